From an optimization exercise on the open Yosys and OpenROAD flow, aimed at small area, a short achievable clock period and few clock cycles; shortcuts taken in it are not production practice. Where RTL was checked, it was by simulation tests only, not by an equivalence proof against the original. The runs stand in the order in which they began. Some may have run side by side, so a run need not build on the results above it, and the first need not be the original design. The series may have gaps, and a smaller design here may also do less where the tests do not look. The RTL of runs 3, 4, 9, 11 and 12 was laid out without a check of its function. Power figures rest on the tool's default switching activity, not on a simulated workload.

[design/flow/run.sh]
#!/bin/bash
# synth_recipe.tcl (not shown) runs the flow's synth.tcl, then flattens the netlist and writes it again
# the make line also repeats each setting of config.mk as NAME=value (left out here)
make -C /OpenROAD-flow-scripts/flow DESIGN_CONFIG=/design/flow/config.mk WORK_HOME=/design/flow/orfs CLKGATE_MAP_FILE= SYNTH_SCRIPT=/design/flow/synth_recipe.tcl finish
[design/flow/config.mk]
export PLATFORM = sky130hd
export DESIGN_NAME = convUnit
export DESIGN_NICKNAME = convUnit
export VERILOG_FILES = /design/flow/design.v
export SDC_FILE = /design/flow/constraint.sdc
export NUM_CORES = 4
export LEC_CHECK = 0
export CAP_MARGIN = 20
export CORE_AREA = 5 5 285 285
export DIE_AREA = 0 0 290 290
export SLEW_MARGIN = 20
[design/flow/constraint.sdc]
create_clock -name core_clock -period 16.0 [get_ports {clk}]
set_input_delay 3.2000 -clock core_clock [delete_from_list [all_inputs] [get_ports {clk}]]
set_output_delay 3.2000 -clock core_clock [all_outputs]
set_load 0.01 [all_outputs]
[design/flow/design.v]
`timescale 100 ns / 10 ps
module floatMult16 (floatA,floatB,product);
input [15:0] floatA, floatB;
output reg [15:0] product;
reg sign;
reg signed [5:0] exponent;  
reg [9:0] mantissa;
reg [10:0] fractionA, fractionB;	 
reg [21:0] fraction;
always @ (floatA or floatB) begin
	if (floatA == 0 || floatB == 0) begin
		product = 0;
	end else begin
		sign = floatA[15] ^ floatB[15];
		exponent = floatA[14:10] + floatB[14:10] - 5'd15 + 5'd2;
		fractionA = {1'b1,floatA[9:0]};
		fractionB = {1'b1,floatB[9:0]};
		fraction = fractionA * fractionB;
		if (fraction[21] == 1'b1) begin
			fraction = fraction << 1;
			exponent = exponent - 1; 
		end else if (fraction[20] == 1'b1) begin
			fraction = fraction << 2;
			exponent = exponent - 2;
		end else if (fraction[19] == 1'b1) begin
			fraction = fraction << 3;
			exponent = exponent - 3;
		end else if (fraction[18] == 1'b1) begin
			fraction = fraction << 4;
			exponent = exponent - 4;
		end else if (fraction[17] == 1'b1) begin
			fraction = fraction << 5;
			exponent = exponent - 5;
		end else if (fraction[16] == 1'b1) begin
			fraction = fraction << 6;
			exponent = exponent - 6;
		end else if (fraction[15] == 1'b1) begin
			fraction = fraction << 7;
			exponent = exponent - 7;
		end else if (fraction[14] == 1'b1) begin
			fraction = fraction << 8;
			exponent = exponent - 8;
		end else if (fraction[13] == 1'b1) begin
			fraction = fraction << 9;
			exponent = exponent - 9;
		end else if (fraction[12] == 1'b0) begin
			fraction = fraction << 10;
			exponent = exponent - 10;
		end 
		mantissa = fraction[21:12];
		if(exponent[5]==1'b1) begin  
			product=16'b0000000000000000;
		end
		else begin
			product = {sign,exponent[4:0],mantissa};
		end
	end
end
endmodule
`timescale 100 ns / 10 ps
module floatAdd16 (floatA,floatB,sum);
input [15:0] floatA, floatB;
output reg [15:0] sum;
reg sign;
reg signed [5:0] exponent;  
reg [9:0] mantissa;
reg [4:0] exponentA, exponentB;
reg [10:0] fractionA, fractionB, fraction;	 
reg [7:0] shiftAmount;
reg cout;
always @ (floatA or floatB) begin
	exponentA = floatA[14:10];
	exponentB = floatB[14:10];
	fractionA = {1'b1,floatA[9:0]};
	fractionB = {1'b1,floatB[9:0]}; 
	exponent = exponentA;
	if (floatA == 0) begin						 
		sum = floatB;
	end else if (floatB == 0) begin					 
		sum = floatA;
	end else if (floatA[14:0] == floatB[14:0] && floatA[15]^floatB[15]==1'b1) begin
		sum=0;
	end else begin
		if (exponentB > exponentA) begin
			shiftAmount = exponentB - exponentA;
			fractionA = fractionA >> (shiftAmount);
			exponent = exponentB;
		end else if (exponentA > exponentB) begin 
			shiftAmount = exponentA - exponentB;
			fractionB = fractionB >> (shiftAmount);
			exponent = exponentA;
		end
		if (floatA[15] == floatB[15]) begin			 
			{cout,fraction} = fractionA + fractionB;
			if (cout == 1'b1) begin
				{cout,fraction} = {cout,fraction} >> 1;
				exponent = exponent + 1;
			end
			sign = floatA[15];
		end else begin						 
			if (floatA[15] == 1'b1) begin
				{cout,fraction} = fractionB - fractionA;
			end else begin
				{cout,fraction} = fractionA - fractionB;
			end
			sign = cout;
			if (cout == 1'b1) begin
				fraction = -fraction;
			end else begin
			end
			if (fraction [10] == 0) begin
				if (fraction[9] == 1'b1) begin
					fraction = fraction << 1;
					exponent = exponent - 1;
				end else if (fraction[8] == 1'b1) begin
					fraction = fraction << 2;
					exponent = exponent - 2;
				end else if (fraction[7] == 1'b1) begin
					fraction = fraction << 3;
					exponent = exponent - 3;
				end else if (fraction[6] == 1'b1) begin
					fraction = fraction << 4;
					exponent = exponent - 4;
				end else if (fraction[5] == 1'b1) begin
					fraction = fraction << 5;
					exponent = exponent - 5;
				end else if (fraction[4] == 1'b1) begin
					fraction = fraction << 6;
					exponent = exponent - 6;
				end else if (fraction[3] == 1'b1) begin
					fraction = fraction << 7;
					exponent = exponent - 7;
				end else if (fraction[2] == 1'b1) begin
					fraction = fraction << 8;
					exponent = exponent - 8;
				end else if (fraction[1] == 1'b1) begin
					fraction = fraction << 9;
					exponent = exponent - 9;
				end else if (fraction[0] == 1'b1) begin
					fraction = fraction << 10;
					exponent = exponent - 10;
				end 
			end
		end
		mantissa = fraction[9:0];
		if(exponent[5]==1'b1) begin  
			sum = 16'b0000000000000000;
		end
		else begin
			sum = {sign,exponent[4:0],mantissa};
		end		
	end		
end
endmodule
`timescale 100 ns / 10 ps
module processingElement16(clk,reset,floatA,floatB,result);
parameter DATA_WIDTH = 16;
input clk, reset;
input [DATA_WIDTH-1:0] floatA, floatB;
output reg [DATA_WIDTH-1:0] result;
wire [DATA_WIDTH-1:0] multResult;
wire [DATA_WIDTH-1:0] addResult;
floatMult16 FM (floatA,floatB,multResult);
floatAdd16 FADD (multResult,result,addResult);
always @ (posedge clk or posedge reset) begin
	if (reset == 1'b1) begin
		result <= 0;
	end else begin
		result <= addResult;
	end
end
endmodule
`timescale 100 ns / 10 ps
module convUnit (
    clk,
    reset,
    image,
    filter,
    result,
    done
);
    parameter DATA_WIDTH = 16;
    parameter D = 1;
    parameter F = 5;
    input clk, reset;
    input [D*F*F*DATA_WIDTH-1:0] image, filter;
    output [DATA_WIDTH-1:0] result;
    output reg done;   
    reg [DATA_WIDTH-1:0] selectedInput1, selectedInput2;
    integer i;
    processingElement16 PE (
        .clk   (clk),
        .reset (reset),
        .floatA(selectedInput1),
        .floatB(selectedInput2),
        .result(result)
    );
    always @(posedge clk, posedge reset) begin
        if (reset == 1'b1) begin   
            i <= 0;
            selectedInput1 <= 0;
            selectedInput2 <= 0;
            done <= 1'b0;
        end else if (i > D*F*F-1) begin  
            selectedInput1 <= 0;
            selectedInput2 <= 0;
            done <= 1'b1;
        end else begin  
            selectedInput1 <= image[DATA_WIDTH*i+:DATA_WIDTH];
            selectedInput2 <= filter[DATA_WIDTH*i+:DATA_WIDTH];
            i <= i + 1;
        end
    end
endmodule
==> results of run 1 <==
## power groups by stage
| stage | sequential [mW] | clock [mW] | combinational [mW] |
|---|---|---|---|
| after global placement | 0.278 | 0 | 2.87 |
| after CTS | 0.273 | 0.228 | 2.86 |
| final | 0.276 | 0.222 | 2.96 |
| after global routing | 0.278 | 0.234 | 3.14 |
| after floorplan | 0.264 | 0 | 1.97 |
| after detailed placement | 0.277 | 0 | 2.85 |
## synth_stat cells (27+ instances only)
cell      instances
nor4_1           27
ha_1            144
nand3_1          45
a211oi_1         27
xor2_1           32
nor3_1           41
and2_1           65
dfrtp_1          81
a21oi_1         112
nor2_1          173
nand2_1         201
buf_1            28
inv_1           205
fa_1             86
mux2i_1          84
o21ai_0         136
clkbuf_1        125
xnor2_1          91
mux4_2          224
## registers in the layout (all words and copies together), names as in the netlist
| register | cells |
|---|---|
| selectedInput1 | 16 |
| PE.result | 16 |
| done | 1 |
| i | 32 |
| selectedInput2 | 16 |
## logic make-up (layout without fill, tap and decap cells)
| family | count (synthesis) | count (layout) | synth area share, % |
|---|---|---|---|
| fa+ha+maj | 230 | 230 | 16.5 |
| compound gates | 587 | 587 | 18.9 |
| mux | 313 | 313 | 27.9 |
| xor+xnor | 126 | 126 | 5.28 |
| flops | 81 | 81 | 9.51 |
| simple gates | 664 | 664 | 14.9 |
| buf+inv | 386 | 1084 | 7.02 |
| other cells | 0 | 7 | 0 |
## critical path, delay by kind of cell, from the launching register on
family	cells	cell delay [ns]
adder cells (fa/ha/maj)	8	3.48
flip-flops	1	0.55
AND/OR/NAND/NOR	8	1.70
multiplexers	1	0.18
AO/OA/AOI/OAI	26	8.02
buffers and inverters	7	0.70
## final timing paths
path	to	depth (start not counted)	from
max reg2reg	PE.result[10]$_DFFE_PP0P_	50	selectedInput1[5]$_DFF_PP0_
min in group asynchronous	PE.result[5]$_DFFE_PP0P_	2	reset
min	done$_DFFE_PP0N_	1	done$_DFFE_PP0N_
min reg2reg	done$_DFFE_PP0N_	1	done$_DFFE_PP0N_
max	PE.result[10]$_DFFE_PP0P_	50	selectedInput1[5]$_DFF_PP0_
max in group asynchronous	i[3]$_DFFE_PP0P_	3	reset
## layer usage
layer,track usage (%),up-vias,wire [microns]
li1,-,10300,-
met1,36.9,11600,50400
met2,46.1,1365,57800
met3,5.96,193,10500
met4,7.90,26,4140
met5,0,-,169
## area by class of cell
cell class | instances | area, sq um
Timing Repair Buffer | 859 | 8510
Multi-Input combinational cell | 1920 | 17800
Clock buffer | 10 | 239
Sequential cell | 81 | 2040
Tap cell | 1040 | 1300
Inverter | 209 | 786
Fill cell | 7871 | 46900
Clock inverter | 6 | 50.0
Antenna cell | 7 | 17.5
==> summary.txt, run 1 <==
The portion of the post-synthesis area used by sequential elements is 9.51%. The slowest library cell on the worst path is o221ai_1. In this run, the number of DRC markers left after iteration 0 of detailed routing was 2650. In this run switching power makes up 57.4% of total power. The post-synthesis average cell area is 8.93 sq um. Setup repair after global routing left no endpoint under its margin. The number of search-and-repair iterations in the first detailed-routing pass came out at 5. The insertion delay of the later-clocked pin in the worst-skew pair came out at 0.39 ns.

The worst register-to-register path has a setup slack of 1.24 ns. In this run, distinct cell masters in the synthesized netlist total 98. The worst-margin pin slew is 1.16 ns. The final cell count without fillers is 4132. The proportion of register bits with asynchronous set or reset after synthesis is 100%. The worst setup path is of the reg -> reg kind. The count of cells resized by post-cts repair is 0. The clock slew seen by the registers of the worst setup and hold paths came out at 0.07 ns. Sorting the synthesized cells by area gives the leading types as mux4_2 (24%), dfrtp_1 (9.5%), ha_1 (8.5%). Combinational logic is responsible for 85.6% of the overall power. For the final database, setup skew stands at 0.0125 ns. The initial antenna violation count came out at 43. For this configuration, the core starts out at a cell density of 27.5%. OpenSTA, run right after detailed placement, puts the worst setup slack at 1.57 ns. The maximum clock rate is 0.0677 GHz. The setup-violating endpoint count in the final report is 0. The part of the power in registers is 8.0%. The combined global-route utilization of all metal layers is 27.9%. The buffer count from post-CTS setup fixing is 0.

The via count of the first global-routing pass is 23100. The post-synthesis instance area came out at 21300 sq um. After detailed routing, the number of vias per cell comes to 5.68.

The capturing element type of the critical path is a register. The clock tree from TritonCTS is built. The setup total negative slack came out at 0 ns. The required time of the critical path is 16.26 ns.

The first global-routing pass estimated 172000 microns of wire. The worst-case IR drop observed on VDD is 0.212 mV. The overall power consumption came out at 3.46 mW. The share of total power in the clock network is 6.4%. Summed over all cells, the static leakage comes to 12.4 nW.

The worst path arrival time came out at 15.02 ns. The area of the die is 84100 sq um. The cell total after placement came out at 4109.

The net count of the mapped netlist is 3419. The number of nets in the layout is 4112. In this run the worst path has a maximum fanout of 24. Clock tree synthesis selected as its root buffer the cell clkbuf_16. In this design, the critical path's most frequently occurring cell is inv_1. The total number of vias is 23500. The delay of the slowest critical-path stage came out at 0.76 ns. The post-DP HPWL is 106000 microns. Summed over all instances, the cell type with the most area after synthesis is mux4_2. The min-delay analysis places its worst path in the category reg -> reg. The final core utilization came out at 39.6%. The total net switching power came out at 1.99 mW. The number of warnings issued by yosys is 4. 819 I/O pins were placed. The number of buffers inserted for hold repair after clock tree synthesis came out at 0. The total count of max-transition violations in the final report was 0.

Routability-driven placement finished with a final weighted congestion of 1.04. The number of buffers between clock root and the deepest sink is 2. Entering global routing, the biggest net connects 92 pins. The fraction of post-synthesis cell area in the top cell type by area came out at 23.7%. The synthesis-to-finish area growth is 44.3%. The final critical-path setup slack is 1.24 ns. The die extent in y came out at 290 microns.

The tightest slew margin relative to the limit is 22.1%. The total global routing overflow came out at 0. The flow ran to the end and the layout has no timing, DRC or antenna violations. The cell area reported after detailed placement came out at 30400 sq um. The number of port buffers is 818. Across the run, the number of max-cap violations was 0.

The internal power of the cells totals 1.47 mW. The die width came out at 290 microns. The worst setup path is launched from a register.

The instance count of the mapped netlist is 2387. The post-route antenna net violation count came out at 0. The number of sinks on the clock net is 81. In the routed design, unresolved DRC markers number 0.

With fillers left out, the area of the finished cells amounts to 30700 sq um. The area of the core is 77600 sq um. The final clock period utilization by the worst path came out at 92.3%. The final layout contains routed wiring with a total length of 123000 microns.

The clock period minus worst slack came out at 14.76 ns. The synthesized flop and latch total came out at 81. The clock buffer count from CTS is 9. The power per cell area is 112 nW/um^2. Leaving out fill and tap cells, the most frequent cell in the layout is clkdlybuf4s50_1. Dividing the detail-routed wire length by the instance count gives 29.8 microns. The share of cells above drive strength 1 is 11.2%. The maximum level of the CTS H-tree came out at 3. The number of core rows came out at 102. The number of enable flip-flop cells after synthesis came out at 0. The final hold violation count came out at 0.

The most used flip-flop cell after synthesis is dfrtp_1. The tightest hold margin is 0.485 ns. Leaving out fill and tap cells, the most frequent cells in the layout are clkdlybuf4s50_1 (818), mux4_2 (224), inv_1 (204).
Testbench counts, summed over its fixed seeds: cycles 13,824.
==> inputs of run 2 (changes only) <==
==> design/flow/design.v (replaced) <==
`timescale 100 ns / 10 ps
module floatMult16 (floatA, floatB, product);
input  [15:0] floatA, floatB;
output [15:0] product;
wire [21:0] p = {1'b1, floatA[9:0]} * {1'b1, floatB[9:0]};
wire [5:0]  esum = {1'b0, floatA[14:10]} + {1'b0, floatB[14:10]};
wire [6:0]  e = {1'b0, esum} - 7'd15 + {6'd0, p[21]};
wire [9:0]  m = p[21] ? p[20:11] : p[19:10];
wire        zero = (floatA == 16'd0) | (floatB == 16'd0) | e[6] | e[5];
assign product = zero ? 16'd0 : {floatA[15] ^ floatB[15], e[4:0], m};
endmodule
`timescale 100 ns / 10 ps
module floatAdd16 (floatA, floatB, sum);
input  [15:0] floatA, floatB;
output [15:0] sum;
wire a_zero = (floatA == 16'd0);
wire b_zero = (floatB == 16'd0);
wire cancel = (floatA[14:0] == floatB[14:0]) & (floatA[15] ^ floatB[15]);
wire a_big  = (floatA[14:0] >= floatB[14:0]);
wire [15:0] x = a_big ? floatA : floatB;    
wire [15:0] y = a_big ? floatB : floatA;
wire [4:0]  ex = x[14:10];
wire [4:0]  d  = x[14:10] - y[14:10];
wire [10:0] fx = {1'b1, x[9:0]};
wire [10:0] fy = {1'b1, y[9:0]} >> d;
wire        sub = floatA[15] ^ floatB[15];
wire [11:0] s   = {1'b0, fx} + {1'b0, fy};
wire [5:0]  es  = {1'b0, ex} + {5'd0, s[11]};
wire [9:0]  ms  = s[11] ? s[10:1] : s[9:0];
wire        zs  = es[5];
wire [10:0] r = fx - fy;
reg  [3:0]  lz;
integer k;
always @(*) begin
    lz = 4'd10;
    for (k = 0; k <= 10; k = k + 1)
        if (r[k]) lz = 4'd10 - k[3:0];
end
wire [10:0] rn = r << lz;
wire [5:0]  ed = {1'b0, ex} - {2'b0, lz};
wire        zd = ed[5];
wire [4:0] eo = sub ? ed[4:0] : es[4:0];
wire [9:0] mo = sub ? rn[9:0] : ms;
wire       zo = sub ? zd : zs;
assign sum = a_zero ? floatB :
             b_zero ? floatA :
             (cancel | zo) ? 16'd0 : {x[15], eo, mo};
endmodule
`timescale 100 ns / 10 ps
module processingElement16(clk,reset,floatA,floatB,valid,result);
parameter DATA_WIDTH = 16;
input clk, reset;
input [DATA_WIDTH-1:0] floatA, floatB;
input valid;
output reg [DATA_WIDTH-1:0] result;
wire [DATA_WIDTH-1:0] multResult;
wire [DATA_WIDTH-1:0] addResult;
reg  [DATA_WIDTH-1:0] product;
reg                   pvalid;
floatMult16 FM (floatA,floatB,multResult);
floatAdd16 FADD (product,result,addResult);
always @ (posedge clk) begin
	product <= multResult;
end
always @ (posedge clk or posedge reset) begin
	if (reset == 1'b1) begin
		pvalid <= 1'b0;
		result <= 0;
	end else begin
		pvalid <= valid;
		if (pvalid) result <= addResult;
	end
end
endmodule
`timescale 100 ns / 10 ps
module convUnit (
    clk,
    reset,
    image,
    filter,
    result,
    done
);
    parameter DATA_WIDTH = 16;
    parameter D = 1;
    parameter F = 5;
    localparam N = D*F*F;
    input clk, reset;
    input [N*DATA_WIDTH-1:0] image, filter;
    output [DATA_WIDTH-1:0] result;
    output reg done;   
    reg  [N-1:1] nz;       
    reg  [N-1:1] used;     
    reg          last;     
    reg          valid;    
    reg  [DATA_WIDTH-1:0] opA, opB;
    wire [N-1:1] pend = nz & ~used;
    wire [N-1:1] sel;
    wire [N-1:0] pick;
    genvar t;
    generate
        for (t = 1; t < N; t = t + 1) begin : g_sel
            if (t == 1) begin : g_first
                assign sel[t] = pend[t];
            end else begin : g_rest
                assign sel[t] = pend[t] & ~|pend[t-1:1];
            end
            assign pick[t] = sel[t] & ~reset;
        end
    endgenerate
    assign pick[0] = reset;
    wire any = |pend;
    reg [DATA_WIDTH-1:0] muxA, muxB;
    integer j;
    always @(*) begin
        muxA = 0;
        muxB = 0;
        for (j = 0; j < N; j = j + 1) begin
            muxA = muxA | ({DATA_WIDTH{pick[j]}} & image[DATA_WIDTH*j+:DATA_WIDTH]);
            muxB = muxB | ({DATA_WIDTH{pick[j]}} & filter[DATA_WIDTH*j+:DATA_WIDTH]);
        end
    end
    integer e;
    always @(posedge clk) begin
        for (e = 1; e < N; e = e + 1)
            nz[e] <= |image[DATA_WIDTH*e+:DATA_WIDTH];
        opA <= muxA;
        opB <= muxB;
        valid <= reset | (any & ~last);
    end
    always @(posedge clk, posedge reset) begin
        if (reset == 1'b1) begin
            used <= 0;
            last <= 1'b0;
            done <= 1'b0;
        end else begin
            used <= used | sel;
            last <= last | ~any;
            done <= last;
        end
    end
    processingElement16 PE (
        .clk   (clk),
        .reset (reset),
        .floatA(opA),
        .floatB(opB),
        .valid (valid),
        .result(result)
    );
endmodule
==> run 2 against run 1 <==
Net effect: largest power group unchanged; synthesized cell count shrank 16%; first-iteration DRC count shrank 7.9%; register-to-register slack gained 3.9 ns; power grew 11%; critical path depth shrank 16; final cell count shrank 7.0%; sequential share of layout area grew 3.0 points; setup slack gained 3.9 ns; maximum frequency grew 36%; largest cell class unchanged; clock power grew 69%.
==> summary.txt, run 2 <==
Status: complete, no violations (unchanged). The number of maximum-capacitance violations is 0 (unchanged). The number of sinks on the clock net is 116 (was 81). The tightest slew margin relative to the limit came out at 27.1% (was 22.1%). The area of the die came out at 84100 sq um (unchanged). The via count of the first global-routing pass is 21200 (was 23100). The class of the tightest hold or removal check is reg -> reg (unchanged). The die width is 290 microns (unchanged).

The worst-margin pin slew is 1.08 ns (was 1.16 ns). The synthesis-to-finish area growth is 61.5% (was 44.3%). The reg-to-reg critical path endpoint is PE.result[7]$_DFFE_PP0P_ (was PE.result[10]$_DFFE_PP0P_). The number of core rows is 102 (unchanged).

The pin count of the biggest net entering global routing is 48 (was 92). In the final layout, the registers with the most flip-flops are nz: 24 flops, used: 24 flops. The number of enable flip-flop cells after synthesis is 0 (unchanged). The portion of the post-synthesis area used by sequential elements came out at 15.6% (was 9.51%). The clock tree from TritonCTS is built (unchanged). The startpoint-to-endpoint class of the critical path is reg -> reg (unchanged). The routing usage on met1 came to 35.8% (was 36.9%). The clock buffer count from CTS is 17 (was 9).

The worst IR drop on VDD was 0.193 mV (was 0.212 mV). The count of cells resized by post-cts repair is 0 (unchanged). The leakage power total came out at 10.2 nW (was 12.4 nW). The post-synthesis average cell area came to 8.09 sq um (was 8.93 sq um). The average vias per placed instance came out at 5.68 (about the same). The category of the worst setup path launch point is a register (unchanged). The maximum level of the CTS H-tree came out at 4 (was 3). The post-synthesis instance area came out at 16300 sq um (was 21300 sq um). The fraction of met2 tracks used by global routing came out at 53.3% (was 46.1%). The post-route antenna net violation count is 0 (unchanged). The count of unique library cells instantiated by Yosys is 98 (unchanged). The final core utilization was 33.8% (was 39.6%). The clock slew seen by the registers of the worst setup and hold paths is 0.06 ns (was 0.07 ns). The fraction of post-synthesis cell area in the top cell type by area came out at 10.2% (was 23.7%). The required time of the critical path came out at 16.40 ns (was 16.26 ns). The register-to-register setup slack is 5.18 ns (was 1.24 ns). The power per cell area came out at 147 nW/um^2 (was 112 nW/um^2). The simple-gate share of the synthesized area was 21.4% (was 14.9%). The final estimated routing congestion in global placement came out at 1.02 (was 1.04). The routed wirelength normalized by instance count came out at 36.5 microns (was 29.8 microns). The endpoint of the worst hold-timing path was PE.pvalid$_DFF_PP0_ (was done$_DFFE_PP0N_).

The final worst clock skew came to 0.0144 ns (was 0.0125 ns). The cell taking the most area after synthesis was fa_1 (was mux4_2). The number of cells on the worst reg-to-reg path is 34 (was 50).

The worst path arrival time is 11.22 ns (was 15.02 ns). The wire length of the first global-routing pass came out at 184000 microns (was 172000 microns). The synthesized flop and latch total is 116 (was 81). The initial antenna violation count came out at 92 (was 43). The share of cells above drive strength 1 is 5.33% (was 11.2%). The met3 demand-to-capacity share in global routing came out at 8.92% (was 5.96%). The proportion of register bits with asynchronous set or reset after synthesis came out at 37.1% (was 100%). The startpoint of the tightest hold check path was valid$_DFF_P_ (was done$_DFFE_PP0N_). The largest fanout of any net on the critical path is 26 (was 24). The net count of the mapped netlist was 3002 (was 3419).

The number of buffers inserted for hold repair after clock tree synthesis came out at 0 (unchanged). The routed wire length is 140000 microns (was 123000 microns). The multiplexer share of the synthesized area came out at 2.09% (was 27.9%). The combined global-route utilization of all metal layers is 31.4% (was 27.9%). The number of instances on the worst hold path is 0 (was 1).

The number of warnings issued by yosys was 3 (was 4). The setup total negative slack came out at 0 ns (unchanged). The main combinational cell family by area after synthesis is compound AO/OA/AOI/OAI gates (was multiplexers). The number of top-level pins is 819 (unchanged). The clock period minus worst slack is 10.82 ns (was 14.76 ns).

The instance count of the mapped netlist was 2009 (was 2387). The top flip-flop cell by instance count after synthesis is dfxtp_1 (was dfrtp_1). The number of buffers between clock root and the deepest sink came out at 2 (unchanged). The xor/xnor share of the synthesized area was 1.83% (was 5.28%). The total count of max-transition violations in the final report came out at 0 (unchanged). The maximum clock rate came out at 0.0924 GHz (was 0.0677 GHz). The number of port buffers came out at 818 (unchanged). The initial DRC count is 2440 (was 2650). The buffer cell driving the clock tree root is clkbuf_16 (unchanged). The post-DP HPWL came out at 124000 microns (was 106000 microns). The insertion delay of the later-clocked pin in the worst-skew pair was 0.46 ns (was 0.39 ns).

The adder and majority cell fraction of the synthesized area came out at 18.5% (was 16.5%). The final critical-path setup slack came out at 5.18 ns (was 1.24 ns). RSZ-0062 raised after global routing: no (unchanged). The number of nets in the layout is 3738 (was 4112).

The post-route DRC violation count is 0 (unchanged). The area of the core is 77600 sq um (unchanged). The slowest library cell on the worst path is and2_1 (was o221ai_1). The delay of the slowest critical-path stage is 0.84 ns (was 0.76 ns).

The startpoint of the most critical register-to-register path is PE.result[10]$_DFFE_PP0P_ (was selectedInput1[5]$_DFF_PP0_). The capturing element type of the critical path is a register (unchanged). The area fraction in compound gates after synthesis is 32.6% (was 18.9%). The most congested layer reported by global routing was met2 (unchanged). The minimum setup slack after placement came out at 5.45 ns (was 1.57 ns). The cell with the most instances after synthesis is inv_1 (was mux4_2).

The die extent in y came out at 290 microns (unchanged). The number of search-and-repair iterations in the first detailed-routing pass is 8 (was 5). The total global routing overflow is 0 (unchanged). The total number of vias is 21800 (was 23500). The final hold violation count came out at 0 (unchanged). Most frequent cells in the layout: clkdlybuf4s50_1 (817), inv_1 (182), a22oi_1 (130), a221oi_1 (130), nand2_1 (114) (was clkdlybuf4s50_1 (818), mux4_2 (224), inv_1 (204)). The setup-violating endpoint count in the final report is 0 (unchanged). Most numerous cell types in the synthesized netlist: inv_1 (183), a221oi_1 (130), a22oi_1 (130) (was mux4_2 (224), inv_1 (205), nand2_1 (201)). The buffer count from post-CTS setup fixing is 0 (unchanged). The final clock period utilization by the worst path is 67.6% (was 92.3%). Top area cells in the synthesized netlist: fa_1 (10%), dfxtp_1 (9.0%), ha_1 (8.3%) (was mux4_2 (24%), dfrtp_1 (9.5%), ha_1 (8.5%)). The effective utilization at floorplan came out at 21.0% (was 27.5%).

The most common cell after layout, fill and taps aside is clkdlybuf4s50_1 (unchanged).
[run 2: cell count changes in the layout (fill, tap and decap cells not counted), moves of 84 or more]
| cell | delta |
|---|---|
| a221o_1 | +89 |
| a221oi_1 | +121 |
| a22oi_1 | +114 |
| mux4_2 | -223 |
| nand2_1 | -86 |
| nor2_1 | -93 |
| nor4_1 | +84 |
[run 2: area by class of cell]
type | instances | area, sq um
inverter | 186 | 699
timing repair buffer | 856 | 8470
sequential | 116 | 2540
antenna | 43 | 108
clock buffer | 20 | 478
fill | 8336 | 51300
multi-input combinational | 1568 | 12600
clock inverter | 12 | 91.3
tap | 1040 | 1300
[run 2: worst max path at each step]
| stage | start | end | slack [ns] | cells after the start |
|---|---|---|---|---|
| after CTS | PE.result[10]$_DFFE_PP0P_ | PE.result[7]$_DFFE_PP0P_ | 5.40 | 34 |
| after global routing | PE.result[10]$_DFFE_PP0P_ | PE.result[7]$_DFFE_PP0P_ | 4.56 | 34 |
| after floorplan | PE.result[4]$_DFFE_PP0P_ | PE.result[7]$_DFFE_PP0P_ | 8.17 | 39 |
| after global placement | PE.result[10]$_DFFE_PP0P_ | PE.result[7]$_DFFE_PP0P_ | 5.64 | 34 |
| after detailed placement | PE.result[10]$_DFFE_PP0P_ | PE.result[7]$_DFFE_PP0P_ | 5.45 | 34 |
| final | PE.result[10]$_DFFE_PP0P_ | PE.result[7]$_DFFE_PP0P_ | 5.18 | 34 |
[run 2: routing by layer]
layer	part of all wire [%]	vias up
met4	6.7	30
met5	0.13	-
met3	9.4	333
li1	-	9323
met1	37	10700
met2	47	1455
[run 2: worst max-delay path, delay by kind of cell, from the launching register on]
kind | cells | cell delay [ns]
buffers and inverters | 2 | 0.24
adders and majority gates | 4 | 1.71
xor gates and xnor gates | 2 | 1.13
DFF | 1 | 0.45
AOI/OAI and AO/OA | 11 | 2.86
and+or+nand+nor | 15 | 4.33
[run 2: kinds of logic after synthesis]
group	Yosys count
fa+ha+maj	191
mux	31
compound gates	681
simple gates	631
xor+xnor	34
buf+inv	325
flops	116
[run 2: per-stage QoR]
stage               instances  hold WS, ns  total power, mW  cell area [sq um]
floorplan                2009        0.316             2.39              16300
global placement         3766        0.321             3.43              25600
detailed placement       3766        0.323             3.39              25600
CTS                      3798        0.324             3.79              26200
global route             3821        0.332             4.08              26200
finish                   3841        0.323             3.85              26300
[run 2: power by group]
part	switching (mW)	leakage (nW)	total, mW	internal, mW
Sequential	0.0597	1.04	0.389	0.329
Clock	0.158	0.287	0.375	0.217
Combinational	1.88	8.93	3.09	1.21
Testbench counts for the RTL of run 2, summed over its fixed seeds: cycles 10,736.
==> inputs of run 3 (changes only) <==
==> design/flow/design.v (replaced) <==
`timescale 100 ns / 10 ps
module floatMult16 (floatA, floatB, product);
input  [15:0] floatA, floatB;
output [15:0] product;
wire [9:0] a = floatA[9:0];
wire [9:0] b = floatB[9:0];
wire [99:0] pp;
genvar gi, gj;
generate
    for (gi = 0; gi < 10; gi = gi + 1) begin : g_i
        for (gj = 0; gj < 10; gj = gj + 1) begin : g_j
            assign pp[gi*10+gj] = a[gi] & b[gj];
        end
    end
endgenerate
    wire s0 = pp[9] ^ pp[18];
    wire c0 = pp[9] & pp[18];
    wire s1 = pp[19] ^ pp[28] ^ pp[37];
    wire c1 = (pp[19] & pp[28]) | (pp[37] & (pp[19] ^ pp[28]));
    wire s2 = pp[46] ^ pp[55];
    wire c2 = pp[46] & pp[55];
    wire s3 = pp[29] ^ pp[38] ^ pp[47];
    wire c3 = (pp[29] & pp[38]) | (pp[47] & (pp[29] ^ pp[38]));
    wire s4 = pp[56] ^ pp[65];
    wire c4 = pp[56] & pp[65];
    wire s5 = pp[39] ^ pp[48] ^ pp[57];
    wire c5 = (pp[39] & pp[48]) | (pp[57] & (pp[39] ^ pp[48]));
    wire s6 = pp[6] ^ pp[15];
    wire c6 = pp[6] & pp[15];
    wire s7 = pp[7] ^ pp[16] ^ pp[25];
    wire c7 = (pp[7] & pp[16]) | (pp[25] & (pp[7] ^ pp[16]));
    wire s8 = pp[34] ^ pp[43];
    wire c8 = pp[34] & pp[43];
    wire s9 = pp[8] ^ pp[17] ^ pp[26];
    wire c9 = (pp[8] & pp[17]) | (pp[26] & (pp[8] ^ pp[17]));
    wire s10 = pp[35] ^ pp[44] ^ pp[53];
    wire c10 = (pp[35] & pp[44]) | (pp[53] & (pp[35] ^ pp[44]));
    wire s11 = pp[62] ^ pp[71];
    wire c11 = pp[62] & pp[71];
    wire s12 = pp[27] ^ pp[36] ^ pp[45];
    wire c12 = (pp[27] & pp[36]) | (pp[45] & (pp[27] ^ pp[36]));
    wire s13 = pp[54] ^ pp[63] ^ pp[72];
    wire c13 = (pp[54] & pp[63]) | (pp[72] & (pp[54] ^ pp[63]));
    wire s14 = pp[81] ^ pp[90] ^ s0;
    wire c14 = (pp[81] & pp[90]) | (s0 & (pp[81] ^ pp[90]));
    wire s15 = pp[64] ^ pp[73] ^ pp[82];
    wire c15 = (pp[64] & pp[73]) | (pp[82] & (pp[64] ^ pp[73]));
    wire s16 = pp[91] ^ a[0] ^ b[0];
    wire c16 = (pp[91] & a[0]) | (b[0] & (pp[91] ^ a[0]));
    wire s17 = s1 ^ s2 ^ c0;
    wire c17 = (s1 & s2) | (c0 & (s1 ^ s2));
    wire s18 = pp[74] ^ pp[83] ^ pp[92];
    wire c18 = (pp[74] & pp[83]) | (pp[92] & (pp[74] ^ pp[83]));
    wire s19 = a[1] ^ b[1] ^ s3;
    wire c19 = (a[1] & b[1]) | (s3 & (a[1] ^ b[1]));
    wire s20 = s4 ^ c1 ^ c2;
    wire c20 = (s4 & c1) | (c2 & (s4 ^ c1));
    wire s21 = pp[66] ^ pp[75] ^ pp[84];
    wire c21 = (pp[66] & pp[75]) | (pp[84] & (pp[66] ^ pp[75]));
    wire s22 = pp[93] ^ a[2] ^ b[2];
    wire c22 = (pp[93] & a[2]) | (b[2] & (pp[93] ^ a[2]));
    wire s23 = s5 ^ c3 ^ c4;
    wire c23 = (s5 & c3) | (c4 & (s5 ^ c3));
    wire s24 = pp[49] ^ pp[58] ^ pp[67];
    wire c24 = (pp[49] & pp[58]) | (pp[67] & (pp[49] ^ pp[58]));
    wire s25 = pp[76] ^ pp[85] ^ pp[94];
    wire c25 = (pp[76] & pp[85]) | (pp[94] & (pp[76] ^ pp[85]));
    wire s26 = a[3] ^ b[3] ^ c5;
    wire c26 = (a[3] & b[3]) | (c5 & (a[3] ^ b[3]));
    wire s27 = pp[59] ^ pp[68] ^ pp[77];
    wire c27 = (pp[59] & pp[68]) | (pp[77] & (pp[59] ^ pp[68]));
    wire s28 = pp[86] ^ pp[95] ^ a[4];
    wire c28 = (pp[86] & pp[95]) | (a[4] & (pp[86] ^ pp[95]));
    wire s29 = pp[69] ^ pp[78] ^ pp[87];
    wire c29 = (pp[69] & pp[78]) | (pp[87] & (pp[69] ^ pp[78]));
    wire s30 = pp[4] ^ pp[13];
    wire c30 = pp[4] & pp[13];
    wire s31 = pp[5] ^ pp[14] ^ pp[23];
    wire c31 = (pp[5] & pp[14]) | (pp[23] & (pp[5] ^ pp[14]));
    wire s32 = pp[32] ^ pp[41];
    wire c32 = pp[32] & pp[41];
    wire s33 = pp[24] ^ pp[33] ^ pp[42];
    wire c33 = (pp[24] & pp[33]) | (pp[42] & (pp[24] ^ pp[33]));
    wire s34 = pp[51] ^ pp[60] ^ s6;
    wire c34 = (pp[51] & pp[60]) | (s6 & (pp[51] ^ pp[60]));
    wire s35 = pp[52] ^ pp[61] ^ pp[70];
    wire c35 = (pp[52] & pp[61]) | (pp[70] & (pp[52] ^ pp[61]));
    wire s36 = s7 ^ s8 ^ c6;
    wire c36 = (s7 & s8) | (c6 & (s7 ^ s8));
    wire s37 = pp[80] ^ s9 ^ s10;
    wire c37 = (pp[80] & s9) | (s10 & (pp[80] ^ s9));
    wire s38 = s11 ^ c7 ^ c8;
    wire c38 = (s11 & c7) | (c8 & (s11 ^ c7));
    wire s39 = s12 ^ s13 ^ s14;
    wire c39 = (s12 & s13) | (s14 & (s12 ^ s13));
    wire s40 = c9 ^ c10 ^ c11;
    wire c40 = (c9 & c10) | (c11 & (c9 ^ c10));
    wire s41 = s15 ^ s16 ^ s17;
    wire c41 = (s15 & s16) | (s17 & (s15 ^ s16));
    wire s42 = c12 ^ c13 ^ c14;
    wire c42 = (c12 & c13) | (c14 & (c12 ^ c13));
    wire s43 = s18 ^ s19 ^ s20;
    wire c43 = (s18 & s19) | (s20 & (s18 ^ s19));
    wire s44 = c15 ^ c16 ^ c17;
    wire c44 = (c15 & c16) | (c17 & (c15 ^ c16));
    wire s45 = s21 ^ s22 ^ s23;
    wire c45 = (s21 & s22) | (s23 & (s21 ^ s22));
    wire s46 = c18 ^ c19 ^ c20;
    wire c46 = (c18 & c19) | (c20 & (c18 ^ c19));
    wire s47 = s24 ^ s25 ^ s26;
    wire c47 = (s24 & s25) | (s26 & (s24 ^ s25));
    wire s48 = c21 ^ c22 ^ c23;
    wire c48 = (c21 & c22) | (c23 & (c21 ^ c22));
    wire s49 = b[4] ^ s27 ^ s28;
    wire c49 = (b[4] & s27) | (s28 & (b[4] ^ s27));
    wire s50 = c24 ^ c25 ^ c26;
    wire c50 = (c24 & c25) | (c26 & (c24 ^ c25));
    wire s51 = pp[96] ^ a[5] ^ b[5];
    wire c51 = (pp[96] & a[5]) | (b[5] & (pp[96] ^ a[5]));
    wire s52 = s29 ^ c27 ^ c28;
    wire c52 = (s29 & c27) | (c28 & (s29 ^ c27));
    wire s53 = pp[79] ^ pp[88] ^ pp[97];
    wire c53 = (pp[79] & pp[88]) | (pp[97] & (pp[79] ^ pp[88]));
    wire s54 = a[6] ^ b[6] ^ c29;
    wire c54 = (a[6] & b[6]) | (c29 & (a[6] ^ b[6]));
    wire s55 = pp[89] ^ pp[98] ^ a[7];
    wire c55 = (pp[89] & pp[98]) | (a[7] & (pp[89] ^ pp[98]));
    wire s56 = pp[3] ^ pp[12];
    wire c56 = pp[3] & pp[12];
    wire s57 = pp[22] ^ pp[31] ^ pp[40];
    wire c57 = (pp[22] & pp[31]) | (pp[40] & (pp[22] ^ pp[31]));
    wire s58 = pp[50] ^ s31 ^ s32;
    wire c58 = (pp[50] & s31) | (s32 & (pp[50] ^ s31));
    wire s59 = s33 ^ s34 ^ c31;
    wire c59 = (s33 & s34) | (c31 & (s33 ^ s34));
    wire s60 = s35 ^ s36 ^ c33;
    wire c60 = (s35 & s36) | (c33 & (s35 ^ s36));
    wire s61 = s37 ^ s38 ^ c35;
    wire c61 = (s37 & s38) | (c35 & (s37 ^ s38));
    wire s62 = s39 ^ s40 ^ c37;
    wire c62 = (s39 & s40) | (c37 & (s39 ^ s40));
    wire s63 = s41 ^ s42 ^ c39;
    wire c63 = (s41 & s42) | (c39 & (s41 ^ s42));
    wire s64 = s43 ^ s44 ^ c41;
    wire c64 = (s43 & s44) | (c41 & (s43 ^ s44));
    wire s65 = s45 ^ s46 ^ c43;
    wire c65 = (s45 & s46) | (c43 & (s45 ^ s46));
    wire s66 = s47 ^ s48 ^ c45;
    wire c66 = (s47 & s48) | (c45 & (s47 ^ s48));
    wire s67 = s49 ^ s50 ^ c47;
    wire c67 = (s49 & s50) | (c47 & (s49 ^ s50));
    wire s68 = s51 ^ s52 ^ c49;
    wire c68 = (s51 & s52) | (c49 & (s51 ^ s52));
    wire s69 = s53 ^ s54 ^ c51;
    wire c69 = (s53 & s54) | (c51 & (s53 ^ s54));
    wire s70 = b[7] ^ s55 ^ c53;
    wire c70 = (b[7] & s55) | (c53 & (b[7] ^ s55));
    wire s71 = pp[99] ^ a[8] ^ b[8];
    wire c71 = (pp[99] & a[8]) | (b[8] & (pp[99] ^ a[8]));
    wire s72 = pp[2] ^ pp[11];
    wire c72 = pp[2] & pp[11];
    wire s73 = pp[21] ^ pp[30] ^ s56;
    wire c73 = (pp[21] & pp[30]) | (s56 & (pp[21] ^ pp[30]));
    wire s74 = s30 ^ s57 ^ c56;
    wire c74 = (s30 & s57) | (c56 & (s30 ^ s57));
    wire s75 = c30 ^ s58 ^ c57;
    wire c75 = (c30 & s58) | (c57 & (c30 ^ s58));
    wire s76 = c32 ^ s59 ^ c58;
    wire c76 = (c32 & s59) | (c58 & (c32 ^ s59));
    wire s77 = c34 ^ s60 ^ c59;
    wire c77 = (c34 & s60) | (c59 & (c34 ^ s60));
    wire s78 = c36 ^ s61 ^ c60;
    wire c78 = (c36 & s61) | (c60 & (c36 ^ s61));
    wire s79 = c38 ^ s62 ^ c61;
    wire c79 = (c38 & s62) | (c61 & (c38 ^ s62));
    wire s80 = c40 ^ s63 ^ c62;
    wire c80 = (c40 & s63) | (c62 & (c40 ^ s63));
    wire s81 = c42 ^ s64 ^ c63;
    wire c81 = (c42 & s64) | (c63 & (c42 ^ s64));
    wire s82 = c44 ^ s65 ^ c64;
    wire c82 = (c44 & s65) | (c64 & (c44 ^ s65));
    wire s83 = c46 ^ s66 ^ c65;
    wire c83 = (c46 & s66) | (c65 & (c46 ^ s66));
    wire s84 = c48 ^ s67 ^ c66;
    wire c84 = (c48 & s67) | (c66 & (c48 ^ s67));
    wire s85 = c50 ^ s68 ^ c67;
    wire c85 = (c50 & s68) | (c67 & (c50 ^ s68));
    wire s86 = c52 ^ s69 ^ c68;
    wire c86 = (c52 & s69) | (c68 & (c52 ^ s69));
    wire s87 = c54 ^ s70 ^ c69;
    wire c87 = (c54 & s70) | (c69 & (c54 ^ s70));
    wire s88 = c55 ^ s71 ^ c70;
    wire c88 = (c55 & s71) | (c70 & (c55 ^ s71));
    wire s89 = a[9] ^ b[9] ^ c71;
    wire c89 = (a[9] & b[9]) | (c71 & (a[9] ^ b[9]));
wire [21:0] r0 = {1'b0, 1'b1, s89, s88, s87, s86, s85, s84, s83, s82, s81, s80, s79, s78, s77, s76, s75, s74, s73, pp[20], pp[1], pp[0]};
wire [21:0] r1 = {1'b0, c89, c88, c87, c86, c85, c84, c83, c82, c81, c80, c79, c78, c77, c76, c75, c74, c73, c72, s72, pp[10], 1'b0};
wire [21:0] p = r0 + r1;
wire [5:0] esum = {1'b0, floatA[14:10]} + {1'b0, floatB[14:10]};
wire [6:0] e0 = {1'b0, esum} - 7'd15;
wire [6:0] e1 = {1'b0, esum} - 7'd14;
wire       ok0 = ~e0[6] & ~e0[5];
wire       ok1 = ~e1[6] & ~e1[5];
wire       nz  = (floatA != 16'd0) & (floatB != 16'd0);
wire [9:0] m   = p[21] ? p[20:11] : p[19:10];
wire [4:0] e   = p[21] ? e1[4:0] : e0[4:0];
wire       ok  = nz & (p[21] ? ok1 : ok0);
assign product = ok ? {floatA[15] ^ floatB[15], e, m} : 16'd0;
endmodule
`timescale 100 ns / 10 ps
module floatAdd16 (floatA, floatB, sum);
input  [15:0] floatA, floatB;
output [15:0] sum;
wire        sa = floatA[15], sb = floatB[15];
wire [4:0]  ea = floatA[14:10], eb = floatB[14:10];
wire [10:0] fa = {1'b1, floatA[9:0]};
wire [10:0] fb = {1'b1, floatB[9:0]};
wire        sub = sa ^ sb;
wire a_zero = (floatA == 16'd0);
wire b_zero = (floatB == 16'd0);
wire cancel = (floatA[14:0] == floatB[14:0]) & sub;
wire [5:0] dab = {1'b0, ea} - {1'b0, eb};
wire [5:0] dba = {1'b0, eb} - {1'b0, ea};
wire       age = ~dab[5];                  
wire [10:0] sha = (dba[4] | (dba[3:0] > 4'd10)) ? 11'd0 : (fa >> dba[3:0]);
wire [10:0] shb = (dab[4] | (dab[3:0] > 4'd10)) ? 11'd0 : (fb >> dab[3:0]);
wire [4:0]  xe  = age ? ea : eb;
wire        xs  = age ? sa : sb;
wire [10:0] fx  = age ? fa : fb;
wire [10:0] fys = age ? shb : sha;
wire [4:0]  xe_p1 = xe + 5'd1;
wire [4:0]  xe_m1 = xe - 5'd1;
wire        xe_max = (xe == 5'd31);
wire        xe_min = (xe == 5'd0);
wire [11:0] s   = {1'b0, fx} + {1'b0, fys};
wire [10:0] r   = fx - fys;                
wire [14:0] res_add  = s[11] ? {xe_p1, s[10:1]} : {xe, s[9:0]};
wire        v_add    = ~(s[11] & xe_max);
wire [14:0] res_fsub = r[10] ? {xe, r[9:0]} : {xe_m1, r[8:0], 1'b0};
wire        v_fsub   = ~(~r[10] & xe_min);
wire        d0  = (ea == eb);
wire        da1 = (dab == 6'd1);             
wire        db1 = (dba == 6'd1);             
wire [11:0] r0  = {1'b0, fa} - {1'b0, fb};   
wire [10:0] r1  = fb - fa;                   
wire [10:0] r2  = fa - {1'b0, fb[10:1]};     
wire [10:0] r3  = fb - {1'b0, fa[10:1]};     
wire [10:0] rc  = d0 ? (r0[11] ? r1 : r0[10:0]) : (da1 ? r2 : r3);
wire        sc  = d0 ? (r0[11] ? sb : sa) : (da1 ? sa : sb);
wire        close = sub & (d0 | da1 | db1);
reg  [3:0]  lz;
integer k;
always @(*) begin
    lz = 4'd10;
    for (k = 0; k <= 10; k = k + 1)
        if (rc[k]) lz = 4'd10 - k[3:0];
end
wire [10:0] rn = rc << lz;
wire [5:0]  ec = {1'b0, xe} - {2'b0, lz};
wire use_b = a_zero;
wire use_a = ~a_zero & b_zero;
wire use_c = ~a_zero & ~b_zero & ~cancel & close;
wire use_s = ~a_zero & ~b_zero & ~cancel & ~close & sub;
wire use_d = ~a_zero & ~b_zero & ~cancel & ~sub;
assign sum = ({16{use_b}} & floatB)
           | ({16{use_a}} & floatA)
           | ({16{use_c & ~ec[5]}} & {sc, ec[4:0], rn[9:0]})
           | ({16{use_s & v_fsub}} & {xs, res_fsub})
           | ({16{use_d & v_add}}  & {xs, res_add});
endmodule
`timescale 100 ns / 10 ps
module processingElement16(clk,reset,floatA,floatB,valid,result);
parameter DATA_WIDTH = 16;
input clk, reset;
input [DATA_WIDTH-1:0] floatA, floatB;
input valid;
output reg [DATA_WIDTH-1:0] result;
wire [DATA_WIDTH-1:0] multResult;
wire [DATA_WIDTH-1:0] addResult;
reg  [DATA_WIDTH-1:0] product;
reg                   pvalid;
floatMult16 FM (floatA,floatB,multResult);
floatAdd16 FADD (product,result,addResult);
always @ (posedge clk) begin
	product <= multResult;
end
always @ (posedge clk or posedge reset) begin
	if (reset == 1'b1) begin
		pvalid <= 1'b0;
		result <= 0;
	end else begin
		pvalid <= valid;
		if (pvalid) result <= addResult;
	end
end
endmodule
`timescale 100 ns / 10 ps
module convUnit (
    clk,
    reset,
    image,
    filter,
    result,
    done
);
    parameter DATA_WIDTH = 16;
    parameter D = 1;
    parameter F = 5;
    localparam N = D*F*F;
    input clk, reset;
    input [N*DATA_WIDTH-1:0] image, filter;
    output [DATA_WIDTH-1:0] result;
    output reg done;   
    reg  [N-1:1] pend;     
    reg          last;     
    reg          valid;    
    reg  [DATA_WIDTH-1:0] opA, opB;
    wire [N-1:1] sel;      
    wire [N-1:0] pick;
    genvar t;
    generate
        for (t = 1; t < N; t = t + 1) begin : g_sel
            if (t == 1) begin : g_first
                assign sel[t] = pend[t];
            end else begin : g_rest
                assign sel[t] = pend[t] & ~|pend[t-1:1];
            end
            assign pick[t] = sel[t] & ~reset;
        end
    endgenerate
    assign pick[0] = reset;
    wire any = |pend;
    reg [DATA_WIDTH-1:0] muxA, muxB;
    reg [N-1:1] nz;
    integer j;
    always @(*) begin
        muxA = 0;
        muxB = 0;
        for (j = 0; j < N; j = j + 1) begin
            muxA = muxA | ({DATA_WIDTH{pick[j]}} & image[DATA_WIDTH*j+:DATA_WIDTH]);
            muxB = muxB | ({DATA_WIDTH{pick[j]}} & filter[DATA_WIDTH*j+:DATA_WIDTH]);
        end
        for (j = 1; j < N; j = j + 1)
            nz[j] = |image[DATA_WIDTH*j+:DATA_WIDTH];
    end
    always @(posedge clk) begin
        pend  <= reset ? nz : (pend & ~sel);
        opA   <= muxA;
        opB   <= muxB;
        valid <= reset | any;
    end
    always @(posedge clk, posedge reset) begin
        if (reset == 1'b1) begin
            last <= 1'b0;
            done <= 1'b0;
        end else begin
            last <= ~any;
            done <= last;
        end
    end
    processingElement16 PE (
        .clk   (clk),
        .reset (reset),
        .floatA(opA),
        .floatB(opB),
        .valid (valid),
        .result(result)
    );
endmodule
==> design/flow/flow/run.sh (new file) <==
#!/bin/bash
set -euo pipefail
export BUFFER_PORTS_ARGS="-buffer_cell sky130_fd_sc_hd__buf_1"
export SETUP_SLACK_MARGIN="${MARGIN:-$(cat flow/margin.txt)}"
bash standard.sh > standard.log 2>&1
==> design/flow/flow/margin.txt (new file) <==
10
==> design/flow/standard.sh (new file) <==
#!/bin/bash
# synth_recipe.tcl (not shown) runs the flow's synth.tcl, then flattens the netlist and writes it again
# the make line also repeats each setting of config.mk as NAME=value (left out here)
make -C /OpenROAD-flow-scripts/flow DESIGN_CONFIG=/design/flow/config.mk WORK_HOME=/design/flow/orfs CLKGATE_MAP_FILE= SYNTH_SCRIPT=/design/flow/synth_recipe.tcl "${@:-finish}"
--- a/design/flow/config.mk
+++ b/design/flow/config.mk
@@ -8,4 +8,4 @@
 export CAP_MARGIN = 20
-export CORE_AREA = 5 5 285 285
-export DIE_AREA = 0 0 290 290
+export CORE_AREA = 5 5 225 225
+export DIE_AREA = 0 0 230 230
 export SLEW_MARGIN = 20
removed: design/flow/run.sh
==> run 3 against run 2 <==
Net effect: via count grew 19%; power grew 47%; count of clock-buffer cells in the layout shrank 9.
==> summary.txt, run 3 <==
The delay of the slowest critical-path stage was 0.44 ns (was 0.84 ns). The final estimated routing congestion in global placement came out at 1.39 (was 1.02). Status: complete, no violations (unchanged).

The slowest library cell on the worst path is a221o_1 (was and2_1). RSZ-0062 raised after global routing: yes (was no). The number of search-and-repair iterations in the first detailed-routing pass was 10 (was 8). The category of the worst setup path launch point is an input pin (was register). The final clock period utilization by the worst path came out at 38.1% (was 67.6%). The average vias per placed instance came out at 6.98 (was 5.68). The number of buffers inserted for hold repair after clock tree synthesis is 0 (unchanged). The fraction of post-synthesis cell area in the top cell type by area is 10.2% (about the same). The class of the tightest hold or removal check is reg -> reg (unchanged). The main combinational cell family by area after synthesis is compound AO/OA/AOI/OAI gates (unchanged). The clock period minus worst slack came out at 6.10 ns (was 10.82 ns).

The post-synthesis average cell area is 7.58 sq um (was 8.09 sq um). The number of core rows is 80 (was 102). The via count of the first global-routing pass is 24200 (was 21200).

The maximum clock rate came out at 0.164 GHz (was 0.0924 GHz). The adder and majority cell fraction of the synthesized area is 18.3% (was 18.5%). The synthesis-to-finish area growth is 29.2% (was 61.5%). The final hold violation count was 0 (unchanged). The number of maximum-capacitance violations came out at 0 (unchanged).

The post-DP HPWL came out at 114000 microns (was 124000 microns). The maximum level of the CTS H-tree is 3 (was 4). The number of top-level pins is 819 (unchanged). The tightest hold margin was 0.339 ns (was 0.323 ns). The effective utilization at floorplan is 36.8% (was 21.0%). The number of enable flip-flop cells after synthesis is 0 (unchanged). The count of unique library cells instantiated by Yosys came out at 86 (was 98). The number of cells on the worst reg-to-reg path is 18 (was 34). The cell taking the most area after synthesis is fa_1 (unchanged). The post-route antenna net violation count is 0 (unchanged). The combined buffer and inverter count along the critical path came out at 3 (was 2). The number of port buffers was 818 (unchanged).

The required time of the critical path is 16.24 ns (was 16.40 ns). The post-route DRC violation count came out at 0 (unchanged). The clock tree from TritonCTS is built (unchanged). The share of cells above drive strength 1 is 9.83% (was 5.33%). The area fraction in compound gates after synthesis is 36.0% (was 32.6%). The initial DRC count came out at 4439 (was 2440). The routed wirelength normalized by instance count came to 36.7 microns (was 36.5 microns). The area taken by flip-flops and latches is 1970 sq um (was 2540 sq um). The synthesized flop and latch total came out at 92 (was 116). The proportion of register bits with asynchronous set or reset after synthesis is 20.7% (was 37.1%).

The combined global-route utilization of all metal layers is 47.9% (was 31.4%). The capturing element type of the critical path is a register (unchanged). The wire length of the first global-routing pass is 183000 microns (was 184000 microns).

The xor/xnor share of the synthesized area is 3.08% (was 1.83%). The cell with the most instances after synthesis is a22oi_1 (was inv_1). The area occupied by multi-input gates was 15400 sq um (was 12600 sq um). The clock buffer count from CTS is 9 (was 17). The startpoint-to-endpoint class of the critical path was in -> reg (was reg -> reg). The power per cell area came to 249 nW/um^2 (was 147 nW/um^2).

The area of the die is 52900 sq um (was 84100 sq um). The net count of the mapped netlist is 3328 (was 3002). The routed wire length is 136000 microns (was 140000 microns). The number of fill cells in the layout was 4910 (was 8336). The worst IR drop on VDD came out at 0.212 mV (was 0.193 mV). The number of buffers between clock root and the deepest sink was 2 (unchanged). The number of nets in the layout came out at 4053 (was 3738). The insertion delay of the later-clocked pin in the worst-skew pair was 0.40 ns (was 0.46 ns). The portion of the post-synthesis area used by sequential elements is 11.0% (was 15.6%).

The die width is 230 microns (was 290 microns). The initial antenna violation count is 52 (was 92). The pin count of the biggest net entering global routing was 46 (was 48). The flip-flop count of the largest register after layout is 24.

The number of sinks on the clock net is 92 (was 116). Traced cell by cell, the critical path runs through buf_4 -> buf_12 -> nor3_1 -> and3_4 -> buf_12 -> a22o_1 -> a21oi_2 -> o21ai_0 -> a21oi_1 -> nand3_2 -> a221oi_2 -> nand2_1 -> a221oi_2 -> nand3_2 -> a221o_1. The simple-gate share of the synthesized area is 21.1% (was 21.4%).

The area of the core came out at 47800 sq um (was 77600 sq um). The total global routing overflow is 0 (unchanged). The number of instances on the worst hold path is 0 (unchanged). The die extent in y is 230 microns (was 290 microns). The final worst clock skew came out at 0.0119 ns (was 0.0144 ns). The register with the most flip-flops is pend.

The top flip-flop cell by instance count after synthesis is dfxtp_1 (unchanged). The total count of max-transition violations in the final report is 0 (unchanged). The instance count of the mapped netlist is 2322 (was 2009). The kind of cell adding the most delay to the critical path is compound AO/OA/AOI/OAI gates (was simple AND/OR/NAND/NOR gates).

The buffer cell driving the clock tree root is clkbuf_16 (unchanged). The clock slew seen by the registers of the worst setup and hold paths is 0.07 ns (was 0.06 ns). The number of cells on the critical path was 15 (was 34). Top area cells in the synthesized netlist: fa_1 (10%), dfxtp_1 (8.3%), ha_1 (8.1%) (was fa_1 (10%), dfxtp_1 (9.0%), ha_1 (8.3%)). The number of warnings issued by yosys came out at 3 (unchanged). The leakage power total is 8.69 nW (was 10.2 nW). The worst path arrival time is 6.35 ns (was 11.22 ns). The setup-violating endpoint count in the final report is 0 (unchanged).

The setup total negative slack is 0 ns (unchanged). Most frequent cells in the layout: buf_1 (817), a22oi_1 (172), inv_1 (170) (was clkdlybuf4s50_1 (817), inv_1 (182), a22oi_1 (130), a221oi_1 (130), nand2_1 (114)). The worst-margin pin slew came to 1.12 ns (was 1.08 ns). The tightest slew margin relative to the limit came to 25.3% (was 27.1%). The total number of vias is 25900 (was 21800). Most numerous cell types in the synthesized netlist: a22oi_1 (176), inv_1 (170), a21oi_1 (159) (was inv_1 (183), a221oi_1 (130), a22oi_1 (130)). The post-synthesis instance area is 17600 sq um (was 16300 sq um).

The multiplexer share of the synthesized area is 3.21% (was 2.09%). The largest fanout of any net on the critical path is 16 (was 26). The most common cell after layout, fill and taps aside is buf_1 (was clkdlybuf4s50_1).
## run 3: cell types whose count changed after synthesis, sizes merged, moves of 26 or more
cell,previous run,this run
a22oi,130,176
and3,39,13
a221oi,130,103
a21oi,84,159
o21ai,74,113
nand2,114,153
a222oi,0,32
nor2,82,148
a221o,96,38
## run 3: worst paths after layout
| check | startpoint | slack [ns] | to |
|---|---|---|---|
| hold / removal | valid$_DFF_P_ | 0.34 | PE.pvalid$_DFF_PP0_ |
| max in group asynchronous | reset | 12.16 | last$_DFF_PP0_ |
| setup reg to reg | opB[8]$_DFF_P_ | 10.22 | PE.product[14]$_SDFF_PN0_ |
| hold reg to reg | valid$_DFF_P_ | 0.34 | PE.pvalid$_DFF_PP0_ |
| min in group asynchronous | reset | 2.93 | PE.result[5]$_DFFE_PP0P_ |
| setup / recovery | reset | 9.90 | opB[10]$_DFF_P_ |
## run 3: per-stage QoR
step           cell area, sq um  total power, mW  instances  util [%]  setup slack, ns
3_3_place_gp              21100             4.84       3631      44.2             8.47
2_1_floorplan             17600             3.66       2322         -            10.35
3_5_place_dp              21100             4.89       3631      44.2             8.46
4_1_cts                   22000             5.23       3650      46.0             9.95
5_1_grt                   22700             6.03       3692      47.5             9.96
6_report                  22700             5.67       3703      47.5             9.90
## run 3: power by group
part	switching (mW)	internal [mW]	total (mW)	leakage, nW
clock	0.113	0.114	0.227	0.138
combinational	3.08	1.93	5.00	7.71
sequential	0.148	0.292	0.439	0.847
total	3.34	2.33	5.67	8.69
## run 3: kinds of logic after synthesis
group                      count (synthesis)
AOI/OAI and AO/OA                        872
and+or+nand+nor                          714
buffers and inverters                    333
adders and majority gates                204
DFF                                       92
xor gates and xnor gates                  61
muxes                                     46
## run 3: per-layer routing
metal	up-vias	routed length, microns	GRT usage (%)
li1	10500	-	-
met3	517	18600	20.4
met1	12500	50800	59.5
met4	36	11400	33.0
met5	-	243	0
met2	2336	54800	66.7
## run 3: cell type report
type                            instances  area share, %
Clock buffer                           11           1.11
Sequential cell                        92           8.68
Timing Repair Buffer                  872           15.7
Tap cell                              615           3.38
Clock inverter                          5          0.149
Multi-Input combinational cell       1899           67.7
Antenna cell                           36          0.396
Inverter                              173           2.88
## run 3: timing repair
action                                  4_1_cts  5_1_grt
pin swaps                                     3       16
cloned                                        2        2
buffers inserted                              1       15
endpoints found under the setup margin       64       64
resized for setup                           109      110
## run 3: worst register-to-register path, cell delays in order, from the launching register on
cell and delay [ns]:
dfxtp_4 0.43, inv_1 0.16, nor2_2 0.16, fa_1 0.46
fa_1 0.52, fa_1 0.46, fa_1 0.49, inv_1 0.05
fa_1 0.50, inv_1 0.05, ha_1 0.36, a21o_1 0.18
a21oi_1 0.17, o22ai_1 0.17, o2111ai_2 0.29, a21oi_4 0.14
o311a_1 0.33, or4b_2 0.63, mux2i_1 0.17
==> inputs of run 4 (changes only) <==
==> design/flow/run.sh (new file) <==
#!/bin/bash
# synth_recipe.tcl (not shown) runs the flow's synth.tcl, then flattens the netlist and writes it again
# the make line also repeats each setting of config.mk as NAME=value (left out here)
make -C /OpenROAD-flow-scripts/flow DESIGN_CONFIG=/design/flow/config.mk WORK_HOME=/design/flow/orfs CLKGATE_MAP_FILE= SYNTH_SCRIPT=/design/flow/synth_recipe.tcl finish
removed: design/flow/flow/run.sh
removed: design/flow/flow/margin.txt
removed: design/flow/standard.sh
==> run 4 against run 3 <==
Net effect: sequential share of layout area shrank 1.4 points; wire length shrank 3.9%; hold slack gained 0.017 ns; sequential power shrank 2%; flip-flop and latch count is the same; power shrank 2.2%; setup slack lost 1.2 ns; count of clock-buffer cells in the layout shrank 1; maximum frequency shrank 17%; largest power group unchanged; highest routed layer unchanged.
==> summary.txt, run 4 <==
The clock slew seen by the registers of the worst setup and hold paths is 0.09 ns (was 0.07 ns). The number of port buffers came out at 818 (unchanged). The initial DRC count came out at 4349 (was 4439). Most numerous cell types in the synthesized netlist: a22oi_1 (176), inv_1 (170), a21oi_1 (159) (unchanged). The clock buffer count from CTS is 9 (unchanged). The die extent in y is 230 microns (unchanged).

The register with the most flip-flops is pend (unchanged). The final estimated routing congestion in global placement is 1.24 (was 1.39). The number of maximum-capacitance violations is 0 (unchanged). The synthesized flop and latch total came out at 92 (unchanged). The final worst clock skew is 0.0267 ns (was 0.0119 ns). The buffer count from post-CTS setup fixing is 0 (was 1). Top area cells in the synthesized netlist: fa_1 (10%), dfxtp_1 (8.3%), ha_1 (8.1%) (unchanged).

The wire length of the first global-routing pass came out at 180000 microns (was 183000 microns). The most common cell after layout, fill and taps aside is clkdlybuf4s50_1 (was buf_1). The delay of the slowest critical-path stage is 0.96 ns (was 0.44 ns). The total number of vias came out at 25300 (was 25900). The clock tree from TritonCTS is built (unchanged). The category of the worst setup path launch point is an input pin (unchanged). The number of sinks on the clock net came to 92 (unchanged).

The synthesis-to-finish area growth came out at 51.5% (was 29.2%). The pin count of the biggest net entering global routing is 47 (was 46). The count of cells resized by post-cts repair was 0 (was 109). The worst IR drop on VDD is 0.207 mV (was 0.212 mV). The routed wirelength normalized by instance count came out at 35.5 microns (was 36.7 microns). The maximum level of the CTS H-tree came out at 3 (unchanged). The post-synthesis instance area is 17600 sq um (unchanged). The kind of cell adding the most delay to the critical path is compound AO/OA/AOI/OAI gates (unchanged). The number of buffers inserted for hold repair after clock tree synthesis is 0 (unchanged). The area of the die is 52900 sq um (unchanged). RSZ-0062 raised after global routing: no (was yes). The required time of the critical path came out at 16.26 ns (was 16.24 ns). The leakage power total came out at 10.5 nW (was 8.69 nW). The average vias per placed instance is 6.88 (was 6.98). The post-synthesis average cell area is 7.58 sq um (unchanged).

The final clock period utilization by the worst path came out at 45.9% (was 38.1%). The net count of the mapped netlist is 3328 (unchanged). The via count of the first global-routing pass came out at 24500 (was 24200).

The number of top-level pins came out at 819 (unchanged). The startpoint-to-endpoint class of the critical path is in -> reg (unchanged). The effective utilization at floorplan is 36.8% (unchanged). The cell taking the most area after synthesis is fa_1 (unchanged).

The die width came to 230 microns (unchanged). The post-route DRC violation count is 0 (unchanged). The instance count of the mapped netlist was 2322 (unchanged). The routed wire length came out at 131000 microns (was 136000 microns). The setup total negative slack is 0 ns (unchanged). The number of enable flip-flop cells after synthesis came out at 0 (unchanged). The slowest library cell on the worst path was a221oi_1 (was a221o_1).

The initial antenna violation count was 37 (was 52). Crit path cell chain: buf_4 -> nor3_1 -> and3_1 -> buf_4 -> a22o_1 -> a21oi_1 -> o21ai_0 -> a21oi_1 -> nand3_1 -> a221oi_1 -> nand2_1 -> a221oi_1 -> nand3_1 -> a221o_1 (was buf_4 -> buf_12 -> nor3_1 -> and3_4 -> buf_12 -> a22o_1 -> a21oi_2 -> o21ai_0 -> a21oi_1 -> nand3_2 -> a221oi_2 -> nand2_1 -> a221oi_2 -> nand3_2 -> a221o_1). The area of the core came to 47800 sq um (unchanged). The largest fanout of any net on the critical path was 38 (was 16).

The worst-margin pin slew is 1.23 ns (was 1.12 ns). The class of the tightest hold or removal check is reg -> reg (unchanged). The worst path arrival time came out at 7.61 ns (was 6.35 ns).

The total global routing overflow is 0 (unchanged). The portion of the post-synthesis area used by sequential elements is 11.0% (unchanged). Most frequent cells in the layout: clkdlybuf4s50_1 (817), a22oi_1 (176), inv_1 (170) (was buf_1 (817), a22oi_1 (172), inv_1 (170)).

The cell area reported after detailed placement was 26300 sq um (was 21100 sq um). The final hold violation count came to 0 (unchanged). Status: complete, no violations (unchanged). The count of unique library cells instantiated by Yosys came out at 86 (unchanged). The setup-violating endpoint count in the final report came out at 0 (unchanged). The clock period minus worst slack is 7.35 ns (was 6.10 ns). The post-DP HPWL came to 111000 microns (was 114000 microns). The fraction of post-synthesis cell area in the top cell type by area was 10.2% (unchanged). The proportion of register bits with asynchronous set or reset after synthesis came out at 20.7% (unchanged). The buffer cell driving the clock tree root was clkbuf_16 (unchanged). The maximum clock rate came out at 0.136 GHz (was 0.164 GHz).

The number of warnings issued by yosys is 3 (unchanged). The power per cell area is 208 nW/um^2 (was 249 nW/um^2). The flip-flop count of the largest register after layout came to 24 (unchanged).

The number of search-and-repair iterations in the first detailed-routing pass came to 12 (was 10). The total count of max-transition violations in the final report came out at 0 (unchanged). The capturing element type of the critical path was a register (unchanged). The tightest slew margin relative to the limit came to 18.1% (was 25.3%). The insertion delay of the later-clocked pin in the worst-skew pair is 0.39 ns (was 0.40 ns). The cell with the most instances after synthesis is a22oi_1 (unchanged).

The share of cells above drive strength 1 came out at 3.86% (was 9.83%). The number of core rows came out at 80 (unchanged). The number of buffers between clock root and the deepest sink is 2 (unchanged). The number of nets in the layout is 4034 (was 4053). The combined global-route utilization of all metal layers came out at 46.4% (was 47.9%). The post-route antenna net violation count came to 0 (unchanged).

The combined buffer and inverter count along the critical path is 2 (was 3). The final core utilization came to 55.8% (was 47.5%). The post-route cell area is 26700 sq um (was 22700 sq um).

The top flip-flop cell by instance count after synthesis is dfxtp_1 (unchanged).
[run 4: worst paths after layout]
| kind | from | to | slack (ns) | cells past startpoint |
|---|---|---|---|---|
| min in group asynchronous | reset | last$_DFF_PP0_ | 3.77 | 4 |
| max in group asynchronous | reset | PE.result[6]$_DFFE_PP0P_ | 11.91 | 4 |
| hold / removal | valid$_DFF_P_ | PE.pvalid$_DFF_PP0_ | 0.36 | 0 |
| setup reg to reg | PE.product[10]$_SDFF_PN0_ | PE.result[15]$_DFFE_PP0P_ | 9.11 | 23 |
| hold reg to reg | valid$_DFF_P_ | PE.pvalid$_DFF_PP0_ | 0.36 | 0 |
| setup / recovery | reset | opB[14]$_DFF_P_ | 8.65 | 14 |
[run 4: cell type report]
| cell class | count | area, sq um |
|---|---|---|
| Fill cell | 4402 | 21200 |
| Multi-Input combinational cell | 1897 | 14500 |
| Timing Repair Buffer | 855 | 8460 |
| Sequential cell | 92 | 1940 |
| Tap cell | 615 | 769 |
| Inverter | 173 | 649 |
| Clock buffer | 10 | 239 |
| Clock inverter | 6 | 93.8 |
| Antenna cell | 31 | 77.6 |
[run 4: metal layers]
| layer | track usage (%) | vias up | part of all wire [%] |
|---|---|---|---|
| met1 | 58.4 | 12100 | 37 |
| met2 | 67.0 | 2314 | 41 |
| li1 | - | 10400 | - |
| met5 | 2.11 | - | 0.17 |
| met4 | 29.0 | 16 | 8.2 |
| met3 | 16.8 | 440 | 14 |
[run 4: power breakdown]
group	switching, mW	internal [mW]	total [mW]
Clock	0.112	0.143	0.255
Sequential	0.142	0.289	0.430
Combinational	2.94	1.92	4.86
Total	3.19	2.35	5.55
[run 4: stage by stage]
step                      std cells  power [mW]  hold WS (ns)  worst slack, ns
after floorplan                2322        3.66         0.316            10.35
after global placement         3631        5.00         0.319             8.53
after detailed placement       3632        5.05         0.322             8.51
after CTS                      3648        5.35         0.364             8.89
after global routing           3672        5.90         0.357             8.63
final                          3679        5.55         0.356             8.65
[run 4: logic make-up (layout without fill, tap and decap cells)]
| kind of cell | after synthesis | count (layout) | share of synthesized area (%) |
|---|---|---|---|
| other | 0 | 31 | 0 |
| buffers and inverters | 333 | 1044 | 7.35 |
| DFF | 92 | 92 | 11.0 |
| AOI/OAI and AO/OA | 872 | 872 | 36.0 |
| adders and majority gates | 204 | 204 | 18.3 |
| and+or+nand+nor | 714 | 714 | 21.1 |
| xor gates and xnor gates | 61 | 61 | 3.08 |
| muxes | 46 | 46 | 3.21 |
[run 4: worst reg2reg max path: stages, from the launching register on]
cell and delay [ns]:
dfxtp_1 0.43, inv_1 0.08, ha_1 0.22, fa_1 0.80, inv_1 0.21, or4_1 0.68
nor3_1 0.63, nor3_1 0.15, o22ai_1 0.31, nand2_1 0.12, o21ba_2 0.26, o31a_1 0.47
clkinv_1 0.37, ha_1 0.37, nor2b_1 0.12, o21ai_0 0.16, nand2b_1 0.12, a211oi_1 0.24
nor2_1 0.09, nand2_1 0.34, nor2_1 0.10, o21ai_0 0.18, o221ai_1 0.14, a22o_1 0.20
==> inputs of run 5 (changes only) <==
--- a/design/flow/design.v
+++ b/design/flow/design.v
@@ -204,6 +204,5 @@
 wire       nz  = (floatA != 16'd0) & (floatB != 16'd0);
-wire [9:0] m   = p[21] ? p[20:11] : p[19:10];
-wire [4:0] e   = p[21] ? e1[4:0] : e0[4:0];
-wire       ok  = nz & (p[21] ? ok1 : ok0);
-assign product = ok ? {floatA[15] ^ floatB[15], e, m} : 16'd0;
+wire [15:0] q0 = (nz & ok0) ? {floatA[15] ^ floatB[15], e0[4:0], p[19:10]} : 16'd0;
+wire [15:0] q1 = (nz & ok1) ? {floatA[15] ^ floatB[15], e1[4:0], p[20:11]} : 16'd0;
+assign product = p[21] ? q1 : q0;
 endmodule
@@ -271,26 +270,34 @@
 `timescale 100 ns / 10 ps
-module processingElement16(clk,reset,floatA,floatB,valid,result);
+module processingElement16(reset, pend, image, filter, opA, opB, nz);
 parameter DATA_WIDTH = 16;
-input clk, reset;
-input [DATA_WIDTH-1:0] floatA, floatB;
-input valid;
-output reg [DATA_WIDTH-1:0] result;
-wire [DATA_WIDTH-1:0] multResult;
-wire [DATA_WIDTH-1:0] addResult;
-reg  [DATA_WIDTH-1:0] product;
-reg                   pvalid;
-floatMult16 FM (floatA,floatB,multResult);
-floatAdd16 FADD (product,result,addResult);
-always @ (posedge clk) begin
-	product <= multResult;
-end
-always @ (posedge clk or posedge reset) begin
-	if (reset == 1'b1) begin
-		pvalid <= 1'b0;
-		result <= 0;
-	end else begin
-		pvalid <= valid;
-		if (pvalid) result <= addResult;
+parameter N = 25;
+input  reset;
+input  [N-1:1] pend;
+input  [N*DATA_WIDTH-1:0] image, filter;
+output [DATA_WIDTH-1:0] opA, opB;
+output reg [N-1:1] nz;
+wire [N-1:1] sel;
+genvar t;
+generate
+	for (t = 1; t < N; t = t + 1) begin : g_sel
+		if (t == 1) begin : g_first
+			assign sel[t] = pend[t];
+		end else begin : g_rest
+			assign sel[t] = pend[t] & ~|pend[t-1:1];
+		end
+	end
+endgenerate
+reg [DATA_WIDTH-1:0] muxA, muxB;
+integer j;
+always @(*) begin
+	muxA = 0;
+	muxB = 0;
+	for (j = 1; j < N; j = j + 1) begin
+		muxA = muxA | ({DATA_WIDTH{sel[j]}} & image[DATA_WIDTH*j+:DATA_WIDTH]);
+		muxB = muxB | ({DATA_WIDTH{sel[j]}} & filter[DATA_WIDTH*j+:DATA_WIDTH]);
+		nz[j] = |image[DATA_WIDTH*j+:DATA_WIDTH];
 	end
 end
+assign opA = reset ? image[DATA_WIDTH-1:0]  : muxA;
+assign opB = reset ? filter[DATA_WIDTH-1:0] : muxB;
 endmodule
@@ -311,41 +318,29 @@
     input [N*DATA_WIDTH-1:0] image, filter;
-    output [DATA_WIDTH-1:0] result;
+    output reg [DATA_WIDTH-1:0] result;
     output reg done;   
-    reg  [N-1:1] pend;     
-    reg          last;     
-    reg          valid;    
-    reg  [DATA_WIDTH-1:0] opA, opB;
-    wire [N-1:1] sel;      
-    wire [N-1:0] pick;
-    genvar t;
-    generate
-        for (t = 1; t < N; t = t + 1) begin : g_sel
-            if (t == 1) begin : g_first
-                assign sel[t] = pend[t];
-            end else begin : g_rest
-                assign sel[t] = pend[t] & ~|pend[t-1:1];
-            end
-            assign pick[t] = sel[t] & ~reset;
-        end
-    endgenerate
-    assign pick[0] = reset;
+    reg  [N-1:1] pend;      
+    reg          last;      
+    reg          valid;     
+    reg          pvalid;    
+    reg  [DATA_WIDTH-1:0] opA, opB, product;
+    wire [N-1:1] nz;
+    wire [DATA_WIDTH-1:0] selA, selB, multResult, addResult;
     wire any = |pend;
-    reg [DATA_WIDTH-1:0] muxA, muxB;
-    reg [N-1:1] nz;
-    integer j;
-    always @(*) begin
-        muxA = 0;
-        muxB = 0;
-        for (j = 0; j < N; j = j + 1) begin
-            muxA = muxA | ({DATA_WIDTH{pick[j]}} & image[DATA_WIDTH*j+:DATA_WIDTH]);
-            muxB = muxB | ({DATA_WIDTH{pick[j]}} & filter[DATA_WIDTH*j+:DATA_WIDTH]);
-        end
-        for (j = 1; j < N; j = j + 1)
-            nz[j] = |image[DATA_WIDTH*j+:DATA_WIDTH];
-    end
+    processingElement16 #(.DATA_WIDTH(DATA_WIDTH), .N(N)) SEL (
+        .reset (reset),
+        .pend  (pend),
+        .image (image),
+        .filter(filter),
+        .opA   (selA),
+        .opB   (selB),
+        .nz    (nz)
+    );
+    floatMult16 FM (opA, opB, multResult);
+    floatAdd16 FADD (product, result, addResult);
     always @(posedge clk) begin
-        pend  <= reset ? nz : (pend & ~sel);
-        opA   <= muxA;
-        opB   <= muxB;
-        valid <= reset | any;
+        pend    <= reset ? nz : (pend & (pend - 1'b1));
+        opA     <= selA;
+        opB     <= selB;
+        valid   <= reset | any;
+        product <= multResult;
     end
@@ -353,17 +348,13 @@
         if (reset == 1'b1) begin
-            last <= 1'b0;
-            done <= 1'b0;
+            last   <= 1'b0;
+            done   <= 1'b0;
+            pvalid <= 1'b0;
+            result <= 0;
         end else begin
-            last <= ~any;
-            done <= last;
+            last   <= ~any;
+            done   <= last;
+            pvalid <= valid;
+            if (pvalid) result <= addResult;
         end
     end
-    processingElement16 PE (
-        .clk   (clk),
-        .reset (reset),
-        .floatA(opA),
-        .floatB(opB),
-        .valid (valid),
-        .result(result)
-    );
 endmodule
==> design/flow/flow/run.sh (new file) <==
#!/bin/bash
set -euo pipefail
export BUFFER_PORTS_ARGS="-buffer_cell sky130_fd_sc_hd__buf_1"
export SETUP_SLACK_MARGIN="${MARGIN:-$(cat flow/margin.txt)}"
bash standard.sh > standard.log 2>&1
==> design/flow/flow/margin.txt (new file) <==
10.5
==> design/flow/standard.sh (new file) <==
#!/bin/bash
# synth_recipe.tcl (not shown) runs the flow's synth.tcl, then flattens the netlist and writes it again
# the make line also repeats each setting of config.mk as NAME=value (left out here)
make -C /OpenROAD-flow-scripts/flow DESIGN_CONFIG=/design/flow/config.mk WORK_HOME=/design/flow/orfs CLKGATE_MAP_FILE= SYNTH_SCRIPT=/design/flow/synth_recipe.tcl "${@:-finish}"
--- a/design/flow/config.mk
+++ b/design/flow/config.mk
@@ -8,4 +8,4 @@
 export CAP_MARGIN = 20
-export CORE_AREA = 5 5 225 225
-export DIE_AREA = 0 0 230 230
+export CORE_AREA = 5 5 245 245
+export DIE_AREA = 0 0 250 250
 export SLEW_MARGIN = 20
removed: design/flow/run.sh
==> run 5 against run 4 <==
Net effect: hold slack worse by 0.017 ns; global-route usage is 12 points lower; flip-flop and latch count did not move; final cell count grew 7.6%; critical path depth down 2; sequential power fell by 6.3%; sequential share of layout area rose by 0.84 points; still clean.
==> summary.txt, run 5 <==
The die width came out at 250 microns (was 230 microns). The effective utilization at floorplan came out at 30.6% (was 36.8%). The area of the core came out at 57400 sq um (was 47800 sq um). The flip-flop count of the largest register after layout came to 24 (unchanged).

The number of enable flip-flop cells after synthesis was 0 (unchanged). The number of maximum-capacitance violations is 0 (unchanged). Most numerous cell types in the synthesized netlist: nand2_1 (325), inv_1 (178), nor2_1 (148) (was a22oi_1 (176), inv_1 (170), a21oi_1 (159)).

The instance count of the mapped netlist came to 2372 (was 2322). The required time of the critical path was 16.25 ns (was 16.26 ns). The number of search-and-repair iterations in the first detailed-routing pass is 10 (was 12). The post-route antenna net violation count came out at 0 (unchanged). The combined global-route utilization of all metal layers is 34.7% (was 46.4%). The insertion delay of the later-clocked pin in the worst-skew pair came to 0.39 ns (about the same). The synthesis-to-finish area growth came out at 40.3% (was 51.5%). The number of port buffers was 818 (unchanged). The post-synthesis instance area is 17500 sq um (was 17600 sq um). The largest fanout of any net on the critical path came out at 11 (was 38). The count of unique library cells instantiated by Yosys is 88 (was 86). The portion of the post-synthesis area used by sequential elements is 11.1% (was 11.0%). The most common cell after layout, fill and taps aside was buf_1 (was clkdlybuf4s50_1). The average vias per placed instance was 6.27 (was 6.88). The most congested layer reported by global routing is met2 (unchanged). The category of the worst setup path launch point is an input pin (unchanged). The number of buffers between clock root and the deepest sink is 2 (unchanged). The via count of the first global-routing pass came out at 23500 (was 24500).

RSZ-0062 raised after global routing: yes (was no). The clock tree from TritonCTS was built (unchanged). The number of top-level pins came out at 819 (unchanged). The setup total negative slack was 0 ns (unchanged).

The fraction of post-synthesis cell area in the top cell type by area is 10.3% (was 10.2%). The total global routing overflow came to 0 (unchanged). The number of warnings issued by yosys came to 3 (unchanged). The wire length of the first global-routing pass came out at 162000 microns (was 180000 microns). Status: complete, no violations (unchanged). Most frequent cells in the layout: buf_1 (815), nand2_1 (310), inv_1 (172) (was clkdlybuf4s50_1 (817), a22oi_1 (176), inv_1 (170)).

The clock period minus worst slack came out at 5.66 ns (was 7.35 ns). The number of nets in the layout came to 4186 (was 4034). The die extent in y is 250 microns (was 230 microns). The met3 demand-to-capacity share in global routing is 11.0% (was 16.8%). The startpoint-to-endpoint class of the critical path was in -> reg (unchanged). The synthesized flop and latch total came out at 92 (unchanged). The routed wire length came out at 119000 microns (was 131000 microns). The clock buffer count from CTS came out at 9 (unchanged). The clock slew seen by the registers of the worst setup and hold paths came out at 0.07 ns (was 0.09 ns). The tightest hold margin came out at 0.339 ns (was 0.356 ns).

The tightest slew margin relative to the limit came out at 30.3% (was 18.1%). Top area cells in the synthesized netlist: fa_1 (10%), dfxtp_1 (8.3%), ha_1 (8.1%) (unchanged). The final estimated routing congestion in global placement came out at 1.16 (was 1.24).

The fraction of met2 tracks used by global routing was 56.8% (was 67.0%). The routing usage on met1 is 43.4% (was 58.4%). The share of cells above drive strength 1 came out at 15.8% (was 3.86%). The proportion of register bits with asynchronous set or reset after synthesis came out at 20.7% (unchanged). The final core utilization came out at 42.9% (was 55.8%). The final hold violation count came out at 0 (unchanged). The post-DP HPWL is 96000 microns (was 111000 microns).

The power per cell area is 250 nW/um^2 (was 208 nW/um^2). The setup-violating endpoint count in the final report came out at 0 (unchanged). The maximum clock rate is 0.177 GHz (was 0.136 GHz). The cell taking the most area after synthesis is fa_1 (unchanged). The pin count of the biggest net entering global routing came out at 39 (was 47).

The number of core rows came out at 88 (was 80). The worst-margin pin slew is 1.04 ns (was 1.23 ns). The initial antenna violation count came out at 19 (was 37).

The total count of max-transition violations in the final report came out at 0 (unchanged). The capturing element type of the critical path was a register (unchanged). The worst path arrival time is 5.91 ns (was 7.61 ns). The leakage power total is 9.02 nW (was 10.5 nW). The area of the die is 62500 sq um (was 52900 sq um). The final clock period utilization by the worst path came out at 35.4% (was 45.9%).

The post-route DRC violation count came out at 0 (unchanged). The routed wirelength normalized by instance count was 30.0 microns (was 35.5 microns). The buffer cell driving the clock tree root was clkbuf_16 (unchanged). The total number of vias is 24800 (was 25300). The worst IR drop on VDD came to 0.223 mV (was 0.207 mV). The cell with the most instances after synthesis was nand2_1 (was a22oi_1). The maximum level of the CTS H-tree came out at 3 (unchanged).

The number of buffers inserted for hold repair after clock tree synthesis is 0 (unchanged). The initial DRC count is 3339 (was 4349). The top flip-flop cell by instance count after synthesis was dfxtp_1 (unchanged). The net count of the mapped netlist came out at 3378 (was 3328). The number of sinks on the clock net came out at 92 (unchanged). The class of the tightest hold or removal check is reg -> reg (unchanged). The final worst clock skew came out at 0.0161 ns (was 0.0267 ns). The post-synthesis average cell area was 7.39 sq um (was 7.58 sq um). The register with the most flip-flops is pend (unchanged).
run 5: worst paths after layout:
kind / start / to / slack (ns) / cells past startpoint
hold / removal: valid$_DFF_P_ / pvalid$_DFF_PP0_ / 0.34 / 0
setup reg to reg: opB[8]$_DFF_P_ / product[1]$_DFF_P_ / 10.57 / 21
max in group asynchronous: reset / result[11]$_DFFE_PP0P_ / 11.90 / 5
min in group asynchronous: reset / result[9]$_DFFE_PP0P_ / 3.19 / 4
setup / recovery: reset / opA[13]$_DFF_P_ / 10.34 / 12
hold reg to reg: valid$_DFF_P_ / pvalid$_DFF_PP0_ / 0.34 / 0
run 5: where the power goes:
group,switching [mW],internal [mW]
clock network,0.108,0.116
logic,3.17,2.34
registers,0.112,0.291
total,3.39,2.75
run 5: layer usage:
metal / part of all wire [%] / wire length [microns]
met5: 0.049 / 58
met4: 4.7 / 5590
met3: 12 / 14500
met2: 46 / 54000
met1: 37 / 44400
run 5: cells by family (layout without fill, tap and decap cells):
group                    after synthesis  count (layout)  share of synthesized area [%]
AND/OR/NAND/NOR                      882             884                           24.5
AO/OA/AOI/OAI                        773             773                           33.4
buffers and inverters                330            1141                           7.31
adder cells (fa/ha/maj)              204             204                           18.4
flip-flops                            92              92                           11.1
XOR/XNOR                              49              49                           2.49
multiplexers                          42              42                           2.74
other                                  0               8                              0
run 5: area by class of cell:
cell class / instances / area [sq um]
Inverter: 179 / 684
Multi-Input combinational cell: 1952 / 16400
Clock buffer: 13 / 260
Timing Repair Buffer: 946 / 4290
Fill cell: 6055 / 32800
Tap cell: 765 / 957
Sequential cell: 92 / 1990
Antenna cell: 8 / 20.0
Clock inverter: 3 / 26.3
run 5: per-stage QoR:
stage / power [mW] / cells / worst slack [ns] / cell area (sq um)
detailed placement: 4.83 / 3837 / 9.01 / 21300
CTS: 5.38 / 3883 / 10.41 / 23000
global route: 6.58 / 3956 / 10.28 / 24600
global placement: 4.85 / 3836 / 8.95 / 21300
floorplan: 3.67 / 2372 / 10.51 / 17500
finish: 6.14 / 3958 / 10.34 / 24600
run 5: critical path, stage by stage:
cell and delay [ns]:
clkbuf_16 0.16, buf_16 0.18, a221oi_4 0.19, nand3_2 0.13, a221oi_2 0.20, nand3_2 0.16
a221o_1 0.37, a221oi_2 0.29, nand2_2 0.15, a221o_1 0.33, a221oi_4 0.32, a41oi_2 0.18
run 5: what timing repair did:
action                                 CTS  global route
setup endpoints to repair               63            64
pin swaps                               91           123
setup buffers                           25            60
gates resized for setup                215           188
endpoints found under the hold margin    0             0
gates cloned                             5             5
Testbench counts for the RTL of run 5, summed over its fixed seeds: cycles 10,736.
==> inputs of run 6 (changes only) <==
==> design/flow/flow/margin.txt (replaced) <==
0
--- a/design/flow/config.mk
+++ b/design/flow/config.mk
@@ -7,2 +7,3 @@
 export LEC_CHECK = 0
+export ABC_AREA = 1
 export CAP_MARGIN = 20
==> run 6 against run 5 <==
Net effect: wire length rose by 1.1%; critical path type is now reg -> reg; final cell count up 14%; count of clock-buffer cells in the layout fell by 1; global-route usage up 1.4 points; synthesized cell count increased by 26%; largest cell class unchanged; clock skew is 0.0013 ns lower; combinational power decreased by 2%; highest routed layer unchanged; power fell by 0.78%; hold slack worse by 0.0055 ns; design area shrank 7.5%.
==> summary.txt, run 6 <==
Status: complete, no violations (unchanged). Most numerous cell types in the synthesized netlist: nand2_1 (763), inv_1 (486), o21ai_0 (157) (was nand2_1 (325), inv_1 (178), nor2_1 (148)). The startpoint of the most critical register-to-register path is opA[5]$_DFF_P_ (was opB[8]$_DFF_P_). The cell-internal power is 2.30 mW (was 2.75 mW). The total net switching power came to 3.79 mW (was 3.39 mW). The average vias per placed instance is 5.64 (was 6.27).

The final estimated routing congestion in global placement came to 1.10 (was 1.16). The post-synthesis average cell area is 6.23 sq um (was 7.39 sq um). The cell taking the most area after synthesis is nand2_1 (was fa_1). The die extent in y came out at 250 microns (unchanged). The initial antenna violation count is 17 (was 19). The effective utilization at floorplan is 32.5% (was 30.6%). The top flip-flop cell by instance count after synthesis is dfxtp_1 (unchanged). The cell with the most instances after synthesis is nand2_1 (unchanged). The required time of the critical path came out at 16.28 ns (was 16.25 ns). The tightest slew margin relative to the limit came out at 21.1% (was 30.3%). The worst path arrival time came to 6.21 ns (was 5.91 ns).

The final hold violation count came out at 0 (unchanged). The wire length of the first global-routing pass came out at 167000 microns (was 162000 microns). The number of maximum-capacitance violations is 0 (unchanged). The buffer count from post-CTS setup fixing came out at 0 (was 25). The net count of the mapped netlist came out at 3995 (was 3378). The clock buffer count from CTS came out at 9 (unchanged). The register-to-register setup slack came out at 10.06 ns (was 10.57 ns).

The number of cells on the worst reg-to-reg path came out at 21 (unchanged). The post-route cell area came out at 22800 sq um (was 24600 sq um). The total number of vias is 25400 (was 24800).

The buffer cell driving the clock tree root was clkbuf_16 (unchanged). The most common cell after layout, fill and taps aside was buf_1 (unchanged). The final worst clock skew came to 0.0148 ns (was 0.0161 ns). The area of the die is 62500 sq um (unchanged).

The clock period minus worst slack is 5.94 ns (was 5.66 ns). The category of the worst setup path launch point was a register (was input pin). The number of core rows came out at 88 (unchanged).

The flip-flop count of the largest register after layout was 24 (unchanged). The post-route DRC violation count came out at 0 (unchanged). Top area cells in the synthesized netlist: nand2_1 (15%), inv_1 (9.8%), fa_1 (9.7%) (was fa_1 (10%), dfxtp_1 (8.3%), ha_1 (8.1%)). The final core utilization is 39.7% (was 42.9%). The final cell count without fillers came to 4506 (was 3958). The endpoint of the worst hold-timing path was pvalid$_DFF_PP0_ (unchanged).

The startpoint-to-endpoint class of the critical path was reg -> reg (was in -> reg). The reg-to-reg critical path endpoint is product[13]$_DFF_P_ (was product[1]$_DFF_P_). The power per cell area came to 268 nW/um^2 (was 250 nW/um^2).

The startpoint of the tightest hold check path is valid$_DFF_P_ (unchanged). The number of search-and-repair iterations in the first detailed-routing pass is 6 (was 10). The cell area reported after detailed placement was 22400 sq um (was 21300 sq um).

The pin count of the biggest net entering global routing is 43 (was 39). The number of top-level pins came to 819 (unchanged). The worst IR drop on VDD came to 0.176 mV (was 0.223 mV). The clock slew seen by the registers of the worst setup and hold paths came out at 0.08 ns (was 0.07 ns). The part of the power in registers came to 7.0% (was 6.6%). The proportion of total power due to net switching was 62.2% (was 55.2%). The capturing element type of the critical path is a register (unchanged). The class of the tightest hold or removal check is reg -> reg (unchanged). The share of cells above drive strength 1 came to 3.91% (was 15.8%). The post-route antenna net violation count came out at 0 (unchanged).

The final clock period utilization by the worst path came to 37.1% (was 35.4%). The fraction of post-synthesis cell area in the top cell type by area came out at 15.4% (was 10.3%). The routed wirelength normalized by instance count is 26.6 microns (was 30.0 microns). The largest fanout of any net on the critical path came to 12 (was 11). The combined global-route utilization of all metal layers was 36.1% (was 34.7%). The via count of the first global-routing pass came out at 24400 (was 23500).

The maximum clock rate came out at 0.168 GHz (was 0.177 GHz). The routed wire length came out at 120000 microns (was 119000 microns). The synthesis-to-finish area growth came out at 22.1% (was 40.3%).

RSZ-0062 raised after global routing: no (was yes). The synthesized flop and latch total came out at 92 (unchanged). The proportion of register bits with asynchronous set or reset after synthesis was 20.7% (unchanged). Most frequent cells in the layout: buf_1 (817), nand2_1 (763), inv_1 (486) (was buf_1 (815), nand2_1 (310), inv_1 (172)). The post-DP HPWL was 103000 microns (was 96000 microns). The worst-margin pin slew is 1.18 ns (was 1.04 ns). The leakage power total is 10.5 nW (was 9.02 nW). The total global routing overflow came out at 0 (unchanged). The number of enable flip-flop cells after synthesis came to 0 (unchanged).

The setup total negative slack is 0 ns (unchanged). The number of warnings issued by yosys is 3 (unchanged). The maximum level of the CTS H-tree came to 3 (unchanged). The total count of max-transition violations in the final report is 0 (unchanged).

The insertion delay of the later-clocked pin in the worst-skew pair came out at 0.40 ns (was 0.39 ns). The logic gate share of total power is 89.2% (was 89.8%). The number of instances on the worst hold path came to 0 (unchanged). The die width came out at 250 microns (unchanged). The setup-violating endpoint count in the final report is 0 (unchanged). The count of unique library cells instantiated by Yosys came out at 73 (was 88). The area of the core is 57400 sq um (unchanged). The post-synthesis instance area is 18600 sq um (was 17500 sq um). The clock tree from TritonCTS is built (unchanged).

The final critical-path setup slack came to 10.06 ns (was 10.34 ns). The register with the most flip-flops is pend (unchanged). The number of buffers between clock root and the deepest sink is 2 (unchanged). The number of nets in the layout is 4733 (was 4186). The cell total after placement was 4481 (was 3837). The initial DRC count was 3221 (was 3339). The count of cells resized by post-cts repair is 0 (was 215). The number of sinks on the clock net is 92 (unchanged). The instance count of the mapped netlist is 2989 (was 2372).

The minimum setup slack after placement came out at 10.13 ns (was 9.01 ns). The share of total power in the clock network is 3.8% (was 3.6%). The number of fill cells in the layout came out at 6568 (was 6055).

The number of buffers inserted for hold repair after clock tree synthesis is 0 (unchanged). The portion of the post-synthesis area used by sequential elements is 10.4% (was 11.1%). The number of port buffers is 818 (unchanged).
[run 6: worst max-delay path: stages (launching register included)]
cell,delay (ns)
dfxtp_1,0.73
nand2_1,0.10
inv_1,0.11
fa_1,0.17
inv_1,0.05
fa_1,0.47
inv_1,0.05
fa_1,0.45
fa_1,0.55
inv_1,0.05
fa_1,0.49
inv_1,0.04
ha_1,0.35
a21oi_1,0.17
o21ai_0,0.08
a2111oi_0,0.49
o21ai_0,0.18
a31oi_1,0.29
inv_1,0.07
nand3_1,0.26
clkinv_1,0.31
a32o_1,0.34
[run 6: routing by layer]
metal / up-vias / global-route usage, % / wire length [microns]
li1: 11700 / - / -
met4: 8 / 15.2 / 6170
met1: 11900 / 46.4 / 47700
met3: 255 / 7.99 / 11900
met2: 1560 / 58.4 / 54100
met5: - / 0 / 67
[run 6: worst max path at each step]
stage	startpoint	to	slack, ns	cells past startpoint
after floorplan	opB[9]$_DFF_P_	product[9]$_DFF_P_	10.80	21
after global placement	opA[5]$_DFF_P_	product[11]$_DFF_P_	10.15	21
after detailed placement	opA[5]$_DFF_P_	product[13]$_DFF_P_	10.13	21
after CTS	opA[5]$_DFF_P_	product[13]$_DFF_P_	10.10	21
after global routing	result[10]$_DFFE_PP0P_	result[0]$_DFFE_PP0P_	9.55	29
final	opA[5]$_DFF_P_	product[13]$_DFF_P_	10.06	21
[run 6: logic make-up after synthesis]
logic type / count (synthesis) / synth area share, %
DFF: 92 / 10.4
adders and majority gates: 204 / 17.3
and+or+nand+nor: 1300 / 31.0
buffers and inverters: 641 / 13.5
AOI/OAI and AO/OA: 690 / 24.9
xor gates and xnor gates: 61 / 2.87
muxes: 1 / 0.0537
[run 6: power by group through the flow]
stage	clock network (mW)	registers (mW)	logic (mW)
global route	0.244	0.431	5.98
detailed placement	0	0.427	5.26
finish	0.231	0.428	5.43
CTS	0.237	0.421	5.29
global placement	0	0.425	5.31
floorplan	0	0.368	4.05
[run 6: metrics by stage]
step | hold slack [ns] | power, mW
floorplan | 0.316 | 4.42
global placement | 0.318 | 5.73
detailed placement | 0.325 | 5.69
CTS | 0.334 | 5.95
global route | 0.336 | 6.66
finish | 0.334 | 6.09
[run 6: area by class of cell]
| cell class | instances | area [sq um] | share of cell area [%] |
|---|---|---|---|
| antenna | 9 | 22.5 | 0.0990 |
| clock buffer | 12 | 258 | 1.13 |
| clock inverter | 4 | 32.5 | 0.143 |
| inverter | 509 | 1920 | 8.42 |
| multi-input combinational | 2256 | 14300 | 62.6 |
| sequential | 92 | 1940 | 8.51 |
| tap | 765 | 957 | 4.21 |
| timing repair buffer | 859 | 3380 | 14.9 |
==> inputs of run 7 (changes only) <==
==> design/flow/flow/margin.txt (replaced) <==
10
==> run 7 against run 6 <==
Net effect: maximum frequency is 5.6% higher; count of clock-buffer cells in the layout stayed put; non-clock buffer count is 3 higher; design area is 0.31% higher; still clean on timing, DRC and antenna; wire length is 0.15% higher; critical path type unchanged.
==> summary.txt, run 7 <==
The startpoint of the most critical register-to-register path is result[10]$_DFFE_PP0P_ (was opA[5]$_DFF_P_). The buffer cell driving the clock tree root is clkbuf_16 (unchanged). The most common cell after layout, fill and taps aside is buf_1 (unchanged).

Most numerous cell types in the synthesized netlist: nand2_1 (763), inv_1 (486), o21ai_0 (157) (unchanged). The final estimated routing congestion in global placement was 1.10 (unchanged). The post-route DRC violation count is 0 (unchanged). The total global routing overflow is 0 (unchanged). The worst path arrival time is 5.88 ns (was 6.21 ns).

The share of cells above drive strength 1 is 4.58% (was 3.91%). The die extent in y was 250 microns (unchanged). The fraction of post-synthesis cell area in the top cell type by area came out at 15.4% (unchanged).

The number of search-and-repair iterations in the first detailed-routing pass came out at 8 (was 6). The initial antenna violation count was 17 (unchanged). The setup total negative slack is 0 ns (unchanged). The number of buffers between clock root and the deepest sink is 2 (unchanged). The number of nets in the layout came out at 4736 (was 4733). The clock buffer count from CTS came out at 9 (unchanged).

The leakage power total came out at 10.5 nW (about the same). The total number of vias is 25400 (about the same). The synthesized flop and latch total came out at 92 (unchanged). The number of top-level pins is 819 (unchanged). The area taken by flip-flops and latches came out at 1960 sq um (was 1940 sq um). The average vias per placed instance is 5.64 (about the same). The die width is 250 microns (unchanged).

The combined global-route utilization of all metal layers is 36.1% (unchanged). The total count of max-transition violations in the final report came out at 0 (unchanged). The initial DRC count was 3150 (was 3221).

The clock slew seen by the registers of the worst setup and hold paths is 0.08 ns (about the same). The synthesis-to-finish area growth came out at 22.5% (was 22.1%). The number of buffers inserted for hold repair after clock tree synthesis came out at 0 (unchanged). The number of maximum-capacitance violations came out at 0 (unchanged). Top area cells in the synthesized netlist: nand2_1 (15%), inv_1 (9.8%), fa_1 (9.7%) (unchanged). The effective utilization at floorplan came out at 32.5% (unchanged).

The insertion delay of the later-clocked pin in the worst-skew pair is 0.40 ns (about the same). The count of unique library cells instantiated by Yosys came out at 73 (unchanged). The post-route antenna net violation count came out at 0 (unchanged). The cell taking the most area after synthesis is nand2_1 (unchanged). The maximum level of the CTS H-tree was 3 (unchanged).

The number of cells on the worst reg-to-reg path is 29 (was 21). The final worst clock skew came to 0.0149 ns (was 0.0148 ns). The tightest hold margin came out at 0.338 ns (was 0.334 ns). The maximum clock rate came to 0.178 GHz (was 0.168 GHz). The cell with the most instances after synthesis is nand2_1 (unchanged). The routed wirelength normalized by instance count is 26.6 microns (about the same). The category of the worst setup path launch point is a register (unchanged).

The number of instances on the worst hold path came out at 0 (unchanged). The setup-violating endpoint count in the final report is 0 (unchanged). The net count of the mapped netlist is 3995 (unchanged).

The pin count of the biggest net entering global routing came out at 43 (unchanged). The number of core rows is 88 (unchanged). RSZ-0062 raised after global routing: yes (was no). The area of the die came out at 62500 sq um (unchanged). Status: complete, no violations (unchanged).

The instance count of the mapped netlist is 2989 (unchanged). The routed wire length came out at 120000 microns (about the same). The power per cell area is 268 nW/um^2 (about the same). The final clock period utilization by the worst path is 35.1% (was 37.1%). The reg-to-reg critical path endpoint is result[6]$_DFFE_PP0P_ (was product[13]$_DFF_P_). The largest fanout of any net on the critical path came out at 12 (unchanged). The register with the most flip-flops is pend (unchanged).

The final hold violation count is 0 (unchanged). The endpoint of the worst hold-timing path is pvalid$_DFF_PP0_ (unchanged). The post-synthesis instance area came to 18600 sq um (unchanged). The via count of the first global-routing pass came out at 24400 (unchanged). The register-to-register setup slack is 10.38 ns (was 10.06 ns). The startpoint of the tightest hold check path is valid$_DFF_P_ (unchanged).

The overall power consumption came out at 6.12 mW (was 6.09 mW). The flip-flop count of the largest register after layout is 24 (unchanged). The number of warnings issued by yosys came out at 3 (unchanged). The post-DP HPWL came out at 103000 microns (unchanged). The worst IR drop on VDD is 0.177 mV (was 0.176 mV).

The worst-margin pin slew came out at 1.17 ns (was 1.18 ns). The wire length of the first global-routing pass is 167000 microns (unchanged). The proportion of register bits with asynchronous set or reset after synthesis came out at 20.7% (unchanged). The startpoint-to-endpoint class of the critical path was reg -> reg (unchanged). The delay of the slowest critical-path stage came out at 0.71 ns (was 0.73 ns).

The critical path's most frequent cell is inv_1 (unchanged). The area occupied by multi-input gates is 14300 sq um (about the same). The slowest library cell on the worst path is fa_2 (was dfxtp_1). The number of enable flip-flop cells after synthesis came out at 0 (unchanged).

The number of fill cells in the layout came out at 6564 (was 6568). The post-synthesis average cell area is 6.23 sq um (unchanged). The required time of the critical path came out at 16.26 ns (was 16.28 ns).

The portion of the post-synthesis area used by sequential elements is 10.4% (unchanged). The class of the tightest hold or removal check is reg -> reg (unchanged). The clock tree from TritonCTS is built (unchanged). The area of the core was 57400 sq um (unchanged). The number of sinks on the clock net is 92 (unchanged). The top flip-flop cell by instance count after synthesis was dfxtp_1 (unchanged). The tightest slew margin relative to the limit came out at 21.9% (was 21.1%).

The capturing element type of the critical path is a register (unchanged). The clock period minus worst slack is 5.62 ns (was 5.94 ns). The number of port buffers is 818 (unchanged). Most frequent cells in the layout: buf_1 (817), nand2_1 (762), inv_1 (486) (was buf_1 (817), nand2_1 (763), inv_1 (486)).
run 7: cell counts after synthesis:
Identical to the previous run, type by type.
run 7: logic make-up after synthesis:
group / synth area share [%]
muxes: 0.0537
and+or+nand+nor: 31.0
adders and majority gates: 17.3
xor gates and xnor gates: 2.87
buffers and inverters: 13.5
DFF: 10.4
AOI/OAI and AO/OA: 24.9
run 7: per-stage QoR:
stage          cells  area, sq um  worst slack [ns]  utilization (%)
2_1_floorplan   2989        18600             10.80                -
3_3_place_gp    4481        22400             10.15             39.1
3_5_place_dp    4481        22400             10.13             39.1
4_1_cts         4497        22700             10.10             39.6
5_1_grt         4504        22800              9.96             39.8
6_report        4508        22800             10.38             39.8
run 7: critical path: cells and delay by family, from the launching register on:
kind / cells / cell delay, ns
adder cells (fa/ha/maj): 3 / 1.38
AO/OA/AOI/OAI: 5 / 0.72
flip-flops: 1 / 0.46
buffers and inverters: 7 / 0.88
AND/OR/NAND/NOR: 14 / 2.01
run 7: repair_timing:
action | CTS | global route
buffers inserted | 0 | 3
setup endpoints to repair | 0 | 31
gates resized for setup | 0 | 24
endpoints found under the hold margin | 0 | 0
run 7: worst max path at each step:
stage | start | end | depth (start not counted)
3_3_place_gp | opA[5]$_DFF_P_ | product[11]$_DFF_P_ | 21
2_1_floorplan | opB[9]$_DFF_P_ | product[9]$_DFF_P_ | 21
4_1_cts | opA[5]$_DFF_P_ | product[13]$_DFF_P_ | 21
5_1_grt | opB[7]$_DFF_P_ | product[13]$_DFF_P_ | 21
3_5_place_dp | opA[5]$_DFF_P_ | product[13]$_DFF_P_ | 21
6_report | result[10]$_DFFE_PP0P_ | result[6]$_DFFE_PP0P_ | 29
run 7: metal layers:
metal / track usage [%] / vias to the layer above / wire length [microns]
met4: 15.2 / 10 / 6320
met1: 46.4 / 12000 / 47200
met3: 7.99 / 236 / 12400
met5: 0 / - / 80
li1: - / 11700 / -
met2: 58.4 / 1546 / 54000
run 7: final cells by class:
| cell class | instances | share of cell area (%) |
|---|---|---|
| Sequential cell | 92 | 8.57 |
| Inverter | 509 | 8.43 |
| Timing Repair Buffer | 862 | 14.9 |
| Antenna cell | 8 | 0.0877 |
| Clock inverter | 4 | 0.143 |
| Multi-Input combinational cell | 2256 | 62.5 |
| Tap cell | 765 | 4.19 |
| Clock buffer | 12 | 1.13 |
run 7: power breakdown:
part           internal, mW  total [mW]  leakage, nW  switching (mW)
sequential            0.305       0.430        0.844           0.125
combinational          1.89        5.46         9.48            3.56
clock                 0.116       0.231        0.140           0.114
==> inputs of run 8 (changes only) <==
==> design/flow/flow/margin.txt (replaced) <==
12
==> run 8 against run 7 <==
Net effect: largest cell class unchanged; maximum frequency grew 12%; critical path depth shrank 7; setup slack gained 0.62 ns; wire length grew 9.8%; still clean; critical path type unchanged; count of clock-buffer cells in the layout shrank 1.
==> summary.txt, run 8 <==
Status: complete, no violations (unchanged). The combined global-route utilization of all metal layers is 39.4% (was 36.1%). The cell taking the most area after synthesis is nand2_1 (unchanged). The capturing element type of the critical path is a register (unchanged).

The class of the tightest hold or removal check is reg -> reg (unchanged). The post-synthesis average cell area is 6.23 sq um (unchanged). The number of top-level pins came out at 819 (unchanged). The setup total negative slack is 0 ns (unchanged). The routed wirelength normalized by instance count is 28.3 microns (was 26.6 microns).

The number of warnings issued by yosys is 3 (unchanged). The clock buffer count from CTS came to 9 (unchanged). The leakage power total came to 11.9 nW (was 10.5 nW).

The worst setup path endpoint is product[8]$_DFF_P_ (was result[6]$_DFFE_PP0P_). The insertion delay of the later-clocked pin in the worst-skew pair came out at 0.40 ns (about the same). The required time of the critical path is 16.29 ns (was 16.26 ns). The number of port buffers came out at 818 (unchanged). The worst-margin pin slew came out at 1.15 ns (was 1.17 ns). The pin count of the biggest net entering global routing was 41 (was 43). The most common cell after layout, fill and taps aside was buf_1 (unchanged). The slowest library cell on the worst path is fa_1 (was fa_2). The effective utilization at floorplan is 32.5% (unchanged). Most frequent cells in the layout: buf_1 (771), nand2_1 (717), inv_1 (447) (was buf_1 (817), nand2_1 (762), inv_1 (486)).

The clock period minus worst slack is 5.00 ns (was 5.62 ns). The total number of vias came out at 27000 (was 25400). The average vias per placed instance was 5.80 (was 5.64). The proportion of register bits with asynchronous set or reset after synthesis is 20.7% (unchanged). The startpoint of the most critical register-to-register path is opA[2]$_DFF_P_ (was result[10]$_DFFE_PP0P_).

The largest fanout of any net on the critical path is 4 (was 12). The launching instance or port of the critical path was opA[2]$_DFF_P_ (was result[10]$_DFFE_PP0P_). The tightest slew margin relative to the limit is 23.3% (was 21.9%). The die extent in y came out at 250 microns (unchanged).

The synthesis-to-finish area growth came out at 43.9% (was 22.5%). The clock slew seen by the registers of the worst setup and hold paths came out at 0.08 ns (about the same). The post-synthesis instance area came out at 18600 sq um (unchanged). The register-to-register setup slack came out at 11.00 ns (was 10.38 ns). The number of cells on the worst reg-to-reg path is 22 (was 29). The worst path arrival time came to 5.29 ns (was 5.88 ns).

The count of unique library cells instantiated by Yosys came to 73 (unchanged). The share of cells above drive strength 1 came out at 17.9% (was 4.58%). The maximum clock rate is 0.200 GHz (was 0.178 GHz). The number of buffers inserted for hold repair after clock tree synthesis was 0 (unchanged). The routed wire length is 132000 microns (was 120000 microns).

The maximum level of the CTS H-tree was 3 (unchanged). The portion of the post-synthesis area used by sequential elements came out at 10.4% (unchanged). The delay of the slowest critical-path stage came out at 0.57 ns (was 0.71 ns).

The post-route DRC violation count came to 0 (unchanged). The area of the die is 62500 sq um (unchanged). The number of nets in the layout came out at 4853 (was 4736). The critical path's most frequent cell is nand2_1 (was inv_1). The setup-violating endpoint count in the final report is 0 (unchanged). The number of search-and-repair iterations in the first detailed-routing pass came out at 5 (was 8). The final estimated routing congestion in global placement is 1.06 (was 1.10). The total global routing overflow came out at 0 (unchanged). The register with the most flip-flops is pend (unchanged).

RSZ-0062 raised after global routing: yes (unchanged). The clock tree from TritonCTS is built (unchanged). The category of the worst setup path launch point is a register (unchanged). The post-route antenna net violation count is 0 (unchanged).

Most numerous cell types in the synthesized netlist: nand2_1 (763), inv_1 (486), o21ai_0 (157) (unchanged). Walking the worst path, the cells encountered are nand2_1 -> inv_1 -> fa_1 -> fa_2 -> fa_2 -> fa_1 -> fa_1 -> ha_4 -> a21oi_2 -> o21ai_1 -> a21oi_2 -> inv_1 -> a21oi_2 -> o21bai_2 -> nand2_1 -> nand2_1 -> nand2_1 -> nand2_2 -> nand3_2 -> nand2_2 -> xor2_2 -> a22o_1. The worst IR drop on VDD is 0.259 mV (was 0.177 mV). The power per cell area is 295 nW/um^2 (was 268 nW/um^2). The buffer cell driving the clock tree root is clkbuf_16 (unchanged). The net count of the mapped netlist is 3995 (unchanged). The number of enable flip-flop cells after synthesis came out at 0 (unchanged). The total count of max-transition violations in the final report came out at 0 (unchanged). The tightest hold margin was 0.330 ns (was 0.338 ns). The initial DRC count is 3037 (was 3150).

The number of maximum-capacitance violations is 0 (unchanged). The flip-flop count of the largest register after layout is 24 (unchanged). The initial antenna violation count is 45 (was 17). The top flip-flop cell by instance count after synthesis was dfxtp_1 (unchanged).

Top area cells in the synthesized netlist: nand2_1 (15%), inv_1 (9.8%), fa_1 (9.7%) (unchanged). The die width is 250 microns (unchanged). The instance count of the mapped netlist came out at 2989 (unchanged). The number of sinks on the clock net came out at 92 (unchanged). The final hold violation count is 0 (unchanged).

The reg-to-reg critical path endpoint is product[8]$_DFF_P_ (was result[6]$_DFFE_PP0P_). The final clock period utilization by the worst path came to 31.2% (was 35.1%). The fraction of post-synthesis cell area in the top cell type by area came out at 15.4% (unchanged).

The number of buffers between clock root and the deepest sink is 2 (unchanged). The wire length of the first global-routing pass is 181000 microns (was 167000 microns). The post-DP HPWL came to 109000 microns (was 103000 microns). The area of the core is 57400 sq um (unchanged). The final worst clock skew came out at 0.0142 ns (was 0.0149 ns). The startpoint-to-endpoint class of the critical path is reg -> reg (unchanged). The number of core rows was 88 (unchanged). The synthesized flop and latch total is 92 (unchanged). The via count of the first global-routing pass is 25900 (was 24400). The cell with the most instances after synthesis is nand2_1 (unchanged).
==> run 8: timing repair <==
| action | 4_1_cts | 5_1_grt |
|---|---|---|
| endpoints found under the setup margin | 113 | 93 |
| pin swaps | 145 | 93 |
| endpoints found under the hold margin | 0 | 0 |
| buffers inserted | 95 | 27 |
| gates cloned | 5 | 1 |
| gates resized for setup | 415 | 174 |
==> run 8: report_power, final <==
part           total (mW)  switching, mW  internal, mW  leakage, nW
logic                7.22           4.38          2.84         10.9
registers           0.440          0.129         0.311        0.834
clock network       0.255          0.118         0.137        0.159
==> run 8: how the worst min path moves through the flow <==
stage,end,startpoint,cells after the start,slack [ns]
2_1_floorplan,pvalid$_DFF_PP0_,valid$_DFF_P_,0,0.32
3_3_place_gp,pvalid$_DFF_PP0_,valid$_DFF_P_,0,0.32
3_5_place_dp,pvalid$_DFF_PP0_,valid$_DFF_P_,0,0.33
4_1_cts,pvalid$_DFF_PP0_,valid$_DFF_P_,0,0.33
5_1_grt,pvalid$_DFF_PP0_,valid$_DFF_P_,0,0.34
6_report,pvalid$_DFF_PP0_,valid$_DFF_P_,0,0.33
==> run 8: layout make-up <==
| cell class | count | area, sq um |
|---|---|---|
| clock inverter | 5 | 66.3 |
| antenna | 34 | 85.1 |
| fill | 6228 | 30500 |
| clock buffer | 11 | 264 |
| multi-input combinational | 2259 | 16600 |
| sequential | 92 | 2010 |
| inverter | 509 | 2000 |
| timing repair buffer | 976 | 4810 |
| tap | 765 | 957 |
==> run 8: routing by layer <==
layer  global-route usage, %  share of wire (%)  wire [microns]
met4                    32.2                 10           13300
met2                    61.6                 44           58000
met3                    9.27                 10           13300
met1                    46.0                 36           47200
met5                       0              0.020              26
==> run 8: kinds of logic after synthesis <==
family / synth area share (%)
and+or+nand+nor: 31.0
AOI/OAI and AO/OA: 24.9
buffers and inverters: 13.5
adders and majority gates: 17.3
DFF: 10.4
xor gates and xnor gates: 2.87
muxes: 0.0537
==> run 8: metrics by stage <==
stage	cell area (sq um)	util [%]	setup WS [ns]	instances	power, mW
after floorplan	19200	-	11.22	2989	4.73
after global placement	22800	39.7	10.49	4471	6.15
after detailed placement	22800	39.7	10.52	4472	6.07
after CTS	25800	45.0	11.03	4588	7.37
after global routing	26800	46.7	10.83	4649	8.47
final	26800	46.7	11.00	4651	7.91
==> run 8: worst max-delay path, delay by kind of cell, from the launching register on <==
family / cells / cell delay (ns)
xor+xnor: 1 / 0.15
compound gates: 6 / 0.91
buf+inv: 2 / 0.13
flops: 1 / 0.40
fa+ha+maj: 6 / 2.78
simple gates: 7 / 0.50
==> inputs of run 9 (changes only) <==
--- a/design/flow/design.v
+++ b/design/flow/design.v
@@ -322,4 +322,2 @@
     reg          last;      
-    reg          valid;     
-    reg          pvalid;    
     reg  [DATA_WIDTH-1:0] opA, opB, product;
@@ -343,4 +341,2 @@
         opB     <= selB;
-        valid   <= reset | any;
-        product <= multResult;
     end
@@ -348,11 +344,11 @@
         if (reset == 1'b1) begin
-            last   <= 1'b0;
-            done   <= 1'b0;
-            pvalid <= 1'b0;
-            result <= 0;
+            last    <= 1'b0;
+            done    <= 1'b0;
+            product <= 0;
+            result  <= 0;
         end else begin
-            last   <= ~any;
-            done   <= last;
-            pvalid <= valid;
-            if (pvalid) result <= addResult;
+            last    <= ~any;
+            done    <= last;
+            product <= multResult;
+            result  <= addResult;
         end
==> design/flow/flow/margin.txt (replaced) <==
11
==> run 9 against run 8 <==
Net effect: still clean; die area unchanged; sequential power shrank 4%; final cell count fell by 2.0%; wire length up 7.7%; count of clock-buffer cells in the layout down 2; non-clock buffer count decreased by 31; via count is 0.68% lower; synthesized cell count decreased by 2.4%; setup slack got worse by 0.067 ns; clock skew is 0.0017 ns higher; largest cell class unchanged; largest power group unchanged.
==> summary.txt, run 9 <==
The startpoint of the tightest hold check path is last$_DFF_PP0_ (was valid$_DFF_P_). The cell with the most instances after synthesis is nand2_1 (unchanged). The maximum clock rate is 0.197 GHz (was 0.200 GHz). The category of the worst setup path launch point was an input pin (was register).

The area of the core came out at 57400 sq um (unchanged). The maximum level of the CTS H-tree came out at 3 (unchanged). The die width came out at 250 microns (unchanged). The area taken by flip-flops and latches came out at 2040 sq um (was 2010 sq um).

The post-route antenna net violation count came out at 0 (unchanged). The initial DRC count is 3441 (was 3037). The startpoint-to-endpoint class of the critical path was in -> reg (was reg -> reg). Top area cells in the synthesized netlist: nand2_1 (15%), fa_1 (9.8%), inv_1 (9.1%) (was nand2_1 (15%), inv_1 (9.8%), fa_1 (9.7%)). The post-DP HPWL came to 121000 microns (was 109000 microns). The routed wirelength normalized by instance count is 31.1 microns (was 28.3 microns). The number of nets in the layout came to 4751 (was 4853). The share of cells above drive strength 1 is 10.4% (was 17.9%). The largest fanout of any net on the critical path came out at 2 (was 4). The area of the die is 62500 sq um (unchanged).

The critical path's most frequent cell was nor2_1 (was nand2_1). Most frequent cells in the layout: buf_1 (813), nand2_1 (743), inv_1 (425) (was buf_1 (771), nand2_1 (717), inv_1 (447)). The adder and majority cell fraction of the synthesized area is 17.6% (was 17.3%). The insertion delay of the later-clocked pin in the worst-skew pair is 0.41 ns (was 0.40 ns). The average vias per placed instance is 5.88 (was 5.80). The area occupied by multi-input gates came to 14800 sq um (was 16600 sq um).

Crit path cell chain: buf_1 -> inv_1 -> nor2_1 -> a221oi_1 -> nand3_1 -> nor2_1 -> a41oi_1 (was nand2_1 -> inv_1 -> fa_1 -> fa_2 -> fa_2 -> fa_1 -> fa_1 -> ha_4 -> a21oi_2 -> o21ai_1 -> a21oi_2 -> inv_1 -> a21oi_2 -> o21bai_2 -> nand2_1 -> nand2_1 -> nand2_1 -> nand2_2 -> nand3_2 -> nand2_2 -> xor2_2 -> a22o_1). The multiplexer share of the synthesized area is 0.218% (was 0.0537%). Most numerous cell types in the synthesized netlist: nand2_1 (752), inv_1 (444), nor2_1 (165) (was nand2_1 (763), inv_1 (486), o21ai_0 (157)). The overall power consumption came out at 6.91 mW (was 7.91 mW). The number of instances on the worst hold path came out at 0 (unchanged). The setup total negative slack came out at 0 ns (unchanged). The simple-gate share of the synthesized area came to 33.1% (was 31.0%).

The clock period minus worst slack is 5.07 ns (was 5.00 ns). The number of fill cells in the layout was 6395 (was 6228). The final estimated routing congestion in global placement came out at 1.18 (was 1.06). RSZ-0062 raised after global routing: yes (unchanged). The final worst clock skew is 0.0159 ns (was 0.0142 ns). The register with the most flip-flops is pend (unchanged).

The routed wire length came out at 142000 microns (was 132000 microns). The worst-margin pin slew is 1.31 ns (was 1.15 ns). The flip-flop count of the largest register after layout came out at 24 (unchanged). The number of port buffers came out at 818 (unchanged).

The clock slew seen by the registers of the worst setup and hold paths came out at 0.08 ns (about the same). The total global routing overflow is 0 (unchanged). The wire length of the first global-routing pass came out at 190000 microns (was 181000 microns). The reg-to-reg critical path endpoint is opA[15]$_DFF_P_ (was product[8]$_DFF_P_). The total number of vias is 26800 (was 27000). The kind of cell adding the most delay to the critical path is compound AO/OA/AOI/OAI gates (was adder cells). The clock buffer count from CTS came out at 9 (unchanged). The most common cell after layout, fill and taps aside is buf_1 (unchanged).

The area fraction in compound gates after synthesis came out at 22.8% (was 24.9%). The tightest slew margin relative to the limit was 12.8% (was 23.3%). The leakage power total is 10.6 nW (was 11.9 nW).

The slowest library cell on the worst path is a221oi_1 (was fa_1). The top flip-flop cell by instance count after synthesis was dfxtp_1 (unchanged). The number of core rows was 88 (unchanged). The class of the tightest hold or removal check was reg -> reg (unchanged).

The number of cells on the worst reg-to-reg path came out at 13 (was 22). The setup-violating endpoint count in the final report is 0 (unchanged). The endpoint of the worst hold-timing path was done$_DFF_PP0_ (was pvalid$_DFF_PP0_). The post-synthesis average cell area is 6.31 sq um (was 6.23 sq um). The count of unique library cells instantiated by Yosys is 68 (was 73). The combined global-route utilization of all metal layers came out at 42.5% (was 39.4%).

The combined buffer and inverter count along the critical path is 2 (unchanged). The cell taking the most area after synthesis is nand2_1 (unchanged). The clock tree from TritonCTS is built (unchanged). The effective utilization at floorplan is 32.1% (was 32.5%). The register-to-register setup slack is 11.00 ns (about the same).

The final core utilization was 42.1% (was 46.7%). The startpoint of the most critical register-to-register path is pend[7]$_DFF_P_ (was opA[2]$_DFF_P_). The instance count of the mapped netlist was 2916 (was 2989). The delay of the slowest critical-path stage is 1.03 ns (was 0.57 ns).

The number of maximum-capacitance violations came out at 0 (unchanged). The pin count of the biggest net entering global routing is 74 (was 41). The buffer cell driving the clock tree root was clkbuf_16 (unchanged). The via count of the first global-routing pass is 25400 (was 25900). The initial antenna violation count is 77 (was 45).

The total count of max-transition violations in the final report is 0 (unchanged). The post-synthesis instance area was 18400 sq um (was 18600 sq um). The synthesized flop and latch total is 90 (was 92).

Status: complete, no violations (unchanged). The number of sinks on the clock net is 90 (was 92). The proportion of register bits with asynchronous set or reset after synthesis came out at 37.8% (was 20.7%). The net count of the mapped netlist is 3922 (was 3995).

The number of search-and-repair iterations in the first detailed-routing pass came out at 8 (was 5). The number of top-level pins is 819 (unchanged). The fraction of post-synthesis cell area in the top cell type by area came to 15.4% (about the same). The main combinational cell family by area after synthesis is simple AND/OR/NAND/NOR gates (unchanged). The required time of the critical path is 16.16 ns (was 16.29 ns). The final clock period utilization by the worst path came out at 31.7% (was 31.2%).

The worst path arrival time came out at 5.23 ns (was 5.29 ns). The number of enable flip-flop cells after synthesis is 0 (unchanged). The worst IR drop on VDD is 0.206 mV (was 0.259 mV). The power per cell area came out at 286 nW/um^2 (was 295 nW/um^2). The die extent in y is 250 microns (unchanged). The post-route DRC violation count came out at 0 (unchanged). The number of buffers between clock root and the deepest sink is 2 (unchanged). The capturing element type of the critical path is a register (unchanged).

The portion of the post-synthesis area used by sequential elements came to 10.7% (was 10.4%). The xor/xnor share of the synthesized area is 2.95% (was 2.87%). The number of buffers inserted for hold repair after clock tree synthesis came out at 0 (unchanged). The final hold violation count is 0 (unchanged). The number of warnings issued by yosys is 3 (unchanged).

The synthesis-to-finish area growth is 31.3% (was 43.9%).
==> run 9: cell types whose count changed in the layout (fill, tap and decap cells not counted), moves of 22 or more <==
cell / delta
a221oi_4: -24
buf_6: -32
a22oi_1: +33
inv_1: -22
buf_4: -24
nor4_1: +30
nand2_1: +26
nand3_1: +27
buf_1: +42
a221oi_1: +56
==> run 9: final cells by class <==
cell class	count	share of cell area (%)
Antenna cell	45	0.466
Clock buffer	9	0.933
Clock inverter	7	0.326
Inverter	463	7.36
Multi-Input combinational cell	2236	61.1
Sequential cell	90	8.46
Tap cell	765	3.96
Timing Repair Buffer	945	17.4
==> run 9: logic make-up after synthesis <==
group,count (synthesis)
multiplexers,4
AND/OR/NAND/NOR,1351
flip-flops,90
AO/OA/AOI/OAI,614
buffers and inverters,591
XOR/XNOR,62
adder cells (fa/ha/maj),204
==> run 9: per-layer routing <==
layer / part of all wire, % / vias up / wire length [microns] / GRT usage [%]
met5: 0.14 / - / 192 / 0
met4: 10 / 34 / 14400 / 35.1
met3: 11 / 505 / 16000 / 13.9
met2: 43 / 2019 / 61600 / 65.1
met1: 35 / 12500 / 49700 / 48.1
li1: - / 11700 / - / -
==> run 9: power by group <==
part	internal [mW]	leakage (nW)	switching, mW
Clock	0.112	0.151	0.127
Combinational	2.34	9.54	3.91
Sequential	0.302	0.886	0.118
==> run 9: worst max-delay path by stage <==
stage                                startpoint               endpoint  slack (ns)  cells past startpoint
final                                image[287]        opA[15]$_DFF_P_       10.93                      7
after global routing      product[10]$_DFF_PP0_    result[7]$_DFF_PP0_       10.80                     28
after CTS                  result[10]$_DFF_PP0_    result[5]$_DFF_PP0_       10.98                     30
after detailed placement   result[14]$_DFF_PP0_    result[5]$_DFF_PP0_        9.97                     29
after global placement           opA[4]$_DFF_P_  product[12]$_DFF_PP0_       10.11                     21
after floorplan                  opB[9]$_DFF_P_  product[13]$_DFF_PP0_       11.09                     21
==> run 9: through the flow <==
step                instances  hold WS [ns]  worst slack, ns  instance area (sq um)
floorplan                2916         0.331            11.09                  18400
global placement         4408         0.336            10.11                  22200
detailed placement       4409         0.337             9.97                  22200
CTS                      4451         0.356            10.98                  23000
global route             4551         0.367            10.80                  24100
finish                   4560         0.355            10.93                  24100
==> run 9: repair_timing <==
item / 4_1_cts / 5_1_grt
gates cloned: 1 / 2
gates resized for setup: 94 / 140
endpoints found under the setup margin: 44 / 41
buffers inserted: 25 / 60
pin swaps: 12 / 51
==> inputs of run 10 (changes only) <==
--- a/design/flow/design.v
+++ b/design/flow/design.v
@@ -322,2 +322,4 @@
     reg          last;      
+    reg          valid;     
+    reg          pvalid;    
     reg  [DATA_WIDTH-1:0] opA, opB, product;
@@ -341,2 +343,4 @@
         opB     <= selB;
+        valid   <= reset | any;
+        product <= multResult;
     end
@@ -344,11 +348,11 @@
         if (reset == 1'b1) begin
-            last    <= 1'b0;
-            done    <= 1'b0;
-            product <= 0;
-            result  <= 0;
+            last   <= 1'b0;
+            done   <= 1'b0;
+            pvalid <= 1'b0;
+            result <= 0;
         end else begin
-            last    <= ~any;
-            done    <= last;
-            product <= multResult;
-            result  <= addResult;
+            last   <= ~any;
+            done   <= last;
+            pvalid <= valid;
+            if (pvalid) result <= addResult;
         end
==> run 10 against run 9 <==
Net effect: sequential power is 2% higher; power is 7.1% higher; largest cell class unchanged; synthesized cell count is 2.5% higher; largest power group unchanged; still clean; clock skew is 0.0030 ns higher; first-iteration DRC count is 13% lower; sequential share of layout area is 0.21 points lower; flip-flop and latch count is 2 higher; maximum frequency is 1.3% higher.
==> summary.txt, run 10 <==
The number of cells on the critical path came out at 22 (was 7). The delay of the slowest critical-path stage was 0.59 ns (was 1.03 ns). The post-route antenna net violation count came out at 0 (unchanged). The launching instance or port of the critical path was opA[3]$_DFF_P_ (was image[287]). The worst path arrival time came to 5.27 ns (was 5.23 ns).

The net count of the mapped netlist is 3995 (was 3922). The number of search-and-repair iterations in the first detailed-routing pass is 6 (was 8). The number of sinks on the clock net came out at 92 (was 90). The worst IR drop on VDD came out at 0.226 mV (was 0.206 mV). Crit path cell chain: nand2_1 -> inv_1 -> fa_1 -> fa_1 -> fa_2 -> fa_1 -> fa_1 -> ha_4 -> a21oi_2 -> o21ai_2 -> a21oi_2 -> inv_1 -> a21oi_2 -> o21bai_4 -> nand2_1 -> nand2_2 -> nand2_1 -> nand2_2 -> nand3_2 -> nand2_2 -> xor2_2 -> a22o_1 (was buf_1 -> inv_1 -> nor2_1 -> a221oi_1 -> nand3_1 -> nor2_1 -> a41oi_1).

The number of port buffers came to 818 (unchanged). The count of unique library cells instantiated by Yosys is 73 (was 68). The worst-margin pin slew came out at 1.19 ns (was 1.31 ns). The total number of vias is 26100 (was 26800). The overall power consumption is 7.40 mW (was 6.91 mW). The register-to-register setup slack was 11.00 ns (about the same).

The buffer cell driving the clock tree root is clkbuf_16 (unchanged). The number of warnings issued by yosys is 3 (unchanged). The initial antenna violation count was 10 (was 77). The area of the die is 62500 sq um (unchanged).

The number of top-level pins is 819 (unchanged). The clock buffer count from CTS came out at 9 (unchanged). The post-route DRC violation count came out at 0 (unchanged). The synthesis-to-finish area growth is 30.7% (was 31.3%).

The final clock period utilization by the worst path came out at 31.3% (was 31.7%). Most frequent cells in the layout: buf_1 (817), nand2_1 (749), inv_1 (467) (was buf_1 (813), nand2_1 (743), inv_1 (425)). The total global routing overflow came out at 0 (unchanged). The routed wirelength normalized by instance count was 26.8 microns (was 31.1 microns). The area of the core is 57400 sq um (unchanged).

The clock period minus worst slack is 5.00 ns (was 5.07 ns). The cell with the most instances after synthesis was nand2_1 (unchanged). The category of the worst setup path launch point is a register (was input pin). The post-DP HPWL came to 104000 microns (was 121000 microns).

Top area cells in the synthesized netlist: nand2_1 (15%), inv_1 (9.8%), fa_1 (9.7%) (was nand2_1 (15%), fa_1 (9.8%), inv_1 (9.1%)). The insertion delay of the later-clocked pin in the worst-skew pair is 0.39 ns (was 0.41 ns). The routed wire length came out at 123000 microns (was 142000 microns).

The number of core rows came to 88 (unchanged). The proportion of register bits with asynchronous set or reset after synthesis came out at 20.7% (was 37.8%). The most common cell after layout, fill and taps aside is buf_1 (unchanged).

The synthesized flop and latch total came out at 92 (was 90). The power per cell area is 304 nW/um^2 (was 286 nW/um^2). The class of the tightest hold or removal check is reg -> reg (unchanged). The via count of the first global-routing pass is 24900 (was 25400).

The flip-flop count of the largest register after layout came out at 24 (unchanged). The clock slew seen by the registers of the worst setup and hold paths came out at 0.09 ns (was 0.08 ns). The combined global-route utilization of all metal layers is 36.8% (was 42.5%). The setup total negative slack came out at 0 ns (unchanged). The cell taking the most area after synthesis is nand2_1 (unchanged).

The number of cells on the worst reg-to-reg path was 22 (was 13). The cell total after placement was 4479 (was 4409). The number of buffers between clock root and the deepest sink was 2 (unchanged). The final cell count without fillers was 4604 (was 4560). The share of cells above drive strength 1 came to 10.8% (was 10.4%). The maximum clock rate came out at 0.200 GHz (was 0.197 GHz).

The post-synthesis instance area came out at 18600 sq um (was 18400 sq um). The kind of cell adding the most delay to the critical path is adder cells (was compound AO/OA/AOI/OAI gates). The effective utilization at floorplan is 32.5% (was 32.1%). The final estimated routing congestion in global placement came to 1.06 (was 1.18). The tightest hold margin is 0.361 ns (was 0.355 ns). The initial DRC count was 2980 (was 3441). The worst setup path endpoint was product[8]$_DFF_P_ (was opA[15]$_DFF_P_). The fraction of post-synthesis cell area in the top cell type by area came to 15.4% (about the same). The capturing element type of the critical path is a register (unchanged). The post-synthesis average cell area came out at 6.23 sq um (was 6.31 sq um). The portion of the post-synthesis area used by sequential elements was 10.4% (was 10.7%). The critical path's most frequent cell is fa_1 (was nor2_1). The setup-violating endpoint count in the final report is 0 (unchanged). The die extent in y came out at 250 microns (unchanged). The final worst clock skew came out at 0.0189 ns (was 0.0159 ns). The slowest library cell on the worst path is fa_2 (was a221oi_1).

The maximum level of the CTS H-tree came to 3 (unchanged). The top flip-flop cell by instance count after synthesis is dfxtp_1 (unchanged). The number of nets in the layout is 4833 (was 4751).

The total count of max-transition violations in the final report is 0 (unchanged). Most numerous cell types in the synthesized netlist: nand2_1 (763), inv_1 (486), o21ai_0 (157) (was nand2_1 (752), inv_1 (444), nor2_1 (165)). The tightest slew margin relative to the limit came to 20.4% (was 12.8%).

RSZ-0062 raised after global routing: yes (unchanged). The startpoint of the most critical register-to-register path is opA[3]$_DFF_P_ (was pend[7]$_DFF_P_). The average vias per placed instance was 5.66 (was 5.88).

The largest fanout of any net on the critical path is 6 (was 2). The clock tree from TritonCTS is built (unchanged). The combined buffer and inverter count along the critical path is 2 (unchanged). The number of enable flip-flop cells after synthesis was 0 (unchanged).

The final hold violation count was 0 (unchanged). The instance count of the mapped netlist is 2989 (was 2916). The reg-to-reg critical path endpoint is product[8]$_DFF_P_ (was opA[15]$_DFF_P_).

The number of maximum-capacitance violations is 0 (unchanged). The required time of the critical path is 16.27 ns (was 16.16 ns). Status: complete, no violations (unchanged). The leakage power total is 11.0 nW (was 10.6 nW). The die width came out at 250 microns (unchanged). The register with the most flip-flops is pend (unchanged).

The pin count of the biggest net entering global routing is 59 (was 74). The startpoint-to-endpoint class of the critical path is reg -> reg (was in -> reg). The wire length of the first global-routing pass came out at 171000 microns (was 190000 microns).
[run 10: cell count changes after synthesis, moves of 16 or more]
cell	change
a211oi_1	+25
a221oi_1	-22
a22o_1	+19
a22oi_1	-32
dfxtp_1	+17
inv_1	+42
nand4_1	-19
nor2_1	-16
nor4_1	-21
o21ai_0	+37
o22ai_1	+18
[run 10: layout make-up]
class | count | area (sq um)
Fill cell | 6385 | 33000
Multi-Input combinational cell | 2257 | 15000
Timing Repair Buffer | 957 | 4140
Sequential cell | 92 | 2010
Inverter | 509 | 1960
Tap cell | 765 | 957
Clock buffer | 10 | 239
Clock inverter | 6 | 53.8
Antenna cell | 7 | 17.5
Timing Repair inverter | 1 | 5.00
[run 10: timing repair]
item / 4_1_cts / 5_1_grt
endpoints found under the setup margin: 36 / 35
cloned: 1 / 1
hold endpoints to repair: 0 / 0
hold buffers: 0 / 0
pin swaps: 15 / 69
setup buffers: 23 / 77
resized for setup: 104 / 143
[run 10: worst min-delay path by stage]
stage | from | end | slack, ns | cells past startpoint
floorplan | valid$_DFF_P_ | pvalid$_DFF_PP0_ | 0.32 | 0
finish | last$_DFF_PP0_ | done$_DFF_PP0_ | 0.36 | 0
detailed placement | last$_DFF_PP0_ | done$_DFF_PP0_ | 0.34 | 0
global placement | last$_DFF_PP0_ | done$_DFF_PP0_ | 0.34 | 0
CTS | last$_DFF_PP0_ | done$_DFF_PP0_ | 0.36 | 0
global route | last$_DFF_PP0_ | done$_DFF_PP0_ | 0.38 | 0
[run 10: logic make-up after synthesis]
family,after synthesis,synth area share [%]
simple gates,1300,31.0
xor+xnor,61,2.87
flops,92,10.4
mux,1,0.0537
buf+inv,641,13.5
compound gates,690,24.9
fa+ha+maj,204,17.3
[run 10: metrics by stage]
stage          area, sq um  worst slack (ns)  util [%]
2_1_floorplan        18600             11.04         -
3_3_place_gp         22400             10.07      39.1
3_5_place_dp         22400             10.06      39.1
4_1_cts              23300             10.96      40.5
5_1_grt              24300             10.85      42.4
6_report             24300             11.00      42.4
[run 10: metal layers]
| metal | wire [microns] | global-route usage [%] | vias up |
|---|---|---|---|
| met5 | 124 | 1.31 | - |
| met4 | 6960 | 16.5 | 4 |
| met3 | 13500 | 9.56 | 265 |
| met2 | 54300 | 57.5 | 1705 |
| met1 | 48400 | 47.6 | 12200 |
| li1 | - | - | 11900 |
[run 10: power breakdown]
part	leakage, nW	internal (mW)	switching [mW]
Sequential	0.835	0.310	0.120
Combinational	10.0	2.57	4.17
Clock	0.142	0.113	0.122
Total	11.0	3.00	4.41
Testbench counts for the RTL of run 10, summed over its fixed seeds: cycles 10,736.
==> inputs of run 11 (changes only) <==
--- a/design/flow/design.v
+++ b/design/flow/design.v
@@ -322,4 +322,2 @@
     reg          last;      
-    reg          valid;     
-    reg          pvalid;    
     reg  [DATA_WIDTH-1:0] opA, opB, product;
@@ -343,4 +341,2 @@
         opB     <= selB;
-        valid   <= reset | any;
-        product <= multResult;
     end
@@ -348,11 +344,11 @@
         if (reset == 1'b1) begin
-            last   <= 1'b0;
-            done   <= 1'b0;
-            pvalid <= 1'b0;
-            result <= 0;
+            last    <= 1'b0;
+            done    <= 1'b0;
+            product <= 0;
+            result  <= 0;
         end else begin
-            last   <= ~any;
-            done   <= last;
-            pvalid <= valid;
-            if (pvalid) result <= addResult;
+            last    <= ~any;
+            done    <= last;
+            product <= multResult;
+            result  <= addResult;
         end
--- a/design/flow/config.mk
+++ b/design/flow/config.mk
@@ -9,4 +9,4 @@
 export CAP_MARGIN = 20
-export CORE_AREA = 5 5 245 245
-export DIE_AREA = 0 0 250 250
+export CORE_AREA = 5 5 220 220
+export DIE_AREA = 0 0 225 225
 export SLEW_MARGIN = 20
==> run 11 against run 10 <==
Net effect: the run now fails in 3_2_place_iop; synthesized cell count shrank 2.4%; area after synthesis shrank 1.3%.
==> summary.txt, run 11 <==
The adder and majority cell fraction of the synthesized area is 17.6% (was 17.3%). The number of enable flip-flop cells after synthesis came out at 0 (unchanged). The proportion of register bits with asynchronous set or reset after synthesis is 37.8% (was 20.7%).

The post-synthesis instance area came out at 18400 sq um (was 18600 sq um). The post-synthesis average cell area came to 6.31 sq um (was 6.23 sq um). The cell taking the most area after synthesis is nand2_1 (unchanged). Top area cells in the synthesized netlist: nand2_1 (15%), fa_1 (9.8%), inv_1 (9.1%) (was nand2_1 (15%), inv_1 (9.8%), fa_1 (9.7%)).

The net count of the mapped netlist was 3922 (was 3995). The number of warnings issued by yosys is 3 (unchanged). The simple-gate share of the synthesized area is 33.1% (was 31.0%). The multiplexer share of the synthesized area came out at 0.218% (was 0.0537%). The effective utilization at floorplan came to 40.3% (was 32.5%). The synthesized flop and latch total came out at 90 (was 92). The die extent in y came to 225 microns (was 250 microns). The instance count of the mapped netlist was 2916 (was 2989). The count of unique library cells instantiated by Yosys came out at 68 (was 73). The top flip-flop cell by instance count after synthesis is dfxtp_1 (unchanged).

The fraction of post-synthesis cell area in the top cell type by area is 15.4% (about the same). The portion of the post-synthesis area used by sequential elements came out at 10.7% (was 10.4%). The main combinational cell family by area after synthesis is simple AND/OR/NAND/NOR gates (unchanged).

Most numerous cell types in the synthesized netlist: nand2_1 (752), inv_1 (444), nor2_1 (165) (was nand2_1 (763), inv_1 (486), o21ai_0 (157)). The xor/xnor share of the synthesized area came to 2.95% (was 2.87%). The tool reported: "[ERROR PPL-0024] Number of IO pins (819) exceeds maximum number of available positions (810). Increase the die perimeter from 900.00um to 1113.84um". The cell with the most instances after synthesis is nand2_1 (unchanged).

It got as far as 3_2_place_iop and failed there. The die width is 225 microns (was 250 microns). Status: aborted with a tool error (was complete, no violations).

The number of core rows came to 78 (was 88). The area fraction in compound gates after synthesis was 22.8% (was 24.9%).
==> run 11: kinds of logic after synthesis <==
| family | count (synthesis) |
|---|---|
| AO/OA/AOI/OAI | 614 |
| XOR/XNOR | 62 |
| adder cells (fa/ha/maj) | 204 |
| buffers and inverters | 591 |
| flip-flops | 90 |
| multiplexers | 4 |
| AND/OR/NAND/NOR | 1351 |
==> inputs of run 12 (changes only) <==
--- a/design/flow/config.mk
+++ b/design/flow/config.mk
@@ -9,4 +9,5 @@
 export CAP_MARGIN = 20
-export CORE_AREA = 5 5 220 220
-export DIE_AREA = 0 0 225 225
+export CORE_AREA = 5 5 235 235
+export DIE_AREA = 0 0 240 240
+export PLACE_DENSITY = 0.7
 export SLEW_MARGIN = 20
==> run 12 against run 11 <==
Net effect: the run now finishes clean; area after synthesis did not move; synthesized cell count unchanged.
==> summary.txt, run 12 <==
The tightest slew margin relative to the limit is 16.5%. Setup total negative slack on the finished layout was measured at 0 ns. Setup repair after global routing could not meet its margin everywhere.

In the layout the commonest cells are buf_1 (817), nand2_1 (741), inv_1 (423). The post-synthesis instance area is 18400 sq um (unchanged). The number of enable flip-flop cells after synthesis came out at 0 (unchanged).

The slowest library cell on the worst path is a211oi_2. The post-DP HPWL came out at 124000 microns. The portion of the post-synthesis area used by sequential elements is 10.7% (unchanged). Walking the worst path, the cells encountered are buf_1 -> a22o_1 -> a21oi_1 -> nand4_1 -> a211oi_1 -> o21ai_0 -> a211oi_2 -> a31oi_1. For this design the top-level I/O count stands at 819.

The worst path arrival time is 5.29 ns. The synthesis-to-finish area growth came out at 29.2%. The top flip-flop cell by instance count after synthesis was dfxtp_1 (unchanged). The final critical-path setup slack came out at 10.94 ns. The number of nets in the layout came out at 4736. The proportion of register bits with asynchronous set or reset after synthesis is 37.8% (unchanged). Together, buffers and inverters on the worst path number 1. The final estimated routing congestion in global placement is 1.16. The instance count of the mapped netlist came out at 2916 (unchanged).

For this design, the CTS-stage hold fixing added 0 buffers. The die width is 240 microns (was 225 microns). The initial DRC count is 3208. The cell-internal power is 2.71 mW.

The initial antenna violation count came out at 43. Top area cells in the synthesized netlist: nand2_1 (15%), fa_1 (9.8%), inv_1 (9.1%) (unchanged). The via count of the first global-routing pass is 25400. Dividing the detail-routed wire length by the instance count gives 32.7 microns.

The fraction of met2 tracks used by global routing is 70.4%. The number of maximum-capacitance violations came out at 0. For this design the static power due to leakage is 10.4 nW.

TritonCTS built the clock tree. The cell taking the most area after synthesis is nand2_1 (unchanged). The final clock period utilization by the worst path is 31.7%. The maximum clock rate is 0.197 GHz. The net count of the mapped netlist came to 3922 (unchanged). After global routing the overflow that remains totals 0. The number of cells on the critical path came out at 8. In this design, the largest share of critical-path delay is due to compound AO/OA/AOI/OAI gates. The combined global-route utilization of all metal layers came out at 47.6%.

The region available for standard cell placement spans 52400 sq um. Measured in cells, the most critical reg-to-reg path has a length of 20. The share of cells above drive strength 1 is 9.78%.

CTS placed an instance of clkbuf_16 at the clock tree root. The routed layout has 27000 vias. The maximum level of the CTS H-tree came out at 3.

The cell with the most instances after synthesis is nand2_1 (unchanged). The routed wire length came out at 146000 microns. The minimum setup slack after placement came out at 9.66 ns.

The register with the most flip-flops in the layout has 24 of them. The post-synthesis average cell area is 6.31 sq um (unchanged). The part of the power in registers came out at 6.0%. In this run the worst path has a maximum fanout of 2. The worst hold path belongs to the class reg -> reg. The effective utilization at floorplan came out at 35.1% (was 40.3%). The met3 demand-to-capacity share in global routing is 19.0%. The worst IR drop on VDD is 0.172 mV. The count of unique library cells instantiated by Yosys is 68 (unchanged). Most numerous cell types in the synthesized netlist: nand2_1 (752), inv_1 (444), nor2_1 (165) (unchanged).

The post-route DRC violation count is 0. The number of buffers between clock root and the deepest sink came out at 2. The launching instance or port of the critical path is image[25]. The pin count of the biggest net entering global routing came out at 72.

The worst-margin pin slew is 1.25 ns. The logic gate share of total power came out at 90.4%. Buffers placed on the I/O ports in this run total 818. In this run, the clock network consumes 3.6% of the power. The delay of the slowest critical-path stage is 0.47 ns. The clock slew seen by the registers of the worst setup and hold paths is 0.07 ns. The proportion of total power due to net switching is 61.3%.

Once detail routing completed, the nets flagged for antenna violations numbered 0. In this run the critical register-to-register path is captured at product[9]$_DFF_PP0_. The register-to-register setup slack is 11.03 ns.

Dividing the detail-routed via count by the number of cells gives 6.05. The required time of the critical path is 16.23 ns. The number of warnings issued by yosys came out at 3 (unchanged). STA classifies the critical path startpoint as an input pin.

The worst path in the final design needs a cycle of 5.06 ns, including I/O delays and setup. Clock skew on the completed layout was measured at 0.0196 ns. The register with the most flip-flops in the final layout is pend. The insertion delay of the later-clocked pin in the worst-skew pair came out at 0.41 ns.

The first global-routing pass estimated 193000 microns of wire. The analysis attributes to net switching a power of 4.30 mW. The startpoint of the most critical register-to-register path is opA[3]$_DFF_P_. The synthesized flop and latch total is 90 (unchanged). The number of sinks on the clock net is 90. The number of core rows came out at 84 (was 78). The number of search-and-repair iterations in the first detailed-routing pass is 6. The worst hold path begins at last$_DFF_PP0_. The number of instances on the worst hold path came out at 0.

The clock buffer count from CTS is 9. The die extent in y came out at 240 microns (was 225 microns). The setup-violating endpoint count in the final report is 0. The area of the die is 57600 sq um.

The final hold violation count is 0. For hold timing, the worst endpoint is done$_DFF_PP0_. Dividing total power by cell area gives a power density of 295 nW/um^2. The setup path with the least slack is of type in -> reg. The global routing stage identified its most utilized layer as met2. The routing usage on met1 came out at 53.2%. Status: complete, no violations (was aborted with a tool error). The total count of max-transition violations in the final report is 0. STA classifies the critical path endpoint as a register.

Leaving out fill and tap cells, the most frequent cell in the layout is buf_1. The fraction of post-synthesis cell area in the top cell type by area is 15.4% (unchanged).
-- run 12: layout make-up --
class                      count  area (sq um)
fill                        5873         28700
inverter                     463          1790
multi-input combinational   2237         14700
antenna                       33          82.6
tap                          688           861
timing repair buffer         929          3950
sequential                    90          2040
clock inverter                 5          80.1
clock buffer                  10           229
-- run 12: layer usage --
layer  vias up  routed length [microns]
met3       509                    18800
met5         -                       87
met2      2032                    61100
met1     12700                    50000
li1      11700                        -
met4        14                    15700
-- run 12: power groups by stage --
stage	Combinational [mW]	Clock, mW	Sequential [mW]
2_1_floorplan	3.82	0	0.360
3_3_place_gp	5.26	0	0.427
3_5_place_dp	5.23	0	0.429
4_1_cts	5.62	0.251	0.421
5_1_grt	6.80	0.258	0.424
6_report	6.33	0.253	0.423
-- run 12: worst reg2reg max path, stage by stage (launching register included) --
cell and delay, ns:
dfxtp_4 0.41, nand2_1 0.08, inv_1 0.05, fa_1 0.51, fa_2 0.57, fa_2 0.45
fa_1 0.59, fa_1 0.47, ha_4 0.31, nand2_1 0.05, inv_1 0.04, nand2_1 0.07
nand2_2 0.09, a21o_1 0.20, nand3_2 0.12, nand2_4 0.10, nand2_4 0.06, o21ai_4 0.20
nand3_4 0.18, buf_6 0.16, o22ai_4 0.16
-- run 12: cells by family after synthesis --
group | synth area share [%]
xor gates and xnor gates | 2.95
AOI/OAI and AO/OA | 22.8
buffers and inverters | 12.6
muxes | 0.218
and+or+nand+nor | 33.1
DFF | 10.7
adders and majority gates | 17.6
-- run 12: worst max-delay path by stage --
stage	endpoint	slack, ns
6_report	opA[9]$_DFF_P_	10.94
5_1_grt	result[6]$_DFF_PP0_	10.93
2_1_floorplan	product[13]$_DFF_PP0_	11.09
4_1_cts	result[5]$_DFF_PP0_	10.99
3_3_place_gp	result[5]$_DFF_PP0_	9.70
3_5_place_dp	result[4]$_DFF_PP0_	9.66
-- run 12: through the flow --
step	instances	utilization [%]	cell area (sq um)	power [mW]	hold WS, ns
after CTS	4391	43.9	23000	6.30	0.368
after global placement	4331	42.1	22100	5.68	0.349
after detailed placement	4332	42.1	22100	5.66	0.340
after floorplan	2916	-	18400	4.18	0.331
final	4455	45.3	23800	7.01	0.366
after global routing	4444	45.3	23700	7.49	0.372
-- run 12: what timing repair did --
item                                    in CTS  in global routing
pin swaps                                   15                 40
buffers inserted                            42                 31
gates cloned                                 2                  0
resized for setup                           87                121
endpoints found under the setup margin      36                 36
==> inputs of run 13 (changes only) <==
--- a/design/flow/design.v
+++ b/design/flow/design.v
@@ -322,2 +322,4 @@
     reg          last;      
+    reg          valid;     
+    reg          pvalid;    
     reg  [DATA_WIDTH-1:0] opA, opB, product;
@@ -341,2 +343,4 @@
         opB     <= selB;
+        valid   <= reset | any;
+        product <= multResult;
     end
@@ -344,11 +348,11 @@
         if (reset == 1'b1) begin
-            last    <= 1'b0;
-            done    <= 1'b0;
-            product <= 0;
-            result  <= 0;
+            last   <= 1'b0;
+            done   <= 1'b0;
+            pvalid <= 1'b0;
+            result <= 0;
         end else begin
-            last    <= ~any;
-            done    <= last;
-            product <= multResult;
-            result  <= addResult;
+            last   <= ~any;
+            done   <= last;
+            pvalid <= valid;
+            if (pvalid) result <= addResult;
         end
--- a/design/flow/config.mk
+++ b/design/flow/config.mk
@@ -8,6 +8,5 @@
 export ABC_AREA = 1
-export CAP_MARGIN = 20
-export CORE_AREA = 5 5 235 235
-export DIE_AREA = 0 0 240 240
-export PLACE_DENSITY = 0.7
-export SLEW_MARGIN = 20
+export CAP_MARGIN = 0
+export CORE_AREA = 5 5 245 245
+export DIE_AREA = 0 0 250 250
+export SLEW_MARGIN = 0
==> run 13 against run 12 <==
Net effect: sequential share of layout area decreased by 0.25 points; clock skew rose by 0.0032 ns; maximum frequency up 0.45%; highest routed layer unchanged.
==> summary.txt, run 13 <==
Status: complete, no violations (unchanged). The number of port buffers came out at 818 (unchanged). The register-to-register setup slack is 11.05 ns (was 11.03 ns). The area of the core is 57400 sq um (was 52400 sq um). The tightest slew margin relative to the limit is 8.13% (was 16.5%). Most frequent cells in the layout: buf_1 (817), nand2_1 (746), inv_1 (469) (was buf_1 (817), nand2_1 (741), inv_1 (423)). Top area cells in the synthesized netlist: nand2_1 (15%), inv_1 (9.8%), fa_1 (9.7%) (was nand2_1 (15%), fa_1 (9.8%), inv_1 (9.1%)). The number of sinks on the clock net is 92 (was 90). The clock slew seen by the registers of the worst setup and hold paths is 0.09 ns (was 0.07 ns).

The startpoint of the tightest hold check path is last$_DFF_PP0_ (unchanged). The number of cells on the worst reg-to-reg path is 22 (was 20). The portion of the post-synthesis area used by sequential elements is 10.4% (was 10.7%).

The number of buffers between clock root and the deepest sink came out at 2 (unchanged). The maximum clock rate is 0.198 GHz (was 0.197 GHz). The number of buffers inserted for hold repair after clock tree synthesis is 0 (unchanged). The total net switching power came to 4.37 mW (was 4.30 mW). The register with the most flip-flops was pend (unchanged).

The instance count of the mapped netlist was 2989 (was 2916). The synthesized flop and latch total came out at 92 (was 90). The final clock period utilization by the worst path is 31.5% (was 31.7%). The maximum level of the CTS H-tree came out at 3 (unchanged). The effective utilization at floorplan is 32.5% (was 35.1%). The number of maximum-capacitance violations came out at 0 (unchanged).

The buffer cell driving the clock tree root was clkbuf_16 (unchanged). The total count of max-transition violations in the final report is 0 (unchanged). The final estimated routing congestion in global placement was 1.06 (was 1.16). The post-route antenna net violation count is 0 (unchanged). The initial antenna violation count is 14 (was 43). The share of total power in the clock network is 3.2% (was 3.6%).

The clock tree from TritonCTS is built (unchanged). The logic gate share of total power is 90.9% (was 90.4%). The proportion of total power due to net switching is 59.7% (was 61.3%). The startpoint of the most critical register-to-register path is opA[3]$_DFF_P_ (unchanged). The routed wire length came out at 123000 microns (was 146000 microns). The routed wirelength normalized by instance count is 26.8 microns (was 32.7 microns). The insertion delay of the later-clocked pin in the worst-skew pair was 0.40 ns (was 0.41 ns).

The initial DRC count is 3097 (was 3208). The category of the worst setup path launch point is an input pin (unchanged). The total global routing overflow is 0 (unchanged). The cell taking the most area after synthesis is nand2_1 (unchanged).

The most common cell after layout, fill and taps aside is buf_1 (unchanged). Most numerous cell types in the synthesized netlist: nand2_1 (763), inv_1 (486), o21ai_0 (157) (was nand2_1 (752), inv_1 (444), nor2_1 (165)). The proportion of register bits with asynchronous set or reset after synthesis came to 20.7% (was 37.8%). The number of fill cells in the layout came to 6390 (was 5873). The post-synthesis instance area came out at 18600 sq um (was 18400 sq um).

The worst-margin pin slew is 1.37 ns (was 1.25 ns). The final core utilization came out at 42.1% (was 45.3%). The post-synthesis average cell area came to 6.23 sq um (was 6.31 sq um).

The cell with the most instances after synthesis is nand2_1 (unchanged). The setup-violating endpoint count in the final report came out at 0 (unchanged). The final critical-path setup slack is 10.96 ns (was 10.94 ns). The post-route DRC violation count came to 0 (unchanged). The total number of vias is 25900 (was 27000). The reg-to-reg critical path endpoint is product[8]$_DFF_P_ (was product[9]$_DFF_PP0_).

RSZ-0062 raised after global routing: yes (unchanged). The net count of the mapped netlist came to 3995 (was 3922). The endpoint of the worst hold-timing path is done$_DFF_PP0_ (unchanged).

The worst IR drop on VDD is 0.237 mV (was 0.172 mV). The number of search-and-repair iterations in the first detailed-routing pass came out at 9 (was 6). The fraction of post-synthesis cell area in the top cell type by area is 15.4% (about the same).

The die extent in y is 250 microns (was 240 microns). The final hold violation count is 0 (unchanged). The worst path arrival time is 5.24 ns (was 5.29 ns). The via count of the first global-routing pass came out at 24900 (was 25400). The class of the tightest hold or removal check is reg -> reg (unchanged). The post-DP HPWL is 104000 microns (was 124000 microns). The largest fanout of any net on the critical path came out at 2 (unchanged). The final worst clock skew came out at 0.0229 ns (was 0.0196 ns). The number of core rows came out at 88 (was 84). The number of instances on the worst hold path was 0 (unchanged). The minimum setup slack after placement came out at 10.05 ns (was 9.66 ns). The top flip-flop cell by instance count after synthesis is dfxtp_1 (unchanged). The area of the die came out at 62500 sq um (was 57600 sq um). The clock period minus worst slack came out at 5.04 ns (was 5.06 ns). The power per cell area came out at 303 nW/um^2 (was 295 nW/um^2). The part of the power in registers came to 5.9% (was 6.0%).

The startpoint-to-endpoint class of the critical path was in -> reg (unchanged). The average vias per placed instance is 5.66 (was 6.05). The combined global-route utilization of all metal layers is 36.7% (was 47.6%).

The clock buffer count from CTS came out at 9 (unchanged). The flip-flop count of the largest register after layout is 24 (unchanged). The capturing element type of the critical path is a register (unchanged). The synthesis-to-finish area growth came to 29.8% (was 29.2%). The number of nets in the layout came out at 4813 (was 4736). The cell-internal power is 2.95 mW (was 2.71 mW). The number of enable flip-flop cells after synthesis came out at 0 (unchanged). The share of cells above drive strength 1 is 10.3% (was 9.78%). The setup total negative slack is 0 ns (unchanged). The count of unique library cells instantiated by Yosys came to 73 (was 68). The die width is 250 microns (was 240 microns). The required time of the critical path is 16.20 ns (was 16.23 ns). The pin count of the biggest net entering global routing is 59 (was 72). The number of warnings issued by yosys is 3 (unchanged). The leakage power total came to 10.9 nW (was 10.4 nW). The wire length of the first global-routing pass was 170000 microns (was 193000 microns). The number of top-level pins is 819 (unchanged).
==> run 13: cell types whose count changed after synthesis, sizes merged, moves of 16 or more <==
cell / previous run / this run
a22o: 26 / 45
nor4: 106 / 85
o21ai: 135 / 179
o22ai: 18 / 36
nand4: 111 / 91
nor2: 182 / 166
inv: 458 / 502
a211oi: 12 / 37
a221oi: 81 / 59
a22oi: 56 / 24
dfxtp: 56 / 73
nand3: 155 / 131
==> run 13: layout make-up <==
type,instances,area [sq um],area share (%)
Antenna cell,7,17.5,0.0725
Sequential cell,92,2010,8.33
Clock inverter,7,62.6,0.259
Inverter,509,1960,8.10
Multi-Input combinational cell,2257,14900,61.8
Timing Repair Buffer,938,4000,16.5
Tap cell,765,957,3.96
Clock buffer,9,225,0.932
==> run 13: per-stage QoR <==
stage	hold slack [ns]	cell area [sq um]	total power [mW]	instances
after floorplan	0.316	18600	4.43	2989
after global routing	0.386	24200	7.91	4582
final	0.364	24200	7.32	4584
after global placement	0.335	22400	5.85	4476
after detailed placement	0.339	22400	5.76	4477
after CTS	0.359	23300	6.42	4527
==> run 13: how the worst max path moves through the flow <==
stage,start,to,slack [ns],cells after the start
after global placement,opA[3]$_DFF_P_,product[13]$_DFF_P_,10.07,19
after floorplan,opB[7]$_DFF_P_,product[8]$_DFF_P_,11.04,21
after global routing,opA[3]$_DFF_P_,product[8]$_DFF_P_,10.86,24
after CTS,opA[3]$_DFF_P_,product[13]$_DFF_P_,10.99,19
final,image[122],opA[10]$_DFF_P_,10.96,7
after detailed placement,opA[3]$_DFF_P_,product[13]$_DFF_P_,10.05,19
==> run 13: power groups by stage <==
| stage | logic (mW) | clock network (mW) | registers [mW] |
|---|---|---|---|
| 2_1_floorplan | 4.06 | 0 | 0.368 |
| 3_3_place_gp | 5.41 | 0 | 0.436 |
| 3_5_place_dp | 5.33 | 0 | 0.438 |
| 4_1_cts | 5.75 | 0.235 | 0.434 |
| 5_1_grt | 7.24 | 0.243 | 0.432 |
| 6_report | 6.65 | 0.235 | 0.431 |
==> run 13: repair_timing <==
action,CTS,global route
gates resized for setup,101,149
setup endpoints to repair,36,32
cloned,1,0
pin swaps,16,62
setup buffers,33,50
==> run 13: critical path: stages <==
cell	delay, ns
buf_1	0.11
inv_1	0.10
o22ai_1	0.10
a211oi_2	0.56
nand3_1	0.21
a211oi_1	0.70
a41oi_1	0.25
==> run 13: layer usage <==
metal  vias up  wire [microns]  GRT usage, %  part of all wire (%)
met5         -              48             0                 0.039
met4         8            7460          17.3                   6.1
met3       301           12800          9.33                    10
met2      1736           53700          57.2                    44
met1     12100           49000          47.6                    40
li1      11800               -             -                     -
==> run 13: logic make-up (layout without fill, tap and decap cells) <==
family                   count (synthesis)  in the layout  synth area share [%]
adder cells (fa/ha/maj)                204            204                  17.3
flip-flops                              92             92                  10.4
AND/OR/NAND/NOR                       1300           1301                  31.0
AO/OA/AOI/OAI                          690            690                  24.9
multiplexers                             1              1                0.0537
XOR/XNOR                                61             61                  2.87
buffers and inverters                  641           1463                  13.5
other                                    0              7                     0
Testbench counts for the RTL of run 13, summed over its fixed seeds: cycles 10,736.
==> inputs of run 14 (changes only) <==
==> design/flow/design.v (replaced) <==
`timescale 100 ns / 10 ps
module floatMult16 (floatA, floatB, product);
input  [15:0] floatA, floatB;
output [15:0] product;
wire [9:0]  a = floatA[9:0];
wire [9:0]  b = floatB[9:0];
wire [10:0] A = {1'b1, a};
    wire one0 = b[0] ^ 1'b0;
    wire two0 = (b[1] & ~b[0] & ~1'b0) | (~b[1] & b[0] & 1'b0);
    wire neg0 = b[1] & ~(b[0] & 1'b0);
    wire p0_0 = ((one0 & A[0]) | (two0 & 1'b0)) ^ neg0;
    wire p0_1 = ((one0 & A[1]) | (two0 & A[0])) ^ neg0;
    wire p0_2 = ((one0 & A[2]) | (two0 & A[1])) ^ neg0;
    wire p0_3 = ((one0 & A[3]) | (two0 & A[2])) ^ neg0;
    wire p0_4 = ((one0 & A[4]) | (two0 & A[3])) ^ neg0;
    wire p0_5 = ((one0 & A[5]) | (two0 & A[4])) ^ neg0;
    wire p0_6 = ((one0 & A[6]) | (two0 & A[5])) ^ neg0;
    wire p0_7 = ((one0 & A[7]) | (two0 & A[6])) ^ neg0;
    wire p0_8 = ((one0 & A[8]) | (two0 & A[7])) ^ neg0;
    wire p0_9 = ((one0 & A[9]) | (two0 & A[8])) ^ neg0;
    wire p0_10 = ((one0 & A[10]) | (two0 & A[9])) ^ neg0;
    wire p0_11 = ((one0 & 1'b0) | (two0 & A[10])) ^ neg0;
    wire one1 = b[2] ^ b[1];
    wire two1 = (b[3] & ~b[2] & ~b[1]) | (~b[3] & b[2] & b[1]);
    wire neg1 = b[3] & ~(b[2] & b[1]);
    wire p1_0 = ((one1 & A[0]) | (two1 & 1'b0)) ^ neg1;
    wire p1_1 = ((one1 & A[1]) | (two1 & A[0])) ^ neg1;
    wire p1_2 = ((one1 & A[2]) | (two1 & A[1])) ^ neg1;
    wire p1_3 = ((one1 & A[3]) | (two1 & A[2])) ^ neg1;
    wire p1_4 = ((one1 & A[4]) | (two1 & A[3])) ^ neg1;
    wire p1_5 = ((one1 & A[5]) | (two1 & A[4])) ^ neg1;
    wire p1_6 = ((one1 & A[6]) | (two1 & A[5])) ^ neg1;
    wire p1_7 = ((one1 & A[7]) | (two1 & A[6])) ^ neg1;
    wire p1_8 = ((one1 & A[8]) | (two1 & A[7])) ^ neg1;
    wire p1_9 = ((one1 & A[9]) | (two1 & A[8])) ^ neg1;
    wire p1_10 = ((one1 & A[10]) | (two1 & A[9])) ^ neg1;
    wire p1_11 = ((one1 & 1'b0) | (two1 & A[10])) ^ neg1;
    wire one2 = b[4] ^ b[3];
    wire two2 = (b[5] & ~b[4] & ~b[3]) | (~b[5] & b[4] & b[3]);
    wire neg2 = b[5] & ~(b[4] & b[3]);
    wire p2_0 = ((one2 & A[0]) | (two2 & 1'b0)) ^ neg2;
    wire p2_1 = ((one2 & A[1]) | (two2 & A[0])) ^ neg2;
    wire p2_2 = ((one2 & A[2]) | (two2 & A[1])) ^ neg2;
    wire p2_3 = ((one2 & A[3]) | (two2 & A[2])) ^ neg2;
    wire p2_4 = ((one2 & A[4]) | (two2 & A[3])) ^ neg2;
    wire p2_5 = ((one2 & A[5]) | (two2 & A[4])) ^ neg2;
    wire p2_6 = ((one2 & A[6]) | (two2 & A[5])) ^ neg2;
    wire p2_7 = ((one2 & A[7]) | (two2 & A[6])) ^ neg2;
    wire p2_8 = ((one2 & A[8]) | (two2 & A[7])) ^ neg2;
    wire p2_9 = ((one2 & A[9]) | (two2 & A[8])) ^ neg2;
    wire p2_10 = ((one2 & A[10]) | (two2 & A[9])) ^ neg2;
    wire p2_11 = ((one2 & 1'b0) | (two2 & A[10])) ^ neg2;
    wire one3 = b[6] ^ b[5];
    wire two3 = (b[7] & ~b[6] & ~b[5]) | (~b[7] & b[6] & b[5]);
    wire neg3 = b[7] & ~(b[6] & b[5]);
    wire p3_0 = ((one3 & A[0]) | (two3 & 1'b0)) ^ neg3;
    wire p3_1 = ((one3 & A[1]) | (two3 & A[0])) ^ neg3;
    wire p3_2 = ((one3 & A[2]) | (two3 & A[1])) ^ neg3;
    wire p3_3 = ((one3 & A[3]) | (two3 & A[2])) ^ neg3;
    wire p3_4 = ((one3 & A[4]) | (two3 & A[3])) ^ neg3;
    wire p3_5 = ((one3 & A[5]) | (two3 & A[4])) ^ neg3;
    wire p3_6 = ((one3 & A[6]) | (two3 & A[5])) ^ neg3;
    wire p3_7 = ((one3 & A[7]) | (two3 & A[6])) ^ neg3;
    wire p3_8 = ((one3 & A[8]) | (two3 & A[7])) ^ neg3;
    wire p3_9 = ((one3 & A[9]) | (two3 & A[8])) ^ neg3;
    wire p3_10 = ((one3 & A[10]) | (two3 & A[9])) ^ neg3;
    wire p3_11 = ((one3 & 1'b0) | (two3 & A[10])) ^ neg3;
    wire one4 = b[8] ^ b[7];
    wire two4 = (b[9] & ~b[8] & ~b[7]) | (~b[9] & b[8] & b[7]);
    wire neg4 = b[9] & ~(b[8] & b[7]);
    wire p4_0 = ((one4 & A[0]) | (two4 & 1'b0)) ^ neg4;
    wire p4_1 = ((one4 & A[1]) | (two4 & A[0])) ^ neg4;
    wire p4_2 = ((one4 & A[2]) | (two4 & A[1])) ^ neg4;
    wire p4_3 = ((one4 & A[3]) | (two4 & A[2])) ^ neg4;
    wire p4_4 = ((one4 & A[4]) | (two4 & A[3])) ^ neg4;
    wire p4_5 = ((one4 & A[5]) | (two4 & A[4])) ^ neg4;
    wire p4_6 = ((one4 & A[6]) | (two4 & A[5])) ^ neg4;
    wire p4_7 = ((one4 & A[7]) | (two4 & A[6])) ^ neg4;
    wire p4_8 = ((one4 & A[8]) | (two4 & A[7])) ^ neg4;
    wire p4_9 = ((one4 & A[9]) | (two4 & A[8])) ^ neg4;
    wire p4_10 = ((one4 & A[10]) | (two4 & A[9])) ^ neg4;
    wire p4_11 = ((one4 & 1'b0) | (two4 & A[10])) ^ neg4;
    wire one5 = 1'b1 ^ b[9];
    wire two5 = (1'b0 & ~1'b1 & ~b[9]) | (~1'b0 & 1'b1 & b[9]);
    wire neg5 = 1'b0 & ~(1'b1 & b[9]);
    wire p5_0 = ((one5 & A[0]) | (two5 & 1'b0)) ^ neg5;
    wire p5_1 = ((one5 & A[1]) | (two5 & A[0])) ^ neg5;
    wire p5_2 = ((one5 & A[2]) | (two5 & A[1])) ^ neg5;
    wire p5_3 = ((one5 & A[3]) | (two5 & A[2])) ^ neg5;
    wire p5_4 = ((one5 & A[4]) | (two5 & A[3])) ^ neg5;
    wire p5_5 = ((one5 & A[5]) | (two5 & A[4])) ^ neg5;
    wire p5_6 = ((one5 & A[6]) | (two5 & A[5])) ^ neg5;
    wire p5_7 = ((one5 & A[7]) | (two5 & A[6])) ^ neg5;
    wire p5_8 = ((one5 & A[8]) | (two5 & A[7])) ^ neg5;
    wire p5_9 = ((one5 & A[9]) | (two5 & A[8])) ^ neg5;
    wire p5_10 = ((one5 & A[10]) | (two5 & A[9])) ^ neg5;
    wire p5_11 = ((one5 & 1'b0) | (two5 & A[10])) ^ neg5;
    wire s0 = p0_10 ^ p1_8;
    wire c0 = p0_10 & p1_8;
    wire s1 = p0_11 ^ p1_9;
    wire c1 = p0_11 & p1_9;
    wire s2 = ~neg0 ^ p1_10 ^ p2_8;
    wire c2 = (~neg0 & p1_10) | (p2_8 & (~neg0 ^ p1_10));
    wire s3 = p1_11 ^ p2_9;
    wire c3 = p1_11 & p2_9;
    wire s4 = p0_6 ^ p1_4;
    wire c4 = p0_6 & p1_4;
    wire s5 = p0_7 ^ p1_5;
    wire c5 = p0_7 & p1_5;
    wire s6 = p0_8 ^ p1_6 ^ p2_4;
    wire c6 = (p0_8 & p1_6) | (p2_4 & (p0_8 ^ p1_6));
    wire s7 = p3_2 ^ p4_0;
    wire c7 = p3_2 & p4_0;
    wire s8 = p0_9 ^ p1_7 ^ p2_5;
    wire c8 = (p0_9 & p1_7) | (p2_5 & (p0_9 ^ p1_7));
    wire s9 = p3_3 ^ p4_1;
    wire c9 = p3_3 & p4_1;
    wire s10 = p2_6 ^ p3_4 ^ p4_2;
    wire c10 = (p2_6 & p3_4) | (p4_2 & (p2_6 ^ p3_4));
    wire s11 = p5_0 ^ neg5 ^ s0;
    wire c11 = (p5_0 & neg5) | (s0 & (p5_0 ^ neg5));
    wire s12 = p2_7 ^ p3_5 ^ p4_3;
    wire c12 = (p2_7 & p3_5) | (p4_3 & (p2_7 ^ p3_5));
    wire s13 = p5_1 ^ s1 ^ c0;
    wire c13 = (p5_1 & s1) | (c0 & (p5_1 ^ s1));
    wire s14 = p3_6 ^ p4_4 ^ p5_2;
    wire c14 = (p3_6 & p4_4) | (p5_2 & (p3_6 ^ p4_4));
    wire s15 = 1'b1 ^ s2 ^ c1;
    wire c15 = (1'b1 & s2) | (c1 & (1'b1 ^ s2));
    wire s16 = p3_7 ^ p4_5 ^ p5_3;
    wire c16 = (p3_7 & p4_5) | (p5_3 & (p3_7 ^ p4_5));
    wire s17 = 1'b1 ^ s3 ^ c2;
    wire c17 = (1'b1 & s3) | (c2 & (1'b1 ^ s3));
    wire s18 = ~neg1 ^ p2_10 ^ p3_8;
    wire c18 = (~neg1 & p2_10) | (p3_8 & (~neg1 ^ p2_10));
    wire s19 = p4_6 ^ p5_4 ^ c3;
    wire c19 = (p4_6 & p5_4) | (c3 & (p4_6 ^ p5_4));
    wire s20 = p2_11 ^ p3_9 ^ p4_7;
    wire c20 = (p2_11 & p3_9) | (p4_7 & (p2_11 ^ p3_9));
    wire s21 = p5_5 ^ 1'b1;
    wire c21 = p5_5 & 1'b1;
    wire s22 = ~neg2 ^ p3_10 ^ p4_8;
    wire c22 = (~neg2 & p3_10) | (p4_8 & (~neg2 ^ p3_10));
    wire s23 = p3_11 ^ p4_9;
    wire c23 = p3_11 & p4_9;
    wire s24 = p0_4 ^ p1_2;
    wire c24 = p0_4 & p1_2;
    wire s25 = p0_5 ^ p1_3;
    wire c25 = p0_5 & p1_3;
    wire s26 = p2_2 ^ p3_0 ^ neg3;
    wire c26 = (p2_2 & p3_0) | (neg3 & (p2_2 ^ p3_0));
    wire s27 = p2_3 ^ p3_1 ^ s5;
    wire c27 = (p2_3 & p3_1) | (s5 & (p2_3 ^ p3_1));
    wire s28 = neg4 ^ s6 ^ s7;
    wire c28 = (neg4 & s6) | (s7 & (neg4 ^ s6));
    wire s29 = s8 ^ s9 ^ c6;
    wire c29 = (s8 & s9) | (c6 & (s8 ^ s9));
    wire s30 = s10 ^ s11 ^ c8;
    wire c30 = (s10 & s11) | (c8 & (s10 ^ s11));
    wire s31 = s12 ^ s13 ^ c10;
    wire c31 = (s12 & s13) | (c10 & (s12 ^ s13));
    wire s32 = s14 ^ s15 ^ c12;
    wire c32 = (s14 & s15) | (c12 & (s14 ^ s15));
    wire s33 = s16 ^ s17 ^ c14;
    wire c33 = (s16 & s17) | (c14 & (s16 ^ s17));
    wire s34 = s18 ^ s19 ^ c16;
    wire c34 = (s18 & s19) | (c16 & (s18 ^ s19));
    wire s35 = s20 ^ s21 ^ c18;
    wire c35 = (s20 & s21) | (c18 & (s20 ^ s21));
    wire s36 = p5_6 ^ s22 ^ c20;
    wire c36 = (p5_6 & s22) | (c20 & (p5_6 ^ s22));
    wire s37 = p5_7 ^ 1'b1 ^ s23;
    wire c37 = (p5_7 & 1'b1) | (s23 & (p5_7 ^ 1'b1));
    wire s38 = ~neg3 ^ p4_10 ^ p5_8;
    wire c38 = (~neg3 & p4_10) | (p5_8 & (~neg3 ^ p4_10));
    wire s39 = p4_11 ^ p5_9;
    wire c39 = p4_11 & p5_9;
    wire s40 = p0_2 ^ p1_0;
    wire c40 = p0_2 & p1_0;
    wire s41 = p0_3 ^ p1_1;
    wire c41 = p0_3 & p1_1;
    wire s42 = p2_0 ^ neg2 ^ s24;
    wire c42 = (p2_0 & neg2) | (s24 & (p2_0 ^ neg2));
    wire s43 = p2_1 ^ s25 ^ c24;
    wire c43 = (p2_1 & s25) | (c24 & (p2_1 ^ s25));
    wire s44 = s4 ^ s26 ^ c25;
    wire c44 = (s4 & s26) | (c25 & (s4 ^ s26));
    wire s45 = c4 ^ s27 ^ c26;
    wire c45 = (c4 & s27) | (c26 & (c4 ^ s27));
    wire s46 = c5 ^ s28 ^ c27;
    wire c46 = (c5 & s28) | (c27 & (c5 ^ s28));
    wire s47 = c7 ^ s29 ^ c28;
    wire c47 = (c7 & s29) | (c28 & (c7 ^ s29));
    wire s48 = c9 ^ s30 ^ c29;
    wire c48 = (c9 & s30) | (c29 & (c9 ^ s30));
    wire s49 = c11 ^ s31 ^ c30;
    wire c49 = (c11 & s31) | (c30 & (c11 ^ s31));
    wire s50 = c13 ^ s32 ^ c31;
    wire c50 = (c13 & s32) | (c31 & (c13 ^ s32));
    wire s51 = c15 ^ s33 ^ c32;
    wire c51 = (c15 & s33) | (c32 & (c15 ^ s33));
    wire s52 = c17 ^ s34 ^ c33;
    wire c52 = (c17 & s34) | (c33 & (c17 ^ s34));
    wire s53 = c19 ^ s35 ^ c34;
    wire c53 = (c19 & s35) | (c34 & (c19 ^ s35));
    wire s54 = c21 ^ s36 ^ c35;
    wire c54 = (c21 & s36) | (c35 & (c21 ^ s36));
    wire s55 = c22 ^ s37 ^ c36;
    wire c55 = (c22 & s37) | (c36 & (c22 ^ s37));
    wire s56 = c23 ^ s38 ^ c37;
    wire c56 = (c23 & s38) | (c37 & (c23 ^ s38));
    wire s57 = 1'b1 ^ s39 ^ c38;
    wire c57 = (1'b1 & s39) | (c38 & (1'b1 ^ s39));
    wire s58 = ~neg4 ^ p5_10 ^ c39;
    wire c58 = (~neg4 & p5_10) | (c39 & (~neg4 ^ p5_10));
    wire s59 = p5_11 ^ 1'b1;
    wire c59 = p5_11 & 1'b1;
wire [21:0] r0 = {s59, s58, s57, s56, s55, s54, s53, s52, s51, s50, s49, s48, s47, s46, s45, s44, s43, s42, s41, neg1, p0_1, p0_0};
wire [21:0] r1 = {c58, c57, c56, c55, c54, c53, c52, c51, c50, c49, c48, c47, c46, c45, c44, c43, c42, c41, c40, s40, 1'b0, neg0};
wire [21:0] p = r0 + r1;
wire [5:0] esum = {1'b0, floatA[14:10]} + {1'b0, floatB[14:10]};
wire [6:0] e0 = {1'b0, esum} - 7'd15;
wire [6:0] e1 = {1'b0, esum} - 7'd14;
wire       ok0 = ~e0[6] & ~e0[5];
wire       ok1 = ~e1[6] & ~e1[5];
wire       nz  = (floatA != 16'd0) & (floatB != 16'd0);
wire [15:0] q0 = (nz & ok0) ? {floatA[15] ^ floatB[15], e0[4:0], p[19:10]} : 16'd0;
wire [15:0] q1 = (nz & ok1) ? {floatA[15] ^ floatB[15], e1[4:0], p[20:11]} : 16'd0;
assign product = p[21] ? q1 : q0;
endmodule
`timescale 100 ns / 10 ps
module floatAdd16 (floatA, floatB, sum);
input  [15:0] floatA, floatB;
output [15:0] sum;
wire        sa = floatA[15], sb = floatB[15];
wire [4:0]  ea = floatA[14:10], eb = floatB[14:10];
wire [10:0] fa = {1'b1, floatA[9:0]};
wire [10:0] fb = {1'b1, floatB[9:0]};
wire        sub = sa ^ sb;
wire a_zero = (floatA == 16'd0);
wire b_zero = (floatB == 16'd0);
wire cancel = (floatA[14:0] == floatB[14:0]) & sub;
wire [5:0] dab = {1'b0, ea} - {1'b0, eb};
wire [5:0] dba = {1'b0, eb} - {1'b0, ea};
wire       age = ~dab[5];                  
wire [10:0] sha = (dba[4] | (dba[3:0] > 4'd10)) ? 11'd0 : (fa >> dba[3:0]);
wire [10:0] shb = (dab[4] | (dab[3:0] > 4'd10)) ? 11'd0 : (fb >> dab[3:0]);
wire [4:0]  xe  = age ? ea : eb;
wire        xs  = age ? sa : sb;
wire [10:0] fx  = age ? fa : fb;
wire [10:0] fys = age ? shb : sha;
wire [4:0]  xe_p1 = xe + 5'd1;
wire [4:0]  xe_m1 = xe - 5'd1;
wire        xe_max = (xe == 5'd31);
wire        xe_min = (xe == 5'd0);
wire [11:0] s   = {1'b0, fx} + {1'b0, fys};
wire [10:0] r   = fx - fys;                
wire [14:0] res_add  = s[11] ? {xe_p1, s[10:1]} : {xe, s[9:0]};
wire        v_add    = ~(s[11] & xe_max);
wire [14:0] res_fsub = r[10] ? {xe, r[9:0]} : {xe_m1, r[8:0], 1'b0};
wire        v_fsub   = ~(~r[10] & xe_min);
wire        d0  = (ea == eb);
wire        da1 = (dab == 6'd1);             
wire        db1 = (dba == 6'd1);             
wire [11:0] r0  = {1'b0, fa} - {1'b0, fb};   
wire [10:0] r1  = fb - fa;                   
wire [10:0] r2  = fa - {1'b0, fb[10:1]};     
wire [10:0] r3  = fb - {1'b0, fa[10:1]};     
wire [10:0] rc  = d0 ? (r0[11] ? r1 : r0[10:0]) : (da1 ? r2 : r3);
wire        sc  = d0 ? (r0[11] ? sb : sa) : (da1 ? sa : sb);
wire        close = sub & (d0 | da1 | db1);
reg  [3:0]  lz;
integer k;
always @(*) begin
    lz = 4'd10;
    for (k = 0; k <= 10; k = k + 1)
        if (rc[k]) lz = 4'd10 - k[3:0];
end
wire [10:0] rn = rc << lz;
wire [5:0]  ec = {1'b0, xe} - {2'b0, lz};
wire use_b = a_zero;
wire use_a = ~a_zero & b_zero;
wire use_c = ~a_zero & ~b_zero & ~cancel & close;
wire use_s = ~a_zero & ~b_zero & ~cancel & ~close & sub;
wire use_d = ~a_zero & ~b_zero & ~cancel & ~sub;
assign sum = ({16{use_b}} & floatB)
           | ({16{use_a}} & floatA)
           | ({16{use_c & ~ec[5]}} & {sc, ec[4:0], rn[9:0]})
           | ({16{use_s & v_fsub}} & {xs, res_fsub})
           | ({16{use_d & v_add}}  & {xs, res_add});
endmodule
`timescale 100 ns / 10 ps
module processingElement16(reset, pend, image, filter, opA, opB, nz);
parameter DATA_WIDTH = 16;
parameter N = 25;
input  reset;
input  [N-1:1] pend;
input  [N*DATA_WIDTH-1:0] image, filter;
output [DATA_WIDTH-1:0] opA, opB;
output reg [N-1:1] nz;
wire [N-1:1] sel;
genvar t;
generate
	for (t = 1; t < N; t = t + 1) begin : g_sel
		if (t == 1) begin : g_first
			assign sel[t] = pend[t];
		end else begin : g_rest
			assign sel[t] = pend[t] & ~|pend[t-1:1];
		end
	end
endgenerate
reg [DATA_WIDTH-1:0] muxA, muxB;
integer j;
always @(*) begin
	muxA = 0;
	muxB = 0;
	for (j = 1; j < N; j = j + 1) begin
		muxA = muxA | ({DATA_WIDTH{sel[j]}} & image[DATA_WIDTH*j+:DATA_WIDTH]);
		muxB = muxB | ({DATA_WIDTH{sel[j]}} & filter[DATA_WIDTH*j+:DATA_WIDTH]);
		nz[j] = |image[DATA_WIDTH*j+:DATA_WIDTH];
	end
end
assign opA = reset ? image[DATA_WIDTH-1:0]  : muxA;
assign opB = reset ? filter[DATA_WIDTH-1:0] : muxB;
endmodule
`timescale 100 ns / 10 ps
module convUnit (
    clk,
    reset,
    image,
    filter,
    result,
    done
);
    parameter DATA_WIDTH = 16;
    parameter D = 1;
    parameter F = 5;
    localparam N = D*F*F;
    input clk, reset;
    input [N*DATA_WIDTH-1:0] image, filter;
    output reg [DATA_WIDTH-1:0] result;
    output reg done;   
    reg  [N-1:1] pend;      
    reg          last;      
    reg  [DATA_WIDTH-1:0] opA, opB, product;
    wire [N-1:1] nz;
    wire [DATA_WIDTH-1:0] selA, selB, multResult, addResult;
    wire any = |pend;
    processingElement16 #(.DATA_WIDTH(DATA_WIDTH), .N(N)) SEL (
        .reset (reset),
        .pend  (pend),
        .image (image),
        .filter(filter),
        .opA   (selA),
        .opB   (selB),
        .nz    (nz)
    );
    floatMult16 FM (opA, opB, multResult);
    floatAdd16 FADD (product, result, addResult);
    always @(posedge clk) begin
        pend    <= reset ? nz : (pend & (pend - 1'b1));
        opA     <= selA;
        opB     <= selB;
    end
    always @(posedge clk, posedge reset) begin
        if (reset == 1'b1) begin
            last    <= 1'b0;
            done    <= 1'b0;
            product <= 0;
            result  <= 0;
        end else begin
            last    <= ~any;
            done    <= last;
            product <= multResult;
            result  <= addResult;
        end
    end
endmodule
--- a/design/flow/config.mk
+++ b/design/flow/config.mk
@@ -8,5 +8,5 @@
 export ABC_AREA = 1
-export CAP_MARGIN = 0
+export CAP_MARGIN = 20
 export CORE_AREA = 5 5 245 245
 export DIE_AREA = 0 0 250 250
-export SLEW_MARGIN = 0
+export SLEW_MARGIN = 20
==> run 14 against run 13 <==
Net effect: hold slack better by 0.0051 ns; sequential share of layout area is 0.17 points higher; die area stayed put; flip-flop and latch count is 2 lower; wire length is 12% higher; synthesized cell count is 3.1% lower; via count is 2.9% higher; setup slack better by 0.021 ns; critical path type unchanged.
==> summary.txt, run 14 <==
The startpoint of the most critical register-to-register path was opB[1]$_DFF_P_ (was opA[3]$_DFF_P_). The number of buffers inserted for hold repair after clock tree synthesis was 0 (unchanged). The clock buffer count from CTS is 9 (unchanged). The effective utilization at floorplan came out at 31.8% (was 32.5%). The pin count of the biggest net entering global routing was 57 (was 59). The count of unique library cells instantiated by Yosys came to 74 (was 73). The kind of cell adding the most delay to the critical path was compound AO/OA/AOI/OAI gates (unchanged).

The share of cells above drive strength 1 is 11.4% (was 10.3%). The share of total power in the clock network came to 3.3% (was 3.2%). The instance count of the mapped netlist is 2895 (was 2989). The combined buffer and inverter count along the critical path is 1 (was 2).

Top area cells in the synthesized netlist: nand2_1 (14%), ha_1 (8.4%), inv_1 (7.2%) (was nand2_1 (15%), inv_1 (9.8%), fa_1 (9.7%)). The maximum level of the CTS H-tree came out at 3 (unchanged). The number of top-level pins came to 819 (unchanged). The total count of max-transition violations in the final report is 0 (unchanged). The number of cells on the critical path came to 7 (unchanged). The cell with the most instances after synthesis is nand2_1 (unchanged). The most common cell after layout, fill and taps aside was buf_1 (unchanged). The synthesis-to-finish area growth is 31.2% (was 29.8%). The part of the power in registers came out at 5.6% (was 5.9%). The number of core rows came to 88 (unchanged). Most frequent cells in the layout: buf_1 (817), nand2_1 (685), inv_1 (325) (was buf_1 (817), nand2_1 (746), inv_1 (469)). The setup total negative slack is 0 ns (unchanged). The initial DRC count is 3333 (was 3097). The final estimated routing congestion in global placement came to 1.06 (about the same). The synthesized flop and latch total was 90 (was 92).

The category of the worst setup path launch point was an input pin (unchanged). The delay of the slowest critical-path stage is 0.83 ns (was 0.70 ns). The die width was 250 microns (unchanged). The final hold violation count was 0 (unchanged). The leakage power total is 9.97 nW (was 10.9 nW). The number of warnings issued by yosys came out at 3 (unchanged).

The reg-to-reg critical path endpoint is product[15]$_DFF_PP0_ (was product[8]$_DFF_P_). The wire length of the first global-routing pass is 188000 microns (was 170000 microns). The class of the tightest hold or removal check is reg -> reg (unchanged).

The post-route antenna net violation count is 0 (unchanged). The cell taking the most area after synthesis is nand2_1 (unchanged). The setup-violating endpoint count in the final report is 0 (unchanged).

The routed wirelength normalized by instance count came out at 30.5 microns (was 26.8 microns). The via count of the first global-routing pass came out at 25200 (was 24900). The logic gate share of total power came out at 91.1% (was 90.9%).

The post-DP HPWL came out at 118000 microns (was 104000 microns). The slowest library cell on the worst path is a211oi_1 (unchanged). The fraction of post-synthesis cell area in the top cell type by area came to 14.4% (was 15.4%). The number of buffers between clock root and the deepest sink came out at 2 (unchanged). The total number of vias came out at 26700 (was 25900).

The register with the most flip-flops is pend (unchanged). The startpoint-to-endpoint class of the critical path was in -> reg (unchanged). The startpoint of the tightest hold check path is last$_DFF_PP0_ (unchanged). The register-to-register setup slack came out at 11.05 ns (about the same). The tightest slew margin relative to the limit was 18.4% (was 8.13%). The cell total after placement came out at 4379 (was 4477). The insertion delay of the later-clocked pin in the worst-skew pair came out at 0.41 ns (was 0.40 ns). The portion of the post-synthesis area used by sequential elements is 10.8% (was 10.4%).

The number of fill cells in the layout is 6528 (was 6390). The worst setup path endpoint was opA[4]$_DFF_P_ (was opA[10]$_DFF_P_). The capturing element type of the critical path is a register (unchanged). The proportion of register bits with asynchronous set or reset after synthesis came out at 37.8% (was 20.7%). The flip-flop count of the largest register after layout is 24 (unchanged). The post-synthesis instance area came out at 18200 sq um (was 18600 sq um). The worst path arrival time is 5.32 ns (was 5.24 ns). The final critical-path setup slack is 10.98 ns (was 10.96 ns). The post-synthesis average cell area came out at 6.29 sq um (was 6.23 sq um).

The combined global-route utilization of all metal layers is 41.3% (was 36.7%). The power per cell area came to 305 nW/um^2 (was 303 nW/um^2). The number of nets in the layout came out at 4698 (was 4813).

The tightest hold margin came to 0.369 ns (was 0.364 ns). The average vias per placed instance came out at 5.91 (was 5.66). The maximum clock rate is 0.199 GHz (was 0.198 GHz). The number of cells on the worst reg-to-reg path was 25 (was 22). The number of maximum-capacitance violations came out at 0 (unchanged).

The area of the core came to 57400 sq um (unchanged). The die extent in y was 250 microns (unchanged). The final cell count without fillers came out at 4514 (was 4584).

The proportion of total power due to net switching came out at 60.0% (was 59.7%). The final clock period utilization by the worst path came out at 31.4% (was 31.5%). The clock tree from TritonCTS is built (unchanged).

The routed wire length is 138000 microns (was 123000 microns). The launching instance or port of the critical path was image[116] (was image[122]). The total global routing overflow is 0 (unchanged). The number of sinks on the clock net was 90 (was 92). The required time of the critical path came out at 16.30 ns (was 16.20 ns).

Status: complete, no violations (unchanged). The worst IR drop on VDD came out at 0.276 mV (was 0.237 mV). The net count of the mapped netlist is 3868 (was 3995).

The worst-margin pin slew is 1.22 ns (was 1.37 ns). The cell-internal power is 2.92 mW (was 2.95 mW). Crit path cell chain: buf_1 -> a22o_1 -> a21oi_1 -> o2111ai_1 -> a211oi_1 -> nand3_1 -> o22a_1 (was buf_1 -> inv_1 -> o22ai_1 -> a211oi_2 -> nand3_1 -> a211oi_1 -> a41oi_1). The initial antenna violation count came out at 29 (was 14).

The area of the die came out at 62500 sq um (unchanged). The post-route DRC violation count came to 0 (unchanged). The top flip-flop cell by instance count after synthesis is dfxtp_1 (unchanged). The final worst clock skew was 0.0213 ns (was 0.0229 ns).

The total net switching power came out at 4.37 mW (about the same). The clock slew seen by the registers of the worst setup and hold paths is 0.09 ns (about the same). RSZ-0062 raised after global routing: yes (unchanged). The number of enable flip-flop cells after synthesis came to 0 (unchanged). The largest fanout of any net on the critical path was 2 (unchanged). The buffer cell driving the clock tree root is clkbuf_16 (unchanged). The number of port buffers is 818 (unchanged). The minimum setup slack after placement is 9.88 ns (was 10.05 ns). The number of search-and-repair iterations in the first detailed-routing pass is 7 (was 9). The final core utilization came out at 41.7% (was 42.1%). The clock period minus worst slack came out at 5.02 ns (was 5.04 ns). Most numerous cell types in the synthesized netlist: nand2_1 (699), inv_1 (351), nor2_1 (172) (was nand2_1 (763), inv_1 (486), o21ai_0 (157)).
-- run 14: cell types whose count changed in the layout (fill, tap and decap cells not counted), moves of 14 or more --
| cell | change |
|---|---|
| nor2_1 | +18 |
| nand3_1 | +25 |
| xor2_1 | +62 |
| nand2_1 | -61 |
| o22ai_1 | +18 |
| a211oi_1 | -27 |
| o21ai_0 | -28 |
| inv_1 | -144 |
| a21oi_1 | +14 |
| a22oi_1 | +33 |
| fa_1 | -37 |
-- run 14: worst reg2reg max path: cells and delay by family (launching register included) --
kind | cells | cell delay (ns)
fa+ha+maj | 5 | 2.07
compound gates | 8 | 1.25
buf+inv | 7 | 0.50
flops | 1 | 0.42
xor+xnor | 2 | 0.40
simple gates | 3 | 0.27
-- run 14: repair_timing --
item / CTS / global route
pin swaps: 19 / 46
endpoints found under the setup margin: 40 / 39
cloned: 1 / 1
hold endpoints to repair: 0 / 0
setup buffers: 42 / 56
gates resized for setup: 109 / 131
-- run 14: final cells by class --
cell class / count / area, sq um / area share (%)
Antenna cell: 19 / 47.5 / 0.199
Clock buffer: 10 / 250 / 1.05
Clock inverter: 6 / 51.3 / 0.215
Inverter: 381 / 1530 / 6.40
Multi-Input combinational cell: 2293 / 14900 / 62.5
Sequential cell: 90 / 2030 / 8.50
Tap cell: 765 / 957 / 4.01
Timing Repair Buffer: 950 / 4110 / 17.2
-- run 14: worst min path at each step --
stage | slack, ns | cells past startpoint | end
after floorplan | 0.33 | 0 | done$_DFF_PP0_
after global placement | 0.34 | 0 | done$_DFF_PP0_
after detailed placement | 0.35 | 0 | done$_DFF_PP0_
after CTS | 0.37 | 0 | done$_DFF_PP0_
after global routing | 0.37 | 0 | done$_DFF_PP0_
final | 0.37 | 0 | done$_DFF_PP0_
-- run 14: per-stage QoR --
stage | instance area (sq um) | total power [mW]
2_1_floorplan | 18300 | 4.53
3_3_place_gp | 22000 | 6.05
3_5_place_dp | 22000 | 5.96
4_1_cts | 23000 | 6.57
5_1_grt | 23900 | 7.90
6_report | 23900 | 7.29
-- run 14: layer usage --
| metal | up-vias | wire [microns] | GRT usage [%] |
|---|---|---|---|
| met5 | - | 58 | 0 |
| met4 | 8 | 9650 | 22.7 |
| met3 | 346 | 15000 | 11.0 |
| met2 | 1831 | 59400 | 63.5 |
| met1 | 12700 | 53700 | 52.5 |
| li1 | 11800 | - | - |
-- run 14: power by group through the flow --
stage | clock (mW) | sequential (mW) | combinational [mW]
finish | 0.241 | 0.406 | 6.64
global route | 0.252 | 0.405 | 7.25
CTS | 0.247 | 0.410 | 5.91
detailed placement | 0 | 0.417 | 5.54
global placement | 0 | 0.416 | 5.63
floorplan | 0 | 0.358 | 4.17
-- run 14: logic make-up (layout without fill, tap and decap cells) --
kind of cell | count (synthesis) | count (layout) | share of synthesized area, %
AND/OR/NAND/NOR | 1318 | 1320 | 33.2
adder cells (fa/ha/maj) | 171 | 171 | 13.7
other | 0 | 19 | 0
buffers and inverters | 514 | 1347 | 11.3
AO/OA/AOI/OAI | 681 | 681 | 25.1
XOR/XNOR | 120 | 120 | 5.77
flip-flops | 90 | 90 | 10.8
multiplexers | 1 | 1 | 0.0618
Testbench counts for the RTL of run 14, summed over its fixed seeds: cycles 10,736.
==> inputs of run 15 (changes only) <==
==> design/flow/flow/margin.txt (replaced) <==
11.5
==> run 15 against run 14 <==
Net effect: final cell count is 1.1% higher; synthesized cell count unchanged; sequential power decreased by 4%; utilization is 2.7 points higher; power increased by 12%; via count up 1.7%; register-to-register slack improved by 0.02 ns; maximum frequency grew 1.9%.
==> summary.txt, run 15 <==
The share of cells above drive strength 1 came out at 16.7% (was 11.4%). The number of warnings issued by yosys is 3 (unchanged). The area of the core is 57400 sq um (unchanged). The cell taking the most area after synthesis is nand2_1 (unchanged). The final clock period utilization by the worst path is 30.8% (was 31.4%). The total count of max-transition violations in the final report came out at 0 (unchanged). The initial DRC count came to 3043 (was 3333).

The top flip-flop cell by instance count after synthesis is dfxtp_1 (unchanged). The initial antenna violation count is 35 (was 29). The total global routing overflow came out at 0 (unchanged).

The setup-violating endpoint count in the final report came out at 0 (unchanged). The worst-margin pin slew came out at 1.20 ns (was 1.22 ns). The cell area reported after detailed placement came out at 22100 sq um (was 22000 sq um).

The post-route DRC violation count is 0 (unchanged). The number of search-and-repair iterations in the first detailed-routing pass was 7 (unchanged). The post-synthesis average cell area came out at 6.29 sq um (unchanged). The cell-internal power came out at 3.42 mW (was 2.92 mW).

The class of the tightest hold or removal check is reg -> reg (unchanged). The buffer cell driving the clock tree root is clkbuf_16 (unchanged). The cell total after placement is 4383 (was 4379).

The clock period minus worst slack is 4.93 ns (was 5.02 ns). The area taken by flip-flops and latches is 2010 sq um (was 2030 sq um). The part of the power in registers is 4.8% (was 5.6%).

The logic gate share of total power came out at 92.2% (was 91.1%). The startpoint-to-endpoint class of the critical path is reg -> reg (was in -> reg). The clock tree from TritonCTS is built (unchanged). The worst IR drop on VDD came out at 0.292 mV (was 0.276 mV).

The capturing element type of the critical path was a register (unchanged). The final cell count without fillers came out at 4563 (was 4514). The overall power consumption was 8.15 mW (was 7.29 mW).

The final worst clock skew came to 0.0150 ns (was 0.0213 ns). The number of nets in the layout came out at 4745 (was 4698). The clock buffer count from CTS is 9 (unchanged). The net count of the mapped netlist is 3868 (unchanged). Status: complete, no violations (unchanged). The area occupied by multi-input gates is 15800 sq um (was 14900 sq um). The die extent in y is 250 microns (unchanged). The number of enable flip-flop cells after synthesis is 0 (unchanged). The instance count of the mapped netlist is 2895 (unchanged). The largest fanout of any net on the critical path was 8 (was 2).

The routed wirelength normalized by instance count came to 30.6 microns (was 30.5 microns). The post-synthesis instance area is 18200 sq um (unchanged). The die width came to 250 microns (unchanged). The number of maximum-capacitance violations came out at 0 (unchanged). The area of the die is 62500 sq um (unchanged). The cell with the most instances after synthesis was nand2_1 (unchanged). The combined global-route utilization of all metal layers was 41.7% (was 41.3%).

The fraction of post-synthesis cell area in the top cell type by area is 14.4% (unchanged). The wire length of the first global-routing pass is 189000 microns (was 188000 microns). The total number of vias came out at 27100 (was 26700). RSZ-0062 raised after global routing: yes (unchanged).

The maximum level of the CTS H-tree is 3 (unchanged). The final estimated routing congestion in global placement came out at 1.03 (was 1.06). The worst path arrival time is 5.24 ns (was 5.32 ns). The clock slew seen by the registers of the worst setup and hold paths is 0.08 ns (was 0.09 ns).

The required time of the critical path came out at 16.31 ns (was 16.30 ns). The post-route antenna net violation count came out at 0 (unchanged). The tightest hold margin is 0.357 ns (was 0.369 ns). The pin count of the biggest net entering global routing came out at 56 (was 57). Most frequent cells in the layout: buf_1 (800), nand2_1 (662), inv_1 (311) (was buf_1 (817), nand2_1 (685), inv_1 (325)). The total net switching power is 4.72 mW (was 4.37 mW).

The register with the most flip-flops is pend (unchanged). The proportion of register bits with asynchronous set or reset after synthesis came out at 37.8% (unchanged). The power per cell area is 320 nW/um^2 (was 305 nW/um^2). Most numerous cell types in the synthesized netlist: nand2_1 (699), inv_1 (351), nor2_1 (172) (unchanged). The post-route cell area came out at 25400 sq um (was 23900 sq um).

The post-DP HPWL came out at 116000 microns (was 118000 microns). The tightest slew margin relative to the limit is 19.0% (was 18.4%). The number of port buffers is 818 (unchanged).

The maximum clock rate came out at 0.203 GHz (was 0.199 GHz). The via count of the first global-routing pass is 25800 (was 25200). The setup total negative slack came out at 0 ns (unchanged). The number of core rows came to 88 (unchanged). The number of fill cells in the layout came out at 6346 (was 6528).

The most common cell after layout, fill and taps aside was buf_1 (unchanged). The number of buffers inserted for hold repair after clock tree synthesis is 0 (unchanged). The portion of the post-synthesis area used by sequential elements came to 10.8% (unchanged).

The leakage power total is 10.6 nW (was 9.97 nW). The category of the worst setup path launch point is a register (was input pin). The flip-flop count of the largest register after layout came out at 24 (unchanged). The effective utilization at floorplan came out at 31.8% (unchanged). The count of unique library cells instantiated by Yosys was 74 (unchanged). The final hold violation count came out at 0 (unchanged). The number of top-level pins came to 819 (unchanged). The routed wire length came out at 140000 microns (was 138000 microns).

The average vias per placed instance is 5.95 (was 5.91). Top area cells in the synthesized netlist: nand2_1 (14%), ha_1 (8.4%), inv_1 (7.2%) (unchanged). The proportion of total power due to net switching came out at 58.0% (was 60.0%). The number of sinks on the clock net came out at 90 (unchanged). The number of buffers between clock root and the deepest sink came out at 2 (unchanged). The synthesis-to-finish area growth is 39.6% (was 31.2%). The synthesized flop and latch total came out at 90 (unchanged). The insertion delay of the later-clocked pin in the worst-skew pair is 0.40 ns (was 0.41 ns). The share of total power in the clock network came out at 3.0% (was 3.3%).
run 15: cell counts after synthesis:
Identical to the previous run, type by type.
run 15: final cells by class:
type | instances | area share, %
Multi-Input combinational cell | 2292 | 62.3
Timing Repair Buffer | 997 | 18.4
Sequential cell | 90 | 7.91
Inverter | 381 | 6.19
Tap cell | 765 | 3.76
Clock buffer | 12 | 1.10
Antenna cell | 21 | 0.207
Clock inverter | 4 | 0.123
Timing Repair inverter | 1 | 0.0344
run 15: path summary, 6_finish.rpt:
kind / start / end / slack (ns) / cells after the start
min in group asynchronous: reset / result[9]$_DFF_PP0_ / 3.13 / 3
worst min register to register: last$_DFF_PP0_ / done$_DFF_PP0_ / 0.36 / 0
worst max register to register: opB[3]$_DFF_P_ / product[13]$_DFF_PP0_ / 11.07 / 26
worst max-delay path: opB[3]$_DFF_P_ / product[13]$_DFF_PP0_ / 11.07 / 26
max in group asynchronous: reset / product[1]$_DFF_PP0_ / 12.34 / 4
worst min-delay path: last$_DFF_PP0_ / done$_DFF_PP0_ / 0.36 / 0
run 15: layer usage:
metal,routed length [microns],vias up,global-route usage [%]
li1,-,11900,-
met4,11700,8,27.4
met2,59600,1887,63.6
met5,73,-,0
met3,15600,431,11.2
met1,52700,12900,51.7
run 15: power by group through the flow:
stage	Clock (mW)	Sequential [mW]	Combinational, mW
2_1_floorplan	0	0.359	4.23
3_3_place_gp	0	0.403	5.65
3_5_place_dp	0	0.403	5.58
4_1_cts	0.247	0.387	6.74
5_1_grt	0.255	0.391	8.08
6_report	0.244	0.391	7.51
run 15: through the flow:
step                      utilization (%)  setup slack, ns
after floorplan                         -            11.23
final                                44.3            11.07
after CTS                            42.4            11.07
after global placement               38.5            10.16
after detailed placement             38.5            10.14
after global routing                 44.3            10.89
run 15: repair_timing:
| item | CTS | global route |
|---|---|---|
| setup buffers | 92 | 48 |
| pin swaps | 89 | 84 |
| setup endpoints to repair | 89 | 58 |
| cloned | 3 | 0 |
| gates resized for setup | 311 | 173 |
run 15: kinds of logic after synthesis:
kind of cell / count (synthesis) / share of synthesized area, %
adders and majority gates: 171 / 13.7
xor gates and xnor gates: 120 / 5.77
buffers and inverters: 514 / 11.3
AOI/OAI and AO/OA: 681 / 25.1
DFF: 90 / 10.8
and+or+nand+nor: 1318 / 33.2
muxes: 1 / 0.0618
run 15: worst max-delay path: stages, from the launching register on:
cell and delay (ns):
dfxtp_4 0.39, ha_4 0.31, clkinv_8 0.08, o22ai_4 0.19
xor2_2 0.10, fa_1 0.51, inv_1 0.04, ha_1 0.27
inv_2 0.04, fa_1 0.49, inv_1 0.05, fa_1 0.49
inv_2 0.05, ha_4 0.22, nand2_2 0.06, inv_2 0.04
a221oi_2 0.22, o21ai_1 0.10, a21oi_2 0.16, inv_1 0.07
a21oi_2 0.18, o21ai_2 0.09, xnor2_2 0.22, nand2_2 0.16
inv_4 0.13, nand2_1 0.05, a22oi_1 0.14

what the ideal ports hide:
Ports are ideal in the flow. The routed layouts listed here were re-timed in OpenROAD.
Step 1 (the two cells are an assumption about what drives the block):
set clk [get_ports {clk}]
set_driving_cell -lib_cell sky130_fd_sc_hd__clkbuf_16 $clk
set_driving_cell -lib_cell sky130_fd_sc_hd__buf_2 [delete_from_list [all_inputs] $clk]
Step 2 adds t to the input delays and takes it off the output delays; t is the mean of the earliest and latest rising clock arrival at the registers after step 1. Input paths then give back, and output paths get back, about the clock's delay inside the block.
Three values: ideal ports, drivers, drivers and shift; two values: the first two.
run	t (ns)	setup WS [ns]	worst data-port slew with drivers (ns)
run 1	0.447	1.236 / 1.236 / 1.236	0.37
run 2	0.518	5.182 / 5.182 / 5.182	0.27
run 3	0.446	9.897 / 9.916 / 9.470	0.21
run 4	0.424	8.649 / 8.659 / 8.235	0.23
run 5	0.446	10.338 / 10.351 / 9.905	0.20
run 6	0.451	10.065 / 10.065 / 10.065	0.22
run 7	0.451	10.378 / 10.378 / 10.330	0.20
run 8	0.452	11.000 / 11.000 / 10.998	0.30
run 9	0.465	10.933 / 10.971 / 10.506	0.32
run 10	0.440	10.999 / 10.999 / 10.634	0.21
run 12	0.458	10.935 / 10.883 / 10.425	0.32
run 13	0.444	10.958 / 10.995 / 10.551	0.23
run 14	0.458	10.980 / 11.002 / 10.544	0.33
run 15	0.462	11.075 / 11.075 / 10.615	0.34
After both steps every run listed still meets setup and hold. The setup slack of run 12, which loses most, moves by -0.052 ns with the drivers and by -0.510 ns with both steps.
